Source: an optimization exercise on an open RTL-to-GDS flow (aim: small area). Production flows keep margins and buffers that such runs may drop. RTL that was checked went through simulation tests only; none was proved equivalent to the original. Runs are listed by start time; runs that overlapped did not see each other's results, and the first one shown may already differ from the original design. The series may have gaps, and a smaller design here may also do less where the tests do not look. Only the layout flow was run in run 6; the RTL was not checked for function there. No driver is modelled on the clock port, so clocking that relies on it looks cheaper here than on a real chip. Power and IR drop assume default switching activity.

==> flow/design.v <==
`timescale 1ns / 1ps
`default_nettype none
module Debounce(
    input wire btn, 
    input wire clk, 
    output reg led
    );
    reg [15:0] counter;  
    wire TC;  
    always @(posedge clk) begin
        if(~btn) begin
            counter <= 0;  
        end
        else begin
            counter <= counter + 1; 
        end
    end
    assign TC = (counter == 65534);  
    always @(posedge clk) begin
        if(~btn) begin
            led <= 0;  
        end
        else if (TC) begin
            led <= 1;  
        end
        else
            led <= led;  
    end
endmodule
`timescale 1ns / 1ps
module edge_generator(input wire clk, input wire rst, input wire signal, output reg out);  
    reg sig_p; 
    always @(posedge clk) begin
        if(rst == 1) begin
            out <= 0;
            sig_p <= 0;
        end else 
        begin
            if((sig_p != signal) && (signal)) begin
                out <= 1; 
            end 
            else out <= 0; 
            sig_p <= signal;
        end
    end
endmodule
`default_nettype none
`timescale 1ns / 1ps
module cla_adder(input wire [3:0] A, input wire [3:0] B, input wire CI, output wire CO, output wire [3:0] SUM);
    wire [3:0] propegated, generated;
    wire [3:0] carries;
    assign carries[0] = CI;
    assign propegated = A ^ B; 
    assign generated = A & B;
    assign carries[1] = generated[0] | (propegated[0] & carries[0]);
    assign carries[2] = generated[1] | (propegated[1] & carries[1]);
    assign carries[3] = generated[2] | (propegated[2] & carries[2]);
    assign CO = generated[3] | (propegated[3] & carries[3]);
    genvar i;
    generate 
        for (i = 0; i < 4; i = i + 1) begin
            FA a(.A(A[i]), .B(B[i]), .CI(carries[i]), .SUM(SUM[i]));
        end
    endgenerate
endmodule 
module FA(input wire A, input wire B, input wire CI, output wire CO, output wire SUM);
    assign CO = (A & B) | (CI & (A ^ B)); 
    assign SUM = A ^ B ^ CI; 
endmodule
`timescale 1ns / 1ps
`default_nettype none
module combo_mult(input wire [3:0] a, input wire [3:0] b, output wire [7:0] res);
    wire [7:0] m [3:0];
    genvar i; 
    generate 
        for(i = 0; i < 4; i = i + 1) begin
            assign m[i] = (a[i] != 0) ? ({{4'b0}, b} << i) : 8'b0;
        end
    endgenerate
    assign res = m[0] + m[1] + m[2] + m[3];
endmodule
`timescale 1ns / 1ps
`default_nettype none
module Calculator(
    input wire [3:0] a, 
    input wire [3:0] b,
    input wire [2:0] op,
    output reg [7:0] out
);
    parameter AND = 3'b000;
    parameter OR = 3'b001;
    parameter NOT = 3'b010;
    parameter XOR = 3'b011;
    parameter ADD = 3'b100;
    parameter SUB = 3'b101;
    parameter MULT = 3'b110;
    parameter DIV = 3'b111; 
    wire adder_co;
    wire [3:0] SUM;
    wire [7:0] PRODUCT;
    wire [3:0] B_adder;
    wire CI;
    assign B_adder = (op == ADD) ? b : 
                     (op == SUB) ? ~b :
                     0; 
    assign CI = (op == SUB) ? 1 : 0; 
    cla_adder ADDER(.A(a),.B(B_adder), .CI(CI), .CO(adder_co), .SUM(SUM));
    combo_mult MULTI(.a(a), .b(b), .res(PRODUCT));
    always @(*) begin
        case(op)
            AND: begin
                out <= {{4{1'b0}}, a&b};
            end
            OR: begin
                out <= {{4{1'b0}}, a|b};
            end
            NOT: begin
                out <= {{4{1'b1}}, ~a};
            end
            XOR: begin
                out <= {{4{1'b0}}, a ^ b};
            end
            ADD: begin
                out <= {{3{1'b0}}, adder_co, SUM};
            end
            SUB: begin
                if (a < b) begin
                    out <= {{4{1'b1}}, SUM};
                end
                else out <= {{4{1'b0}}, SUM};
            end
            MULT: begin
                out <= PRODUCT;
            end
            DIV: begin
                out <= (b == 4'd0) ? 8'hFF : a/b;
            end
        endcase
   end
endmodule 
`timescale 1ns / 1ps
module val_bcd(
    input wire clk,  
    input wire reset, 
    input wire en, 
    input wire [11:0] count, 
    output reg [15:0] BCD,
    output reg rdy
    );
    parameter IDLE = 0; 
    parameter SHIFT = 1;
    parameter ADD = 2;
    reg [11:0] count_p;  
    reg [3:0] shift_idx;  
    reg [1:0] state;  
    reg [15:0] BCD_temp;  
    always @(posedge clk or posedge reset) begin
        if(reset) begin
            BCD <= 0;
            rdy <= 0; 
            shift_idx <= 0; 
            count_p <= 0; 
            state <= IDLE;
        end
        else begin
            case(state)
                IDLE : begin  
                    if(en) begin  
                        BCD <= 0;  
                        count_p <= count;  
                        shift_idx <= 0;  
                        state <= SHIFT;  
                    end 
                    else state <= IDLE;  
                    rdy <= 0;  
                end
                SHIFT : begin  
                    BCD <= {BCD[14:0], count_p[11 - shift_idx]};  
                    shift_idx <= shift_idx + 1;  
                    state <= ADD;  
                    rdy <= 0;  
                end
                ADD : begin  
                    if(shift_idx == 12) begin
                        rdy <= 1;     
                        state <= IDLE;   
                    end
                    else begin  
                        BCD <= {(BCD[15:12] >= 5) ? BCD[15:12] + 4'd3 : BCD[15:12], 
                            (BCD[11:8] >= 5) ? BCD[11:8] + 4'd3 : BCD[11:8],
                            (BCD[7:4] >= 5) ? BCD[7:4] + 4'd3 : BCD[7:4],
                            (BCD[3:0] >= 5) ? BCD[3:0] + 4'd3 : BCD[3:0]}; 
                        state <= SHIFT;  
                        rdy <= 0;  
                    end
                end
            endcase             
        end
    end
endmodule
`timescale 1ns / 1ps
`default_nettype none
module bcd_seg(
    input wire [3:0] BCD, 
    output reg [7:0] s
);
    always @(*) begin
        case(BCD)
            0: s = 8'b0000_0011; 
            1: s = 8'b1001_1111;
            2: s = 8'b0010_0101;
            3: s = 8'b0000_1101;
            4: s = 8'b1001_1001;
            5: s = 8'b0100_1001;
            6: s = 8'b0100_0001;
            7: s = 8'b0001_1111;
            8: s = 8'b0000_0001;
            9: s = 8'b0000_1001;
            10: s = 8'b1111_1101; 
            default s = 8'b1111_1111;
        endcase
end
endmodule
`timescale 1ns / 1ps
`default_nettype none
module op_seg(
    input wire [2:0] OP, 
    output reg [31:0] s
);
    always @(*) begin
        case(OP)
            0: s = 32'b1111_1111_0001_0001_1101_0101_1000_0101;  
            1: s = 32'b1111_1111_1111_1111_0000_0011_1111_0101;  
            2: s = 32'b1111_1111_1101_0101_1100_0101_1110_0001;  
            3: s = 32'b1111_1111_1001_0001_0000_0011_1111_0101;  
            4: s = 32'b1111_1111_0001_0001_1000_0101_1000_0101;  
            5: s = 32'b1111_1111_0100_1001_1100_0111_1100_0001;  
            6: s = 32'b0011_0011_0001_1011_1110_0011_1110_0001;  
            7: s = 32'b1111_1111_1000_0101_1001_1111_1000_0011;  
            default s = 32'b1111_1111_1111_1111_1111_1111_1111_1111;
        endcase
    end
endmodule
`timescale 1ns / 1ps
`default_nettype none
module Multi_Driver(
    input wire clk, 
    input wire rst, 
    input wire [31:0] segValues,
    output reg [3:0] an,
    output reg [7:0] seg
    );
    parameter DELAY = 4095; 
    reg [11:0] count;  
    always @(posedge clk) begin
        if(count < (DELAY / 4)) begin
            an <= 4'b1110;
            seg <= segValues[7:0];
        end
        else if (count < (DELAY / 2)) begin
            an <= 4'b1101;
            seg <= segValues[15:8];
        end
        else if (count < ((3 * DELAY) / 4)) begin
            an <= 4'b1011;
            seg <= segValues[23:16];
        end
        else begin
            an <= 4'b0111;
            seg <= segValues[31:24];
        end
        if (rst) count <= 0;
        else count <= count + 1; 
    end
endmodule
`timescale 1ns / 1ps
`default_nettype none
module Calculator_top(
    input wire [3:0] a, 
    input wire [3:0] b,
    input wire clk, 
    input wire rst, 
    input wire enter, 
    input wire back,
    input wire up, 
    input wire down,
    output wire [3:0] an, 
    output wire [7:0] seg,
    output reg bin_ind
);
    reg [2:0] op; 
    wire [7:0] calculator_result;  
    reg [31:0] display_value;  
    reg convert_value_enable;  
    wire up_d; wire down_d; wire enter_d; wire back_d; wire rst_d;  
    Debounce dd(.btn(down), .clk(clk), .led(down_d));
    Debounce ud(.btn(up), .clk(clk), .led(up_d));
    Debounce ed(.btn(enter), .clk(clk), .led(enter_d));
    Debounce bd(.btn(back), .clk(clk), .led(back_d));
    Debounce rd(.btn(rst), .clk(clk), .led(rst_d)); 
    Calculator calc(.a(a), .b(b), .op(op), .out(calculator_result));
    wire [15:0] BCD_result; 
    reg [11:0] value_to_convert; 
    wire bcd_val_rdy; 
    val_bcd VAL(.clk(clk), .reset(rst_d), .en(convert_value_enable), .count(value_to_convert), .rdy(bcd_val_rdy), .BCD(BCD_result));
    wire [31:0] BCD_seg;
    reg [31:0] BCD_seg_buffer;
    bcd_seg A(.BCD(BCD_result[15:12]),.s(BCD_seg[31:24]));
    bcd_seg B(.BCD(BCD_result[11:8]),.s(BCD_seg[23:16]));
    bcd_seg C(.BCD(BCD_result[7:4]),.s(BCD_seg[15:8]));
    bcd_seg D(.BCD(BCD_result[3:0]),.s(BCD_seg[7:0]));
    wire [31:0] op_seg;
    op_seg OPS(.OP(op), .s(op_seg)); 
    parameter DISP_ZEROS = 32'b0000_0011_0000_0011_0000_0011_0000_0011;
    Multi_Driver md(.segValues(display_value), .clk(clk), .rst(rst_d), .an(an), .seg(seg));
    parameter IDLE = 0;  
    parameter VALUE_SET = 1;
    parameter CONV = 2;  
    parameter RES = 3;  
    parameter OP = 4;  
    reg [1:0] result_neg; 
    reg [2:0] cs;  
    reg [2:0] ns;  
    always @(posedge clk) begin
        if(op < 4) begin  
            value_to_convert <= (1000 * calculator_result[3]) + (100 * calculator_result[2]) + (10 * calculator_result[1]) + (calculator_result[0]);
        end 
        else if(op == 5) begin  
             if(calculator_result[7]) begin  
                 result_neg[0] <= 1; 
                 value_to_convert <= {{8{1'b0}}, ((~calculator_result) + 1) & 4'b1111};  
                 if((((~calculator_result) + 1) & 4'b1111) >= 10) result_neg[1] <= 1;
                 else result_neg[1] <= 0; 
             end
             else value_to_convert <= {{4{1'b0}}, calculator_result}; 
        end 
        else begin
            value_to_convert <= {{4{1'b0}}, calculator_result}; 
        end
        if(rst_d == 1) begin
            op <= 0; 
            convert_value_enable <= 0; 
            ns <= IDLE;
            result_neg <= 0;
            display_value <= DISP_ZEROS;
        end
        else begin
            case (cs)
                IDLE: begin
                    display_value <= DISP_ZEROS; 
                    op <= 0;
                    if(ENTER) begin
                        ns <= CONV;
                    end
                    else if (UP | DOWN) begin
                        ns <= OP;
                        op <= 0; 
                    end
                end
                CONV: begin
                    if(op >= 5) begin
                        bin_ind <= 0; 
                    end else begin
                        bin_ind <= 1; 
                    end
                    display_value <= op_seg; 
                    convert_value_enable <= 1; 
                    if(bcd_val_rdy) begin
                        ns <= RES;
                        convert_value_enable <= 0;
                        if(result_neg[0]) begin  
                            if(result_neg[1]) begin
                                BCD_seg_buffer <= {16'b1111_1111_1111_1101, BCD_seg[15:0]};  
                            end else begin
                                BCD_seg_buffer <= {24'b1111_1111_1111_1111_1111_1101, BCD_seg[7:0]};  
                            end
                            result_neg <= 2'b0; 
                        end else begin
                            BCD_seg_buffer <= BCD_seg;
                        end
                    end
                    else ns <= CONV; 
                end
                RES: begin
                    result_neg <= 2'b0;
                    display_value <= BCD_seg_buffer; 
                    if (BACK) begin
                        ns <= IDLE;
                    end
                    else if (ENTER) begin
                        ns <= CONV;
                    end
                    else if (UP | DOWN) begin
                        ns <= OP;
                        op <= 0;
                    end
                    else ns <= RES;
                end
                OP: begin
                    result_neg <= 2'b0;
                    display_value <= op_seg; 
                    if (ENTER) begin
                        ns <= CONV;
                    end
                    else if(BACK) begin
                        ns <= RES;
                    end else begin
                        ns <= OP; 
                    end
                    if(UP) begin
                        op <= op + 1;
                    end
                    else if(DOWN) begin
                        op <= op - 1;
                    end
                end
            endcase 
        end
    end
    wire DOWN; wire UP; wire BACK; wire ENTER;
    edge_generator de(.clk(clk), .rst(rst_d), .signal(down_d), .out(DOWN));
    edge_generator ue(.clk(clk), .rst(rst_d), .signal(back_d), .out(BACK));
    edge_generator be(.clk(clk), .rst(rst_d), .signal(up_d), .out(UP));
    edge_generator ee(.clk(clk), .rst(rst_d), .signal(enter_d), .out(ENTER));
    always @(negedge clk) begin
        if(rst_d) begin
            cs <= IDLE; 
        end
        else begin
            cs <= ns; 
        end
    end
endmodule
==> flow/run.sh <==
#!/bin/bash
# synth_recipe.tcl (not shown) runs the flow's synth.tcl, then flattens the netlist and writes it again
# the make line also repeats each setting of config.mk as NAME=value (left out here)
make -C /OpenROAD-flow-scripts/flow DESIGN_CONFIG=/design/flow/config.mk WORK_HOME=/design/flow/orfs CLKGATE_MAP_FILE= SYNTH_SCRIPT=/design/flow/synth_recipe.tcl finish
==> flow/config.mk <==
export PLATFORM = sky130hd
export DESIGN_NAME = Calculator_top
export DESIGN_NICKNAME = Calculator_top
export VERILOG_FILES = /design/flow/design.v
export SDC_FILE = /design/flow/constraint.sdc
export NUM_CORES = 4
export LEC_CHECK = 0
export CAP_MARGIN = 20
export CORE_MARGIN = 2
export CORE_UTILIZATION = 40
export SLEW_MARGIN = 20
==> flow/constraint.sdc <==
create_clock -name core_clock -period 12.0 [get_ports {clk}]
set_input_delay 2.4000 -clock core_clock [delete_from_list [all_inputs] [get_ports {clk}]]
set_output_delay 2.4000 -clock core_clock [all_outputs]
set_load 0.01 [all_outputs]
==> results of run 1 <==
placed cells by master (no fill, tap or decap), drive strengths merged, types with 10 or more instances in the layout:
cell and instances:
nand4 27, a31oi 10, or3 32, inv 79, a21oi 73, a21boi 22, ha 108, mux2i 10
o21a 16, xor2 20, nor3 35, a22oi 19, xnor2 55, nor2 110, edfxtp 29, o21ai 142
clkdlybuf4s50 25, mux2 14, dfrtp 33, nand2 140, and3 13, dfxtp 185, buf 37, nand2b 14
nor2b 32, nand3 54, o22ai 13, clkbuf 38, and2 58, a211oi 23, or2 12
synth_stat cells (4+ instances only):
| library cell | instances | share of area |
|---|---|---|
| a21boi_0 | 22 | 0.012 |
| fa_1 | 9 | 0.013 |
| inv_1 | 77 | 0.021 |
| a211oi_1 | 22 | 0.012 |
| o31ai_1 | 6 | 0.0033 |
| mux2_2 | 13 | 0.011 |
| a22oi_1 | 19 | 0.011 |
| edfxtp_1 | 29 | 0.064 |
| nor4_1 | 4 | 0.0018 |
| a31oi_1 | 9 | 0.0042 |
| nand2_1 | 140 | 0.039 |
| a32oi_1 | 7 | 0.0045 |
| ha_1 | 108 | 0.10 |
| nor2b_1 | 32 | 0.015 |
| nor3_1 | 35 | 0.013 |
| mux2i_1 | 10 | 0.0074 |
| and3_1 | 13 | 0.0060 |
| xor2_1 | 20 | 0.013 |
| o221a_2 | 4 | 0.0033 |
| nand4_1 | 26 | 0.012 |
| a22o_1 | 7 | 0.0045 |
| dfrtp_1 | 33 | 0.061 |
| o22ai_1 | 13 | 0.0060 |
| o211ai_1 | 7 | 0.0039 |
| buf_1 | 5 | 0.0014 |
| o21ai_0 | 141 | 0.052 |
| and2_1 | 58 | 0.027 |
| a21o_1 | 6 | 0.0033 |
| nand3_1 | 53 | 0.020 |
| or2_2 | 12 | 0.0055 |
| or3_1 | 30 | 0.014 |
| a21oi_1 | 73 | 0.027 |
| o21a_1 | 16 | 0.0089 |
| and4_1 | 4 | 0.0026 |
| dfxtp_1 | 185 | 0.27 |
| xnor2_1 | 55 | 0.036 |
| nor2_1 | 110 | 0.030 |
| clkbuf_1 | 45 | 0.012 |
| nand2b_1 | 14 | 0.0065 |
layout make-up:
class,count,area (µm²)
Clock inverter,13,92.59
Tap cell,448,560.5
Clock buffer,38,853.3
Inverter,77,289.0
Multi-Input combinational cell,1147,7684
Timing Repair Buffer,62,528.0
Sequential cell,247,5401
Fill cell,3177,18040
logic make-up (layout without fill, tap and decap cells):
| logic type | count (synthesis) | after routing | share of synthesized area |
|---|---|---|---|
| fa+ha+maj | 117 | 117 | 0.1131 |
| simple gates | 543 | 543 | 0.2007 |
| other cells | 2 | 5 | 0.0005546 |
| xor+xnor | 75 | 75 | 0.04851 |
| mux | 26 | 26 | 0.02264 |
| compound gates | 381 | 381 | 0.1793 |
| flops | 247 | 247 | 0.3988 |
| buf+inv | 130 | 190 | 0.03641 |
worst reg2reg max path, delay by kind of cell (launching register included):
family / cells / cell delay (ps)
buf+inv: 1 / 290
flops: 1 / 300
compound gates: 3 / 1170
simple gates: 6 / 1810
timing repair:
| item | CTS | global route |
|---|---|---|
| setup endpoints to repair | 0 | 4 |
| hold buffers | 0 | 0 |
| gates resized for setup | 0 | 5 |
| buffers inserted | 0 | 2 |
| endpoints found under the hold margin | 0 | 0 |
worst paths after layout:
kind,end,startpoint,cells past startpoint
setup reg to reg,op_seg[17],cs[0],10
hold reg to reg,ee.out,ee.sig_p,1
max in group asynchronous,VAL.count_p[1],rd.led,3
min in group asynchronous,VAL.BCD[13],rd.led,3
setup / recovery,result_neg[1],b[0],46
hold / removal,ee.out,ee.sig_p,1
report_power, final:
group	internal, mW	switching [mW]	total (mW)
combinational	0.170	0.194	0.364
sequential	0.874	0.0394	0.914
clock	0.517	0.329	0.846
total	1.56	0.562	2.12
per-layer routing:
layer / track usage / wire [µm] / vias up
met3: 0.01703 / 867 / 43
met4: 0.03755 / 597 / 0
met5: 0 / 0 / -
met1: 0.2229 / 14110 / 5055
met2: 0.2843 / 13600 / 169
li1: - / - / 5449
sequential cells by signal (all words and copies together) (netlist names), 2 cells and up:
signal / flops
BCD_seg_buffer: 28
VAL.BCD: 16
VAL.count_p: 10
VAL.shift_idx: 4
VAL.state: 2
bd.counter: 16
cs: 3
dd.counter: 16
display_value: 28
ed.counter: 16
md.an: 4
md.count: 12
md.seg: 7
ns: 3
op: 3
op_seg: 19
rd.counter: 16
result_neg: 2
ud.counter: 16
value_to_convert: 10
metrics by stage:
step	total power, mW	hold WS (ps)	utilization	cells
floorplan	1.185	367.4	-	1524
global placement	1.288	372.3	0.4313	1980
detailed placement	1.294	373.2	0.4313	1980
CTS	2.145	382.5	0.4595	2030
global route	2.244	389.0	0.4607	2032
finish	2.124	380.4	0.4607	2032
==> reports/summary.txt, run 1 <==
status: no timing/DRC/antenna violations
first-pass GRT wire length: 49,700 µm
Yosys cell types: 76
R2R setup slack: 2260 ps
placed cell area: 0.01443 mm²
ANT cells: 0
CP endpoint kind: flop
maxcap violations: 0
clk sink count: 247
ys flop type: dfxtp_1
DIE WIDTH: 188.0 µm
TritonRoute pass-1 iters: 5
sequential area share after synthesis: 0.3988
PortBufs: 25
Pwr Density: 137.8 mW/mm²
nets@finish: 1,696
Post-Synthesis Cells: 1,521
DRC: 0
syn avg cell area: 8.902 µm²
slew margin rel.: 0.4296
H-tree levels: 1
Reg clk slew, reported paths: 60 ps
Post-synth EDFFs: 29
DIE HEIGHT: 188.0 µm
total gr overflow: 0
Routed WL per cell: 14.35 µm
num ports: 27
startpoint types: primary input
critical path data required time: 12,440 ps
Leakage Power: 6.262 nW
clock tree buffer depth: 3
clk root buf: clkbuf_16
critical-path maximum fanout: 6
die area: 0.03534 mm²
fin crit period: 11,290 ps
via count: 10,716
slack of the critical path: 709.3 ps
Via density: 5.274
WS Path Type: primary input to flop
Final Hold Viols: 0
Starting Density: 0.4048
Place WS: -171.6 ps
Hold Path Class: flop to flop
f_max: 88.57 MHz
initial antenna violation count: 0
antenna viol nets, final: 0
synthesized cell area: 0.01354 mm²
final WL: 29,170 µm
setup TNS: 0 ps
Ys Warns: 9
CP most frequent cell: ha_1
Slew @ Worst Pin: 855.6 ps
Worst Path Buf+Inv: 2
Async SR Flop Fraction: 0.1336
Final Setup Violations: 0
vias in the first global route: 10,339
Inserted Clock Buffers: 27
row count: 67
CP max-delay cell: clkdlybuf4s50_1
GPL Wtd Cong: 0.8794
synthesis-stage register bit count: 247
layout cells sized above 1: 0.08586
CP arrival: 11,730 ps
unrepaired setup endpoints after global routing: no
CP delay by family, top: compound AO/OA/AOI/OAI gates
GRT Total Usage: 0.1651
Clk Latency, worst-skew pair: 570 ps
Peak VDD IR: 0.0001132 V
largest stage delay on the critical path: 490 ps
largest net degree at the start of global routing: 47
final non-filler cell area: 0.01541 mm²
P&R area growth vs syn: 13.80%
Placeable Area: 0.03345 mm²
First DRT Iteration DRCs: 715
fin crit share: 0.9409
CTS tree: built
clk_skew: 53.18 ps
fin. max-slew vios: 0
Detailed Place HPWL: 20,950 µm
==> run 2: changes to the inputs <==
==> flow/design.v (replaced) <==
`timescale 1ns / 1ps
`default_nettype none
module Debounce #(
    parameter W = 16,
    parameter [W-1:0] TAPS = 16'b1101_0000_0000_1000
) (
    input  wire btn,
    input  wire clk,
    output wire led
);
    reg [W-1:0] s;
    wire low_ones = &s[W-2:0];
    wire fb = ~(^(s & TAPS)) | low_ones;
    always @(posedge clk) begin
        if (~btn) s <= {{(W-1){1'b1}}, 1'b0};
        else      s <= {s[W-2:0], fb};
    end
    assign led = low_ones & s[W-1];
endmodule
`timescale 1ns / 1ps
module edge_generator(input wire clk, input wire rst, input wire signal, output reg out);
    reg sig_p;
    always @(posedge clk) begin
        if (rst) begin
            out <= 1'b0;
            sig_p <= 1'b0;
        end else begin
            out <= signal & ~sig_p;
            sig_p <= signal;
        end
    end
endmodule
`timescale 1ns / 1ps
`default_nettype none
module Calculator(
    input  wire [3:0] a,
    input  wire [3:0] b,
    input  wire [2:0] op,
    output reg        bin,
    output reg  [7:0] v
);
    always @(*) begin
        bin = ~op[2];
        case (op)
            3'd0: v = {4'b0, a & b};
            3'd1: v = {4'b0, a | b};
            3'd2: v = {4'b0, ~a};
            3'd3: v = {4'b0, a ^ b};
            3'd4: v = {4'b0, a} + {4'b0, b};
            3'd5: v = (a < b) ? {4'b0, b - a} : {4'b0, a - b};
            3'd6: v = a * b;
            default: v = (b == 4'd0) ? 8'hFF : {4'b0, a / b};
        endcase
    end
endmodule
`timescale 1ns / 1ps
`default_nettype none
module val_bcd(
    input  wire [7:0] v,
    output wire [3:0] hun,
    output wire [3:0] ten,
    output wire [3:0] one
    );
    assign hun = v / 8'd100;
    assign ten = (v / 8'd10) % 8'd10;
    assign one = v % 8'd10;
endmodule
`timescale 1ns / 1ps
`default_nettype none
module bcd_seg(
    input wire [3:0] BCD,
    output reg [7:0] s
);
    always @(*) begin
        case(BCD)
            0: s = 8'b0000_0011;
            1: s = 8'b1001_1111;
            2: s = 8'b0010_0101;
            3: s = 8'b0000_1101;
            4: s = 8'b1001_1001;
            5: s = 8'b0100_1001;
            6: s = 8'b0100_0001;
            7: s = 8'b0001_1111;
            8: s = 8'b0000_0001;
            9: s = 8'b0000_1001;
            10: s = 8'b1111_1101;
            default s = 8'b1111_1111;
        endcase
    end
endmodule
`timescale 1ns / 1ps
`default_nettype none
module op_seg(
    input wire [2:0] OP,
    input wire [1:0] d,
    output wire [7:0] s
);
    reg [31:0] w;
    always @(*) begin
        case(OP)
            0: w = 32'b1111_1111_0001_0001_1101_0101_1000_0101;  
            1: w = 32'b1111_1111_1111_1111_0000_0011_1111_0101;  
            2: w = 32'b1111_1111_1101_0101_1100_0101_1110_0001;  
            3: w = 32'b1111_1111_1001_0001_0000_0011_1111_0101;  
            4: w = 32'b1111_1111_0001_0001_1000_0101_1000_0101;  
            5: w = 32'b1111_1111_0100_1001_1100_0111_1100_0001;  
            6: w = 32'b0011_0011_0001_1011_1110_0011_1110_0001;  
            default: w = 32'b1111_1111_1000_0101_1001_1111_1000_0011;  
        endcase
    end
    assign s = w[{d, 3'b000} +: 8];
endmodule
`timescale 1ns / 1ps
`default_nettype none
module Multi_Driver(
    input  wire clk,
    input  wire rst,
    output reg  [1:0] dsel
    );
    reg [11:0] count;
    always @(posedge clk) begin
        if (count < 12'd1023)      dsel <= 2'd0;
        else if (count < 12'd2047) dsel <= 2'd1;
        else if (count < 12'd3071) dsel <= 2'd2;
        else                       dsel <= 2'd3;
        if (rst) count <= 12'd0;
        else     count <= count + 12'd1;
    end
endmodule
`timescale 1ns / 1ps
`default_nettype none
module Calculator_top(
    input wire [3:0] a,
    input wire [3:0] b,
    input wire clk,
    input wire rst,
    input wire enter,
    input wire back,
    input wire up,
    input wire down,
    output wire [3:0] an,
    output wire [7:0] seg,
    output reg bin_ind
);
    wire up_d, down_d, enter_d, back_d, rst_d;
    Debounce dd(.btn(down),  .clk(clk), .led(down_d));
    Debounce ud(.btn(up),    .clk(clk), .led(up_d));
    Debounce ed(.btn(enter), .clk(clk), .led(enter_d));
    Debounce bd(.btn(back),  .clk(clk), .led(back_d));
    Debounce rd(.btn(rst),   .clk(clk), .led(rst_d));
    wire DOWN, UP, BACK, ENTER;
    edge_generator de(.clk(clk), .rst(rst_d), .signal(down_d),  .out(DOWN));
    edge_generator ue(.clk(clk), .rst(rst_d), .signal(back_d),  .out(BACK));
    edge_generator be(.clk(clk), .rst(rst_d), .signal(up_d),    .out(UP));
    edge_generator ee(.clk(clk), .rst(rst_d), .signal(enter_d), .out(ENTER));
    localparam [4:0] S_IDLE = 5'd0, S_RES = 5'd1, S_OP = 5'd2, S_CONV0 = 5'd5;
    reg [4:0] st;
    wire conv      = |st[4:2];
    wire conv_frst = ~st[4] & ~st[3] & st[2] & ~st[1];
    wire conv_last = &st;
    wire idle      = ~conv & ~st[1] & ~st[0];
    wire res       = ~conv & ~st[1] & st[0];
    reg [2:0] op;
    reg [1:0] result_neg;
    reg [3:0] a_l, b_l;           
    reg [10:0] r;                 
    localparam [3:0] D_ZERO = 4'd8, D_RES = 4'd9;
    reg [3:0] dcode, dcode2;
    wire       c_bin;
    wire [7:0] c_val;
    Calculator calc(.a(a_l), .b(b_l), .op(op), .bin(c_bin), .v(c_val));
    always @(posedge clk) begin
        if (op == 3'd5 && a < b) begin
            result_neg[0] <= 1'b1;
            result_neg[1] <= (b - a) >= 4'd10;
        end
        if (rst_d) begin
            op <= 3'd0;
            st <= S_IDLE;
            result_neg <= 2'b0;
            dcode <= D_ZERO;
        end else if (conv) begin
            bin_ind <= ~(op >= 3'd5);
            dcode <= {1'b0, op};
            if (conv_frst) begin
                a_l <= a;
                b_l <= b;
            end
            if (conv_last) begin
                st <= S_RES;
                r <= {result_neg[0], result_neg[1], c_bin, c_val};
                if (result_neg[0]) result_neg <= 2'b0;
            end else begin
                st <= st + 5'd1;
            end
        end else if (idle) begin
            dcode <= D_ZERO;
            op <= 3'd0;
            if (ENTER) st <= S_CONV0;
            else if (UP | DOWN) st <= S_OP;
        end else if (res) begin
            result_neg <= 2'b0;
            dcode <= D_RES;
            if (BACK) st <= S_IDLE;
            else if (ENTER) st <= S_CONV0;
            else if (UP | DOWN) begin
                st <= S_OP;
                op <= 3'd0;
            end
        end else begin
            result_neg <= 2'b0;
            dcode <= {1'b0, op};
            if (ENTER) st <= S_CONV0;
            else if (BACK) st <= S_RES;
            if (UP) op <= op + 3'd1;
            else if (DOWN) op <= op - 3'd1;
        end
        dcode2 <= dcode;
    end
    wire [1:0] dsel;
    Multi_Driver md(.clk(clk), .rst(rst_d), .dsel(dsel));
    assign an = ~(4'b0001 << dsel);
    wire [3:0] hun, ten, one;
    val_bcd conv_bcd(.v(r[7:0]), .hun(hun), .ten(ten), .one(one));
    wire rbin = r[8];
    wire [3:0] d_ten = rbin ? {3'b0, r[1]} : ten;
    wire [3:0] d_one = rbin ? {3'b0, r[0]} : one;
    reg [3:0] dig;
    always @(*) begin
        if (r[10]) begin
            case (dsel)
                2'd0: dig = d_one;
                2'd1: dig = r[9] ? d_ten : 4'd10;
                2'd2: dig = r[9] ? 4'd10 : 4'd15;
                default: dig = 4'd15;
            endcase
        end else begin
            case (dsel)
                2'd0: dig = d_one;
                2'd1: dig = d_ten;
                2'd2: dig = rbin ? {3'b0, r[2]} : hun;
                default: dig = rbin ? {3'b0, r[3]} : 4'd0;
            endcase
        end
    end
    wire [7:0] res_seg, name_seg;
    bcd_seg bs(.BCD(dig), .s(res_seg));
    op_seg os(.OP(dcode2[2:0]), .d(dsel), .s(name_seg));
    assign seg = ~dcode2[3] ? name_seg :
                 dcode2[0]  ? res_seg  : 8'b0000_0011;
endmodule
==> reports/summary.txt, run 2 <==
status: no timing/DRC/antenna violations
syn avg cell area: 9.144 µm²
hold endpoint: dcode2[1]
Slew @ Worst Pin: 959.6 ps
PortBufs: 25
DIE WIDTH: 145.6 µm
f_max: 114.5 MHz
Yosys cell types: 79
largest net degree at the start of global routing: 22
cts repair resizes: 0
first-pass GRT wire length: 27,120 µm
Pwr Density: 146.7 mW/mm²
H-tree levels: 4
Final Setup Violations: 0
synthesis-stage register bit count: 140
hold buffers post-CTS: 0
DIE HEIGHT: 145.6 µm
final WL: 15,730 µm
clock tree buffer depth: 2
synthesized cell area: 0.008019 mm²
TritonRoute pass-1 iters: 5
Hold Crit Start: dcode[1]
nets@finish: 974
startpoint types: flop
P&R area growth vs syn: 11.78%
CTS tree: built
total gr overflow: 0
die area: 0.02120 mm²
clk sink count: 140
CP most frequent cell: ha_1
Post-Synthesis Cells: 877
critical-path maximum fanout: 14
Detailed Place HPWL: 11,430 µm
most frequent cell after synthesis: dfxtp_1
ys flop type: dfxtp_1
CP arrival: 6340 ps
fin crit period: 8737 ps
WHS: 317.9 ps
Starting Density: 0.4093
Clk Latency, worst-skew pair: 410 ps
WS Path Type: flop to output pin
clk_skew: 10.20 ps
DRC: 0
largest stage delay on the critical path: 770 ps
slew margin rel.: 0.3553
GPL Wtd Cong: 0.8397
CP endpoint kind: output pin
Ys Warns: 7
Worst R2R End: r[0]
Leakage Power: 3.617 nW
Peak VDD IR: 0.0001158 V
critical path data required time: 9600 ps
Post-synth EDFFs: 20
CP delay by family, top: compound AO/OA/AOI/OAI gates
commonest non-fill, non-tap cell in the layout: dfxtp_1
ANT cells: 0
num ports: 27
sequential area share after synthesis: 0.3745
R2R setup slack: 7390 ps
area share of the leading cell type in the synthesized netlist: 0.2996
Final Hold Viols: 0
First DRT Iteration DRCs: 298
fin. max-slew vios: 0
vias in the first global route: 5,647
WHS Path Cells: 0
crit path cell chain: clkinv_1, ha_1, nand2b_1, a22o_1, a211o_1, nor2_2, o21ai_4, ha_1, nand2_1, a21oi_1, and4_4, a21o_2, xnor2_1, ha_1, o21ai_0, a31oi_1, o311ai_2, nor2_1, a2111o_1, o211ai_1, clkdlybuf4s50_1
row count: 51
Inserted Clock Buffers: 17
Placeable Area: 0.01959 mm²
fin crit share: 0.7281
reg2reg start: b_l[0]
GRT Total Usage: 0.1521
Critical path origin: r[3]
most frequent cells in the layout: 120 x dfxtp_1, 82 x nand2b_1, 69 x nor2_1
CP max-delay cell: o311ai_2
Async SR Flop Fraction: 0
maxcap violations: 0
Routed WL per cell: 13.54 µm
Worst Path Buf+Inv: 2
antenna viol nets, final: 0
layout cells sized above 1: 0.05909
Hold Path Class: flop to flop
post-CTS setup buffer count: 0
setup TNS: 0 ps
Synth area leader: dfxtp_1
reg2reg path depth: 16
Area contributors post-synth: dfxtp_1 30%, ha_1 10%, edfxtp_1 7.5%
initial antenna violation count: 0
via count: 6,127
Post-synth top cells: 120 x dfxtp_1, 82 x nand2b_1, 69 x nor2_1
Via density: 5.273
Reg clk slew, reported paths: 60 ps
unrepaired setup endpoints after global routing: no
clk root buf: clkbuf_16
[run 2: cell types whose count changed after synthesis, moves of 25 or more]
cell,change
o21ai_0,-105
nand2_1,-102
nand2b_1,+68
dfxtp_1,-65
and2_1,-53
ha_1,-42
nor2_1,-41
dfrtp_1,-33
nand3_1,-30
or3_1,-28
clkbuf_1,-25
[run 2: how the worst max path moves through the flow]
stage | endpoint | slack (ps) | cells after the start
4_1_cts | seg[4] | 3280 | 21
3_3_place_gp | seg[4] | 3910 | 21
3_5_place_dp | seg[4] | 3750 | 21
2_1_floorplan | seg[3] | 5390 | 22
5_1_grt | seg[4] | 2890 | 21
6_report | seg[4] | 3260 | 21
[run 2: layer usage]
metal  GRT usage  share of wire
met1      0.2128           0.50
met2      0.2360           0.44
met3     0.02884          0.044
met4     0.05196          0.015
met5           0              0
[run 2: kinds of logic (layout without fill, tap and decap cells)]
| family | Yosys count | in the layout | synth area share |
|---|---|---|---|
| AO/OA/AOI/OAI | 206 | 206 | 0.1793 |
| XOR/XNOR | 44 | 44 | 0.04806 |
| adder cells (fa/ha/maj) | 74 | 74 | 0.1230 |
| buffers and inverters | 93 | 113 | 0.05555 |
| flip-flops | 140 | 140 | 0.3745 |
| multiplexers | 13 | 13 | 0.01670 |
| other | 1 | 1 | 0.0004676 |
| AND/OR/NAND/NOR | 306 | 306 | 0.2025 |
[run 2: layout make-up]
type | count | area, µm²
multi-input combinational | 644 | 4577
sequential | 140 | 3003
inverter | 56 | 210.2
tap | 265 | 331.6
clock buffer | 22 | 496.7
fill | 1883 | 10630
clock inverter | 8 | 80.08
timing repair buffer | 27 | 265.3
[run 2: power by group]
group	total (mW)	switching, mW	internal (mW)	leakage [nW]
Combinational	0.267	0.141	0.125	2.18
Sequential	0.552	0.0431	0.509	1.16
Clock	0.497	0.183	0.313	0.283
Total	1.32	0.368	0.948	3.62
[run 2: worst reg2reg max path, stage by stage (launching register included)]
cell and delay, ps:
edfxtp_1 520, inv_1 240, ha_1 280, a21oi_1 180
ha_1 270, o21a_1 120, o211ai_1 400, o21ai_0 190
ha_1 340, o21a_1 150, o21ai_0 70, a21oi_1 410
mux2_2 400, ha_1 260, nor2b_1 120, o21ai_0 240
a31oi_1 140
[run 2: metrics by stage]
step | worst slack, ps | instances | area [µm²] | utilization | total power, mW
finish | 3263 | 1162 | 8964 | 0.4576 | 1.315
global route | 2885 | 1162 | 8964 | 0.4576 | 1.391
CTS | 3283 | 1162 | 8964 | 0.4576 | 1.329
detailed placement | 3747 | 1132 | 8387 | 0.4281 | 0.8282
global placement | 3909 | 1132 | 8387 | 0.4281 | 0.8266
floorplan | 5390 | 877 | 8019 | - | 0.7518
==> run 3: changes to the inputs <==
--- a/flow/config.mk
+++ b/flow/config.mk
@@ -7,2 +7,3 @@
 export LEC_CHECK = 0
+export ABC_AREA = 1
 export CAP_MARGIN = 20
==> reports/summary.txt, run 3 <==
Routed WL per cell: 11.47 µm
Pwr Density: 149.3 mW/mm²
synthesis-stage register bit count: 140
Place WS: 5129 ps
Post-Synthesis Cells: 944
most frequent cells in the layout: 127 x inv_1, 127 x nand2_1, 120 x dfxtp_1
DIE WIDTH: 143.5 µm
Area contributors post-synth: dfxtp_1 31%, ha_1 11%, edfxtp_1 7.7%
setup TNS: 0 ps
total gr overflow: 0
final WL: 14,370 µm
die area: 0.02058 mm²
Inserted Clock Buffers: 17
Starting Density: 0.4037
initial antenna violation count: 0
Final Setup Violations: 0
ANT cells: 0
hold buffers post-CTS: 0
slack of the critical path: 4692 ps
P&R area growth vs syn: 13.77%
clk_skew: 8.734 ps
sequential area share after synthesis: 0.3860
TritonRoute pass-1 iters: 4
critical path data required time: 9600 ps
CP max-delay cell: edfxtp_1
Post-synth top cells: 127 x inv_1, 127 x nand2_1, 120 x dfxtp_1
area share of the leading cell type in the synthesized netlist: 0.3088
critical-path maximum fanout: 7
Ys Warns: 7
clock tree buffer depth: 2
status: no timing/DRC/antenna violations
Async SR Flop Fraction: 0
First DRT Iteration DRCs: 277
layout cells sized above 1: 0.1621
antenna viol nets, final: 0
synthesized cell area: 0.007780 mm²
fin crit share: 0.6090
Slew @ Worst Pin: 871.8 ps
largest net degree at the start of global routing: 23
Hold Path Class: flop to flop
maxcap violations: 0
Clk Latency, worst-skew pair: 420 ps
GRT Total Usage: 0.1509
CP most frequent cell: nand2_1
via count: 5,926
clk sink count: 140
WS Path Type: flop to output pin
Yosys cell types: 55
Reg clk slew, reported paths: 60 ps
first-pass GRT wire length: 25,330 µm
Synth area leader: dfxtp_1
Post-synth EDFFs: 20
fin. max-slew vios: 0
DIE HEIGHT: 143.5 µm
slew margin rel.: 0.4167
Leakage Power: 3.955 nW
DRC: 0
num ports: 27
cts repair resizes: 0
vias in the first global route: 5,677
fin crit period: 7308 ps
dpl cells: 1,220
combinational power share: 0.221
H-tree levels: 4
Detailed Place HPWL: 11,070 µm
Via density: 4.733
startpoint types: flop
clk root buf: clkbuf_16
Fillers: 1,929
row count: 51
Placeable Area: 0.01927 mm²
post-CTS setup buffer count: 0
Tot Pwr: 1.321 mW
Reg power frac: 0.413
final non-filler cell area: 0.008851 mm²
largest stage delay on the critical path: 460 ps
f_max: 136.8 MHz
Final Util: 0.4593
placed cell area: 0.008295 mm²
fin cells: 1,252
GPL Wtd Cong: 0.8751
CP arrival: 4910 ps
Sw Ratio: 0.3122
Clk pwr share: 0.365
unrepaired setup endpoints after global routing: no
Sw Pwr: 0.4124 mW
WHS: 323.2 ps
ys flop type: dfxtp_1
Peak VDD IR: 0.0001454 V
PortBufs: 25
nets@finish: 1,062
P_int: 0.9087 mW
Final Hold Viols: 0
CTS tree: built
CP endpoint kind: output pin
syn avg cell area: 8.241 µm²
-- run 3: changes by cell type in the layout (fill, tap and decap cells not counted), moves of 18 or more --
cell,previous run,this run
nand2_1,38,127
inv_1,53,127
nand2b_1,82,0
nand2_2,0,18
or2_2,1,76
-- run 3: per-layer routing --
layer  GRT usage  wire length, µm
met1      0.2053             7384
met2      0.2406             6320
met3     0.02932              446
met4     0.05057              214
met5           0                0
-- run 3: worst paths after layout --
kind / from / end / slack, ps / cells after the start
setup reg to reg: b_l[0] / r[0] / 7030 / 21
hold / removal: dcode[2] / dcode2[2] / 320 / 0
hold reg to reg: dcode[2] / dcode2[2] / 320 / 0
setup / recovery: r[3] / seg[1] / 4690 / 28
-- run 3: final cells by class --
| cell class | instances | area, µm² | area share |
|---|---|---|---|
| sequential | 140 | 3003 | 0.3393 |
| clock inverter | 15 | 130.1 | 0.01470 |
| multi-input combinational | 654 | 4200 | 0.4746 |
| clock buffer | 17 | 425.4 | 0.04806 |
| tap | 265 | 331.6 | 0.03746 |
| timing repair buffer | 25 | 250.2 | 0.02827 |
| inverter | 136 | 510.5 | 0.05768 |
-- run 3: worst max-delay path: cells and delay by family (launching register included) --
kind	cells	cell delay [ps]
AO/OA/AOI/OAI	2	280
adder cells (fa/ha/maj)	2	440
buffers and inverters	7	1120
flip-flops	1	460
multiplexers	1	250
AND/OR/NAND/NOR	16	1950
-- run 3: power groups by stage --
stage,Clock [mW],Combinational (mW),Sequential [mW]
2_1_floorplan,0,0.218,0.544
6_report,0.483,0.293,0.546
4_1_cts,0.498,0.294,0.546
3_3_place_gp,0,0.290,0.556
3_5_place_dp,0,0.291,0.556
5_1_grt,0.518,0.340,0.551
-- run 3: kinds of logic after synthesis --
kind of cell,share of synthesized area
AND/OR/NAND/NOR,0.2654
adder cells (fa/ha/maj),0.1267
multiplexers,0.003055
buffers and inverters,0.07414
AO/OA/AOI/OAI,0.1150
other,0.0004820
XOR/XNOR,0.02927
flip-flops,0.3860
==> run 4: changes to the inputs <==
==> flow/flow/run.sh (new file) <==
#!/bin/bash
# Standard layout, except that the combinational logic of the standard
# synthesis is re-mapped for area by yosys/abc before floorplanning.
set -u
HERE=$(pwd)
F=$HERE/flow
RES=$HERE/orfs/results/$FLOW_PLATFORM/Calculator_top/base
LIB=$FLOW_HOME/platforms/$FLOW_PLATFORM/lib/sky130_fd_sc_hd__tt_025C_1v80.lib
YOSYS=$(command -v yosys || echo /OpenROAD-flow-scripts/tools/install/yosys/bin/yosys)
cp standard.sh standard.sh.txt 2>/dev/null

bash standard.sh synth > std_synth.log 2>&1 || { echo "standard synth failed"; exit 1; }
cp $RES/1_2_yosys.v $HERE/std_1_2_yosys.v

# combinational cell models for the re-mapping
$YOSYS -q -p "read_liberty -ignore_miss_func $LIB; write_verilog -noattr $HERE/cells_all.v" > cells.log 2>&1
python3 $F/combcells.py $HERE/cells_all.v $HERE/combcells.v > combcells.log 2>&1

cat > $HERE/resyn.ys <<EOS
read_liberty -lib $LIB
read_verilog -defer $HERE/std_1_2_yosys.v
hierarchy -top $FLOW_TOP
techmap -map $HERE/combcells.v
techmap
opt -purge
abc -liberty $LIB -dont_use *probe* -dont_use *lpflow* -script $F/area.abc
opt_clean -purge
hilomap -singleton -hicell sky130_fd_sc_hd__conb_1 HI -locell sky130_fd_sc_hd__conb_1 LO
insbuf -buf sky130_fd_sc_hd__buf_4 A X
check -assert -mapped
tee -o $HERE/resyn_stat.txt stat -liberty $LIB
write_verilog -noattr -nohex -nodec $HERE/resyn_1_2_yosys.v
EOS
if $YOSYS -s $HERE/resyn.ys > resyn.log 2>&1 && python3 $F/sameregs.py $HERE/std_1_2_yosys.v $HERE/resyn_1_2_yosys.v > sameregs.log 2>&1; then
  cp $HERE/resyn_1_2_yosys.v $RES/1_2_yosys.v
  rm -f $RES/1_synth.odb $RES/1_synth.sdc
  echo "using the re-mapped netlist"
else
  echo "re-mapping failed; keeping the standard netlist"
fi
bash standard.sh finish > std_finish.log 2>&1 || { echo "standard finish failed"; exit 1; }
test -f out/final.def
==> flow/flow/area.abc (new file) <==
strash; &get -n; &fraig -x; &put; scorr; dc2; balance; rewrite; refactor; balance; rewrite; rewrite -z; balance; refactor -z; rewrite -z; balance; strash; &get -n; &dch -f; &nf -a -R 1000; &put
==> flow/flow/combcells.py (new file) <==
import re, sys
s = open(sys.argv[1]).read()
keep = [b for b, n in re.findall(r'(module (\S+)\(.*?endmodule\n)', s, re.S)
        if 'always' not in b and 'reg ' not in b]
open(sys.argv[2], 'w').write('\n'.join(keep))
print(len(keep), "combinational cell models")
==> flow/flow/sameregs.py (new file) <==
# Checks that two netlists have the same sequential cell instances (name and type).
import re, sys
def regs(p):
    s = open(p).read()
    return sorted(re.findall(r'\b(sky130_fd_sc_hd__(?:e?df\w+|sdf\w+|dl\w+))\s+(\\?\S+)\s*\(', s))
a, b = regs(sys.argv[1]), regs(sys.argv[2])
print(len(a), len(b))
sys.exit(0 if a == b and len(a) > 0 else 1)
==> flow/standard.sh (new file) <==
#!/bin/bash
# synth_recipe.tcl (not shown) runs the flow's synth.tcl, then flattens the netlist and writes it again
# the make line also repeats each setting of config.mk as NAME=value (left out here)
make -C /OpenROAD-flow-scripts/flow DESIGN_CONFIG=/design/flow/config.mk WORK_HOME=/design/flow/orfs CLKGATE_MAP_FILE= SYNTH_SCRIPT=/design/flow/synth_recipe.tcl "${@:-finish}"
--- a/flow/config.mk
+++ b/flow/config.mk
@@ -7,3 +7,2 @@
 export LEC_CHECK = 0
-export ABC_AREA = 1
 export CAP_MARGIN = 20
removed: flow/run.sh
==> reports/summary.txt, run 4 <==
initial antenna violation count: 0
clk_skew: 6.163 ps
GRT Total Usage: 0.1598
Peak VDD IR: 0.0001136 V
R2R setup slack: 8870 ps
GPL Wtd Cong: 0.8766
fin. max-slew vios: 0
final WL: 13,730 µm
placed cell area: 0.007012 mm²
fin crit period: 7237 ps
clk root buf: clkbuf_16
Reg area: 0.003003 mm²
syn avg cell area: 8.606 µm²
startpoint types: flop
Hold Crit Start: dcode[2]
synthesized cell area: 0.006566 mm²
num ports: 27
cts repair resizes: 0
WS Path Type: flop to output pin
CP arrival: 4840 ps
nets@finish: 811
first-pass GRT wire length: 23,280 µm
Fillers: 1,517
layout cells sized above 1: 0.04198
Slew @ Worst Pin: 964.9 ps
Post-Synthesis Cells: 763
Worst R2R End: r[2]
reg2reg path depth: 11
antenna viol nets, final: 0
DRC: 0
CP endpoint kind: output pin
final non-filler cell area: 0.007615 mm²
fin crit share: 0.6030
Starting Density: 0.4119
critical path data required time: 9600 ps
unrepaired setup endpoints after global routing: no
Final Setup Violations: 0
hold endpoint: dcode2[2]
reg2reg start: b_l[0]
Pwr Density: 185.1 mW/mm²
f_max: 138.2 MHz
clk sink count: 140
footprint of the multi-input gates: 0.003402 mm²
First DRT Iteration DRCs: 285
Final Hold Viols: 0
ANT cells: 0
slew margin rel.: 0.3486
commonest non-fill, non-tap cell in the layout: dfxtp_1
Reg clk slew, reported paths: 50 ps
DIE HEIGHT: 132.1 µm
CTS tree: built
TritonRoute pass-1 iters: 5
largest net degree at the start of global routing: 21
WHS Path Cells: 0
Via density: 5.329
WHS: 324.8 ps
most frequent cells in the layout: 120 x dfxtp_1, 94 x nand2b_1, 74 x nor2_1
vias in the first global route: 5,142
Placeable Area: 0.01594 mm²
Inserted Clock Buffers: 17
Clk Latency, worst-skew pair: 420 ps
Ys Warns: 7
die area: 0.01746 mm²
total gr overflow: 0
PortBufs: 25
Detailed Place HPWL: 9870 µm
row count: 46
clock tree buffer depth: 2
setup TNS: 0 ps
Leakage Power: 2.774 nW
Hold Path Class: flop to flop
Routed WL per cell: 13.38 µm
H-tree levels: 4
hold buffers post-CTS: 0
status: no timing/DRC/antenna violations
P&R area growth vs syn: 15.97%
via count: 5,468
maxcap violations: 0
post-CTS setup buffer count: 0
DIE WIDTH: 132.1 µm
critical-path maximum fanout: 7
run 4: changes by cell type in the layout (fill, tap and decap cells not counted), sizes merged, moves of 21 or more:
cell,previous run,this run
clkinv,4,25
nand2b,0,94
or2,80,10
nand2,156,72
ha,66,0
inv,144,2
nand3,45,24
run 4: routing by layer:
layer / part of all wire / wire length, µm / global-route usage
met3: 0.045 / 614 / 0.04421
met4: 0.019 / 263 / 0.05978
met2: 0.46 / 6270 / 0.2569
met1: 0.48 / 6585 / 0.2051
met5: 0 / 0 / 0
run 4: area by class of cell:
type	count	area share
timing repair buffer	27	0.03483
tap	216	0.03549
inverter	19	0.009366
multi-input combinational	592	0.4468
clock buffer	19	0.06096
clock inverter	13	0.01824
sequential	140	0.3943
run 4: power by group:
group	total [mW]	internal [mW]	switching [mW]
registers	0.572	0.516	0.0558
logic	0.319	0.136	0.183
clock network	0.519	0.324	0.195
run 4: how the worst max path moves through the flow:
stage	start	to	slack (ps)	cells past startpoint
after floorplan	r[5]	seg[6]	6280	17
after global placement	r[5]	seg[6]	5570	17
after detailed placement	r[4]	seg[6]	5290	17
after CTS	r[4]	seg[6]	4840	17
after global routing	r[5]	seg[6]	4350	17
final	r[4]	seg[6]	4760	17
run 4: critical path: stages, from the launching register on:
cell             delay (ps)
edfxtp_1                480
nor2b_1                 190
or2_0                   270
o221ai_1                400
nor2_1                  120
o21ai_0                 430
nor2b_1                 240
nor2_1                  100
o21ai_0                 170
a21oi_1                  70
o41ai_1                 470
nand2b_1                240
clkinv_1                100
a21oi_1                 180
nand2_1                 140
o31a_1                  140
o21ai_0                 100
clkdlybuf4s50_1         570
run 4: through the flow:
step / instances / power, mW / utilization / setup slack [ps]
finish: 1026 / 1.409 / 0.4776 / 4763
global route: 1026 / 1.487 / 0.4776 / 4345
global placement: 994 / 0.8833 / 0.4398 / 5566
floorplan: 763 / 0.8096 / - / 6277
detailed placement: 994 / 0.8951 / 0.4398 / 5291
CTS: 1026 / 1.416 / 0.4776 / 4839
==> run 5: changes to the inputs <==
--- a/flow/flow/run.sh
+++ b/flow/flow/run.sh
@@ -40,3 +40,5 @@
 fi
-bash standard.sh finish > std_finish.log 2>&1 || { echo "standard finish failed"; exit 1; }
+bash standard.sh "BUFFER_PORTS_ARGS=-buffer_cell sky130_fd_sc_hd__buf_1" \
+  "CTS_ARGS=-sink_clustering_enable -repair_clock_nets -dont_use_dummy_load -buf_list sky130_fd_sc_hd__clkbuf_4 -root_buf sky130_fd_sc_hd__clkbuf_8 -sink_clustering_size 30 -sink_clustering_max_diameter 100" \
+  finish > std_finish.log 2>&1 || { echo "standard finish failed"; exit 1; }
 test -f out/final.def
--- a/flow/config.mk
+++ b/flow/config.mk
@@ -7,2 +7,3 @@
 export LEC_CHECK = 0
+export ABC_AREA = 1
 export CAP_MARGIN = 20
==> reports/summary.txt, run 5 <==
WS Path Type: flop to output pin
Hold Crit Start: dcode[2]
layout cells sized above 1: 0.02368
P_int: 0.6699 mW
final WL: 12,540 µm
post-CTS setup buffer count: 0
slack of the critical path: 4783 ps
Pwr Density: 145.8 mW/mm²
Leakage Power: 2.444 nW
TritonRoute pass-1 iters: 5
top layer reached by signal wires: met4
First DRT Iteration DRCs: 429
Placeable Area: 0.01531 mm²
Final Util: 0.4400
Final Hold Viols: 0
antenna viol nets, final: 0
CP arrival: 4820 ps
Hold Path Class: flop to flop
syn avg cell area: 8.671 µm²
Clk Latency, worst-skew pair: 430 ps
hold buffers post-CTS: 0
Reg clk slew, reported paths: 110 ps
critical-path maximum fanout: 6
Slew @ Worst Pin: 934.2 ps
CP endpoint kind: output pin
met1 wire length: 6216 µm
via count: 5,179
Ys Warns: 7
DIE WIDTH: 129.8 µm
Sw Pwr: 0.3123 mW
Routed WL per cell: 12.91 µm
clk root buf: clkbuf_8
reg2reg start: b_l[1]
CTS tree: built
maxcap violations: 0
setup TNS: 0 ps
initial antenna violation count: 0
nets@finish: 776
Detailed Place HPWL: 9065 µm
Post-Synthesis Cells: 730
vias in the first global route: 4,808
Starting Density: 0.4133
largest net degree at the start of global routing: 22
WHS: 312.7 ps
fin crit share: 0.6014
H-tree levels: 4
ANT cells: 0
Detail Route met2 WL: 5503 µm
clock tree buffer depth: 2
Place WS: 5287 ps
Critical path origin: r[5]
Peak VDD IR: 0.00009354 V
Inserted Clock Buffers: 17
fin. max-slew vios: 0
Via density: 5.334
DRC: 0
Reg power frac: 0.568
PortBufs: 25
fin crit period: 7217 ps
clk sink count: 140
commonest non-fill, non-tap cell in the layout: dfxtp_1
GPL Wtd Cong: 0.8929
unrepaired setup endpoints after global routing: no
Final Setup Violations: 0
die area: 0.01685 mm²
startpoint types: flop
num ports: 27
slew margin rel.: 0.3720
row count: 45
status: no timing/DRC/antenna violations
total gr overflow: 0
met3 WL: 619 µm
most frequent cells in the layout: 120 x dfxtp_1, 91 x nand2b_1, 74 x nor2_1
Clk pwr share: 0.211
f_max: 138.6 MHz
first-pass GRT wire length: 21,950 µm
synthesized cell area: 0.006330 mm²
P&R area growth vs syn: 6.444%
Sw Ratio: 0.3180
DIE HEIGHT: 129.8 µm
Tot Pwr: 0.9823 mW
GRT Total Usage: 0.1607
clk_skew: 41.26 ps
combinational power share: 0.220
cts repair resizes: 0
critical path data required time: 9600 ps
run 5: stage by stage:
| stage | instances | cell area, µm² |
|---|---|---|
| after floorplan | 730 | 6330 |
| after global placement | 954 | 6604 |
| after detailed placement | 954 | 6604 |
| after CTS | 971 | 6738 |
| after global routing | 971 | 6738 |
| final | 971 | 6738 |
run 5: final timing paths:
kind               endpoint  slack [ps]  cells past startpoint
hold reg to reg   dcode2[2]         310                      0
setup reg to reg       r[0]        8320                     14
hold / removal    dcode2[2]         310                      0
setup / recovery     seg[7]        4780                     21
run 5: per-layer routing:
metal | global-route usage | up-vias
li1 | - | 2624
met1 | 0.2216 | 2388
met5 | 0 | -
met2 | 0.2439 | 148
met3 | 0.03526 | 19
met4 | 0.06831 | 0
run 5: layout make-up:
cell class                      instances  area, µm²
Multi-Input combinational cell        562       3183
Inverter                               16      60.06
Tap cell                              211      264.0
Timing Repair Buffer                   25      93.84
Sequential cell                       140       3003
Clock buffer                           17      133.9
Fill cell                            1544       8577
run 5: power groups by stage:
stage / Combinational (mW) / Clock (mW) / Sequential, mW
2_1_floorplan: 0.177 / 0 / 0.555
3_3_place_gp: 0.209 / 0 / 0.567
3_5_place_dp: 0.214 / 0 / 0.568
4_1_cts: 0.215 / 0.217 / 0.558
5_1_grt: 0.247 / 0.233 / 0.566
6_report: 0.216 / 0.208 / 0.558
run 5: critical path, cell delays in order, from the launching register on:
cell and delay (ps):
edfxtp_1 460, nand2b_1 250, o22ai_1 230, o211a_1 220, nor2_1 80, o21a_1 230, nor2_1 160, xor2_1 160
nor2_1 80, and2_0 170, o22ai_1 160, nor2b_1 240, nor2_1 90, nor3_1 240, a22oi_1 120, o21ai_0 480
clkinv_1 230, o211ai_1 370, a21oi_1 110, o21ai_0 100, o31ai_1 100, buf_1 140
==> run 6: changes to the inputs <==
--- a/flow/design.v
+++ b/flow/design.v
@@ -10,9 +10,9 @@
 );
-    reg [W-1:0] s;
+    localparam [W-1:0] POL = {(W/2){2'b10}};
+    reg  [W-1:0] q;
+    wire [W-1:0] s = q ^ POL;
     wire low_ones = &s[W-2:0];
     wire fb = ~(^(s & TAPS)) | low_ones;
-    always @(posedge clk) begin
-        if (~btn) s <= {{(W-1){1'b1}}, 1'b0};
-        else      s <= {s[W-2:0], fb};
-    end
+    wire [W-1:0] s_next = btn ? {s[W-2:0], fb} : {{(W-1){1'b1}}, 1'b0};
+    always @(posedge clk) q <= s_next ^ POL;
     assign led = low_ones & s[W-1];
@@ -35,2 +35,5 @@
 module Calculator(
+    input  wire       clk,
+    input  wire       load,
+    input  wire       step,
     input  wire [3:0] a,
@@ -38,16 +41,36 @@
     input  wire [2:0] op,
-    output reg        bin,
+    output wire       bin,
     output reg  [7:0] v
 );
-    always @(*) begin
-        bin = ~op[2];
+    reg [3:0] x, y, h;
+    wire [4:0] m_sum = {1'b0, h} + (x[0] ? {1'b0, y} : 5'd0);
+    wire [4:0] d_t   = {h, x[3]};
+    wire       d_ge  = d_t >= {1'b0, y};
+    wire [4:0] d_r   = d_t - {1'b0, y};
+    always @(posedge clk) begin
+        if (load) begin
+            x <= a;
+            y <= b;
+            h <= 4'd0;
+        end else if (step & op[2] & op[1]) begin
+            if (~op[0]) begin
+                h <= m_sum[4:1];
+                x <= {m_sum[0], x[3:1]};
+            end else begin
+                h <= d_ge ? d_r[3:0] : d_t[3:0];
+                x <= {x[2:0], d_ge};
+            end
+        end
+    end
+    assign bin = ~op[2];
+    always @(*) begin
         case (op)
-            3'd0: v = {4'b0, a & b};
-            3'd1: v = {4'b0, a | b};
-            3'd2: v = {4'b0, ~a};
-            3'd3: v = {4'b0, a ^ b};
-            3'd4: v = {4'b0, a} + {4'b0, b};
-            3'd5: v = (a < b) ? {4'b0, b - a} : {4'b0, a - b};
-            3'd6: v = a * b;
-            default: v = (b == 4'd0) ? 8'hFF : {4'b0, a / b};
+            3'd0: v = {4'b0, x & y};
+            3'd1: v = {4'b0, x | y};
+            3'd2: v = {4'b0, ~x};
+            3'd3: v = {4'b0, x ^ y};
+            3'd4: v = {4'b0, x} + {4'b0, y};
+            3'd5: v = (x < y) ? {4'b0, y - x} : {4'b0, x - y};
+            3'd6: v = {h, x};
+            default: v = (y == 4'd0) ? 8'hFF : {4'b0, x};
         endcase
@@ -55,13 +78,20 @@
 endmodule
-`timescale 1ns / 1ps
-`default_nettype none
-module val_bcd(
-    input  wire [7:0] v,
-    output wire [3:0] hun,
-    output wire [3:0] ten,
-    output wire [3:0] one
-    );
-    assign hun = v / 8'd100;
-    assign ten = (v / 8'd10) % 8'd10;
-    assign one = v % 8'd10;
+module add3(input wire [3:0] i, output reg [3:0] o);
+  always @(*) case (i)
+    4'd5: o = 4'd8; 4'd6: o = 4'd9; 4'd7: o = 4'd10; 4'd8: o = 4'd11; 4'd9: o = 4'd12;
+    default: o = i;
+  endcase
+endmodule
+module val_bcd(input wire [7:0] v, output wire [1:0] hun, output wire [3:0] ten, output wire [3:0] one);
+  wire [3:0] c1,c2,c3,c4,c5,c6,c7;
+  add3 m1(.i({1'b0,v[7:5]}), .o(c1));
+  add3 m2(.i({c1[2:0],v[4]}), .o(c2));
+  add3 m3(.i({c2[2:0],v[3]}), .o(c3));
+  add3 m4(.i({c3[2:0],v[2]}), .o(c4));
+  add3 m5(.i({c4[2:0],v[1]}), .o(c5));
+  add3 m6(.i({1'b0,c1[3],c2[3],c3[3]}), .o(c6));
+  add3 m7(.i({c6[2:0],c4[3]}), .o(c7));
+  assign one = {c5[2:0], v[0]};
+  assign ten = {c7[2:0], c5[3]};
+  assign hun = {c6[3], c7[3]};
 endmodule
@@ -164,3 +194,2 @@
     reg [1:0] result_neg;
-    reg [3:0] a_l, b_l;           
     reg [10:0] r;                 
@@ -170,3 +199,5 @@
     wire [7:0] c_val;
-    Calculator calc(.a(a_l), .b(b_l), .op(op), .bin(c_bin), .v(c_val));
+    wire calc_step = ~st[4] & st[3] & ~st[2];    
+    Calculator calc(.clk(clk), .load(conv_frst), .step(calc_step),
+                    .a(a), .b(b), .op(op), .bin(c_bin), .v(c_val));
     always @(posedge clk) begin
@@ -184,6 +215,2 @@
             dcode <= {1'b0, op};
-            if (conv_frst) begin
-                a_l <= a;
-                b_l <= b;
-            end
             if (conv_last) begin
@@ -222,3 +249,3 @@
     assign an = ~(4'b0001 << dsel);
-    wire [3:0] hun, ten, one;
+    wire [1:0] hun; wire [3:0] ten, one;
     val_bcd conv_bcd(.v(r[7:0]), .hun(hun), .ten(ten), .one(one));
@@ -240,3 +267,3 @@
                 2'd1: dig = d_ten;
-                2'd2: dig = rbin ? {3'b0, r[2]} : hun;
+                2'd2: dig = rbin ? {3'b0, r[2]} : {2'b0, hun};
                 default: dig = rbin ? {3'b0, r[3]} : 4'd0;
--- a/flow/flow/run.sh
+++ b/flow/flow/run.sh
@@ -1,4 +1,7 @@
 #!/bin/bash
-# Standard layout, except that the combinational logic of the standard
-# synthesis is re-mapped for area by yosys/abc before floorplanning.
+# Standard layout, except that:
+#  - the combinational logic of the standard synthesis is re-mapped for area
+#    by yosys/abc (flip-flops kept as they are) before floorplanning;
+#  - ports are buffered with buf_1, and CTS uses small clock buffers and no
+#    dummy loads (settings in flow/cts_args).
 set -u
@@ -9,3 +12,2 @@
 YOSYS=$(command -v yosys || echo /OpenROAD-flow-scripts/tools/install/yosys/bin/yosys)
-cp standard.sh standard.sh.txt 2>/dev/null
 
@@ -41,4 +43,3 @@
 bash standard.sh "BUFFER_PORTS_ARGS=-buffer_cell sky130_fd_sc_hd__buf_1" \
-  "CTS_ARGS=-sink_clustering_enable -repair_clock_nets -dont_use_dummy_load -buf_list sky130_fd_sc_hd__clkbuf_4 -root_buf sky130_fd_sc_hd__clkbuf_8 -sink_clustering_size 30 -sink_clustering_max_diameter 100" \
-  finish > std_finish.log 2>&1 || { echo "standard finish failed"; exit 1; }
+  "CTS_ARGS=$(cat $F/cts_args)" finish > std_finish.log 2>&1 || { echo "standard finish failed"; exit 1; }
 test -f out/final.def
==> flow/flow/area.abc (replaced) <==
strash; &get -n; &deepsyn -T 60; &put; strash; &get -n; &dch -f; &nf -a -R 1000; &put
==> flow/flow/cts_args (new file) <==
-sink_clustering_enable -repair_clock_nets -dont_use_dummy_load -buf_list sky130_fd_sc_hd__clkbuf_8 -sink_clustering_size 30 -sink_clustering_max_diameter 100
==> reports/summary.txt, run 6 <==
unrepaired setup endpoints after global routing: no
GRT Total Usage: 0.1579
Place WS: 6100 ps
syn avg cell area: 8.961 µm²
CTS tree: built
Slew @ Worst Pin: 1028 ps
Leakage Power: 2.341 nW
Pwr Density: 187.4 mW/mm²
Tot Pwr: 1.220 mW
Starting Density: 0.4112
DRC: 0
via count: 4,802
clk_skew: 31.32 ps
Crit path depth: 15
num ports: 27
critical-path maximum fanout: 10
final WL: 12,000 µm
GPL Wtd Cong: 0.8995
placed cell area: 0.006277 mm²
most frequent cells in the layout: 124 x dfxtp_1, 96 x nand2_1, 58 x nor2_1
setup TNS: 0 ps
fin crit share: 0.5356
dpl cells: 871
fin. max-slew vios: 0
fin cells: 888
Detailed Place HPWL: 8697 µm
Worst Path Buf+Inv: 1
clock tree buffer depth: 2
post-CTS setup buffer count: 0
Reg clk slew, reported paths: 80 ps
fin crit period: 6427 ps
Hold Path Class: flop to flop
Placeable Area: 0.01464 mm²
First DRT Iteration DRCs: 218
row count: 44
Ys Warns: 8
Final Util: 0.4446
CP most frequent cell: a21oi_1
slew margin rel.: 0.3133
H-tree levels: 4
Peak VDD IR: 0.00008306 V
Inserted Clock Buffers: 17
CP max-delay cell: edfxtp_1
cts repair resizes: 0
final non-filler cell area: 0.006511 mm²
slack of the critical path: 5573 ps
Via density: 5.408
Final Hold Viols: 0
hold buffers post-CTS: 0
antenna viol nets, final: 0
clk sink count: 144
CP endpoint kind: output pin
die area: 0.01605 mm²
WHS Path Cells: 0
Clk Latency, worst-skew pair: 450 ps
WHS: 312.5 ps
nets@finish: 720
ANT cells: 0
startpoint types: flop
initial antenna violation count: 0
largest stage delay on the critical path: 520 ps
PortBufs: 25
vias in the first global route: 4,529
crit path cell chain: nor2b_1, a21oi_1, a221oi_1, a311oi_1, o21ai_0, a2111oi_0, a21oi_1, nand2_1, nor2_1, xnor2_1, nand4_1, nand2_1, mux2_1, a21oi_1, buf_1
Fillers: 1,439
layout cells sized above 1: 0.02841
TritonRoute pass-1 iters: 4
CP delay by family, top: compound AO/OA/AOI/OAI gates
maxcap violations: 0
Routed WL per cell: 13.51 µm
Post-Synthesis Cells: 672
reg2reg path depth: 13
largest net degree at the start of global routing: 24
f_max: 155.6 MHz
CP arrival: 4030 ps
status: no timing/DRC/antenna violations
total gr overflow: 0
WS Path Type: flop to output pin
critical path data required time: 9600 ps
clk root buf: clkbuf_8
synthesized cell area: 0.006022 mm²
first-pass GRT wire length: 20,810 µm
commonest non-fill, non-tap cell in the layout: dfxtp_1
P&R area growth vs syn: 8.124%
DIE HEIGHT: 126.7 µm
DIE WIDTH: 126.7 µm
Final Setup Violations: 0
run 6: layer usage:
layer / up-vias / global-route usage / wire length, µm
met1: 2229 / 0.2035 / 5730
met3: 26 / 0.04555 / 559
met2: 109 / 0.2486 / 5458
li1: 2438 / - / -
met5: - / 0 / 0
met4: 0 / 0.06787 / 251
run 6: worst reg2reg max path, cell delays in order, from the launching register on:
cell and delay, ps:
edfxtp_1 550, clkinv_1 210, nor2_1 220, o21ai_0 120
nand2_1 60, o21ai_0 150, o21ai_0 120, nand2_1 100
a21oi_1 180, nand2_1 90, o21ai_0 250, nor2_1 100
or3_1 370, a41o_1 200
run 6: final timing paths:
kind              from   endpoint  slack [ps]
max               r[7]     seg[1]        5570
max reg2reg  calc.y[1]       r[3]        9040
min reg2reg   dcode[3]  dcode2[3]         310
min           dcode[3]  dcode2[3]         310
run 6: power breakdown:
group | total (mW) | internal [mW] | switching (mW)
Clock | 0.272 | 0.124 | 0.147
Sequential | 0.625 | 0.549 | 0.0759
Combinational | 0.324 | 0.131 | 0.193
Total | 1.22 | 0.805 | 0.416
run 6: cell type report:
class,count,area [µm²],area share
multi-input combinational,503,2806,0.4310
sequential,144,3083,0.4735
tap,184,230.2,0.03536
timing repair buffer,27,108.9,0.01672
inverter,13,48.80,0.007494
clock buffer,17,234.0,0.03593
==> run 7: changes to the inputs <==
--- a/flow/design.v
+++ b/flow/design.v
@@ -149,10 +149,17 @@
     );
-    reg [11:0] count;
-    always @(posedge clk) begin
-        if (count < 12'd1023)      dsel <= 2'd0;
-        else if (count < 12'd2047) dsel <= 2'd1;
-        else if (count < 12'd3071) dsel <= 2'd2;
-        else                       dsel <= 2'd3;
-        if (rst) count <= 12'd0;
-        else     count <= count + 12'd1;
+    reg [9:0] lo;
+    reg [1:0] hi;
+    wire low_zero = ~|lo[8:0];
+    wire lo_last  = lo[9] & low_zero;     
+    wire m_zero   = ~lo[9] & low_zero & ~hi[1] & ~hi[0];
+    wire fb       = lo[9] ^ lo[6] ^ low_zero;
+    always @(posedge clk) begin
+        dsel <= m_zero ? 2'd3 : hi;
+        if (rst) begin
+            lo <= 10'd1;                  
+            hi <= 2'd0;
+        end else begin
+            lo <= {lo[8:0], fb};
+            hi <= hi + {1'b0, lo_last};
+        end
     end
==> reports/summary.txt, run 7 <==
die area: 0.01608 mm²
First DRT Iteration DRCs: 306
top layer reached by signal wires: met4
CP arrival: 4750 ps
DIE HEIGHT: 126.8 µm
Final Hold Viols: 0
fin crit share: 0.5957
Ys Warns: 8
startpoint types: flop
setup TNS: 0 ps
hold buffers post-CTS: 0
Starting Density: 0.4120
nets@finish: 719
PortBufs: 25
critical-path maximum fanout: 4
Pwr Density: 192.7 mW/mm²
clk sink count: 144
Peak VDD IR: 0.00006816 V
Leakage Power: 2.401 nW
maxcap violations: 0
clk root buf: clkbuf_8
Via density: 5.398
Hold Crit Start: dcode[3]
GPL Wtd Cong: 0.8496
cts repair resizes: 0
fin crit period: 7148 ps
Routed WL per cell: 13.28 µm
Detailed Place HPWL: 8486 µm
Hold Path Class: flop to flop
clk_skew: 33.99 ps
total gr overflow: 0
Clk Latency, worst-skew pair: 440 ps
Tot Pwr: 1.255 mW
antenna viol nets, final: 0
num ports: 27
Inserted Clock Buffers: 17
Detail Route met2 WL: 5395 µm
slew margin rel.: 0.3531
H-tree levels: 4
syn avg cell area: 8.978 µm²
WS Path Type: flop to output pin
Post-Synthesis Cells: 672
largest net degree at the start of global routing: 30
P&R area growth vs syn: 7.922%
ANT cells: 0
f_max: 139.9 MHz
synthesized cell area: 0.006033 mm²
Critical path origin: r[2]
TritonRoute pass-1 iters: 5
vias in the first global route: 4,529
reg2reg start: calc.y[2]
layout cells sized above 1: 0.02703
final WL: 11,780 µm
first-pass GRT wire length: 20,670 µm
CTS tree: built
most frequent cells in the layout: 124 x dfxtp_1, 89 x nand2_1, 65 x nor2b_1
DRC: 0
post-CTS setup buffer count: 0
row count: 44
GRT Total Usage: 0.1535
met1 wire length: 5773 µm
Final Util: 0.4446
initial antenna violation count: 0
Reg clk slew, reported paths: 70 ps
Slew @ Worst Pin: 968.4 ps
DIE WIDTH: 126.8 µm
clock tree buffer depth: 2
met3 WL: 504 µm
commonest non-fill, non-tap cell in the layout: dfxtp_1
status: no timing/DRC/antenna violations
unrepaired setup endpoints after global routing: no
critical path data required time: 9600 ps
CP endpoint kind: output pin
via count: 4,788
fin. max-slew vios: 0
Placeable Area: 0.01464 mm²
Final Setup Violations: 0
## run 7: metal layers
layer  vias up  track usage
met5         -            0
met4         0      0.05882
met3        12      0.03585
met2       119       0.2426
met1      2231       0.2051
li1       2426            -
## run 7: final timing paths
| path | end | slack (ps) | cells after the start |
|---|---|---|---|
| max | seg[4] | 4850 | 18 |
| min | dcode2[3] | 330 | 0 |
| min reg2reg | dcode2[3] | 330 | 0 |
| max reg2reg | r[1] | 9280 | 11 |
## run 7: worst max-delay path: stages, from the launching register on
cell and delay [ps]:
edfxtp_1 440, nand2b_1 200, o21ai_0 430, nor4_1 150, a221o_1 310, o21ai_0 340, xor2_1 270, mux2_1 380
nor3b_1 170, a211o_1 300, o21a_1 100, o21ai_0 200, a21o_1 140, o21a_1 170, a31oi_1 100, nor2_1 200
a41oi_1 90, o211ai_1 150, buf_1 170
## run 7: report_power, final
group	internal (mW)	total, mW	leakage [nW]	switching, mW
combinational	0.149	0.361	1.09	0.212
sequential	0.545	0.625	1.19	0.0799
clock	0.125	0.269	0.122	0.145
total	0.818	1.25	2.40	0.436
## run 7: cell type report
type,instances,area (µm²)
fill,1412,8133
sequential,144,3083
multi-input combinational,500,2803
clock buffer,17,234.0
tap,184,230.2
timing repair buffer,26,101.3
inverter,16,60.06
## run 7: per-stage QoR
step,instance area (µm²),cells,hold slack [ps],worst slack [ps]
after floorplan,6033,672,309.6,5895
after global placement,6277,870,314.7,5564
after detailed placement,6277,870,312.8,5383
after CTS,6511,887,327.0,4881
after global routing,6511,887,330.6,4527
final,6511,887,326.4,4852
==> run 8: changes to the inputs <==
==> flow/flow/cts_args (replaced) <==
-sink_clustering_enable -repair_clock_nets -dont_use_dummy_load -buf_list {sky130_fd_sc_hd__clkbuf_4 sky130_fd_sc_hd__clkbuf_8} -root_buf sky130_fd_sc_hd__clkbuf_8
==> reports/summary.txt, run 8 <==
slew margin rel.: 0.3531
Inserted Clock Buffers: 17
GPL Wtd Cong: 0.8496
unrepaired setup endpoints after global routing: no
WS Path Type: flop to output pin
CP endpoint kind: output pin
status: no timing/DRC/antenna violations
clk sink count: 144
Hold Path Class: flop to flop
GRT Total Usage: 0.1535
CP most frequent cell: o21ai_0
clk root buf: clkbuf_8
fin cells: 887
first-pass GRT wire length: 20,670 µm
Starting Density: 0.4120
antenna viol nets, final: 0
commonest non-fill, non-tap cell in the layout: dfxtp_1
TritonRoute pass-1 iters: 5
Peak VDD IR: 0.00006816 V
total gr overflow: 0
critical path data required time: 9600 ps
DIE WIDTH: 126.8 µm
maxcap violations: 0
cts repair resizes: 0
syn avg cell area: 8.978 µm²
DIE HEIGHT: 126.8 µm
Via density: 5.398
critical-path maximum fanout: 4
num ports: 27
initial antenna violation count: 0
Clk Latency, worst-skew pair: 440 ps
startpoint types: flop
setup TNS: 0 ps
Placeable Area: 0.01464 mm²
vias in the first global route: 4,529
DRC: 0
CP arrival: 4750 ps
crit path cell chain: nand2b_1, o21ai_0, nor4_1, a221o_1, o21ai_0, xor2_1, mux2_1, nor3b_1, a211o_1, o21a_1, o21ai_0, a21o_1, o21a_1, a31oi_1, nor2_1, a41oi_1, o211ai_1, buf_1
clk_skew: 33.99 ps
dpl cells: 870
row count: 44
Pwr Density: 192.7 mW/mm²
largest net degree at the start of global routing: 30
post-CTS setup buffer count: 0
fin crit share: 0.5957
P&R area growth vs syn: 7.922%
most frequent cells in the layout: 124 x dfxtp_1, 89 x nand2_1, 65 x nor2b_1
final non-filler cell area: 0.006511 mm²
Final Setup Violations: 0
layout cells sized above 1: 0.02703
via count: 4,788
CP max-delay cell: edfxtp_1
die area: 0.01608 mm²
placed cell area: 0.006277 mm²
CTS tree: built
Detailed Place HPWL: 8486 µm
Ys Warns: 8
hold buffers post-CTS: 0
Tot Pwr: 1.255 mW
Final Util: 0.4446
Post-Synthesis Cells: 672
f_max: 139.9 MHz
synthesized cell area: 0.006033 mm²
fin. max-slew vios: 0
largest stage delay on the critical path: 440 ps
First DRT Iteration DRCs: 306
clock tree buffer depth: 2
Leakage Power: 2.401 nW
final WL: 11,780 µm
Final Hold Viols: 0
fin crit period: 7148 ps
nets@finish: 719
H-tree levels: 4
ANT cells: 0
PortBufs: 25
Reg clk slew, reported paths: 70 ps
Slew @ Worst Pin: 968.4 ps
Routed WL per cell: 13.28 µm
==> run 8: area by class of cell <==
cell class              instances  area, µm²
repair buffers                 26      101.3
clock buffers                  17      234.0
fillers                      1412       8133
inverters                      16      60.06
multi-input cells             500       2803
well taps                     184      230.2
flip-flops and latches        144       3083
==> run 8: power by group <==
group	switching, mW	internal (mW)	leakage [nW]
Sequential	0.0799	0.545	1.19
Combinational	0.212	0.149	1.09
Clock	0.145	0.125	0.122
Total	0.436	0.818	2.40
==> run 8: worst max-delay path, delay by kind of cell (launching register included) <==
family,cells,cell delay (ps)
compound gates,11,2330
xor+xnor,1,270
buf+inv,1,170
flops,1,440
mux,1,380
simple gates,4,720
==> run 8: final timing paths <==
kind / startpoint / to / slack [ps] / depth (start not counted)
worst max-delay path: r[2] / seg[4] / 4850 / 18
worst min-delay path: dcode[3] / dcode2[3] / 330 / 0
worst max register to register: calc.y[2] / r[1] / 9280 / 11
worst min register to register: dcode[3] / dcode2[3] / 330 / 0
==> run 8: layer usage <==
layer | share of wire | track usage
met5 | 0 | 0
met4 | 0.0088 | 0.05882
met3 | 0.043 | 0.03585
met2 | 0.46 | 0.2426
met1 | 0.49 | 0.2051
==> run 8: through the flow <==
stage | hold WS (ps) | setup slack [ps]
global route | 330.6 | 4527
floorplan | 309.6 | 5895
global placement | 314.7 | 5564
finish | 326.4 | 4852
CTS | 327.0 | 4881
detailed placement | 312.8 | 5383
==> run 9: changes to the inputs <==
--- a/flow/design.v
+++ b/flow/design.v
@@ -42,6 +42,9 @@
     output wire       bin,
-    output reg  [7:0] v
+    output wire [7:0] v
 );
     reg [3:0] x, y, h;
-    wire [4:0] m_sum = {1'b0, h} + (x[0] ? {1'b0, y} : 5'd0);
+    wire lt = a < b;
+    wire is_sub = (op == 3'd5);
+    wire       cin   = is_sub & x[0];
+    wire [4:0] m_sum = {1'b0, h} + (x[0] ? {1'b0, y} : 5'd0) + {4'b0, cin};
     wire [4:0] d_t   = {h, x[3]};
@@ -51,8 +54,14 @@
         if (load) begin
-            x <= a;
-            y <= b;
-            h <= 4'd0;
-        end else if (step & op[2] & op[1]) begin
-            if (~op[0]) begin
-                h <= m_sum[4:1];
+            case (op)
+                3'd0: begin x <= a & b;   h <= 4'd0; y <= b; end
+                3'd1: begin x <= a | b;   h <= 4'd0; y <= b; end
+                3'd2: begin x <= ~a;      h <= 4'd0; y <= b; end
+                3'd3: begin x <= a ^ b;   h <= 4'd0; y <= b; end
+                3'd4: begin x <= 4'd1;    h <= a;    y <= b; end
+                3'd5: begin x <= 4'd1;    h <= lt ? b : a;  y <= ~(lt ? a : b); end
+                default: begin x <= a;    h <= 4'd0; y <= b; end
+            endcase
+        end else if (step & op[2]) begin
+            if (op != 3'd7) begin
+                h <= {m_sum[4] & ~is_sub, m_sum[3:1]};
                 x <= {m_sum[0], x[3:1]};
@@ -65,14 +74,3 @@
     assign bin = ~op[2];
-    always @(*) begin
-        case (op)
-            3'd0: v = {4'b0, x & y};
-            3'd1: v = {4'b0, x | y};
-            3'd2: v = {4'b0, ~x};
-            3'd3: v = {4'b0, x ^ y};
-            3'd4: v = {4'b0, x} + {4'b0, y};
-            3'd5: v = (x < y) ? {4'b0, y - x} : {4'b0, x - y};
-            3'd6: v = {h, x};
-            default: v = (y == 4'd0) ? 8'hFF : {4'b0, x};
-        endcase
-    end
+    assign v = {(op == 3'd7) ? {4{y == 4'd0}} : h, x};
 endmodule
==> flow/flow/cts_args (replaced) <==
-sink_clustering_enable -repair_clock_nets -dont_use_dummy_load -buf_list sky130_fd_sc_hd__clkbuf_8 -sink_clustering_size 30 -sink_clustering_max_diameter 100
==> reports/summary.txt, run 9 <==
post-CTS setup buffer count: 0
Via density: 5.307
GRT busiest layer: met2
Post-Synthesis Cells: 637
fin. max-slew vios: 0
Sw Ratio: 0.3293
clk root buf: clkbuf_8
maxcap violations: 0
fin crit share: 0.5956
CTS tree: built
GR Util met1: 0.1887
Slew @ Worst Pin: 861.2 ps
fin crit period: 7147 ps
Final Setup Violations: 0
row count: 44
setup TNS: 0 ps
Peak VDD IR: 0.00008533 V
Ys Warns: 8
startpoint types: flop
antenna viol nets, final: 0
f_max: 139.9 MHz
most frequent cells in the layout: 120 x dfxtp_1, 85 x nand2_1, 61 x nor2b_1
P&R area growth vs syn: 8.212%
commonest non-fill, non-tap cell in the layout: dfxtp_1
synthesized cell area: 0.005912 mm²
Detailed Place HPWL: 8202 µm
via count: 4,527
clk_skew: 27.58 ps
Reg power frac: 0.511
Starting Density: 0.4083
Tot Pwr: 1.186 mW
Final Hold Viols: 0
largest net degree at the start of global routing: 30
total gr overflow: 0
status: no timing/DRC/antenna violations
syn avg cell area: 9.281 µm²
Pwr Density: 185.3 mW/mm²
hold buffers post-CTS: 0
GPL Wtd Cong: 0.8817
Sw Pwr: 0.3904 mW
critical path data required time: 9600 ps
DIE WIDTH: 125.6 µm
H-tree levels: 4
critical-path maximum fanout: 9
CP delay by family, top: compound AO/OA/AOI/OAI gates
First DRT Iteration DRCs: 217
cts repair resizes: 0
PortBufs: 25
Leakage Power: 2.291 nW
Reg clk slew, reported paths: 80 ps
largest stage delay on the critical path: 500 ps
CP max-delay cell: edfxtp_1
Routed WL per cell: 13.46 µm
combinational power share: 0.264
initial antenna violation count: 0
ANT cells: 0
die area: 0.01577 mm²
final WL: 11,480 µm
GRT Total Usage: 0.1504
CP arrival: 4750 ps
clk sink count: 144
nets@finish: 685
TritonRoute pass-1 iters: 4
CP most frequent cell: nor2_1
Fillers: 1,391
M3 GR Usage: 0.04236
Placeable Area: 0.01448 mm²
DRC: 0
WS Path Type: flop to output pin
DIE HEIGHT: 125.6 µm
crit path cell chain: nand2b_1, a21oi_1, o21ai_0, nand3_1, nor4_1, nor2_1, a31oi_1, o31ai_1, nor2_1, nor2_1, a32oi_1, o31ai_1, or2_0, o22ai_1, nor2_1, a21oi_1, nor2_1, nand2_1, o31a_1, o311ai_0, buf_1
Clk Latency, worst-skew pair: 440 ps
Hold Path Class: flop to flop
CP endpoint kind: output pin
clock tree buffer depth: 2
Worst Path Buf+Inv: 1
Inserted Clock Buffers: 17
num ports: 27
slew margin rel.: 0.4238
first-pass GRT wire length: 19,600 µm
Clk pwr share: 0.226
P_int: 0.7953 mW
unrepaired setup endpoints after global routing: no
layout cells sized above 1: 0.02990
vias in the first global route: 4,349
GR Util met2: 0.2401
## run 9: final cells by class
cell class	count	area [µm²]	area share
flip-flops and latches	144	3123	0.4882
repair buffers	27	108.9	0.01702
inverters	15	56.30	0.008801
multi-input cells	466	2645	0.4135
clock buffers	17	234.0	0.03657
well taps	184	230.2	0.03599
## run 9: per-layer routing
layer | wire length, µm | up-vias
met2 | 5073 | 96
li1 | - | 2315
met3 | 539 | 20
met5 | 0 | -
met1 | 5653 | 2096
met4 | 212 | 0
## run 9: power groups by stage
stage	registers, mW	logic, mW	clock network (mW)
after floorplan	0.595	0.272	0
after global placement	0.612	0.305	0
after detailed placement	0.614	0.311	0
after CTS	0.604	0.313	0.280
after global routing	0.612	0.355	0.298
final	0.606	0.313	0.268
## run 9: worst register-to-register path, cell delays in order, from the launching register on
cell and delay [ps]:
dfxtp_1 450, nand2_1 220, nand2b_1 90, nand2_1 70
nand2_1 70, and2_0 160, o21ai_0 160, clkinv_1 130
maj3_1 390, o21ai_0 240, a21o_1 130, nor2_1 50
o22ai_1 190, nor2_1 60
## run 9: stage by stage
stage | util | hold WS, ps | worst slack (ps) | cells | cell area, µm²
final | 0.4418 | 322.3 | 4853 | 853 | 6397
after global routing | 0.4418 | 335.3 | 4360 | 853 | 6397
after CTS | 0.4418 | 324.3 | 4925 | 853 | 6397
after detailed placement | 0.4257 | 312.1 | 5398 | 836 | 6163
after global placement | 0.4257 | 312.5 | 5655 | 836 | 6163
after floorplan | - | 309.6 | 6102 | 637 | 5912
## run 9: path summary, 6_finish.rpt
kind	start	to	slack, ps	depth (start not counted)
hold / removal	dcode[1]	dcode2[1]	320	0
setup / recovery	r[7]	seg[4]	4850	21
setup reg to reg	op[2]	calc.h[2]	9350	13
hold reg to reg	dcode[1]	dcode2[1]	320	0
==> run 10: changes to the inputs <==
==> flow/flow/cts_args (replaced) <==
-sink_clustering_enable -repair_clock_nets -dont_use_dummy_load -buf_list sky130_fd_sc_hd__clkbuf_8 -sink_clustering_size 50 -sink_clustering_max_diameter 300 -sink_clustering_levels 1
==> reports/summary.txt, run 10 <==
GPL Wtd Cong: 0.9262
Starting Density: 0.4094
post-CTS setup buffer count: 0
fin cells: 857
slew margin rel.: 0.4291
layout cells sized above 1: 0.02972
Reg clk slew, reported paths: 80 ps
clk sink count: 144
num ports: 27
CP arrival: 4390 ps
die area: 0.01581 mm²
CP delay by family, top: compound AO/OA/AOI/OAI gates
First DRT Iteration DRCs: 351
H-tree levels: 4
fin crit share: 0.5662
CP max-delay cell: edfxtp_1
Pwr Density: 173.4 mW/mm²
WHS Path Cells: 0
total gr overflow: 0
GRT Total Usage: 0.1504
crit path cell chain: nor2b_1, o21ai_0, o22ai_1, nor4_1, a221oi_1, a31oi_1, a41oi_1, a311o_1, a221o_1, nand3_1, a21oi_1, mux2i_1, clkinv_1, a21oi_1, o22ai_1, buf_1
commonest non-fill, non-tap cell in the layout: dfxtp_1
reg2reg start: op[0]
CP endpoint kind: output pin
ANT cells: 0
largest stage delay on the critical path: 500 ps
WS Path Type: flop to output pin
clock tree buffer depth: 2
initial antenna violation count: 0
Routed WL per cell: 13.39 µm
unrepaired setup endpoints after global routing: no
reg2reg path depth: 6
WHS: 323.5 ps
critical path data required time: 9600 ps
final WL: 11,480 µm
Placeable Area: 0.01448 mm²
row count: 44
Inserted Clock Buffers: 17
hold endpoint: dcode2[2]
Worst R2R End: calc.h[2]
R2R setup slack: 9380 ps
clk root buf: clkbuf_8
nets@finish: 689
largest net degree at the start of global routing: 30
startpoint types: flop
Hold Crit Start: dcode[2]
dpl cells: 840
Via density: 5.391
Leakage Power: 2.280 nW
Slew @ Worst Pin: 854.6 ps
DIE WIDTH: 125.7 µm
DIE HEIGHT: 125.7 µm
fin crit period: 6794 ps
maxcap violations: 0
Tot Pwr: 1.112 mW
placed cell area: 0.006178 mm²
DRC: 0
syn avg cell area: 9.246 µm²
hold buffers post-CTS: 0
Post-Synthesis Cells: 641
first-pass GRT wire length: 20,010 µm
critical-path maximum fanout: 9
synthesized cell area: 0.005927 mm²
final non-filler cell area: 0.006412 mm²
Hold Path Class: flop to flop
Fillers: 1,406
Worst Path Buf+Inv: 2
TritonRoute pass-1 iters: 5
clk_skew: 21.92 ps
Peak VDD IR: 0.00006673 V
cts repair resizes: 0
PortBufs: 25
P&R area growth vs syn: 8.191%
vias in the first global route: 4,435
Final Hold Viols: 0
Detailed Place HPWL: 8222 µm
Clk Latency, worst-skew pair: 430 ps
Ys Warns: 8
status: no timing/DRC/antenna violations
via count: 4,620
antenna viol nets, final: 0
fin. max-slew vios: 0
setup TNS: 0 ps
most frequent cells in the layout: 120 x dfxtp_1, 84 x nand2_1, 60 x nor2b_1
CTS tree: built
f_max: 147.2 MHz
Final Setup Violations: 0
-- run 10: through the flow --
step,setup slack (ps),utilization
after floorplan,6178,-
after global placement,5905,0.4267
after detailed placement,5722,0.4267
after CTS,5254,0.4429
after global routing,4802,0.4429
final,5206,0.4429
-- run 10: area by class of cell --
cell class | instances | area, µm² | share of cell area
sequential | 144 | 3123 | 0.4870
multi-input combinational | 466 | 2645 | 0.4125
clock buffer | 17 | 234.0 | 0.03649
tap | 184 | 230.2 | 0.03590
timing repair buffer | 27 | 108.9 | 0.01698
inverter | 19 | 71.32 | 0.01112
-- run 10: worst max path at each step --
stage | endpoint | slack (ps) | start | cells after the start
2_1_floorplan | seg[5] | 6180 | r[7] | 16
6_report | seg[5] | 5210 | r[6] | 16
3_5_place_dp | seg[5] | 5720 | r[6] | 16
4_1_cts | seg[5] | 5250 | r[6] | 16
5_1_grt | seg[5] | 4800 | r[6] | 16
3_3_place_gp | seg[5] | 5910 | r[7] | 16
-- run 10: per-layer routing --
metal | wire, µm | vias to the layer above | global-route usage
li1 | - | 2339 | -
met1 | 5547 | 2142 | 0.1984
met2 | 5143 | 124 | 0.2369
met3 | 646 | 15 | 0.04630
met4 | 141 | 0 | 0.04771
met5 | 0 | - | 0
-- run 10: report_power, final --
| part | switching [mW] | internal [mW] |
|---|---|---|
| Combinational | 0.159 | 0.100 |
| Clock | 0.145 | 0.125 |
| Sequential | 0.0479 | 0.535 |
| Total | 0.352 | 0.760 |
-- run 10: worst register-to-register path, cell delays in order (launching register included) --
cell and delay [ps]:
dfxtp_1 610, nand2_1 220, nor2_1 460, and2_0 430, nor3_1 150, a221oi_1 410, nor3_1 80
==> run 11: changes to the inputs <==
==> flow/flow/cts_args (replaced) <==
-sink_clustering_enable -repair_clock_nets -dont_use_dummy_load -buf_list sky130_fd_sc_hd__clkbuf_16
==> reports/summary.txt, run 11 <==
Sw Ratio: 0.2950
Reg clk slew, reported paths: 50 ps
Worst R2R End: calc.h[1]
Detailed Place HPWL: 8222 µm
Leakage Power: 2.367 nW
critical path data required time: 9600 ps
row count: 44
PortBufs: 25
status: no timing/DRC/antenna violations
hold buffers post-CTS: 0
fin crit share: 0.5659
antenna viol nets, final: 0
reg2reg start: op[0]
first-pass GRT wire length: 20,070 µm
vias in the first global route: 4,442
startpoint types: flop
Starting Density: 0.4094
WHS: 324.4 ps
DIE WIDTH: 125.7 µm
Tot Pwr: 1.250 mW
most frequent cells in the layout: 120 x dfxtp_1, 84 x nand2_1, 60 x nor2b_1
Peak VDD IR: 0.00008997 V
Place WS: 5722 ps
Pwr Density: 189.3 mW/mm²
ANT cells: 0
H-tree levels: 4
P&R area growth vs syn: 11.42%
Slew @ Worst Pin: 854.1 ps
Hold Path Class: flop to flop
DRC: 0
slack of the critical path: 5209 ps
Final Setup Violations: 0
Placeable Area: 0.01448 mm²
nets@finish: 689
DIE HEIGHT: 125.7 µm
Clk pwr share: 0.326
Final Util: 0.4561
largest net degree at the start of global routing: 30
GPL Wtd Cong: 0.9262
CP max-delay cell: edfxtp_1
die area: 0.01581 mm²
Clk Latency, worst-skew pair: 400 ps
total gr overflow: 0
clock tree buffer depth: 2
R2R setup slack: 9400 ps
CP arrival: 4390 ps
final WL: 11,460 µm
Ys Warns: 8
CP endpoint: seg[5]
critical-path maximum fanout: 9
Inserted Clock Buffers: 17
GRT Total Usage: 0.1518
CTS tree: built
placed cell area: 0.006178 mm²
First DRT Iteration DRCs: 341
via count: 4,621
layout cells sized above 1: 0.02972
clk sink count: 144
Fillers: 1,383
largest stage delay on the critical path: 500 ps
syn avg cell area: 9.246 µm²
final non-filler cell area: 0.006604 mm²
Sw Pwr: 0.3687 mW
Post-Synthesis Cells: 641
cts repair resizes: 0
clk root buf: clkbuf_16
initial antenna violation count: 0
WS Path Type: flop to output pin
Final Hold Viols: 0
Via density: 5.392
f_max: 147.3 MHz
maxcap violations: 0
TritonRoute pass-1 iters: 5
Critical path origin: r[6]
CP endpoint kind: output pin
P_int: 0.8811 mW
crit path cell chain: nor2b_1, o21ai_0, o22ai_1, nor4_1, a221oi_1, a31oi_1, a41oi_1, a311o_1, a221o_1, nand3_1, a21oi_1, mux2i_1, clkinv_1, a21oi_1, o22ai_1, buf_1
reg2reg path depth: 6
fin crit period: 6791 ps
combinational power share: 0.207
fin. max-slew vios: 0
synthesized cell area: 0.005927 mm²
fin cells: 857
unrepaired setup endpoints after global routing: no
setup TNS: 0 ps
commonest non-fill, non-tap cell in the layout: dfxtp_1
dpl cells: 840
post-CTS setup buffer count: 0
num ports: 27
Routed WL per cell: 13.37 µm
Reg power frac: 0.467
slew margin rel.: 0.4294
clk_skew: 12.38 ps
-- run 11: worst min-delay path by stage --
stage | from | to | depth (start not counted) | slack (ps)
2_1_floorplan | dcode[0] | dcode2[0] | 0 | 310
3_3_place_gp | dcode[2] | dcode2[2] | 0 | 310
3_5_place_dp | dcode[3] | dcode2[3] | 0 | 310
4_1_cts | dcode[3] | dcode2[3] | 0 | 320
5_1_grt | dcode[1] | dcode2[1] | 0 | 330
6_report | dcode[3] | dcode2[3] | 0 | 320
-- run 11: metal layers --
layer | part of all wire | vias up | GRT usage
met5 | 0 | - | 0
li1 | - | 2341 | -
met3 | 0.050 | 15 | 0.04248
met1 | 0.49 | 2144 | 0.1998
met4 | 0.011 | 0 | 0.05948
met2 | 0.45 | 121 | 0.2375
-- run 11: final cells by class --
| type | count | area, µm² | area share |
|---|---|---|---|
| Inverter | 19 | 71.32 | 0.01080 |
| Multi-Input combinational cell | 466 | 2645 | 0.4005 |
| Sequential cell | 144 | 3123 | 0.4729 |
| Clock buffer | 17 | 425.4 | 0.06442 |
| Timing Repair Buffer | 27 | 108.9 | 0.01648 |
| Tap cell | 184 | 230.2 | 0.03486 |
-- run 11: worst max-delay path: cells and delay by family (launching register included) --
family          cells  cell delay, ps
compound gates     10            2290
buf+inv             2             250
flops               1             500
mux                 1             190
simple gates        3             770
-- run 11: power by group through the flow --
stage | combinational, mW | sequential [mW] | clock (mW)
2_1_floorplan | 0.225 | 0.578 | 0
6_report | 0.259 | 0.584 | 0.407
3_3_place_gp | 0.252 | 0.591 | 0
3_5_place_dp | 0.257 | 0.593 | 0
5_1_grt | 0.297 | 0.591 | 0.438
4_1_cts | 0.258 | 0.583 | 0.418
==> run 12: changes to the inputs <==
==> flow/flow/cts_args (replaced) <==
-repair_clock_nets -dont_use_dummy_load -buf_list sky130_fd_sc_hd__clkbuf_8 -sink_clustering_size 40
==> reports/summary.txt, run 12 <==
status: no timing/DRC/antenna violations
commonest non-fill, non-tap cell in the layout: dfxtp_1
DRC: 0
cts repair resizes: 0
R2R setup slack: 9380 ps
Reg power frac: 0.524
CP endpoint kind: output pin
die area: 0.01581 mm²
clk root buf: clkbuf_8
hold endpoint: dcode2[2]
H-tree levels: 4
critical-path maximum fanout: 9
Detailed Place HPWL: 8222 µm
startpoint types: flop
GPL Wtd Cong: 0.9262
Reg area: 0.003123 mm²
P&R area growth vs syn: 8.191%
Leakage Power: 2.280 nW
Reg clk slew, reported paths: 80 ps
f_max: 147.2 MHz
Hold Crit Start: dcode[2]
slew margin rel.: 0.4291
total gr overflow: 0
First DRT Iteration DRCs: 351
maxcap violations: 0
layout cells sized above 1: 0.02972
synthesized cell area: 0.005927 mm²
Final Setup Violations: 0
WHS Path Cells: 0
Starting Density: 0.4094
Via density: 5.391
setup TNS: 0 ps
fin. max-slew vios: 0
CTS tree: built
vias in the first global route: 4,435
TritonRoute pass-1 iters: 5
Sw Ratio: 0.3164
Clk Latency, worst-skew pair: 430 ps
num ports: 27
GRT Total Usage: 0.1504
Inserted Clock Buffers: 17
hold buffers post-CTS: 0
footprint of the multi-input gates: 0.002645 mm²
Routed WL per cell: 13.39 µm
Slew @ Worst Pin: 854.6 ps
Final Hold Viols: 0
Pwr Density: 173.4 mW/mm²
placed cell area: 0.006178 mm²
most frequent cells in the layout: 120 x dfxtp_1, 84 x nand2_1, 60 x nor2b_1
Ys Warns: 8
fin crit period: 6794 ps
post-CTS setup buffer count: 0
via count: 4,620
Peak VDD IR: 0.00006673 V
largest net degree at the start of global routing: 30
WS Path Type: flop to output pin
reg2reg path depth: 6
syn avg cell area: 9.246 µm²
critical path data required time: 9600 ps
Worst R2R End: calc.h[2]
combinational power share: 0.233
antenna viol nets, final: 0
PortBufs: 25
Sw Pwr: 0.3519 mW
Post-Synthesis Cells: 641
initial antenna violation count: 0
fin crit share: 0.5662
Fillers: 1,406
Clk pwr share: 0.243
clk sink count: 144
Placeable Area: 0.01448 mm²
Hold Path Class: flop to flop
nets@finish: 689
ANT cells: 0
final WL: 11,480 µm
CP arrival: 4390 ps
first-pass GRT wire length: 20,010 µm
unrepaired setup endpoints after global routing: no
reg2reg start: op[0]
clock tree buffer depth: 2
row count: 44
DIE WIDTH: 125.7 µm
final non-filler cell area: 0.006412 mm²
clk_skew: 21.92 ps
DIE HEIGHT: 125.7 µm
P_int: 0.7603 mW
[run 12: how the worst max path moves through the flow]
stage | from | end | slack (ps) | depth (start not counted)
floorplan | r[7] | seg[5] | 6180 | 16
global placement | r[7] | seg[5] | 5910 | 16
detailed placement | r[6] | seg[5] | 5720 | 16
CTS | r[6] | seg[5] | 5250 | 16
global route | r[6] | seg[5] | 4800 | 16
finish | r[6] | seg[5] | 5210 | 16
[run 12: stage by stage]
step	setup slack, ps	hold WS (ps)	power [mW]	cells	utilization
2_1_floorplan	6178	309.6	0.8032	641	-
6_report	5206	323.5	1.112	857	0.4429
3_5_place_dp	5722	312.1	0.8500	840	0.4267
3_3_place_gp	5905	312.1	0.8439	840	0.4267
5_1_grt	4802	331.0	1.185	857	0.4429
4_1_cts	5254	323.1	1.121	857	0.4429
[run 12: worst max-delay path, stage by stage, from the launching register on]
cell,delay [ps]
edfxtp_1,500
nor2b_1,210
o21ai_0,400
o22ai_1,170
nor4_1,430
a221oi_1,190
a31oi_1,330
a41oi_1,190
a311o_1,320
a221o_1,280
nand3_1,130
a21oi_1,80
mux2i_1,190
clkinv_1,110
a21oi_1,200
o22ai_1,110
buf_1,140
[run 12: final cells by class]
cell class                 instances  share of cell area
sequential                       144              0.4870
multi-input combinational        466              0.4125
clock buffer                      17             0.03649
tap                              184             0.03590
timing repair buffer              27             0.01698
inverter                          19             0.01112
[run 12: power by group through the flow]
stage	Sequential, mW	Combinational, mW	Clock (mW)
after floorplan	0.578	0.225	0
after global placement	0.591	0.252	0
after detailed placement	0.593	0.257	0
after CTS	0.582	0.258	0.280
after global routing	0.590	0.297	0.298
final	0.583	0.259	0.270
[run 12: routing by layer]
metal / vias up / routed length [µm] / global-route usage
met4: 0 / 141 / 0.04771
met2: 124 / 5143 / 0.2369
met1: 2142 / 5547 / 0.1984
li1: 2339 / - / -
met5: - / 0 / 0
met3: 15 / 646 / 0.04630
==> run 13: changes to the inputs <==
==> flow/flow/cts_args (replaced) <==
-sink_clustering_enable -repair_clock_nets -dont_use_dummy_load -buf_list sky130_fd_sc_hd__clkbuf_8 -sink_clustering_size 40 -sink_clustering_max_diameter 400 -clustering_unbalance_ratio 0.9
==> reports/summary.txt, run 13 <==
Clk Latency, worst-skew pair: 420 ps
hold endpoint: dcode2[3]
die area: 0.01581 mm²
Detailed Place HPWL: 8222 µm
Via density: 5.386
Reg area: 0.003123 mm²
CP max-delay cell: edfxtp_1
Inserted Clock Buffers: 17
post-CTS setup buffer count: 0
via count: 4,616
commonest non-fill, non-tap cell in the layout: dfxtp_1
PortBufs: 25
First DRT Iteration DRCs: 325
Ys Warns: 8
critical-path maximum fanout: 9
Final Setup Violations: 0
most frequent cells in the layout: 120 x dfxtp_1, 84 x nand2_1, 60 x nor2b_1
H-tree levels: 4
dpl cells: 840
GRT Total Usage: 0.1511
Clk pwr share: 0.241
P&R area growth vs syn: 8.191%
Reg clk slew, reported paths: 80 ps
placed cell area: 0.006178 mm²
CP endpoint kind: output pin
slew margin rel.: 0.4280
fin crit share: 0.5666
synthesized cell area: 0.005927 mm²
combinational power share: 0.233
Peak VDD IR: 0.00006647 V
num ports: 27
maxcap violations: 0
f_max: 147.1 MHz
CTS tree: built
GPL Wtd Cong: 0.9262
Post-Synthesis Cells: 641
cts repair resizes: 0
Worst R2R End: calc.h[1]
Reg power frac: 0.525
clk sink count: 144
footprint of the multi-input gates: 0.002645 mm²
Tot Pwr: 1.110 mW
clk_skew: 34.39 ps
startpoint types: flop
Sw Pwr: 0.3495 mW
final WL: 11,470 µm
vias in the first global route: 4,450
status: no timing/DRC/antenna violations
initial antenna violation count: 0
setup TNS: 0 ps
total gr overflow: 0
reg2reg path depth: 6
Routed WL per cell: 13.38 µm
TritonRoute pass-1 iters: 5
reg2reg start: op[0]
DRC: 0
unrepaired setup endpoints after global routing: no
P_int: 0.7600 mW
Worst Path Buf+Inv: 2
crit path cell chain: nor2b_1, o21ai_0, o22ai_1, nor4_1, a221oi_1, a31oi_1, a41oi_1, a311o_1, a221o_1, nand3_1, a21oi_1, mux2i_1, clkinv_1, a21oi_1, o22ai_1, buf_1
fin cells: 857
fin crit period: 6799 ps
critical path data required time: 9600 ps
row count: 44
final non-filler cell area: 0.006412 mm²
WHS Path Cells: 0
Fillers: 1,405
Starting Density: 0.4094
Sw Ratio: 0.3150
Final Hold Viols: 0
hold buffers post-CTS: 0
syn avg cell area: 9.246 µm²
Placeable Area: 0.01448 mm²
largest stage delay on the critical path: 500 ps
clk root buf: clkbuf_8
nets@finish: 689
Leakage Power: 2.280 nW
Hold Path Class: flop to flop
layout cells sized above 1: 0.02972
WS Path Type: flop to output pin
Hold Crit Start: dcode[3]
fin. max-slew vios: 0
ANT cells: 0
Slew @ Worst Pin: 856.3 ps
DIE HEIGHT: 125.7 µm
antenna viol nets, final: 0
largest net degree at the start of global routing: 30
R2R setup slack: 9360 ps
CP arrival: 4400 ps
first-pass GRT wire length: 20,030 µm
clock tree buffer depth: 2
CP delay by family, top: compound AO/OA/AOI/OAI gates
DIE WIDTH: 125.7 µm
Pwr Density: 173.0 mW/mm²
run 13: cell counts in the layout (fill, tap and decap cells not counted):
Identical to the previous run, type by type.
run 13: routing by layer:
| metal | global-route usage | up-vias | routed length, µm |
|---|---|---|---|
| li1 | - | 2332 | - |
| met1 | 0.1971 | 2146 | 5533 |
| met5 | 0 | - | 0 |
| met3 | 0.04758 | 13 | 580 |
| met2 | 0.2391 | 125 | 5206 |
| met4 | 0.04967 | 0 | 148 |
run 13: stage by stage:
| stage | util | setup slack, ps | hold WS, ps |
|---|---|---|---|
| floorplan | - | 6178 | 309.6 |
| global placement | 0.4267 | 5905 | 312.1 |
| detailed placement | 0.4267 | 5722 | 312.1 |
| CTS | 0.4429 | 5245 | 330.8 |
| global route | 0.4429 | 4789 | 341.0 |
| finish | 0.4429 | 5201 | 330.9 |
run 13: layout make-up:
type	count	share of cell area
Multi-Input combinational cell	466	0.4125
Tap cell	184	0.03590
Inverter	19	0.01112
Timing Repair Buffer	27	0.01698
Clock buffer	17	0.03649
Sequential cell	144	0.4870
run 13: power groups by stage:
| stage | clock, mW | combinational, mW | sequential (mW) |
|---|---|---|---|
| 2_1_floorplan | 0 | 0.225 | 0.578 |
| 3_3_place_gp | 0 | 0.252 | 0.591 |
| 3_5_place_dp | 0 | 0.257 | 0.593 |
| 4_1_cts | 0.281 | 0.258 | 0.582 |
| 5_1_grt | 0.298 | 0.297 | 0.590 |
| 6_report | 0.268 | 0.259 | 0.583 |
run 13: worst max-delay path by stage:
stage | startpoint | to | slack, ps | cells past startpoint
finish | r[6] | seg[5] | 5200 | 16
global route | r[6] | seg[5] | 4790 | 16
CTS | r[6] | seg[5] | 5250 | 16
detailed placement | r[6] | seg[5] | 5720 | 16
global placement | r[7] | seg[5] | 5910 | 16
floorplan | r[7] | seg[5] | 6180 | 16
==> run 14: changes to the inputs <==
==> flow/flow/cts_args (replaced) <==
-sink_clustering_enable -repair_clock_nets -dont_use_dummy_load -buf_list sky130_fd_sc_hd__clkbuf_8 -sink_buffer_max_cap_derate 2.0
==> reports/summary.txt, run 14 <==
status: aborted with a tool error
Exit stage: clock tree synthesis
stop err: [ERROR CTS-0109] sink_buffer_max_cap_derate needs to be between 0 and 1.0.
Ys Warns: 8
dpl cells: 846
DIE HEIGHT: 125.8 µm
Place WS: 5415 ps
PortBufs: 25
Detailed Place HPWL: 7989 µm
syn avg cell area: 9.174 µm²
DIE WIDTH: 125.8 µm
row count: 44
num ports: 27
synthesized cell area: 0.005936 mm²
GPL Wtd Cong: 0.8676
Starting Density: 0.4084
Post-Synthesis Cells: 647
==> run 14: power groups by stage <==
stage          Combinational [mW]  Clock, mW  Sequential [mW]
2_1_floorplan               0.275          0            0.603
3_3_place_gp                0.311          0            0.622
3_5_place_dp                0.317          0            0.624
==> run 14: worst max-delay path by stage <==
stage / startpoint / end / depth (start not counted)
3_3_place_gp: r[4] / seg[3] / 22
3_5_place_dp: r[4] / seg[3] / 21
2_1_floorplan: r[4] / seg[3] / 21
==> run 14: through the flow <==
step / instance area, µm² / power, mW / utilization / hold WS [ps]
after floorplan: 5936 / 0.8788 / - / 309.6
after global placement: 6191 / 0.9331 / 0.4260 / 313.0
after detailed placement: 6191 / 0.9405 / 0.4260 / 321.2
==> run 15: changes to the inputs <==
==> flow/flow/cts_args (replaced) <==
-sink_clustering_enable -repair_clock_nets -dont_use_dummy_load -buf_list sky130_fd_sc_hd__clkbuf_8 -sink_buffer_max_cap_derate 0.5
==> reports/summary.txt, run 15 <==
DIE HEIGHT: 125.7 µm
CP endpoint kind: output pin
final WL: 11,480 µm
Clk Latency, worst-skew pair: 430 ps
largest net degree at the start of global routing: 30
First DRT Iteration DRCs: 351
Starting Density: 0.4094
nets@finish: 689
Inserted Clock Buffers: 17
f_max: 147.2 MHz
initial antenna violation count: 0
layout cells sized above 1: 0.02972
ANT cells: 0
slack of the critical path: 5206 ps
GRT Total Usage: 0.1504
P&R area growth vs syn: 8.191%
Pwr Density: 173.4 mW/mm²
status: no timing/DRC/antenna violations
Critical path origin: r[6]
synthesized cell area: 0.005927 mm²
Place WS: 5722 ps
dpl cells: 840
Routed WL per cell: 13.39 µm
fin crit share: 0.5662
Placeable Area: 0.01448 mm²
unrepaired setup endpoints after global routing: no
commonest non-fill, non-tap cell in the layout: dfxtp_1
Post-Synthesis Cells: 641
Detailed Place HPWL: 8222 µm
vias in the first global route: 4,435
cts repair resizes: 0
reg2reg path depth: 6
Via density: 5.391
hold buffers post-CTS: 0
fin cells: 857
Slew @ Worst Pin: 854.6 ps
Crit path depth: 16
syn avg cell area: 9.246 µm²
Reg clk slew, reported paths: 80 ps
startpoint types: flop
row count: 44
Final Setup Violations: 0
critical-path maximum fanout: 9
DIE WIDTH: 125.7 µm
total gr overflow: 0
DRC: 0
CTS tree: built
crit path cell chain: nor2b_1, o21ai_0, o22ai_1, nor4_1, a221oi_1, a31oi_1, a41oi_1, a311o_1, a221o_1, nand3_1, a21oi_1, mux2i_1, clkinv_1, a21oi_1, o22ai_1, buf_1
Leakage Power: 2.280 nW
die area: 0.01581 mm²
Fillers: 1,406
post-CTS setup buffer count: 0
Hold Path Class: flop to flop
TritonRoute pass-1 iters: 5
fin. max-slew vios: 0
critical path data required time: 9600 ps
Final Hold Viols: 0
Peak VDD IR: 0.00006673 V
clk root buf: clkbuf_8
num ports: 27
most frequent cells in the layout: 120 x dfxtp_1, 84 x nand2_1, 60 x nor2b_1
largest stage delay on the critical path: 500 ps
clock tree buffer depth: 2
clk sink count: 144
via count: 4,620
first-pass GRT wire length: 20,010 µm
footprint of the multi-input gates: 0.002645 mm²
WHS Path Cells: 0
antenna viol nets, final: 0
CP arrival: 4390 ps
Reg area: 0.003123 mm²
WS Path Type: flop to output pin
H-tree levels: 4
setup TNS: 0 ps
CP max-delay cell: edfxtp_1
reg2reg start: op[0]
fin crit period: 6794 ps
CP delay by family, top: compound AO/OA/AOI/OAI gates
Ys Warns: 8
PortBufs: 25
slew margin rel.: 0.4291
maxcap violations: 0
Worst Path Buf+Inv: 2
clk_skew: 21.92 ps
Hold Crit Start: dcode[2]
GPL Wtd Cong: 0.9262
-- run 15: routing by layer --
metal | vias up | GRT usage | wire length, µm
met5 | - | 0 | 0
li1 | 2339 | - | -
met2 | 124 | 0.2369 | 5143
met1 | 2142 | 0.1984 | 5547
met4 | 0 | 0.04771 | 141
met3 | 15 | 0.04630 | 646
-- run 15: layout make-up --
class                           count  share of cell area
Clock buffer                       17             0.03649
Inverter                           19             0.01112
Sequential cell                   144              0.4870
Multi-Input combinational cell    466              0.4125
Timing Repair Buffer               27             0.01698
Tap cell                          184             0.03590
-- run 15: power breakdown --
part	internal [mW]	leakage (nW)	total [mW]	switching (mW)
Combinational	0.100	0.966	0.259	0.159
Clock	0.125	0.122	0.270	0.145
Sequential	0.535	1.19	0.583	0.0479
Total	0.760	2.28	1.11	0.352
-- run 15: worst reg2reg max path: cells and delay by family (launching register included) --
kind | cells | cell delay (ps)
AND/OR/NAND/NOR | 5 | 1340
flip-flops | 1 | 610
AO/OA/AOI/OAI | 1 | 410
-- run 15: path summary, 6_finish.rpt --
kind                                   to  slack (ps)
worst min-delay path            dcode2[2]         320
worst max-delay path               seg[5]        5210
worst max register to register  calc.h[2]        9380
worst min register to register  dcode2[2]         320
-- run 15: through the flow --
stage / power, mW / util / hold slack (ps) / cell area [µm²]
finish: 1.112 / 0.4429 / 323.5 / 6412
global route: 1.185 / 0.4429 / 331.0 / 6412
CTS: 1.121 / 0.4429 / 323.1 / 6412
detailed placement: 0.8500 / 0.4267 / 312.1 / 6178
global placement: 0.8439 / 0.4267 / 312.1 / 6178
floorplan: 0.8032 / - / 309.6 / 5927
==> run 16: changes to the inputs <==
--- a/flow/design.v
+++ b/flow/design.v
@@ -145,3 +145,3 @@
     input  wire rst,
-    output reg  [1:0] dsel
+    output wire [1:0] dsel
     );
@@ -149,2 +149,3 @@
     reg [1:0] hi;
+    reg rst_p;
     wire low_zero = ~|lo[8:0];
@@ -154,4 +155,4 @@
     always @(posedge clk) begin
-        dsel <= m_zero ? 2'd3 : hi;
-        if (rst) begin
+        rst_p <= rst;
+        if (rst_p) begin
             lo <= 10'd1;                  
@@ -163,2 +164,3 @@
     end
+    assign dsel = m_zero ? 2'd3 : hi;
 endmodule
==> flow/flow/cts_args (replaced) <==
-sink_clustering_enable -repair_clock_nets -dont_use_dummy_load -sink_clustering_size 30 -sink_clustering_max_diameter 100 -sink_clustering_buffer sky130_fd_sc_hd__clkbuf_8 -root_buf sky130_fd_sc_hd__clkbuf_8 -buf_list sky130_fd_sc_hd__clkbuf_8
==> reports/summary.txt, run 16 <==
status: no timing/DRC/antenna violations
Leakage Power: 2.258 nW
ANT cells: 0
hold buffers post-CTS: 0
Sw Ratio: 0.3258
num ports: 27
CP endpoint kind: output pin
critical path data required time: 9600 ps
Peak VDD IR: 0.00008028 V
antenna viol nets, final: 0
synthesized cell area: 0.005911 mm²
clock tree buffer depth: 2
reg2reg start: op[1]
PortBufs: 25
layout cells sized above 1: 0.02711
fin crit period: 6814 ps
clk sink count: 143
Placeable Area: 0.01448 mm²
Inserted Clock Buffers: 17
clk root buf: clkbuf_8
Reg power frac: 0.514
Detailed Place HPWL: 8395 µm
nets@finish: 680
Fillers: 1,440
combinational power share: 0.254
commonest non-fill, non-tap cell in the layout: dfxtp_1
Starting Density: 0.4082
initial antenna violation count: 0
dpl cells: 831
f_max: 146.8 MHz
die area: 0.01577 mm²
hold endpoint: dcode2[2]
Final Setup Violations: 0
GPL Wtd Cong: 0.9056
Post-Synthesis Cells: 633
fin cells: 848
Via density: 5.343
DIE WIDTH: 125.6 µm
row count: 44
first-pass GRT wire length: 19,900 µm
largest net degree at the start of global routing: 23
GRT Total Usage: 0.1510
WHS: 315.1 ps
P_int: 0.7816 mW
Slew @ Worst Pin: 848.9 ps
post-CTS setup buffer count: 0
First DRT Iteration DRCs: 328
Sw Pwr: 0.3777 mW
WHS Path Cells: 0
maxcap violations: 0
Hold Crit Start: dcode[2]
Ys Warns: 8
vias in the first global route: 4,349
Final Hold Viols: 0
syn avg cell area: 9.338 µm²
Worst R2R End: calc.h[2]
slew margin rel.: 0.4329
TritonRoute pass-1 iters: 5
Routed WL per cell: 13.49 µm
WS Path Type: flop to output pin
reg2reg path depth: 9
clk_skew: 28.78 ps
most frequent cells in the layout: 119 x dfxtp_1, 80 x nand2_1, 66 x nor2b_1
final non-filler cell area: 0.006386 mm²
Clk Latency, worst-skew pair: 430 ps
CP max-delay cell: edfxtp_1
crit path cell chain: and2_0, nor2_1, a21oi_1, a21oi_1, o21ai_0, o21ai_0, nand4_1, a2111o_1, a21oi_1, nor2_1, nand2_1, nand3_1, nor3b_1, clkinv_1, o21ai_0, nand2_1, a31oi_1, buf_1
total gr overflow: 0
fin. max-slew vios: 0
CTS tree: built
fin crit share: 0.5678
DIE HEIGHT: 125.6 µm
unrepaired setup endpoints after global routing: no
Reg clk slew, reported paths: 90 ps
largest stage delay on the critical path: 480 ps
startpoint types: flop
Pwr Density: 181.5 mW/mm²
final WL: 11,440 µm
H-tree levels: 4
P&R area growth vs syn: 8.044%
critical-path maximum fanout: 8
placed cell area: 0.006152 mm²
cts repair resizes: 0
Clk pwr share: 0.233
Hold Path Class: flop to flop
via count: 4,531
setup TNS: 0 ps
CP arrival: 4410 ps
R2R setup slack: 8960 ps
DRC: 0
[run 16: how the worst max path moves through the flow]
stage	from	endpoint	slack [ps]	cells past startpoint
floorplan	r[7]	seg[1]	6230	18
global placement	r[5]	seg[1]	5820	18
detailed placement	r[5]	seg[1]	5670	18
CTS	r[5]	seg[1]	5190	18
global route	r[5]	seg[1]	4690	18
finish	r[5]	seg[1]	5190	18
[run 16: area by class of cell]
| type | count | area (µm²) | share of cell area |
|---|---|---|---|
| Sequential cell | 143 | 3103 | 0.4859 |
| Multi-Input combinational cell | 461 | 2654 | 0.4156 |
| Clock buffer | 17 | 234.0 | 0.03664 |
| Tap cell | 184 | 230.2 | 0.03605 |
| Timing Repair Buffer | 26 | 101.3 | 0.01587 |
| Inverter | 17 | 63.81 | 0.009992 |
[run 16: layer usage]
metal / wire length, µm / global-route usage / share of wire
met5: 0 / 0 / 0
met4: 165 / 0.06144 / 0.014
met3: 498 / 0.03594 / 0.044
met2: 5260 / 0.2442 / 0.46
met1: 5515 / 0.1950 / 0.48
[run 16: stage by stage]
| stage | util | setup WS [ps] | total power [mW] |
|---|---|---|---|
| floorplan | - | 6233 | 0.8376 |
| global placement | 0.4249 | 5822 | 0.8891 |
| detailed placement | 0.4249 | 5673 | 0.8965 |
| CTS | 0.4411 | 5190 | 1.169 |
| global route | 0.4411 | 4694 | 1.237 |
| finish | 0.4411 | 5186 | 1.159 |
[run 16: critical path: cells and delay by family, from the launching register on]
kind | cells | cell delay, ps
buf+inv | 2 | 320
compound gates | 8 | 1870
flops | 1 | 480
simple gates | 8 | 1320
[run 16: power by group through the flow]
stage	logic [mW]	registers [mW]	clock network, mW
after floorplan	0.249	0.589	0
final	0.294	0.595	0.270
after CTS	0.293	0.595	0.281
after global placement	0.286	0.604	0
after global routing	0.335	0.604	0.298
after detailed placement	0.291	0.605	0
==> run 17: changes to the inputs <==
==> flow/flow/cts_args (replaced) <==
-sink_clustering_enable -repair_clock_nets -sink_clustering_size 30 -sink_clustering_max_diameter 100
==> reports/summary.txt, run 17 <==
P_int: 0.9648 mW
nets@finish: 680
row count: 44
Sw Ratio: 0.3202
fin crit share: 0.5680
vias in the first global route: 4,349
fin cells: 863
most frequent cells in the layout: 119 x dfxtp_1, 80 x nand2_1, 66 x nor2b_1
f_max: 146.7 MHz
Critical path origin: r[5]
initial antenna violation count: 0
commonest non-fill, non-tap cell in the layout: dfxtp_1
Hold Crit Start: dcode[2]
Peak VDD IR: 0.0001101 V
P&R area growth vs syn: 14.33%
Final Setup Violations: 0
antenna viol nets, final: 0
fin crit period: 6815 ps
combinational power share: 0.208
die area: 0.01577 mm²
Sw Pwr: 0.4544 mW
largest net degree at the start of global routing: 23
unrepaired setup endpoints after global routing: no
clk_skew: 7.911 ps
Reg clk slew, reported paths: 60 ps
Placeable Area: 0.01448 mm²
Slew @ Worst Pin: 844.8 ps
CTS tree: built
layout cells sized above 1: 0.04860
WS Path Type: flop to output pin
synthesized cell area: 0.005911 mm²
First DRT Iteration DRCs: 368
critical-path maximum fanout: 8
Pwr Density: 210.0 mW/mm²
CP arrival: 4420 ps
first-pass GRT wire length: 20,440 µm
clk sink count: 143
Tot Pwr: 1.419 mW
Detailed Place HPWL: 8395 µm
Ys Warns: 8
CP endpoint kind: output pin
startpoint types: flop
Via density: 5.261
dpl cells: 831
cts repair resizes: 0
PortBufs: 25
Final Util: 0.4667
slew margin rel.: 0.4356
Leakage Power: 2.431 nW
hold buffers post-CTS: 0
Inserted Clock Buffers: 17
Starting Density: 0.4082
final WL: 11,650 µm
syn avg cell area: 9.338 µm²
Final Hold Viols: 0
clk root buf: clkbuf_16
Post-Synthesis Cells: 633
via count: 4,540
DIE HEIGHT: 125.6 µm
Clk pwr share: 0.372
H-tree levels: 4
ANT cells: 0
DRC: 0
num ports: 27
TritonRoute pass-1 iters: 5
setup TNS: 0 ps
GPL Wtd Cong: 0.9056
total gr overflow: 0
Clk Latency, worst-skew pair: 410 ps
clock tree buffer depth: 2
GRT Total Usage: 0.1565
status: no timing/DRC/antenna violations
DIE WIDTH: 125.6 µm
Hold Path Class: flop to flop
fin. max-slew vios: 0
reg2reg start: op[1]
Routed WL per cell: 13.50 µm
Reg power frac: 0.420
maxcap violations: 0
post-CTS setup buffer count: 0
critical path data required time: 9600 ps
[run 17: path summary, 6_finish.rpt]
check,endpoint,slack [ps],cells past startpoint
max,seg[1],5180,18
min,dcode2[2],330,0
max reg2reg,calc.h[2],8950,9
min reg2reg,dcode2[2],330,0
[run 17: cell type report]
cell class	instances	area, µm²
clock buffer	18	450.4
clock inverter	14	155.1
fill	1404	7721
inverter	17	63.81
multi-input combinational	461	2654
sequential	143	3103
tap	184	230.2
timing repair buffer	26	101.3
[run 17: power by group through the flow]
stage                     clock, mW  sequential (mW)  combinational (mW)
after CTS                     0.540            0.595               0.294
after global routing          0.561            0.605               0.336
after detailed placement          0            0.605               0.291
final                         0.528            0.596               0.296
after floorplan                   0            0.589               0.249
after global placement            0            0.604               0.286
[run 17: routing by layer]
layer,global-route usage,up-vias,part of all wire
li1,-,2326,-
met1,0.2016,2110,0.48
met2,0.2502,88,0.46
met3,0.04236,16,0.042
met4,0.06209,0,0.015
met5,0,-,0
[run 17: critical path: stages (launching register included)]
cell	delay (ps)
edfxtp_1	480
and2_0	230
nor2_1	170
a21oi_1	120
a21oi_1	120
o21ai_0	120
o21ai_0	370
nand4_1	160
a2111o_1	430
a21oi_1	310
nor2_1	90
nand2_1	80
nand3_1	150
nor3b_1	360
clkinv_1	160
o21ai_0	260
nand2_1	80
a31oi_1	140
buf_1	170
[run 17: through the flow]
stage / hold slack [ps] / area [µm²] / worst slack (ps)
2_1_floorplan: 309.6 / 5911 / 6233
3_3_place_gp: 312.6 / 6152 / 5822
3_5_place_dp: 312.1 / 6152 / 5673
4_1_cts: 323.8 / 6758 / 5205
5_1_grt: 340.9 / 6758 / 4697
6_report: 325.0 / 6758 / 5185
==> run 18: changes to the inputs <==
--- a/flow/flow/run.sh
+++ b/flow/flow/run.sh
@@ -3,5 +3,6 @@
 #  - the combinational logic of the standard synthesis is re-mapped for area
-#    by yosys/abc (flip-flops kept as they are) before floorplanning;
-#  - ports are buffered with buf_1, and CTS uses small clock buffers and no
-#    dummy loads (settings in flow/cts_args).
+#    by yosys/abc (flip-flops kept as they are) before floorplanning; four
+#    abc runs with different seeds, the smallest is kept;
+#  - ports are buffered with buf_1, and CTS uses the clock buffers and
+#    options in flow/cts_args, without dummy loads.
 set -u
@@ -20,3 +21,5 @@
 
-cat > $HERE/resyn.ys <<EOS
+for S in 0 1 2 3; do
+  echo "strash; &get -n; &deepsyn -T 60 -S $S; &put; strash; &get -n; &dch -f; &nf -a -R 1000; &put" > $HERE/area$S.abc
+  cat > $HERE/resyn$S.ys <<EOS
 read_liberty -lib $LIB
@@ -27,3 +30,3 @@
 opt -purge
-abc -liberty $LIB -dont_use *probe* -dont_use *lpflow* -script $F/area.abc
+abc -liberty $LIB -dont_use *probe* -dont_use *lpflow* -script $HERE/area$S.abc
 opt_clean -purge
@@ -32,9 +35,20 @@
 check -assert -mapped
-tee -o $HERE/resyn_stat.txt stat -liberty $LIB
-write_verilog -noattr -nohex -nodec $HERE/resyn_1_2_yosys.v
+tee -o $HERE/resyn${S}_stat.txt stat -liberty $LIB
+write_verilog -noattr -nohex -nodec $HERE/resyn${S}_1_2_yosys.v
 EOS
-if $YOSYS -s $HERE/resyn.ys > resyn.log 2>&1 && python3 $F/sameregs.py $HERE/std_1_2_yosys.v $HERE/resyn_1_2_yosys.v > sameregs.log 2>&1; then
-  cp $HERE/resyn_1_2_yosys.v $RES/1_2_yosys.v
+  ( $YOSYS -s $HERE/resyn$S.ys > resyn$S.log 2>&1 && python3 $F/sameregs.py $HERE/std_1_2_yosys.v $HERE/resyn${S}_1_2_yosys.v > sameregs$S.log 2>&1 && touch $HERE/resyn$S.ok ) &
+done
+wait
+
+BEST=""; BESTA=""
+for S in 0 1 2 3; do
+  [ -f $HERE/resyn$S.ok ] || continue
+  A=$(grep -i "chip area" $HERE/resyn${S}_stat.txt | awk '{print $NF}')
+  echo "seed $S: $A"
+  if [ -z "$BEST" ] || python3 -c "import sys; sys.exit(0 if $A < $BESTA else 1)"; then BEST=$S; BESTA=$A; fi
+done
+if [ -n "$BEST" ]; then
+  cp $HERE/resyn${BEST}_1_2_yosys.v $RES/1_2_yosys.v
   rm -f $RES/1_synth.odb $RES/1_synth.sdc
-  echo "using the re-mapped netlist"
+  echo "using the re-mapped netlist of seed $BEST ($BESTA)"
 else
==> flow/flow/cts_args (replaced) <==
-sink_clustering_enable -repair_clock_nets -dont_use_dummy_load -buf_list sky130_fd_sc_hd__clkbuf_8 -sink_clustering_size 30 -sink_clustering_max_diameter 100
removed: flow/flow/area.abc
==> reports/summary.txt, run 18 <==
Leakage Power: 2.258 nW
clock tree buffer depth: 2
TritonRoute pass-1 iters: 5
final WL: 11,440 µm
slew margin rel.: 0.4329
Fillers: 1,440
f_max: 146.8 MHz
GPL Wtd Cong: 0.9056
fin crit share: 0.5678
Final Hold Viols: 0
CP endpoint kind: output pin
critical path data required time: 9600 ps
fin. max-slew vios: 0
clk root buf: clkbuf_8
setup TNS: 0 ps
DIE WIDTH: 125.6 µm
initial antenna violation count: 0
DRC: 0
layout cells sized above 1: 0.02711
via count: 4,531
top layer reached by signal wires: met4
Routed WL per cell: 13.49 µm
row count: 44
met1 wire length: 5515 µm
R2R setup slack: 8960 ps
most frequent cells in the layout: 119 x dfxtp_1, 80 x nand2_1, 66 x nor2b_1
post-CTS setup buffer count: 0
Reg clk slew, reported paths: 90 ps
final non-filler cell area: 0.006386 mm²
First DRT Iteration DRCs: 328
WHS: 315.1 ps
Via density: 5.343
Inserted Clock Buffers: 17
PortBufs: 25
Detail Route met2 WL: 5260 µm
H-tree levels: 4
GRT Total Usage: 0.1510
DIE HEIGHT: 125.6 µm
CP max-delay cell: edfxtp_1
Placeable Area: 0.01448 mm²
num ports: 27
Hold Path Class: flop to flop
maxcap violations: 0
fin crit period: 6814 ps
synthesized cell area: 0.005911 mm²
startpoint types: flop
antenna viol nets, final: 0
total gr overflow: 0
unrepaired setup endpoints after global routing: no
Post-Synthesis Cells: 633
cts repair resizes: 0
ANT cells: 0
critical-path maximum fanout: 8
Ys Warns: 8
clk_skew: 28.78 ps
P&R area growth vs syn: 8.044%
Pwr Density: 181.5 mW/mm²
nets@finish: 680
WS Path Type: flop to output pin
largest stage delay on the critical path: 480 ps
hold buffers post-CTS: 0
slack of the critical path: 5186 ps
met3 WL: 498 µm
Starting Density: 0.4082
Clk Latency, worst-skew pair: 430 ps
die area: 0.01577 mm²
placed cell area: 0.006152 mm²
Place WS: 5673 ps
Slew @ Worst Pin: 848.9 ps
CP arrival: 4410 ps
crit path cell chain: and2_0, nor2_1, a21oi_1, a21oi_1, o21ai_0, o21ai_0, nand4_1, a2111o_1, a21oi_1, nor2_1, nand2_1, nand3_1, nor3b_1, clkinv_1, o21ai_0, nand2_1, a31oi_1, buf_1
Final Setup Violations: 0
clk sink count: 143
CTS tree: built
largest net degree at the start of global routing: 23
commonest non-fill, non-tap cell in the layout: dfxtp_1
first-pass GRT wire length: 19,900 µm
vias in the first global route: 4,349
syn avg cell area: 9.338 µm²
Peak VDD IR: 0.00008028 V
status: no timing/DRC/antenna violations
Detailed Place HPWL: 8395 µm
## run 18: where the power goes
part,internal (mW),total (mW),switching [mW]
registers,0.543,0.595,0.0522
logic,0.114,0.294,0.181
clock network,0.125,0.270,0.145
total,0.782,1.16,0.378
## run 18: cell type report
cell class                      count  area, µm²  share of cell area
Sequential cell                   143       3103              0.4859
Tap cell                          184      230.2             0.03605
Clock buffer                       17      234.0             0.03664
Multi-Input combinational cell    461       2654              0.4156
Inverter                           17      63.81            0.009992
Timing Repair Buffer               26      101.3             0.01587
## run 18: routing by layer
metal / vias up / track usage
met5: - / 0
met4: 0 / 0.06144
met3: 13 / 0.03594
met2: 86 / 0.2442
met1: 2124 / 0.1950
li1: 2308 / -
## run 18: worst paths after layout
check	depth (start not counted)	startpoint	end
worst max register to register	9	op[1]	calc.h[2]
worst min register to register	0	dcode[2]	dcode2[2]
worst min-delay path	0	dcode[2]	dcode2[2]
worst max-delay path	18	r[5]	seg[1]
## run 18: per-stage QoR
stage / cells / util / total power, mW
after floorplan: 633 / - / 0.8376
after global placement: 831 / 0.4249 / 0.8891
after detailed placement: 831 / 0.4249 / 0.8965
after CTS: 848 / 0.4411 / 1.169
after global routing: 848 / 0.4411 / 1.237
final: 848 / 0.4411 / 1.159
## run 18: critical path, delay by kind of cell, from the launching register on
| family | cells | cell delay [ps] |
|---|---|---|
| and+or+nand+nor | 8 | 1320 |
| DFF | 1 | 480 |
| buffers and inverters | 2 | 320 |
| AOI/OAI and AO/OA | 8 | 1870 |
==> run 19: changes to the inputs <==
--- a/flow/flow/run.sh
+++ b/flow/flow/run.sh
@@ -5,4 +5,6 @@
 #    abc runs with different seeds, the smallest is kept;
-#  - ports are buffered with buf_1, and CTS uses the clock buffers and
-#    options in flow/cts_args, without dummy loads.
+#  - ports are buffered with buf_1;
+#  - the clock tree is built by flow/mycts.tcl (root buffer and leaf buffers
+#    over k-means clusters of flip-flops); if that fails, CTS runs with the
+#    options in flow/cts_args.
 set -u
@@ -56,4 +58,10 @@
 fi
-bash standard.sh "BUFFER_PORTS_ARGS=-buffer_cell sky130_fd_sc_hd__buf_1" \
-  "CTS_ARGS=$(cat $F/cts_args)" finish > std_finish.log 2>&1 || { echo "standard finish failed"; exit 1; }
+bash standard.sh "BUFFER_PORTS_ARGS=-buffer_cell sky130_fd_sc_hd__buf_1" place > std_place.log 2>&1 || { echo "standard place failed"; exit 1; }
+# clock tree built by flow/mycts.tcl; CTS itself only sees the port's net
+if ! bash standard.sh "PRE_CTS_TCL=$F/mycts.tcl" "CTS_ARGS=-clk_nets clk -dont_use_dummy_load -buf_list sky130_fd_sc_hd__clkbuf_8" cts > std_cts.log 2>&1; then
+  echo "hand-built clock tree failed; using CTS"
+  bash standard.sh clean_cts > std_clean_cts.log 2>&1
+  bash standard.sh "CTS_ARGS=$(cat $F/cts_args)" cts > std_cts2.log 2>&1 || { echo "standard cts failed"; exit 1; }
+fi
+bash standard.sh finish > std_finish.log 2>&1 || { echo "standard finish failed"; exit 1; }
 test -f out/final.def
==> flow/flow/mycts.tcl (new file) <==
# PRE_CTS hook: builds a two-level clock tree by hand. The clock port drives
# one root buffer, which drives NLEAF leaf buffers; the flip-flops are split
# among the leaves by location (k-means), so every flip-flop sees the same
# two buffers between the port and its clock pin. clock_tree_synthesis is
# then limited to the port's net, which has a single sink, so it adds nothing.
set per_leaf 24
set bufname sky130_fd_sc_hd__clkbuf_16
set rootname sky130_fd_sc_hd__clkbuf_16
set block [ord::get_db_block]
set db [ord::get_db]
set master [$db findMaster $bufname]
set rmaster [$db findMaster $rootname]
set clk [$block findNet clk]

set sinks {}
foreach it [$clk getITerms] {
  if {[$it isInputSignal]} { lappend sinks $it }
}
set n [llength $sinks]
set k [expr {int(ceil(double($n) / $per_leaf))}]
puts "mycts: $n clock sinks, $k leaf buffers"

proc loc {it} {
  set inst [$it getInst]
  set b [$inst getBBox]
  return [list [expr {([$b xMin] + [$b xMax]) / 2}] [expr {([$b yMin] + [$b yMax]) / 2}]]
}
set pts {}
foreach it $sinks { lappend pts [loc $it] }

# k-means, seeded with sinks spread along the sorted x order
set order [lsort -integer -indices [lmap p $pts {lindex $p 0}]]
set cent {}
for {set c 0} {$c < $k} {incr c} {
  set idx [lindex $order [expr {int(($c + 0.5) * $n / $k)}]]
  lappend cent [lindex $pts $idx]
}
# balanced assignment: each centre takes at most cap sinks, nearest first
set cap [expr {int(ceil(double($n) / $k))}]
for {set iter 0} {$iter < 30} {incr iter} {
  set pairs {}
  for {set i 0} {$i < $n} {incr i} {
    lassign [lindex $pts $i] x y
    for {set c 0} {$c < $k} {incr c} {
      lassign [lindex $cent $c] cx cy
      lappend pairs [list [expr {abs($x - $cx) + abs($y - $cy)}] $i $c]
    }
  }
  set pairs [lsort -integer -index 0 $pairs]
  set assign [lrepeat $n -1]
  set cnt [lrepeat $k 0]
  foreach p $pairs {
    lassign $p d i c
    if {[lindex $assign $i] >= 0 || [lindex $cnt $c] >= $cap} continue
    lset assign $i $c
    lset cnt $c [expr {[lindex $cnt $c] + 1}]
  }
  set newcent {}
  for {set c 0} {$c < $k} {incr c} {
    set sx 0; set sy 0; set m 0
    for {set i 0} {$i < $n} {incr i} {
      if {[lindex $assign $i] == $c} {
        lassign [lindex $pts $i] x y
        incr sx $x; incr sy $y; incr m
      }
    }
    if {$m > 0} { lappend newcent [list [expr {$sx / $m}] [expr {$sy / $m}]] } else { lappend newcent [lindex $cent $c] }
  }
  set cent $newcent
}

# root buffer at the centre of the leaves
set rx 0; set ry 0
foreach c $cent { incr rx [lindex $c 0]; incr ry [lindex $c 1] }
set rx [expr {$rx / $k}]; set ry [expr {$ry / $k}]
set root [odb::dbInst_create $block $rmaster "clkroot_buf"]
set rootnet [odb::dbNet_create $block "clkroot_net"]
$rootnet setSigType CLOCK
[$root findITerm A] connect $clk
[$root findITerm X] connect $rootnet
$root setLocation $rx $ry
$root setPlacementStatus PLACED

for {set c 0} {$c < $k} {incr c} {
  set leaf [odb::dbInst_create $block $master "clkleaf_buf_$c"]
  set leafnet [odb::dbNet_create $block "clkleaf_net_$c"]
  $leafnet setSigType CLOCK
  [$leaf findITerm A] connect $rootnet
  [$leaf findITerm X] connect $leafnet
  lassign [lindex $cent $c] cx cy
  $leaf setLocation $cx $cy
  $leaf setPlacementStatus PLACED
  for {set i 0} {$i < $n} {incr i} {
    if {[lindex $assign $i] == $c} {
      set it [lindex $sinks $i]
      $it disconnect
      $it connect $leafnet
    }
  }
}
set_propagated_clock [all_clocks]
puts "mycts: done"
==> reports/summary.txt, run 19 <==
status: no timing/DRC/antenna violations
Detailed Place HPWL: 8326 µm
Pwr Density: 178.9 mW/mm²
Fillers: 1,436
fin cells: 851
CP endpoint kind: output pin
clk_skew: 12.92 ps
DIE WIDTH: 125.6 µm
slack of the critical path: 5654 ps
row count: 44
cts repair resizes: 0
Via density: 5.351
initial antenna violation count: 0
GRT Total Usage: 0.1421
fin crit period: 6346 ps
footprint of the multi-input gates: 0.002683 mm²
via count: 4,554
layout cells sized above 1: 0.01349
nets@finish: 683
fin. max-slew vios: 0
Hold Path Class: flop to flop
Reg area: 0.003103 mm²
setup TNS: 0 ps
commonest non-fill, non-tap cell in the layout: dfxtp_1
DRC: 0
Tot Pwr: 1.135 mW
TritonRoute pass-1 iters: 5
synthesized cell area: 0.005917 mm²
WHS: 323.5 ps
dpl cells: 844
Post-Synthesis Cells: 645
Peak VDD IR: 0.0001312 V
critical-path maximum fanout: 9
PortBufs: 25
slew margin rel.: 0.3726
most frequent cells in the layout: 119 x dfxtp_1, 85 x nand2_1, 63 x nor2b_1
hold buffers post-CTS: 0
largest net degree at the start of global routing: 25
Routed WL per cell: 13.41 µm
final WL: 11,410 µm
Leakage Power: 2.273 nW
GPL Wtd Cong: 0.8711
die area: 0.01578 mm²
ANT cells: 0
post-CTS setup buffer count: 0
syn avg cell area: 9.174 µm²
first-pass GRT wire length: 19,970 µm
Final Hold Viols: 0
DIE HEIGHT: 125.6 µm
First DRT Iteration DRCs: 342
CP arrival: 3950 ps
critical path data required time: 9600 ps
unrepaired setup endpoints after global routing: no
f_max: 157.6 MHz
Place WS: 6106 ps
WS Path Type: flop to output pin
Placeable Area: 0.01448 mm²
maxcap violations: 0
num ports: 27
Ys Warns: 8
fin crit share: 0.5288
Starting Density: 0.4087
startpoint types: flop
P&R area growth vs syn: 7.169%
Clk Latency, worst-skew pair: 340 ps
vias in the first global route: 4,333
Reg clk slew, reported paths: 90 ps
antenna viol nets, final: 0
total gr overflow: 0
Final Setup Violations: 0
Slew @ Worst Pin: 939.2 ps
## run 19: changes by cell type in the layout (fill, tap and decap cells not counted), moves of 5 or more
cell | before | now
nor2_1 | 44 | 62
clkbuf_8 | 17 | 0
a21oi_1 | 31 | 42
o21ai_0 | 39 | 31
clkbuf_16 | 0 | 7
clkinv_1 | 17 | 11
nand2_1 | 80 | 85
or2_0 | 2 | 7
## run 19: final cells by class
class / count / area share
inverters: 11 / 0.006511
repair buffers: 27 / 0.01717
plain buffers: 7 / 0.02762
well taps: 184 / 0.03631
multi-input cells: 479 / 0.4230
flip-flops and latches: 143 / 0.4893
## run 19: per-stage QoR
step / util / instance area [µm²]
5_1_grt: 0.4380 / 6341
3_5_place_dp: 0.4259 / 6166
3_3_place_gp: 0.4259 / 6166
2_1_floorplan: - / 5917
4_1_cts: 0.4380 / 6341
6_report: 0.4380 / 6341
## run 19: final timing paths
check	cells past startpoint	startpoint	slack (ps)	to
setup / recovery	16	r[7]	5650	seg[7]
hold / removal	0	dcode[0]	320	dcode2[0]
setup reg to reg	7	op[2]	9240	calc.h[1]
hold reg to reg	0	dcode[0]	320	dcode2[0]
## run 19: worst max-delay path: stages (launching register included)
cell	delay, ps
edfxtp_1	510
nand2b_1	200
or2_0	310
nand2_1	150
o221ai_1	170
nor4_1	470
a211oi_1	130
o21ai_0	100
and3_1	240
clkinv_1	110
xnor2_1	140
nor3_1	320
nor2_1	100
o21bai_1	240
a21oi_1	60
or2_0	220
buf_1	130
## run 19: routing by layer
metal	part of all wire	global-route usage	routed length (µm)
met5	0	0	0
met4	0.013	0.01961	150
met3	0.057	0.01827	652
met2	0.46	0.2493	5247
met1	0.47	0.1927	5358
## run 19: where the power goes
| part | total [mW] | internal, mW | switching, mW |
|---|---|---|---|
| clock | 0.239 | 0.105 | 0.133 |
| combinational | 0.293 | 0.116 | 0.177 |
| sequential | 0.603 | 0.544 | 0.0591 |
| total | 1.13 | 0.765 | 0.370 |
==> run 20: changes to the inputs <==
--- a/flow/flow/mycts.tcl
+++ b/flow/flow/mycts.tcl
@@ -5,4 +5,4 @@
 # then limited to the port's net, which has a single sink, so it adds nothing.
-set per_leaf 24
-set bufname sky130_fd_sc_hd__clkbuf_16
+set per_leaf 16
+set bufname sky130_fd_sc_hd__clkbuf_8
 set rootname sky130_fd_sc_hd__clkbuf_16
==> reports/summary.txt, run 20 <==
GPL Wtd Cong: 0.9056
Detailed Place HPWL: 8395 µm
initial antenna violation count: 0
die area: 0.01577 mm²
final non-filler cell area: 0.006301 mm²
Routed WL per cell: 13.56 µm
Post-Synthesis Cells: 633
Slew @ Worst Pin: 879.3 ps
final WL: 11,400 µm
DIE WIDTH: 125.6 µm
largest net degree at the start of global routing: 23
DIE HEIGHT: 125.6 µm
CP arrival: 4380 ps
Fillers: 1,457
num ports: 27
TritonRoute pass-1 iters: 4
first-pass GRT wire length: 19,830 µm
Pwr Density: 176.0 mW/mm²
Leakage Power: 2.212 nW
critical-path maximum fanout: 8
Ys Warns: 8
maxcap violations: 0
critical path data required time: 9600 ps
footprint of the multi-input gates: 0.002654 mm²
GRT Total Usage: 0.1420
PortBufs: 25
crit path cell chain: and2_0, nor2_1, a21oi_1, a21oi_1, o21ai_0, o21ai_0, nand4_1, a2111o_1, a21oi_1, nor2_1, nand2_1, nand3_1, nor3b_1, clkinv_1, o21ai_0, nand2_1, a31oi_1, buf_1
fin crit share: 0.5647
fin. max-slew vios: 0
status: no timing/DRC/antenna violations
First DRT Iteration DRCs: 330
f_max: 147.6 MHz
cts repair resizes: 0
commonest non-fill, non-tap cell in the layout: dfxtp_1
Hold Path Class: flop to flop
WS Path Type: flop to output pin
synthesized cell area: 0.005911 mm²
via count: 4,476
CP max-delay cell: edfxtp_1
post-CTS setup buffer count: 0
Clk Latency, worst-skew pair: 350 ps
R2R setup slack: 8960 ps
row count: 44
most frequent cells in the layout: 119 x dfxtp_1, 80 x nand2_1, 66 x nor2b_1
Final Hold Viols: 0
startpoint types: flop
layout cells sized above 1: 0.01674
Peak VDD IR: 0.00009172 V
Starting Density: 0.4082
ANT cells: 0
P&R area growth vs syn: 6.605%
Placeable Area: 0.01448 mm²
antenna viol nets, final: 0
Reg area: 0.003103 mm²
setup TNS: 0 ps
Reg clk slew, reported paths: 90 ps
nets@finish: 673
vias in the first global route: 4,288
fin crit period: 6776 ps
Via density: 5.322
syn avg cell area: 9.338 µm²
Worst Path Buf+Inv: 2
Final Setup Violations: 0
largest stage delay on the critical path: 490 ps
hold buffers post-CTS: 0
DRC: 0
total gr overflow: 0
placed cell area: 0.006152 mm²
CP endpoint kind: output pin
slew margin rel.: 0.4126
CP delay by family, top: compound AO/OA/AOI/OAI gates
unrepaired setup endpoints after global routing: no
clk_skew: 13.58 ps
==> run 20: layer usage <==
layer | vias up | wire [µm] | track usage
li1 | 2292 | - | -
met1 | 2089 | 5410 | 0.1924
met2 | 78 | 5310 | 0.2486
met3 | 17 | 506 | 0.01840
met4 | 0 | 175 | 0.02026
met5 | - | 0 | 0
==> run 20: worst paths after layout <==
path,depth (start not counted),to,start
min,0,dcode2[2],dcode[2]
max,18,seg[1],r[5]
min reg2reg,0,dcode2[2],dcode[2]
max reg2reg,9,calc.h[2],op[1]
==> run 20: worst register-to-register path: stages, from the launching register on <==
cell and delay, ps:
dfxtp_1 580, nor2_1 230, maj3_1 440, maj3_1 410
maj3_1 390, o21ai_0 230, a21oi_1 100, o21bai_1 140
nor2_1 60, a311oi_1 280
==> run 20: per-stage QoR <==
stage / std cells / power [mW] / util / worst slack (ps) / hold slack, ps
6_report: 841 / 1.109 / 0.4352 / 5224 / 334.1
5_1_grt: 841 / 1.187 / 0.4352 / 4747 / 351.9
4_1_cts: 841 / 1.118 / 0.4352 / 5264 / 333.4
3_5_place_dp: 831 / 0.8965 / 0.4249 / 5673 / 312.1
3_3_place_gp: 831 / 0.8891 / 0.4249 / 5822 / 312.6
2_1_floorplan: 633 / 0.8376 / - / 6233 / 309.6
==> run 20: where the power goes <==
group          switching, mW  internal, mW  total (mW)
clock network          0.137        0.0833       0.220
registers             0.0518         0.543       0.594
logic                  0.181         0.114       0.295
==> run 20: cell type report <==
cell class	count	area share
buffer	10	0.02363
inverter	17	0.01013
multi-input combinational	461	0.4212
sequential	143	0.4925
tap	184	0.03654
timing repair buffer	26	0.01608
==> run 21: changes to the inputs <==
--- a/flow/flow/run.sh
+++ b/flow/flow/run.sh
@@ -4,3 +4,3 @@
 #    by yosys/abc (flip-flops kept as they are) before floorplanning; four
-#    abc runs with different seeds, the smallest is kept;
+#    abc runs (two seeds, two mappers), the smallest is kept;
 #  - ports are buffered with buf_1;
@@ -24,3 +24,7 @@
 for S in 0 1 2 3; do
-  echo "strash; &get -n; &deepsyn -T 60 -S $S; &put; strash; &get -n; &dch -f; &nf -a -R 1000; &put" > $HERE/area$S.abc
+  if [ $S -lt 2 ]; then
+    echo "strash; &get -n; &deepsyn -T 60 -S $S; &put; strash; dch -f; amap; topo" > $HERE/area$S.abc
+  else
+    echo "strash; &get -n; &deepsyn -T 60 -S $((S - 2)); &put; strash; &get -n; &dch -f; &nf -a -R 1000; &put" > $HERE/area$S.abc
+  fi
   cat > $HERE/resyn$S.ys <<EOS
==> reports/summary.txt, run 21 <==
clk_skew: 22.41 ps
Reg clk slew, reported paths: 90 ps
die area: 0.01557 mm²
CP arrival: 4590 ps
hold buffers post-CTS: 0
status: no timing/DRC/antenna violations
vias in the first global route: 4,571
antenna viol nets, final: 0
DRC: 0
unrepaired setup endpoints after global routing: no
Detailed Place HPWL: 9164 µm
DIE WIDTH: 124.8 µm
CP endpoint kind: output pin
footprint of the multi-input gates: 0.002327 mm²
fin crit period: 6988 ps
startpoint types: flop
Ys Warns: 8
initial antenna violation count: 0
Starting Density: 0.4061
slew margin rel.: 0.4257
setup TNS: 0 ps
Pwr Density: 176.9 mW/mm²
Final Setup Violations: 0
post-CTS setup buffer count: 0
nets@finish: 745
Place WS: 5599 ps
R2R setup slack: 8310 ps
P&R area growth vs syn: 6.947%
Fillers: 1,437
fin. max-slew vios: 0
first-pass GRT wire length: 20,660 µm
Routed WL per cell: 13.44 µm
GPL Wtd Cong: 0.9448
Slew @ Worst Pin: 858.3 ps
commonest non-fill, non-tap cell in the layout: nor2_1
Clk Latency, worst-skew pair: 360 ps
Post-Synthesis Cells: 703
slack of the critical path: 5012 ps
GRT Total Usage: 0.1504
Leakage Power: 2.209 nW
Reg area: 0.003103 mm²
via count: 4,798
largest net degree at the start of global routing: 18
Final Hold Viols: 0
WS Path Type: flop to output pin
row count: 44
most frequent cells in the layout: 172 x nor2_1, 119 x dfxtp_1, 84 x clkinv_1
Peak VDD IR: 0.0001241 V
Placeable Area: 0.01437 mm²
First DRT Iteration DRCs: 366
final WL: 12,270 µm
f_max: 143.1 MHz
WHS: 328.9 ps
cts repair resizes: 0
Hold Path Class: flop to flop
DIE HEIGHT: 124.8 µm
TritonRoute pass-1 iters: 5
synthesized cell area: 0.005836 mm²
ANT cells: 0
critical path data required time: 9600 ps
PortBufs: 25
total gr overflow: 0
Via density: 5.255
layout cells sized above 1: 0.01783
fin crit share: 0.5824
critical-path maximum fanout: 4
maxcap violations: 0
syn avg cell area: 8.301 µm²
num ports: 27
run 21: cell count changes in the layout (fill, tap and decap cells not counted), moves of 7 or more:
cell | before | now
nor4_1 | 13 | 6
xor2_1 | 13 | 3
nand2b_1 | 10 | 0
a211oi_1 | 5 | 16
nand2_1 | 80 | 56
a21boi_0 | 7 | 0
clkinv_1 | 17 | 84
nor2b_1 | 66 | 7
nor2_1 | 44 | 172
xnor2_1 | 14 | 0
o21ai_0 | 39 | 46
run 21: cell type report:
type                       instances  share of cell area
timing repair buffer              28             0.01864
multi-input combinational        464              0.3729
buffer                            10             0.02386
inverter                          84             0.05052
tap                              184             0.03689
sequential                       143              0.4972
run 21: per-layer routing:
| metal | vias to the layer above | track usage | part of all wire |
|---|---|---|---|
| met3 | 19 | 0.01976 | 0.047 |
| met2 | 109 | 0.2620 | 0.47 |
| li1 | 2450 | - | - |
| met1 | 2220 | 0.2008 | 0.46 |
| met5 | - | 0 | 0 |
| met4 | 0 | 0.03040 | 0.017 |
run 21: per-stage QoR:
| step | utilization | std cells | cell area (µm²) | power, mW |
|---|---|---|---|---|
| 3_3_place_gp | 0.4240 | 903 | 6092 | 0.8850 |
| 4_1_cts | 0.4343 | 913 | 6241 | 1.113 |
| 3_5_place_dp | 0.4240 | 903 | 6092 | 0.8905 |
| 2_1_floorplan | - | 703 | 5836 | 0.8299 |
| 6_report | 0.4343 | 913 | 6241 | 1.104 |
| 5_1_grt | 0.4343 | 913 | 6241 | 1.179 |
run 21: worst paths after layout:
kind | start | end | cells after the start
setup / recovery | r[5] | seg[1] | 22
hold reg to reg | dcode[3] | dcode2[3] | 0
hold / removal | dcode[3] | dcode2[3] | 0
setup reg to reg | op[2] | calc.h[3] | 16
run 21: critical path, cell delays in order, from the launching register on:
cell      delay (ps)
edfxtp_1         430
clkinv_1         100
nor2_1            80
nor2_1           130
nand2_1           90
o21ai_0          140
clkinv_1         130
a221oi_1         400
o21ai_0          260
nand2_1          150
a21oi_1           90
o21a_1           120
or4_1            390
a31oi_1          210
nor2_1           110
a21oi_1          270
nand2_1          120
nor2_1           170
clkinv_1          90
o21ai_0          270
a211oi_1         120
a31oi_1          180
buf_1            180
run 21: report_power, final:
group | switching (mW) | total (mW) | internal, mW
clock network | 0.137 | 0.221 | 0.0833
logic | 0.201 | 0.309 | 0.108
registers | 0.0338 | 0.574 | 0.541
total | 0.372 | 1.10 | 0.732
==> run 22: changes to the inputs <==
--- a/flow/flow/run.sh
+++ b/flow/flow/run.sh
@@ -4,3 +4,4 @@
 #    by yosys/abc (flip-flops kept as they are) before floorplanning; four
-#    abc runs (two seeds, two mappers), the smallest is kept;
+#    abc runs (two seeds, two mappers), the smallest is kept, and nor2b_1
+#    cells that invert the same net share one inverter (flow/fixinv.py);
 #  - ports are buffered with buf_1;
@@ -56,2 +57,24 @@
 if [ -n "$BEST" ]; then
+  # share the inversions of nor2b_1 cells, if yosys proves the result equivalent
+  python3 $F/fixinv.py $HERE/resyn${BEST}_1_2_yosys.v $HERE/fixinv_1_2_yosys.v > fixinv.log 2>&1
+  cat > $HERE/fixinv_eq.ys <<EOS
+read_verilog $HERE/resyn${BEST}_1_2_yosys.v
+rename $FLOW_TOP gold
+read_verilog $HERE/fixinv_1_2_yosys.v
+rename $FLOW_TOP gate
+read_verilog $HERE/cells_all.v
+hierarchy -check
+flatten
+proc
+opt_clean
+equiv_make gold gate equiv
+hierarchy -top equiv
+equiv_simple -seq 2
+equiv_induct
+equiv_status -assert
+EOS
+  if $YOSYS -s $HERE/fixinv_eq.ys > fixinv_eq.log 2>&1 && python3 $F/sameregs.py $HERE/std_1_2_yosys.v $HERE/fixinv_1_2_yosys.v >> fixinv.log 2>&1; then
+    cp $HERE/fixinv_1_2_yosys.v $HERE/resyn${BEST}_1_2_yosys.v
+    echo "shared inversions: $(head -1 fixinv.log)"
+  fi
   cp $HERE/resyn${BEST}_1_2_yosys.v $RES/1_2_yosys.v
==> flow/flow/fixinv.py (new file) <==
# Where several nor2b_1 cells invert the same net, inverts that net once
# (inv_1) and makes those cells nor2_1: nor2b(A, B_N) = nor2(A, ~B_N).
import re, sys, collections
src = open(sys.argv[1]).read()
pat = re.compile(r'(  sky130_fd_sc_hd__nor2b_1 (\S+) \((.*?)\);\n)', re.S)
uses = collections.Counter()
for whole, name, body in pat.findall(src):
    m = re.search(r'\.B_N\(([^()]*)\)', body)
    uses[m.group(1).strip()] += 1
shared = {n: i for i, n in enumerate(sorted(n for n, c in uses.items() if c >= 2))}
def repl(m):
    whole, name, body = m.group(1), m.group(2), m.group(3)
    b = re.search(r'\.B_N\(([^()]*)\)', body).group(1).strip()
    if b not in shared:
        return whole
    body = re.sub(r'\.B_N\([^()]*\)', '.B(fixinv_n%d)' % shared[b], body)
    return '  sky130_fd_sc_hd__nor2_1 %s (%s);\n' % (name, body)
out = pat.sub(repl, src)
extra = ''.join('  wire fixinv_n%d;\n  sky130_fd_sc_hd__inv_1 fixinv_i%d (\n    .A(%s),\n    .Y(fixinv_n%d)\n  );\n'
                % (i, i, n + (' ' if n.startswith('\\') else ''), i) for n, i in shared.items())
k = out.rindex('endmodule')
out = out[:k] + extra + out[k:]
open(sys.argv[2], 'w').write(out)
print(len(shared), 'shared inversions,', sum(uses[n] for n in shared), 'cells changed')
==> reports/summary.txt, run 22 <==
num ports: 27
synthesized cell area: 0.005836 mm²
hold endpoint: dcode2[3]
Peak VDD IR: 0.0001241 V
Slew @ Worst Pin: 858.3 ps
GRT Total Usage: 0.1504
crit path cell chain: clkinv_1, nor2_1, nor2_1, nand2_1, o21ai_0, clkinv_1, a221oi_1, o21ai_0, nand2_1, a21oi_1, o21a_1, or4_1, a31oi_1, nor2_1, a21oi_1, nand2_1, nor2_1, clkinv_1, o21ai_0, a211oi_1, a31oi_1, buf_1
syn avg cell area: 8.301 µm²
via count: 4,798
most frequent cells in the layout: 172 x nor2_1, 119 x dfxtp_1, 84 x clkinv_1
WHS Path Cells: 0
GPL Wtd Cong: 0.9448
status: no timing/DRC/antenna violations
unrepaired setup endpoints after global routing: no
Ys Warns: 8
vias in the first global route: 4,571
cts repair resizes: 0
R2R setup slack: 8310 ps
Final Hold Viols: 0
Via density: 5.255
CP endpoint kind: output pin
DIE WIDTH: 124.8 µm
commonest non-fill, non-tap cell in the layout: nor2_1
reg2reg start: op[2]
WS Path Type: flop to output pin
Worst R2R End: calc.h[3]
largest net degree at the start of global routing: 18
P&R area growth vs syn: 6.947%
Detailed Place HPWL: 9164 µm
Leakage Power: 2.209 nW
Reg clk slew, reported paths: 90 ps
CP arrival: 4590 ps
critical path data required time: 9600 ps
final WL: 12,270 µm
critical-path maximum fanout: 4
layout cells sized above 1: 0.01783
dpl cells: 903
Routed WL per cell: 13.44 µm
CP max-delay cell: edfxtp_1
maxcap violations: 0
hold buffers post-CTS: 0
Pwr Density: 176.9 mW/mm²
Post-Synthesis Cells: 703
antenna viol nets, final: 0
largest stage delay on the critical path: 430 ps
Final Setup Violations: 0
CP delay by family, top: compound AO/OA/AOI/OAI gates
GRT busiest layer: met2
DRC: 0
die area: 0.01557 mm²
DIE HEIGHT: 124.8 µm
fin crit period: 6988 ps
Worst Path Buf+Inv: 4
fin. max-slew vios: 0
post-CTS setup buffer count: 0
fin cells: 913
fin crit share: 0.5824
PortBufs: 25
slack of the critical path: 5012 ps
GR Util met2: 0.2620
Hold Crit Start: dcode[3]
First DRT Iteration DRCs: 366
startpoint types: flop
ANT cells: 0
Place WS: 5599 ps
f_max: 143.1 MHz
clk_skew: 22.41 ps
Fillers: 1,437
reg2reg path depth: 16
Final Util: 0.4343
Hold Path Class: flop to flop
Clk Latency, worst-skew pair: 360 ps
TritonRoute pass-1 iters: 5
M3 GR Usage: 0.01976
GR Util met1: 0.2008
Placeable Area: 0.01437 mm²
CP most frequent cell: nor2_1
row count: 44
initial antenna violation count: 0
slew margin rel.: 0.4257
Starting Density: 0.4061
total gr overflow: 0
first-pass GRT wire length: 20,660 µm
nets@finish: 745
setup TNS: 0 ps
[run 22: cell counts in the layout (fill, tap and decap cells not counted)]
No cell type changed its count.
[run 22: stage by stage]
step                      area (µm²)  hold WS (ps)  power [mW]
final                           6241         328.9       1.104
after global routing            6241         342.7       1.179
after CTS                       6241         330.9       1.113
after detailed placement        6092         313.8      0.8905
after global placement          6092         311.7      0.8850
after floorplan                 5836         309.6      0.8299
[run 22: cell type report]
cell class	instances	area, µm²	area share
Buffer	10	148.9	0.02386
Inverter	84	315.3	0.05052
Multi-Input combinational cell	464	2327	0.3729
Sequential cell	143	3103	0.4972
Tap cell	184	230.2	0.03689
Timing Repair Buffer	28	116.4	0.01864
[run 22: power breakdown]
part           switching (mW)  internal, mW  total (mW)
clock network           0.137        0.0833       0.221
logic                   0.201         0.108       0.309
registers              0.0338         0.541       0.574
[run 22: metal layers]
metal,vias to the layer above,share of wire
li1,2450,-
met1,2220,0.46
met2,109,0.47
met3,19,0.047
met4,0,0.017
met5,-,0
[run 22: worst max path at each step]
stage | from | endpoint | depth (start not counted)
floorplan | r[5] | seg[1] | 22
global placement | r[5] | seg[1] | 22
detailed placement | r[7] | seg[1] | 22
CTS | r[6] | seg[1] | 19
global route | r[6] | seg[1] | 19
finish | r[5] | seg[1] | 22
==> run 23: changes to the inputs <==
--- a/flow/design.v
+++ b/flow/design.v
@@ -60,3 +60,3 @@
                 3'd4: begin x <= 4'd1;    h <= a;    y <= b; end
-                3'd5: begin x <= 4'd1;    h <= lt ? b : a;  y <= ~(lt ? a : b); end
+                3'd5: begin x <= 4'd1;    h <= a ^ {4{lt}}; y <= b ^ {4{~lt}}; end
                 default: begin x <= a;    h <= 4'd0; y <= b; end
==> reports/summary.txt, run 23 <==
Starting Density: 0.4142
unrepaired setup endpoints after global routing: no
CP most frequent cell: clkinv_1
First DRT Iteration DRCs: 465
GRT Total Usage: 0.1465
layout cells sized above 1: 0.01693
die area: 0.01546 mm²
Reg clk slew, reported paths: 90 ps
Routed WL per cell: 13.50 µm
Via density: 5.418
Post-Synthesis Cells: 684
Pwr Density: 177.5 mW/mm²
fin crit period: 6599 ps
startpoint types: flop
via count: 4,817
WHS Path Cells: 0
largest net degree at the start of global routing: 17
crit path cell chain: clkinv_1, nand4_1, nor4_1, clkinv_1, o21ai_0, clkinv_1, nor3_1, clkinv_1, o21ai_0, o21a_1, a211oi_1, nor2_1, o22a_1, nor2_1, o21ai_0, o41a_1, buf_1
antenna viol nets, final: 0
fin cells: 889
ANT cells: 0
Final Util: 0.4423
Leakage Power: 2.204 nW
TritonRoute pass-1 iters: 8
final non-filler cell area: 0.006187 mm²
setup TNS: 0 ps
post-CTS setup buffer count: 0
critical-path maximum fanout: 6
GPL Wtd Cong: 0.8998
placed cell area: 0.006038 mm²
Tot Pwr: 1.099 mW
P&R area growth vs syn: 6.780%
CP max-delay cell: nor3_1
Final Setup Violations: 0
first-pass GRT wire length: 20,180 µm
vias in the first global route: 4,470
fin. max-slew vios: 0
DRC: 0
PortBufs: 25
WS Path Type: flop to output pin
num ports: 27
clk_skew: 27.42 ps
Clk Latency, worst-skew pair: 360 ps
DIE HEIGHT: 124.4 µm
fin crit share: 0.5499
DIE WIDTH: 124.4 µm
critical path data required time: 9600 ps
most frequent cells in the layout: 167 x nor2_1, 119 x dfxtp_1, 79 x clkinv_1
maxcap violations: 0
Placeable Area: 0.01399 mm²
status: no timing/DRC/antenna violations
commonest non-fill, non-tap cell in the layout: nor2_1
synthesized cell area: 0.005794 mm²
dpl cells: 879
reg2reg path depth: 15
row count: 43
hold buffers post-CTS: 0
Detailed Place HPWL: 9009 µm
cts repair resizes: 0
CP arrival: 4200 ps
syn avg cell area: 8.471 µm²
Peak VDD IR: 0.00009604 V
Slew @ Worst Pin: 861.6 ps
Hold Path Class: flop to flop
f_max: 151.5 MHz
largest stage delay on the critical path: 630 ps
CP endpoint kind: output pin
nets@finish: 725
total gr overflow: 0
initial antenna violation count: 0
Ys Warns: 8
slew margin rel.: 0.4235
final WL: 12,000 µm
Final Hold Viols: 0
[run 23: worst max-delay path: cells and delay by family (launching register included)]
family / cells / cell delay [ps]
buffers and inverters: 5 / 950
AND/OR/NAND/NOR: 5 / 1250
AO/OA/AOI/OAI: 7 / 1360
flip-flops: 1 / 310
[run 23: stage by stage]
step | setup WS (ps) | hold slack (ps)
final | 5401 | 336.2
after global routing | 5016 | 343.8
after CTS | 5414 | 338.3
after detailed placement | 5803 | 315.7
after global placement | 5914 | 310.7
after floorplan | 6533 | 309.6
[run 23: area by class of cell]
type	instances	area, µm²
Buffer	10	148.9
Fill cell	1380	7801
Inverter	79	296.5
Multi-Input combinational cell	450	2305
Sequential cell	143	3103
Tap cell	180	225.2
Timing Repair Buffer	27	108.9
[run 23: worst paths after layout]
check	startpoint	end	slack, ps
setup reg to reg	op[2]	calc.h[2]	8760
setup / recovery	md.lo[1]	seg[1]	5400
hold / removal	dcode[1]	dcode2[1]	340
hold reg to reg	dcode[1]	dcode2[1]	340
[run 23: per-layer routing]
metal / global-route usage / wire, µm / part of all wire / vias up
met2: 0.2517 / 5371 / 0.45 / 140
met1: 0.1982 / 5759 / 0.48 / 2222
met5: 0 / 0 / 0 / -
met4: 0.03371 / 287 / 0.024 / 0
met3: 0.01675 / 581 / 0.048 / 25
li1: - / - / - / 2430
[run 23: where the power goes]
group          leakage (nW)  internal [mW]  total [mW]  switching [mW]
Combinational         0.940          0.104       0.302           0.197
Clock                0.0770         0.0833       0.220           0.137
Sequential             1.19          0.541       0.576          0.0351
Total                  2.20          0.729        1.10           0.369
==> run 24: changes to the inputs <==
--- a/flow/flow/mycts.tcl
+++ b/flow/flow/mycts.tcl
@@ -37,21 +37,14 @@
 }
-# balanced assignment: each centre takes at most cap sinks, nearest first
-set cap [expr {int(ceil(double($n) / $k))}]
-for {set iter 0} {$iter < 30} {incr iter} {
-  set pairs {}
+# k-means: each sink joins its nearest centre
+for {set iter 0} {$iter < 50} {incr iter} {
+  set assign {}
   for {set i 0} {$i < $n} {incr i} {
     lassign [lindex $pts $i] x y
+    set best 0; set bd -1
     for {set c 0} {$c < $k} {incr c} {
       lassign [lindex $cent $c] cx cy
-      lappend pairs [list [expr {abs($x - $cx) + abs($y - $cy)}] $i $c]
+      set d [expr {($x - $cx) * ($x - $cx) + ($y - $cy) * ($y - $cy)}]
+      if {$bd < 0 || $d < $bd} { set bd $d; set best $c }
     }
-  }
-  set pairs [lsort -integer -index 0 $pairs]
-  set assign [lrepeat $n -1]
-  set cnt [lrepeat $k 0]
-  foreach p $pairs {
-    lassign $p d i c
-    if {[lindex $assign $i] >= 0 || [lindex $cnt $c] >= $cap} continue
-    lset assign $i $c
-    lset cnt $c [expr {[lindex $cnt $c] + 1}]
+    lappend assign $best
   }
@@ -84,2 +77,5 @@
 for {set c 0} {$c < $k} {incr c} {
+  set m [llength [lsearch -all -exact $assign $c]]
+  puts "mycts: leaf $c has $m sinks"
+  if {$m == 0} continue
   set leaf [odb::dbInst_create $block $master "clkleaf_buf_$c"]
==> reports/summary.txt, run 24 <==
ANT cells: 0
first-pass GRT wire length: 19,990 µm
Final Hold Viols: 0
Peak VDD IR: 0.00008109 V
fin. max-slew vios: 0
Hold Path Class: flop to flop
via count: 4,774
die area: 0.01546 mm²
status: no timing/DRC/antenna violations
final WL: 11,780 µm
syn avg cell area: 8.471 µm²
commonest non-fill, non-tap cell in the layout: nor2_1
initial antenna violation count: 0
Clk Latency, worst-skew pair: 350 ps
DRC: 0
R2R setup slack: 8710 ps
nets@finish: 725
fin crit share: 0.5565
DIE HEIGHT: 124.4 µm
total gr overflow: 0
TritonRoute pass-1 iters: 6
row count: 43
Starting Density: 0.4142
GPL Wtd Cong: 0.8998
PortBufs: 25
clk_skew: 32.60 ps
Fillers: 1,381
synthesized cell area: 0.005794 mm²
Post-Synthesis Cells: 684
DIE WIDTH: 124.4 µm
startpoint types: flop
f_max: 149.7 MHz
reg2reg path depth: 15
WS Path Type: flop to output pin
Leakage Power: 2.204 nW
antenna viol nets, final: 0
Via density: 5.370
Final Setup Violations: 0
First DRT Iteration DRCs: 481
fin crit period: 6678 ps
Tot Pwr: 1.090 mW
Routed WL per cell: 13.25 µm
layout cells sized above 1: 0.01693
cts repair resizes: 0
most frequent cells in the layout: 167 x nor2_1, 119 x dfxtp_1, 79 x clkinv_1
Reg clk slew, reported paths: 110 ps
Pwr Density: 176.2 mW/mm²
largest net degree at the start of global routing: 21
setup TNS: 0 ps
Final Util: 0.4423
Slew @ Worst Pin: 859.0 ps
CP endpoint kind: output pin
num ports: 27
GRT Total Usage: 0.1448
post-CTS setup buffer count: 0
P&R area growth vs syn: 6.780%
slew margin rel.: 0.4252
Ys Warns: 8
final non-filler cell area: 0.006187 mm²
vias in the first global route: 4,465
placed cell area: 0.006038 mm²
CP arrival: 4280 ps
WHS Path Cells: 0
critical path data required time: 9600 ps
maxcap violations: 0
WHS: 337.2 ps
hold buffers post-CTS: 0
Detailed Place HPWL: 9009 µm
unrepaired setup endpoints after global routing: no
Placeable Area: 0.01399 mm²
critical-path maximum fanout: 6
## run 24: report_power, final
| part | total (mW) | internal (mW) | leakage [nW] | switching (mW) |
|---|---|---|---|---|
| sequential | 0.576 | 0.541 | 1.19 | 0.0345 |
| combinational | 0.301 | 0.104 | 0.940 | 0.197 |
| clock | 0.213 | 0.0831 | 0.0770 | 0.130 |
| total | 1.09 | 0.729 | 2.20 | 0.361 |
## run 24: cell type report
class | count | area, µm² | area share
flip-flops and latches | 143 | 3103 | 0.5015
multi-input cells | 450 | 2305 | 0.3725
inverters | 79 | 296.5 | 0.04793
well taps | 180 | 225.2 | 0.03640
plain buffers | 10 | 148.9 | 0.02406
repair buffers | 27 | 108.9 | 0.01759
## run 24: stage by stage
stage	setup WS [ps]	std cells
final	5322	889
after global routing	4985	889
after CTS	5390	889
after detailed placement	5803	879
after global placement	5914	879
after floorplan	6533	684
## run 24: routing by layer
metal | GRT usage | vias up | part of all wire
li1 | - | 2436 | -
met5 | 0 | - | 0
met2 | 0.2488 | 116 | 0.45
met4 | 0.03503 | 0 | 0.022
met3 | 0.01675 | 27 | 0.046
met1 | 0.1949 | 2195 | 0.48
## run 24: final timing paths
path	endpoint	start
max reg2reg	calc.h[2]	op[2]
max	seg[1]	md.lo[1]
min reg2reg	dcode2[2]	dcode[2]
min	dcode2[2]	dcode[2]
## run 24: critical path, stage by stage, from the launching register on
cell and delay, ps:
dfxtp_1 320, clkinv_1 50, nand4_1 90, nor4_1 320, clkinv_1 180, o21ai_0 470
clkinv_1 270, nor3_1 630, clkinv_1 310, o21ai_0 220, o21a_1 150, a211oi_1 80
nor2_1 170, o22a_1 210, nor2_1 40, o21ai_0 80, o41a_1 170, buf_1 160
==> run 25: changes to the inputs <==
--- a/flow/flow/mycts.tcl
+++ b/flow/flow/mycts.tcl
@@ -5,3 +5,3 @@
 # then limited to the port's net, which has a single sink, so it adds nothing.
-set per_leaf 16
+set per_leaf 18
 set bufname sky130_fd_sc_hd__clkbuf_8
==> reports/summary.txt, run 25 <==
vias in the first global route: 4,466
fin. max-slew vios: 0
clk_skew: 27.59 ps
DIE HEIGHT: 124.4 µm
Final Setup Violations: 0
initial antenna violation count: 0
reg2reg path depth: 15
Starting Density: 0.4142
Slew @ Worst Pin: 867.0 ps
final WL: 11,690 µm
via count: 4,748
Tot Pwr: 1.080 mW
fin crit period: 6673 ps
setup TNS: 0 ps
post-CTS setup buffer count: 0
reg2reg start: op[2]
most frequent cells in the layout: 167 x nor2_1, 119 x dfxtp_1, 79 x clkinv_1
critical-path maximum fanout: 6
Fillers: 1,384
Routed WL per cell: 13.16 µm
unrepaired setup endpoints after global routing: no
Reg clk slew, reported paths: 110 ps
P&R area growth vs syn: 6.543%
DIE WIDTH: 124.4 µm
slew margin rel.: 0.4198
f_max: 149.9 MHz
First DRT Iteration DRCs: 440
ANT cells: 0
startpoint types: flop
CP endpoint: seg[1]
largest net degree at the start of global routing: 23
synthesized cell area: 0.005794 mm²
Hold Path Class: flop to flop
nets@finish: 724
Post-Synthesis Cells: 684
Via density: 5.347
status: no timing/DRC/antenna violations
Placeable Area: 0.01399 mm²
layout cells sized above 1: 0.01554
footprint of the multi-input gates: 0.002305 mm²
WS Path Type: flop to output pin
Final Hold Viols: 0
CP endpoint kind: output pin
R2R setup slack: 8730 ps
Final Util: 0.4413
syn avg cell area: 8.471 µm²
Place WS: 5803 ps
total gr overflow: 0
num ports: 27
Clk Latency, worst-skew pair: 350 ps
DRC: 0
Detailed Place HPWL: 9009 µm
slack of the critical path: 5327 ps
CP arrival: 4270 ps
dpl cells: 879
GRT Total Usage: 0.1445
fin cells: 888
Peak VDD IR: 0.0001021 V
Critical path origin: md.lo[1]
die area: 0.01546 mm²
TritonRoute pass-1 iters: 5
fin crit share: 0.5561
Ys Warns: 8
antenna viol nets, final: 0
critical path data required time: 9600 ps
Pwr Density: 174.9 mW/mm²
row count: 43
cts repair resizes: 0
Worst R2R End: calc.h[2]
maxcap violations: 0
hold buffers post-CTS: 0
Leakage Power: 2.196 nW
first-pass GRT wire length: 20,000 µm
Reg area: 0.003103 mm²
GPL Wtd Cong: 0.8998
PortBufs: 25
commonest non-fill, non-tap cell in the layout: nor2_1
-- run 25: changes by cell type in the layout (fill, tap and decap cells not counted), sizes merged --
cell    delta
clkbuf     -1
-- run 25: routing by layer --
metal  up-vias  track usage  share of wire
li1       2427            -              -
met3        23      0.01761          0.049
met4         0      0.03040          0.022
met2       131       0.2507           0.45
met1      2167       0.1939           0.48
met5         -            0              0
-- run 25: how the worst min path moves through the flow --
| stage | startpoint | endpoint | slack [ps] | depth (start not counted) |
|---|---|---|---|---|
| 5_1_grt | dcode[2] | dcode2[2] | 340 | 0 |
| 3_5_place_dp | dcode[3] | dcode2[3] | 320 | 0 |
| 3_3_place_gp | dcode[0] | dcode2[0] | 310 | 0 |
| 2_1_floorplan | dcode[0] | dcode2[0] | 310 | 0 |
| 4_1_cts | dcode[3] | dcode2[3] | 340 | 0 |
| 6_report | dcode[2] | dcode2[2] | 340 | 0 |
-- run 25: area by class of cell --
type | instances | share of cell area
sequential | 143 | 0.5026
multi-input combinational | 450 | 0.3733
tap | 180 | 0.03648
buffer | 9 | 0.02189
inverter | 79 | 0.04803
timing repair buffer | 27 | 0.01763
-- run 25: critical path: stages, from the launching register on --
cell,delay (ps)
dfxtp_1,320
clkinv_1,50
nand4_1,90
nor4_1,320
clkinv_1,180
o21ai_0,480
clkinv_1,280
nor3_1,640
clkinv_1,300
o21ai_0,210
o21a_1,150
a211oi_1,80
nor2_1,170
o22a_1,210
nor2_1,40
o21ai_0,80
o41a_1,170
buf_1,160
-- run 25: where the power goes --
group	switching [mW]	internal, mW
combinational	0.196	0.104
clock	0.128	0.0759
sequential	0.0344	0.541
-- run 25: per-stage QoR --
step           hold slack, ps  instance area, µm²
2_1_floorplan           309.6                5794
3_3_place_gp            310.7                6038
3_5_place_dp            315.7                6038
4_1_cts                 339.0                6173
5_1_grt                 345.0                6173
6_report                337.5                6173
==> run 26: changes to the inputs <==
--- a/flow/flow/mycts.tcl
+++ b/flow/flow/mycts.tcl
@@ -5,5 +5,5 @@
 # then limited to the port's net, which has a single sink, so it adds nothing.
-set per_leaf 18
+set per_leaf 16
 set bufname sky130_fd_sc_hd__clkbuf_8
-set rootname sky130_fd_sc_hd__clkbuf_16
+set rootname sky130_fd_sc_hd__clkbuf_8
 set block [ord::get_db_block]
==> reports/summary.txt, run 26 <==
status: no timing/DRC/antenna violations
Reg clk slew, reported paths: 110 ps
clk_skew: 33.31 ps
TritonRoute pass-1 iters: 5
Leakage Power: 2.198 nW
Peak VDD IR: 0.00008093 V
nets@finish: 725
Place WS: 5803 ps
cts repair resizes: 0
CP max-delay cell: nor3_1
critical-path maximum fanout: 6
slack of the critical path: 5298 ps
total gr overflow: 0
largest net degree at the start of global routing: 21
f_max: 149.2 MHz
footprint of the multi-input gates: 0.002305 mm²
vias in the first global route: 4,455
Worst Path Buf+Inv: 5
Final Setup Violations: 0
startpoint types: flop
synthesized cell area: 0.005794 mm²
fin cells: 889
Pwr Density: 175.3 mW/mm²
Reg area: 0.003103 mm²
Detailed Place HPWL: 9009 µm
Fillers: 1,385
antenna viol nets, final: 0
post-CTS setup buffer count: 0
DRC: 0
critical path data required time: 9600 ps
Final Hold Viols: 0
via count: 4,756
Ys Warns: 8
die area: 0.01546 mm²
R2R setup slack: 8710 ps
syn avg cell area: 8.471 µm²
initial antenna violation count: 0
First DRT Iteration DRCs: 431
CP endpoint kind: output pin
DIE HEIGHT: 124.4 µm
Clk Latency, worst-skew pair: 400 ps
num ports: 27
GPL Wtd Cong: 0.8998
Placeable Area: 0.01399 mm²
PortBufs: 25
most frequent cells in the layout: 167 x nor2_1, 119 x dfxtp_1, 79 x clkinv_1
Via density: 5.350
unrepaired setup endpoints after global routing: no
Routed WL per cell: 13.26 µm
final WL: 11,790 µm
first-pass GRT wire length: 20,000 µm
Slew @ Worst Pin: 856.2 ps
WS Path Type: flop to output pin
Hold Path Class: flop to flop
DIE WIDTH: 124.4 µm
P&R area growth vs syn: 6.586%
fin crit period: 6702 ps
layout cells sized above 1: 0.01693
CP most frequent cell: clkinv_1
commonest non-fill, non-tap cell in the layout: nor2_1
row count: 43
CP delay by family, top: compound AO/OA/AOI/OAI gates
CP arrival: 4300 ps
fin crit share: 0.5585
GRT Total Usage: 0.1448
slew margin rel.: 0.4271
Starting Density: 0.4142
fin. max-slew vios: 0
largest stage delay on the critical path: 630 ps
hold buffers post-CTS: 0
ANT cells: 0
dpl cells: 879
crit path cell chain: clkinv_1, nand4_1, nor4_1, clkinv_1, o21ai_0, clkinv_1, nor3_1, clkinv_1, o21ai_0, o21a_1, a211oi_1, nor2_1, o22a_1, nor2_1, o21ai_0, o41a_1, buf_1
Post-Synthesis Cells: 684
maxcap violations: 0
setup TNS: 0 ps
[run 26: path summary, 6_finish.rpt]
path,startpoint,endpoint,cells after the start
worst min-delay path,dcode[2],dcode2[2],0
worst max-delay path,md.lo[1],seg[1],17
worst min register to register,dcode[2],dcode2[2],0
worst max register to register,op[2],calc.h[2],15
[run 26: power by group]
part           internal (mW)  switching (mW)
Sequential             0.541          0.0347
Clock                 0.0752           0.130
Combinational          0.104           0.197
Total                  0.721           0.362
[run 26: cell type report]
cell class	instances	share of cell area
repair buffers	27	0.01763
inverters	79	0.04801
well taps	180	0.03647
flip-flops and latches	143	0.5024
plain buffers	10	0.02229
multi-input cells	450	0.3732
[run 26: through the flow]
| stage | hold slack (ps) | util | instance area (µm²) | power [mW] |
|---|---|---|---|---|
| 6_report | 337.2 | 0.4415 | 6176 | 1.083 |
| 5_1_grt | 343.2 | 0.4415 | 6176 | 1.155 |
| 4_1_cts | 338.5 | 0.4415 | 6176 | 1.089 |
| 3_5_place_dp | 315.7 | 0.4317 | 6038 | 0.8827 |
| 3_3_place_gp | 310.7 | 0.4317 | 6038 | 0.8773 |
| 2_1_floorplan | 309.6 | - | 5794 | 0.8231 |
[run 26: per-layer routing]
metal  vias to the layer above  GRT usage  wire length (µm)
met3                        19    0.01847               552
li1                       2430          -                 -
met1                      2202     0.1947              5625
met5                         -          0                 0
met4                         0    0.03239               260
met2                       105     0.2491              5347
==> run 27: changes to the inputs <==
--- a/flow/flow/mycts.tcl
+++ b/flow/flow/mycts.tcl
@@ -5,3 +5,3 @@
 # then limited to the port's net, which has a single sink, so it adds nothing.
-set per_leaf 16
+set per_leaf 18
 set bufname sky130_fd_sc_hd__clkbuf_8
==> reports/summary.txt, run 27 <==
CP arrival: 4320 ps
Fillers: 1,386
CP endpoint kind: output pin
Routed WL per cell: 13.15 µm
Final Util: 0.4405
TritonRoute pass-1 iters: 5
startpoint types: flop
GRT Total Usage: 0.1445
via count: 4,748
fin crit period: 6718 ps
DIE HEIGHT: 124.4 µm
dpl cells: 879
DRC: 0
hold buffers post-CTS: 0
Reg area: 0.003103 mm²
Via density: 5.347
total gr overflow: 0
slew margin rel.: 0.4198
num ports: 27
most frequent cells in the layout: 167 x nor2_1, 119 x dfxtp_1, 79 x clkinv_1
Slew @ Worst Pin: 867.0 ps
first-pass GRT wire length: 20,000 µm
status: no timing/DRC/antenna violations
fin cells: 888
Detailed Place HPWL: 9009 µm
unrepaired setup endpoints after global routing: no
clk_skew: 27.53 ps
First DRT Iteration DRCs: 440
WS Path Type: flop to output pin
Tot Pwr: 1.072 mW
Placeable Area: 0.01399 mm²
Final Hold Viols: 0
row count: 43
commonest non-fill, non-tap cell in the layout: nor2_1
f_max: 148.8 MHz
slack of the critical path: 5282 ps
synthesized cell area: 0.005794 mm²
Leakage Power: 2.191 nW
WHS: 337.6 ps
die area: 0.01546 mm²
maxcap violations: 0
Pwr Density: 174.0 mW/mm²
placed cell area: 0.006038 mm²
DIE WIDTH: 124.4 µm
final non-filler cell area: 0.006162 mm²
cts repair resizes: 0
Starting Density: 0.4142
Final Setup Violations: 0
syn avg cell area: 8.471 µm²
GPL Wtd Cong: 0.8998
Peak VDD IR: 0.0001020 V
initial antenna violation count: 0
Post-Synthesis Cells: 684
critical-path maximum fanout: 6
largest net degree at the start of global routing: 23
final WL: 11,680 µm
Reg clk slew, reported paths: 110 ps
antenna viol nets, final: 0
Clk Latency, worst-skew pair: 400 ps
Place WS: 5803 ps
ANT cells: 0
post-CTS setup buffer count: 0
layout cells sized above 1: 0.01554
vias in the first global route: 4,466
nets@finish: 724
setup TNS: 0 ps
footprint of the multi-input gates: 0.002305 mm²
PortBufs: 25
fin crit share: 0.5599
Ys Warns: 8
Hold Path Class: flop to flop
critical path data required time: 9600 ps
fin. max-slew vios: 0
P&R area growth vs syn: 6.349%
## run 27: critical path: stages, from the launching register on
cell and delay, ps:
dfxtp_1 320, clkinv_1 50, nand4_1 90, nor4_1 320, clkinv_1 180, o21ai_0 480
clkinv_1 280, nor3_1 640, clkinv_1 300, o21ai_0 210, o21a_1 150, a211oi_1 80
nor2_1 170, o22a_1 210, nor2_1 40, o21ai_0 80, o41a_1 170, buf_1 160
## run 27: worst paths after layout
path / start / endpoint / slack (ps) / depth (start not counted)
worst max-delay path: md.lo[1] / seg[1] / 5280 / 17
worst min-delay path: dcode[2] / dcode2[2] / 340 / 0
worst max register to register: op[2] / calc.h[2] / 8730 / 15
worst min register to register: dcode[2] / dcode2[2] / 340 / 0
## run 27: routing by layer
layer / track usage / share of wire / vias up
met5: 0 / 0 / -
met4: 0.03040 / 0.022 / 0
met3: 0.01761 / 0.051 / 23
met2: 0.2507 / 0.45 / 135
met1: 0.1939 / 0.47 / 2162
li1: - / - / 2428
## run 27: final cells by class
class | count | area share
plain buffers | 9 | 0.02010
repair buffers | 27 | 0.01766
inverters | 79 | 0.04812
multi-input cells | 450 | 0.3740
flip-flops and latches | 143 | 0.5036
well taps | 180 | 0.03655
## run 27: where the power goes
part | switching (mW) | total, mW | leakage (nW) | internal, mW
logic | 0.196 | 0.301 | 0.940 | 0.104
registers | 0.0345 | 0.576 | 1.19 | 0.541
clock network | 0.127 | 0.196 | 0.0647 | 0.0681
total | 0.358 | 1.07 | 2.19 | 0.714

## afterwards: timing with drivers on the ports
No port has a modelled driver above. Below, the same layouts with a new extraction and two added sets of constraints. Step 1 assumes that a clkbuf_16 drives the clock port and a buf_2 every other input. Step 2, shift: input delay + t, output delay - t, t = (earliest + latest rising clock arrival at the registers) / 2. This alone moves slack from input paths to output paths. Slacks: ideal / step 1 / step 2; pairs: ideal / step 1.
| run | t (ns) | slack for setup (ns) | hold WS [ns] | worst data-port slew with drivers (ns) |
|---|---|---|---|---|
| run 2 | 0.442 | 3.263 / 3.225 / 3.667 | 0.318 / 0.318 / 0.318 | 0.04 |
| run 3 | 0.455 | 4.692 / 4.650 / 5.105 | 0.323 / 0.323 / 0.323 | 0.03 |
| run 4 | 0.448 | 4.763 / 4.728 / 5.176 | 0.325 / 0.325 / 0.325 | 0.03 |
| run 5 | 0.442 | 4.783 / 4.747 / 5.189 | 0.313 / 0.313 / 0.313 | 0.03 |
| run 6 | 0.468 | 5.573 / 5.539 / 6.007 | 0.312 / 0.312 / 0.312 | 0.04 |
| run 7 | 0.458 | 4.852 / 4.819 / 5.276 | 0.326 / 0.326 / 0.326 | 0.05 |
| run 8 | 0.458 | 4.852 / 4.819 / 5.276 | 0.326 / 0.326 / 0.326 | 0.05 |
| run 9 | 0.460 | 4.853 / 4.820 / 5.280 | 0.322 / 0.322 / 0.322 | 0.03 |
| run 10 | 0.448 | 5.206 / 5.173 / 5.621 | 0.323 / 0.323 / 0.323 | 0.03 |
| run 11 | 0.436 | 5.209 / 5.172 / 5.608 | 0.324 / 0.324 / 0.324 | 0.03 |
| run 12 | 0.448 | 5.206 / 5.173 / 5.621 | 0.323 / 0.323 / 0.323 | 0.03 |
| run 13 | 0.441 | 5.201 / 5.168 / 5.609 | 0.331 / 0.331 / 0.331 | 0.03 |
| run 15 | 0.448 | 5.206 / 5.173 / 5.621 | 0.323 / 0.323 / 0.323 | 0.03 |
| run 16 | 0.454 | 5.186 / 5.151 / 5.605 | 0.315 / 0.315 / 0.315 | 0.04 |
| run 17 | 0.449 | 5.185 / 5.145 / 5.594 | 0.325 / 0.325 / 0.325 | 0.04 |
| run 18 | 0.454 | 5.186 / 5.151 / 5.605 | 0.315 / 0.315 / 0.315 | 0.04 |
| run 19 | 0.371 | 5.654 / 5.618 / 5.989 | 0.324 / 0.324 / 0.324 | 0.05 |
| run 20 | 0.380 | 5.224 / 5.188 / 5.568 | 0.334 / 0.334 / 0.334 | 0.04 |
| run 21 | 0.381 | 5.012 / 4.976 / 5.357 | 0.329 / 0.329 / 0.329 | 0.05 |
| run 22 | 0.381 | 5.012 / 4.976 / 5.357 | 0.329 / 0.329 / 0.329 | 0.05 |
| run 23 | 0.385 | 5.401 / 5.365 / 5.750 | 0.336 / 0.336 / 0.336 | 0.05 |
| run 24 | 0.369 | 5.322 / 5.286 / 5.655 | 0.337 / 0.337 / 0.337 | 0.05 |
| run 25 | 0.373 | 5.327 / 5.292 / 5.665 | 0.338 / 0.338 / 0.338 | 0.05 |
| run 26 | 0.413 | 5.298 / 5.267 / 5.680 | 0.337 / 0.337 / 0.337 | 0.05 |
| run 27 | 0.413 | 5.282 / 5.251 / 5.665 | 0.338 / 0.338 / 0.338 | 0.05 |
After both steps every run listed still meets setup and hold.
